Background: an optimization exercise with open tools, aiming at small area and a short achievable clock period. Do not read the settings as production practice.
RTL that was checked went through simulation tests only; none was proved equivalent to the original.
Runs are listed by start time; runs that overlapped did not see each other's results, and the first one shown may already differ from the original design.
Some runs may be left out. An edit can pass the tests and still lose a function that they never use.
Only the layout flow was run in runs 4 to 7; the RTL was not checked for function there.
Power figures rest on the tool's default switching activity, not on a simulated workload.

--- flow/config.mk ---
export PLATFORM = sky130hd
export DESIGN_NAME = Calculator
export DESIGN_NICKNAME = Calculator
export VERILOG_FILES = /design/flow/design.v
export SDC_FILE = /design/flow/constraint.sdc
export NUM_CORES = 4
export LEC_CHECK = 0
export CAP_MARGIN = 20
export CORE_MARGIN = 2
export CORE_UTILIZATION = 40
export SLEW_MARGIN = 20
--- flow/constraint.sdc ---
create_clock -name core_clock -period 40.0 [get_ports {clk}]
set_input_delay 8.0000 -clock core_clock [delete_from_list [all_inputs] [get_ports {clk}]]
set_output_delay 8.0000 -clock core_clock [all_outputs]
set_load 0.01 [all_outputs]
--- flow/design.v ---
module Four_Bit_Adder #(parameter W = 4) (A, B, s0, s1, Result, sel, Reset);
    output [2*W:0]Result;
    input [W-1:0]A,B;
    input Reset, s0, s1;
    input [1:0]sel;
    reg [2*W-1:0]TResult;
    reg [2*W:0]Result;
    reg temp;
    always @(*)
        begin
            TResult = {2*W{1'b0}};
            temp = 1'b0;
            if(Reset)    
                begin
                    TResult = {2*W{1'b0}};
                    temp = 1'b0;
                end
            else
                begin
                    if(sel == 2'b0)  
                        begin   
                            if(s0 && ~s1)    
                                begin
                                    if(A>B)   
                                        begin
                                            TResult = B - A;   
                                            temp = 1'b1;
                                        end
                                    else if(A<B)  
                                        begin
                                            TResult = B - A;   
                                            temp = 1'b0;   
                                        end   
                                    else
                                        begin
                                            TResult = B-A;
                                            temp = 1'b0;
                                        end
                                end     
                            else if(~s0 && s1)  
                                begin
                                    if(A>B)   
                                        begin
                                            TResult = A - B;   
                                            temp = 1'b0;
                                        end
                                    else if(A<B)  
                                        begin
                                            TResult = A - B;   
                                            temp = 1'b1;
                                        end
                                    else
                                        begin
                                            TResult = A-B;
                                            temp = 1'b0;
                                        end
                                end    
                            else if(s0 && s1)    
                                begin
                                    TResult = (-A) + (-B);    
                                    temp = 1'b1;
                                end
                            else
                                begin
                                    TResult = A + B;
                                    temp = 1'b0;
                                end
                        end   
                    else   
                        begin
                            TResult = {2*W{1'b0}};
                            temp = 1'b0;
                        end
                end
            Result = {temp, TResult};
        end
endmodule
module Four_Bit_Multiplier #(parameter W = 4) (A, B, s0, s1, Result, sel, Reset);
    output [2*W:0]Result;
    input [W-1:0]A,B;
    input [1:0]sel;
    input s0, s1, Reset;
    reg temp;
    reg [2*W-1:0]TResult;
    reg [2*W:0]Result;
    always @(*)
        begin
            TResult = {2*W{1'b0}};
            temp = 1'b0;
            if(Reset)
                begin
                    TResult = {2*W{1'b0}};
                    temp = 1'b0;
                end
            else
                begin
                    if(sel == 2'b01)
                        begin
                            temp = s0^s1;
                            if(temp)
                                begin
                                    if(~s0 && s1)
                                        TResult = A*(-B);
                                    else if(s0 && ~s1)
                                        TResult = (-A)*B;
                                end
                            else
                                TResult = A*B;
                        end
                    else
                        begin
                            TResult = {2*W{1'b0}};
                            temp = 1'b0;
                        end
                end
            Result = {temp, TResult};
        end
endmodule
module Divider #(parameter W = 4) (A, B, Q, s0, s1, sel, reset);
    output [2*W:0]Q;
    input [W-1:0]A, B;
    input s0, s1, reset;
    input [1:0]sel;
    reg [2*W-1:0]Qr;
    reg [2*W:0]Q;
    always @(*)
        begin
            if(B == {W{1'b0}})
                Qr = {{W{1'b0}}, {W{1'b1}}};
            else
                Qr = A/B;
            if(reset)
                begin
                    Q = {(2*W+1){1'b0}};
                end
            else
                begin
                    if(sel == 2'b10)
                        begin
                            if((s0 && ~s1) || (~s0 && s1))
                                Q = ((~{1'b0, Qr})+1'b1);
                            else
                                Q = {1'b0, Qr};
                        end
                    else
                        begin
                            Q = {(2*W+1){1'b0}};
                        end
                end
        end
endmodule
module Conversion_B_G #(parameter W = 4) (Bin, Gout, sel, Reset);
    output [W-1:0]Gout;
    input [W-1:0]Bin;
    input [1:0]sel;
    input Reset;
    reg [W-1:0]Gout;
    always @(*)
        begin
            if(Reset)
                Gout = {W{1'b0}};
            else
                begin
                    if(sel == 2'b11)
                        Gout = Bin ^ (Bin >> 1);
                    else
                        Gout = {W{1'b0}};
                end
        end
endmodule
module Calculator #(parameter W = 8) (clk, Ain, Bin, s0, s1, ALUout, sel, Reset);
    input clk;
    input [W-1:0]Ain,Bin;
    input [1:0]sel;
    input s0, s1, Reset;
    output [2*W:0]ALUout;
    reg [2*W:0]ALUout;
    reg [2*W:0]ALUnext;
    wire [2*W:0]ASout, Mout, Dout;
    wire [W-1:0]Cout;
    Four_Bit_Adder #(.W(W)) mod1(.A(Ain), .B(Bin), .s0(s0), .s1(s1), .Result(ASout), .sel(sel), .Reset(Reset));
    Four_Bit_Multiplier #(.W(W)) mod2(.A(Ain), .B(Bin), .s0(s0), .s1(s1), .Result(Mout), .sel(sel), .Reset(Reset));
    Divider #(.W(W)) mod3(.A(Ain), .B(Bin), .Q(Dout), .s0(s0), .s1(s1), .sel(sel), .reset(Reset));
    Conversion_B_G #(.W(W)) mod4(.Bin(Ain), .Gout(Cout), .sel(sel), .Reset(Reset));
    always @(*)
        begin
            if(Reset)
                ALUnext = {(2*W+1){1'b0}};
            else
                begin
                    case(sel)
                        2'b00: ALUnext = ASout;
                        2'b01: ALUnext = Mout;
                        2'b10: ALUnext = Dout;
                        default: ALUnext = {{(W+1){1'b0}}, Cout};
                    endcase
                end
        end
    always @(posedge clk)
        ALUout <= ALUnext;
endmodule
--- flow/run.sh ---
#!/bin/bash
# synth_recipe.tcl (not shown) runs the flow's synth.tcl, then flattens the netlist and writes it again
# the make line also repeats each setting of config.mk as NAME=value (left out here)
make -C /OpenROAD-flow-scripts/flow DESIGN_CONFIG=/design/flow/config.mk WORK_HOME=/design/flow/orfs CLKGATE_MAP_FILE= SYNTH_SCRIPT=/design/flow/synth_recipe.tcl finish
==> metrics.yaml, run 1 <==
synth.ff_latch_count: 17
dieArea_um2: 43700
powerDensity_nw_per_um2: 68.96
cp_common_cell: "sky130_fd_sc_hd__o21a_1"
design_power_total_mw: 1.328
post-dp-hpwl_mm: 45.41
cts-root-to-sink-buffers: 2
chipHeight_um: 209.0
final_period_minus_worst_setup_slack_ns: 38.44
vias_per_cell: 5.788
global_route.overflow_total: 0
timing_worst_slew_pin_value_ns: 1.034
cts_root_buffer: "sky130_fd_sc_hd__clkbuf_16"
maxCapViolCount: 0
power.switching_fraction: 0.5468
synth-seq-area-share: 0.02024
syn2layout_area_growth_pct: 14.49
place_area_um2: 18440
route.detailed.drc: 0
totalWireLength_mm: 58.54
route.detailed.wl_per_inst_um: 20.29
grt_pass1_wl_mm: 91.22
grt_start_max_net_pins: 59
ant_nets: 0
ioPinCount: 39
cts_max_level: 1
async_flop_share: 0
numPortBuffers: 38
pre_cts_ws_ns: -1.229
cts.sinks: 17
design.final.nets: 2772
floorplan.rows: 75
clock.fmax_ghz: 0.02601
mapped_cell_area_um2: 16820
fin_area_um2: 19250
cts_hold_repair.buffers: 0
p_comb_frac: 0.966
cts_buffer_count: 3
regMostFlops: "ALUout"
cellInternalPower_uw: 601.7
first_pass_iters: 7
fin_hold_ws_ns: 8.613
postSynthAreaPerCell_um2: 7.518
cpMaxStageDelayCell: "sky130_fd_sc_hd__or4b_2"
floorplan.initialDensity: 0.4027
largest_reg_flops: 17
chipWidth_um: 209.0
hold_violations: 0
core_um2: 41760
layout_common_cells: "258 x sky130_fd_sc_hd__inv_1, 233 x sky130_fd_sc_hd__ha_1, 230 x sky130_fd_sc_hd__nand2_1"
grt_pass1_vias: 16840
worst_slew_margin_rel: 0.3098
setup_viol_count_final: 0
grt_antenna_before_repair: 1
antenna_cells_inserted: 0
timing_worst_setup_path_type: "in2reg"
layout.cells.most_common: "sky130_fd_sc_hd__inv_1"
timing.critical_path.fanout_max: 15
cts_tree: "built"
critPathArrivalTime_ns: 38.61
top_regs: "ALUout x17"
vias: 16700
sequentialPowerShare: 0.016
syn-instance-count: 2237
final_clock_period_utilization_by_the_worst_path: 0.9610
clk_transition_reported_paths_ns: 0.07
drt-initial-drc-count: 1128
globalplace.congestion: 0.9444
hold_path_class: "in2reg"
clock_power_share: 0.018
critPathLaunchType: "input pin"
synth_top_flop_cell: "sky130_fd_sc_hd__dfxtp_1"
count_of_flip_flops_with_a_built_in_enable_after_synthesis: 0
grt_usage: 0.2630
setup_ws_ns: 1.560
synth_cell_type_count: 102
cp_endpoint_kind: "flop"
worst_path_largest_cell_delay_ns: 0.64
vdd_drop_max_mv: 0.08689
p_leak_nw: 9.125
report.final.slew_viol_count: 0
timing.critical_path.required_ns: 40.17
post-route-util: 0.4611
power.switching_uw: 726.0
proportion_of_layout_cells_with_a_drive_suffix_above_1: 0.1219
outcome: "no timing/DRC/antenna violations"
synth.yosys.warnings: 5
synth_nets: 2661
==> routing by layer <==
layer,up-vias,track usage,part of all wire
met2,574,0.4598,0.47
met5,-,0,0
met4,0,0.1027,0.044
li1,7941,-,-
met1,8035,0.3360,0.43
met3,154,0.02209,0.056
==> final cells by class <==
cell class              count  area [um^2]
clock buffers               3        75.07
well taps                 539        674.4
fillers                  4183        22510
repair buffers            190         1545
clock inverters             1        7.507
multi-input cells        1866        15600
flip-flops and latches     17        340.3
inverters                 270         1013
==> kinds of logic (layout without fill, tap and decap cells) <==
| logic type | Yosys count | count (layout) | synth area share |
|---|---|---|---|
| xor gates and xnor gates | 141 | 141 | 0.07343 |
| buffers and inverters | 355 | 464 | 0.08035 |
| muxes | 35 | 35 | 0.02306 |
| AOI/OAI and AO/OA | 537 | 538 | 0.2151 |
| DFF | 17 | 17 | 0.02024 |
| and+or+nand+nor | 750 | 750 | 0.2173 |
| adders and majority gates | 402 | 402 | 0.3705 |
==> stage by stage <==
stage	instances	TNS (ns)
finish	2886	0
global route	2886	-0.2525
CTS	2851	0
detailed placement	2842	-11.36
global placement	2842	-1.977
floorplan	2237	0
==> timing repair <==
item / in CTS / in global routing
buffers inserted: 4 / 34
pin swaps: 5 / 36
endpoints found under the setup margin: 14 / 17
gates cloned: 1 / 1
resized for setup: 17 / 75
==> path summary, 6_finish.rpt <==
check	start	endpoint	depth (start not counted)
hold / removal	Reset	ALUout[16]$_SDFF_PP0_	2
setup / recovery	Ain[2]	ALUout[6]$_SDFF_PP0_	147
==> power groups by stage <==
stage / Sequential, mW / Clock, mW / Combinational, mW
after floorplan: 0.0226 / 0 / 0.907
after global placement: 0.0222 / 0 / 1.16
after CTS: 0.0218 / 0.0243 / 1.19
after global routing: 0.0220 / 0.0244 / 1.43
final: 0.0219 / 0.0239 / 1.28
after detailed placement: 0.0221 / 0 / 1.17
==> worst max-delay path, delay by kind of cell <==
| family | cells | cell delay [ns] |
|---|---|---|
| AND/OR/NAND/NOR | 46 | 7.96 |
| AO/OA/AOI/OAI | 67 | 13.01 |
| multiplexers | 7 | 2.55 |
| buffers and inverters | 10 | 1.82 |
| adder cells (fa/ha/maj) | 17 | 5.21 |
==> synthesized netlist by cell type, drive strengths merged (16+ instances only) <==
| cell type | instances | area, um^2 |
|---|---|---|
| a21oi | 167 | 835.8 |
| ha | 242 | 3028 |
| o21a | 48 | 360.4 |
| a221oi | 17 | 148.9 |
| o31ai | 21 | 162.6 |
| inv | 261 | 979.7 |
| a211oi | 28 | 227.7 |
| mux2i | 17 | 170.2 |
| nand2 | 236 | 895.9 |
| nor2b | 19 | 118.9 |
| o21ai | 76 | 387.9 |
| nand3 | 33 | 170.2 |
| clkbuf | 65 | 244.0 |
| and2 | 72 | 452.9 |
| mux2 | 17 | 195.2 |
| dfxtp | 17 | 340.3 |
| nor3 | 75 | 390.4 |
| a21o | 21 | 157.7 |
| o21bai | 47 | 352.8 |
| fa | 160 | 3203 |
| xnor2 | 106 | 928.4 |
| nor4 | 16 | 151.4 |
| nor2 | 200 | 758.2 |
| xor2 | 35 | 306.5 |
| buf | 20 | 93.84 |
==> run 2, diff against run 1 <==
==> flow/design.v (replaced) <==
module Calculator #(parameter W = 8) (clk, Ain, Bin, s0, s1, ALUout, sel, Reset);
    input clk;
    input [W-1:0] Ain, Bin;
    input [1:0] sel;
    input s0, s1, Reset;
    output [2*W:0] ALUout;
    reg [2*W:0] ALUout;
    wire [7:0] q;
    wire [0:0] t7 = Ain[7];
    wire [1:0] d7 = {1'b0, t7} - {1'b0, Bin[0:0]};
    assign q[7] = ~d7[1] & ~|Bin[7:1];
    wire [0:0] r7 = q[7] ? d7[0:0] : t7;
    wire [1:0] t6 = {r7, Ain[6]};
    wire [2:0] d6 = {1'b0, t6} - {1'b0, Bin[1:0]};
    assign q[6] = ~d6[2] & ~|Bin[7:2];
    wire [1:0] r6 = q[6] ? d6[1:0] : t6;
    wire [2:0] t5 = {r6, Ain[5]};
    wire [3:0] d5 = {1'b0, t5} - {1'b0, Bin[2:0]};
    assign q[5] = ~d5[3] & ~|Bin[7:3];
    wire [2:0] r5 = q[5] ? d5[2:0] : t5;
    wire [3:0] t4 = {r5, Ain[4]};
    wire [4:0] d4 = {1'b0, t4} - {1'b0, Bin[3:0]};
    assign q[4] = ~d4[4] & ~|Bin[7:4];
    wire [3:0] r4 = q[4] ? d4[3:0] : t4;
    wire [4:0] t3 = {r4, Ain[3]};
    wire [5:0] d3 = {1'b0, t3} - {1'b0, Bin[4:0]};
    assign q[3] = ~d3[5] & ~|Bin[7:5];
    wire [4:0] r3 = q[3] ? d3[4:0] : t3;
    wire [5:0] t2 = {r3, Ain[2]};
    wire [6:0] d2 = {1'b0, t2} - {1'b0, Bin[5:0]};
    assign q[2] = ~d2[6] & ~|Bin[7:6];
    wire [5:0] r2 = q[2] ? d2[5:0] : t2;
    wire [6:0] t1 = {r2, Ain[1]};
    wire [7:0] d1 = {1'b0, t1} - {1'b0, Bin[6:0]};
    assign q[1] = ~d1[7] & ~|Bin[7:7];
    wire [6:0] r1 = q[1] ? d1[6:0] : t1;
    wire [7:0] t0 = {r1, Ain[0]};
    wire [8:0] d0 = {1'b0, t0} - {1'b0, Bin[7:0]};
    assign q[0] = ~d0[8];
    wire m = s0 ^ s1;
    wire [9:0] avs = {2'b00, Ain} + ({2'b00, Bin} ^ {10{m}}) + {9'd0, m};
    wire [15:0] prod = Ain * Bin;
    reg [15:0] v;
    reg n;
    always @(*) begin
        case (sel)
            2'b00: begin v = {{6{avs[9]}}, avs}; n = s0; end
            2'b01: begin v = prod; n = m; end
            2'b10: begin v = {8'd0, q}; n = m; end
            default: begin v = {8'd0, Ain ^ (Ain >> 1)}; n = 1'b0; end
        endcase
    end
    wire [15:0] r = (v ^ {16{n}}) + {15'd0, n};
    reg f;
    always @(*) begin
        case (sel)
            2'b00: f = r[15] | (s0 & s1);
            2'b01: f = m;
            2'b10: f = r[15];
            default: f = 1'b0;
        endcase
    end
    always @(posedge clk)
        if (Reset) ALUout <= {(2*W+1){1'b0}};
        else ALUout <= {f, r};
endmodule
--- a/flow/config.mk
+++ b/flow/config.mk
@@ -5,6 +5,7 @@
 export SDC_FILE = /design/flow/constraint.sdc
 export NUM_CORES = 4
 export LEC_CHECK = 0
+export ABC_AREA = 1
 export CAP_MARGIN = 20
 export CORE_MARGIN = 2
 export CORE_UTILIZATION = 40
==> metrics.yaml, run 2 <==
outcome: "no timing/DRC/antenna violations"
worst_path_largest_cell_delay_ns: 0.76
cts_max_level: 1
count_of_flip_flops_with_a_built_in_enable_after_synthesis: 0
ant_nets: 0
mapped_cell_area_um2: 5967
cts-root-to-sink-buffers: 2
proportion_of_layout_cells_with_a_drive_suffix_above_1: 0.07104
final_cell_count_no_fill: 1113
power.switching_uw: 110.1
chipWidth_um: 126.1
ioPinCount: 39
critical_path_buf_inv_count: 6
vias: 5493
grt_pass1_wl_mm: 25.93
antenna_cells_inserted: 0
synth-compound-area-share: 0.1023
sequentialPowerShare: 0.099
vias_per_cell: 4.935
postCtsSetupBuffers: 0
cpMaxStageDelayCell: "sky130_fd_sc_hd__clkdlybuf4s50_1"
powerDensity_nw_per_um2: 31.64
cts_buffer_count: 3
cts_root_buffer: "sky130_fd_sc_hd__clkbuf_16"
route.detailed.wl_per_inst_um: 13.54
clock.fmax_ghz: 0.05230
placedCellCount: 1109
cts_hold_repair.buffers: 0
synth_simple_gate_area_share: 0.3252
synth_top_family_by_area: "adder cells"
chipHeight_um: 126.1
maxCapViolCount: 0
final_clock_period_utilization_by_the_worst_path: 0.4780
final_period_minus_worst_setup_slack_ns: 19.12
timing_worst_setup_path_type: "in2reg"
finalSetupTns_ns: 0
post-dp-hpwl_mm: 12.25
timing_worst_slew_pin_value_ns: 0.8038
report.final.slew_viol_count: 0
core_um2: 14530
synth.top_cells.by_count: "231 x sky130_fd_sc_hd__nand2_1, 169 x sky130_fd_sc_hd__inv_1, 93 x sky130_fd_sc_hd__ha_1, 63 x sky130_fd_sc_hd__nand3_1"
synth-xor-area-share: 0.03670
critPathArrivalTime_ns: 19.25
setup_viol_count_final: 0
synth.ff_latch_count: 17
synth.top_cells.by_area: "sky130_fd_sc_hd__ha_1 20%, sky130_fd_sc_hd__nand2_1 15%, sky130_fd_sc_hd__fa_1 14%"
design.final.nets: 1088
grt_start_max_net_pins: 20
floorplan.rows: 44
largest_reg_flops: 17
async_flop_share: 0
worst_slew_margin_rel: 0.4625
adder_cell_share_of_the_synthesized_area: 0.3393
timing.critical_path.max_delay_family: "simple AND/OR/NAND/NOR gates"
synth_top_cell_area_share: 0.1950
synthMuxAreaShare: 0.003355
drt-initial-drc-count: 268
layout.cells.most_common: "sky130_fd_sc_hd__nand2_1"
globalplace.congestion: 0.8837
critPathLaunchType: "input pin"
power.switching_fraction: 0.5320
multi_input_area_um2: 4815
postSynthAreaPerCell_um2: 6.564
clk_transition_reported_paths_ns: 0.05
clock_power_share: 0.096
totalWireLength_mm: 15.07
grt_usage: 0.1958
fill_cells: 1563
cellInternalPower_uw: 96.85
first_pass_iters: 5
post_cts_resized: 0
cp_common_cell: "sky130_fd_sc_hd__nand2_1"
grt_antenna_before_repair: 0
cp_endpoint_kind: "flop"
floorplan.initialDensity: 0.4106
regMostFlops: "ALUout"
layout_common_cells: "231 x sky130_fd_sc_hd__nand2_1, 169 x sky130_fd_sc_hd__inv_1, 93 x sky130_fd_sc_hd__ha_1"
sequential_cell_area_um2: 340.3
synth.yosys.warnings: 1
syn-instance-count: 909
global_route.overflow_total: 0
cts_tree: "built"
dieArea_um2: 15910
synth_cell_type_count: 41
hold_path_class: "in2reg"
p_leak_nw: 3.721
syn2layout_area_growth_pct: 9.625
synthMostInstantiatedCell: "sky130_fd_sc_hd__nand2_1"
synth-seq-area-share: 0.05704
cts.sinks: 17
vdd_drop_max_mv: 0.01544
rsz0062_at_grt: "no"
numPortBuffers: 38
top_regs: "ALUout x17"
timing.critical_path.required_ns: 40.13
grt_pass1_vias: 5510
most_area_hungry_cell_type_in_the_yosys_netlist: "sky130_fd_sc_hd__ha_1"
hold_violations: 0
p_comb_frac: 0.804
synth_top_flop_cell: "sky130_fd_sc_hd__dfxtp_1"
timing.critical_path.fanout_max: 12
route.detailed.drc: 0
synth_nets: 1067
[run 2: path summary, 6_finish.rpt]
kind / from / depth (start not counted) / to
setup / recovery: Bin[7] / 62 / ALUout[14]$_SDFF_PP0_
hold / removal: Reset / 2 / ALUout[3]$_SDFF_PP0_
[run 2: kinds of logic after synthesis]
logic type      after synthesis
simple gates                412
buf+inv                     203
fa+ha+maj                   136
compound gates              114
xor+xnor                     25
flops                        17
mux                           2
[run 2: through the flow]
| step | hold slack (ns) | total power, mW | utilization | instance area, um^2 | worst slack, ns |
|---|---|---|---|---|---|
| final | 8.368 | 0.2069 | 0.4501 | 6541 | 20.88 |
| after global routing | 8.424 | 0.2351 | 0.4501 | 6541 | 19.57 |
| after CTS | 8.377 | 0.2086 | 0.4501 | 6541 | 20.84 |
| after detailed placement | 8.631 | 0.1872 | 0.4446 | 6462 | 20.61 |
| after global placement | 8.629 | 0.1871 | 0.4446 | 6462 | 20.82 |
| after floorplan | 8.071 | 0.1483 | - | 5967 | 22.86 |
[run 2: layout make-up]
cell class,count,share of cell area
Clock buffer,4,0.01205
Inverter,177,0.1020
Multi-Input combinational cell,689,0.7360
Sequential cell,17,0.05203
Tap cell,184,0.03520
Timing Repair Buffer,42,0.06274
[run 2: power groups by stage]
stage          clock network (mW)  logic [mW]  registers, mW
3_5_place_dp                    0       0.166         0.0209
4_1_cts                    0.0202       0.168         0.0205
5_1_grt                    0.0215       0.193         0.0208
6_report                   0.0200       0.166         0.0205
3_3_place_gp                    0       0.166         0.0209
2_1_floorplan                   0       0.126         0.0225
[run 2: metal layers]
| metal | wire length (um) | GRT usage | vias up |
|---|---|---|---|
| li1 | - | - | 2881 |
| met1 | 7187 | 0.2608 | 2504 |
| met2 | 7377 | 0.3580 | 92 |
| met3 | 351 | 0.01147 | 16 |
| met4 | 154 | 0.02586 | 0 |
| met5 | 0 | 0 | - |
==> run 3, diff against run 2 <==
--- a/flow/config.mk
+++ b/flow/config.mk
@@ -8,5 +8,5 @@
 export ABC_AREA = 1
 export CAP_MARGIN = 20
 export CORE_MARGIN = 2
-export CORE_UTILIZATION = 40
+export CORE_UTILIZATION = 70
 export SLEW_MARGIN = 20
==> metrics.yaml, run 3 <==
critical_path_buf_inv_count: 6
synth_top_flop_cell: "sky130_fd_sc_hd__dfxtp_1"
syn-instance-count: 909
count_of_flip_flops_with_a_built_in_enable_after_synthesis: 0
route.detailed.drc: 0
grt_most_used_layer: "met2"
post-dp-hpwl_mm: 12.09
critPathArrivalTime_ns: 19.52
globalplace.congestion: 1.025
maxCapViolCount: 0
p_leak_nw: 3.693
timing_worst_slew_pin_value_ns: 0.7900
final_period_minus_worst_setup_slack_ns: 19.37
power.switching_fraction: 0.5521
synth.top_cells.by_area: "sky130_fd_sc_hd__ha_1 20%, sky130_fd_sc_hd__nand2_1 15%, sky130_fd_sc_hd__fa_1 14%"
grt_start_max_net_pins: 20
cts_tree: "built"
chipWidth_um: 96.33
power.switching_uw: 112.9
mapped_cell_area_um2: 5967
outcome: "no timing/DRC/antenna violations"
first_pass_iters: 5
timing.critical_path.max_delay_family: "adder cells"
timing.critical_path.fanout_max: 18
most_area_hungry_cell_type_in_the_yosys_netlist: "sky130_fd_sc_hd__ha_1"
design.final.nets: 1085
floorplan.rows: 33
worst_path_largest_cell_delay_ns: 0.84
synth-seq-area-share: 0.05704
synth.top_cells.by_count: "231 x sky130_fd_sc_hd__nand2_1, 169 x sky130_fd_sc_hd__inv_1, 93 x sky130_fd_sc_hd__ha_1, 63 x sky130_fd_sc_hd__nand3_1"
dieArea_um2: 9279
sequentialPowerShare: 0.100
global_route.overflow_total: 0
cts_hold_repair.buffers: 0
hold_crit_endpoint: "ALUout[15]$_SDFF_PP0_"
fin_hold_ws_ns: 8.381
ioPinCount: 39
fin_area_um2: 6387
groute.layer.met1.usage: 0.4259
async_flop_share: 0
numPortBuffers: 38
clock.fmax_ghz: 0.05163
timing.critical_path.required_ns: 40.15
synth_top_cell_area_share: 0.1950
postSynthAreaPerCell_um2: 6.564
hold_path_class: "in2reg"
powerDensity_nw_per_um2: 32.02
report.final.slew_viol_count: 0
grt_pass1_vias: 5693
cts_max_level: 1
cp_endpoint_kind: "flop"
synth_nets: 1067
cts_buffer_count: 3
largest_reg_flops: 17
clk_transition_reported_paths_ns: 0.07
global_routing_met3_resource_utilization: 0.01644
finalSetupTns_ns: 0
syn2layout_area_growth_pct: 7.046
layout_common_cells: "231 x sky130_fd_sc_hd__nand2_1, 169 x sky130_fd_sc_hd__inv_1, 93 x sky130_fd_sc_hd__ha_1"
worst_slew_margin_rel: 0.4717
post_cts_resized: 0
synth_cell_type_count: 41
route.detailed.wl_per_inst_um: 14.75
fill_cells: 648
regMostFlops: "ALUout"
place_area_um2: 6341
grt_usage: 0.3435
proportion_of_layout_cells_with_a_drive_suffix_above_1: 0.06911
timing_worst_setup_path_type: "in2reg"
core_um2: 8258
drt-initial-drc-count: 438
cts.sinks: 17
final_clock_period_utilization_by_the_worst_path: 0.4842
cts_root_buffer: "sky130_fd_sc_hd__clkbuf_8"
cts-root-to-sink-buffers: 2
totalWireLength_mm: 15.21
clock_power_share: 0.062
postCtsSetupBuffers: 0
chipHeight_um: 96.33
grt_pass1_wl_mm: 25.21
setup_viol_count_final: 0
vias: 5847
cellInternalPower_uw: 91.59
vdd_drop_max_mv: 0.02748
synthMostInstantiatedCell: "sky130_fd_sc_hd__nand2_1"
top_regs: "ALUout x17"
globalRouteMet2Util: 0.6267
setup_ws_ns: 20.63
p_comb_frac: 0.837
layout.cells.most_common: "sky130_fd_sc_hd__nand2_1"
pre_cts_ws_ns: 20.67
cp_common_cell: "sky130_fd_sc_hd__o21ai_0"
critPathLaunchType: "input pin"
hold_violations: 0
antenna_cells_inserted: 0
floorplan.initialDensity: 0.7226
rsz0062_at_grt: "no"
cpMaxStageDelayCell: "sky130_fd_sc_hd__clkdlybuf4s50_1"
synth.ff_latch_count: 17
hold_depth: 2
vias_per_cell: 5.671
ant_nets: 0
grt_antenna_before_repair: 0
worstHoldStart: "Reset"
synth.yosys.warnings: 1
-- run 3: per-layer routing --
layer / vias up / share of wire / wire length, um
met2: 223 / 0.47 / 7209
li1: 2880 / - / -
met1: 2697 / 0.42 / 6432
met3: 47 / 0.066 / 998
met4: 0 / 0.037 / 565
met5: - / 0 / 0
-- run 3: power by group through the flow --
stage	clock, mW	sequential [mW]	combinational, mW
3_3_place_gp	0	0.0208	0.163
2_1_floorplan	0	0.0225	0.126
6_report	0.0127	0.0205	0.171
5_1_grt	0.0135	0.0208	0.194
4_1_cts	0.0128	0.0205	0.169
3_5_place_dp	0	0.0209	0.168
-- run 3: worst max path at each step --
stage | start | endpoint | slack [ns] | cells past startpoint
detailed placement | Bin[0] | ALUout[14]$_SDFF_PP0_ | 20.67 | 60
global placement | Bin[0] | ALUout[14]$_SDFF_PP0_ | 21.34 | 60
CTS | Bin[0] | ALUout[14]$_SDFF_PP0_ | 20.92 | 60
global route | Bin[0] | ALUout[14]$_SDFF_PP0_ | 19.61 | 61
finish | Bin[0] | ALUout[14]$_SDFF_PP0_ | 20.63 | 60
floorplan | Ain[7] | ALUout[14]$_SDFF_PP0_ | 22.86 | 63
-- run 3: through the flow --
| step | utilization | instances | power (mW) |
|---|---|---|---|
| 6_report | 0.7735 | 1031 | 0.2045 |
| 5_1_grt | 0.7735 | 1031 | 0.2285 |
| 4_1_cts | 0.7735 | 1031 | 0.2026 |
| 3_5_place_dp | 0.7679 | 1027 | 0.1891 |
| 3_3_place_gp | 0.7679 | 1027 | 0.1834 |
| 2_1_floorplan | - | 909 | 0.1483 |
-- run 3: final cells by class --
| class | count | area (um^2) | share of cell area |
|---|---|---|---|
| clock buffers | 3 | 41.29 | 0.006464 |
| inverters | 177 | 666.9 | 0.1044 |
| multi-input cells | 689 | 4815 | 0.7538 |
| well taps | 105 | 131.4 | 0.02057 |
| clock inverters | 1 | 5.005 | 0.0007835 |
| flip-flops and latches | 17 | 340.3 | 0.05328 |
| repair buffers | 39 | 387.9 | 0.06072 |
-- run 3: cells by family (layout without fill, tap and decap cells) --
family / count (synthesis) / after routing / synth area share
compound gates: 114 / 114 / 0.1023
flops: 17 / 17 / 0.05704
xor+xnor: 25 / 25 / 0.03670
mux: 2 / 2 / 0.003355
fa+ha+maj: 136 / 136 / 0.3393
buf+inv: 203 / 220 / 0.1361
simple gates: 412 / 412 / 0.3252
==> run 4, diff against run 3 <==
==> flow/design.v (replaced) <==
module Calculator #(parameter W = 8) (clk, Ain, Bin, s0, s1, ALUout, sel, Reset);
    input clk;
    input [W-1:0] Ain, Bin;
    input [1:0] sel;
    input s0, s1, Reset;
    output [2*W:0] ALUout;
    reg [2*W:0] ALUout;
    wire [7:0] q;
    wire [8:0] b2 = {Bin, 1'b0};
    wire [9:0] b3 = {1'b0, b2} + {2'b00, Bin};
    wire [1:0] t6 = Ain[7:6];
    wire [2:0] d1_6 = {1'b0, t6[1:0]} - {1'b0, Bin[1:0]};
    wire c1_6 = ~d1_6[2] & ~|Bin[7:2];
    wire [2:0] d2_6 = {1'b0, t6[1:0]} - {1'b0, b2[1:0]};
    wire c2_6 = ~d2_6[2] & ~|b2[8:2];
    wire [2:0] d3_6 = {1'b0, t6[1:0]} - {1'b0, b3[1:0]};
    wire c3_6 = ~d3_6[2] & ~|b3[9:2];
    assign q[7] = c2_6;
    assign q[6] = c3_6 | (c1_6 & ~c2_6);
    wire [1:0] r6 = c3_6 ? d3_6[1:0] : c2_6 ? d2_6[1:0] : c1_6 ? d1_6[1:0] : t6[1:0];
    wire [3:0] t4 = {r6, Ain[5:4]};
    wire [4:0] d1_4 = {1'b0, t4[3:0]} - {1'b0, Bin[3:0]};
    wire c1_4 = ~d1_4[4] & ~|Bin[7:4];
    wire [4:0] d2_4 = {1'b0, t4[3:0]} - {1'b0, b2[3:0]};
    wire c2_4 = ~d2_4[4] & ~|b2[8:4];
    wire [4:0] d3_4 = {1'b0, t4[3:0]} - {1'b0, b3[3:0]};
    wire c3_4 = ~d3_4[4] & ~|b3[9:4];
    assign q[5] = c2_4;
    assign q[4] = c3_4 | (c1_4 & ~c2_4);
    wire [3:0] r4 = c3_4 ? d3_4[3:0] : c2_4 ? d2_4[3:0] : c1_4 ? d1_4[3:0] : t4[3:0];
    wire [5:0] t2 = {r4, Ain[3:2]};
    wire [6:0] d1_2 = {1'b0, t2[5:0]} - {1'b0, Bin[5:0]};
    wire c1_2 = ~d1_2[6] & ~|Bin[7:6];
    wire [6:0] d2_2 = {1'b0, t2[5:0]} - {1'b0, b2[5:0]};
    wire c2_2 = ~d2_2[6] & ~|b2[8:6];
    wire [6:0] d3_2 = {1'b0, t2[5:0]} - {1'b0, b3[5:0]};
    wire c3_2 = ~d3_2[6] & ~|b3[9:6];
    assign q[3] = c2_2;
    assign q[2] = c3_2 | (c1_2 & ~c2_2);
    wire [5:0] r2 = c3_2 ? d3_2[5:0] : c2_2 ? d2_2[5:0] : c1_2 ? d1_2[5:0] : t2[5:0];
    wire [7:0] t0 = {r2, Ain[1:0]};
    wire [8:0] d1_0 = {1'b0, t0[7:0]} - {1'b0, Bin[7:0]};
    wire c1_0 = ~d1_0[8];
    wire [8:0] d2_0 = {1'b0, t0[7:0]} - {1'b0, b2[7:0]};
    wire c2_0 = ~d2_0[8] & ~|b2[8:8];
    wire [8:0] d3_0 = {1'b0, t0[7:0]} - {1'b0, b3[7:0]};
    wire c3_0 = ~d3_0[8] & ~|b3[9:8];
    assign q[1] = c2_0;
    assign q[0] = c3_0 | (c1_0 & ~c2_0);
    wire m = s0 ^ s1;
    wire [9:0] avs = {2'b00, Ain} + ({2'b00, Bin} ^ {10{m}}) + {9'd0, m};
    wire [15:0] prod = Ain * Bin;
    reg [15:0] v;
    reg n;
    always @(*) begin
        case (sel)
            2'b00: begin v = {{6{avs[9]}}, avs}; n = s0; end
            2'b01: begin v = prod; n = m; end
            2'b10: begin v = {8'd0, q}; n = m; end
            default: begin v = {8'd0, Ain ^ (Ain >> 1)}; n = 1'b0; end
        endcase
    end
    wire [15:0] r = (v ^ {16{n}}) + {15'd0, n};
    reg f;
    always @(*) begin
        case (sel)
            2'b00: f = r[15] | (s0 & s1);
            2'b01: f = m;
            2'b10: f = r[15];
            default: f = 1'b0;
        endcase
    end
    always @(posedge clk)
        if (Reset) ALUout <= {(2*W+1){1'b0}};
        else ALUout <= {f, r};
endmodule
==> flow/flow/run.sh (new file) <==
#!/bin/bash
# Standard synthesis, then the combinational logic between the standard synthesis's
# registers is mapped again by ABC without the full/half-adder cells (the registers,
# their names and cell types are kept), then the standard layout from floorplan on.
set -euo pipefail
W=$(pwd)
R=$W/orfs/results/$FLOW_PLATFORM/Calculator/base
LIB=$FLOW_HOME/platforms/$FLOW_PLATFORM/lib/sky130_fd_sc_hd__tt_025C_1v80.lib

bash standard.sh synth > $W/log_synth_std.txt 2>&1
cp $R/1_2_yosys.v $W/std_synth.v

DU="-dont_use *clkbuf* -dont_use *probe* -dont_use *lpflow* -dont_use *dlygate* -dont_use *clkdly* -dont_use *buf_16* -dont_use *fa_* -dont_use *ha_*"
cat > $W/resynth.ys <<Y
read_liberty -ignore_miss_func $LIB
read_verilog $W/std_synth.v
hierarchy -top $FLOW_TOP
setattr -mod -set keep_hierarchy 1 sky130_fd_sc_hd__dfxtp_1
flatten
select $FLOW_TOP
opt -purge
abc -liberty $LIB $DU -script $W/flow/resynth.abc
opt_clean -purge
hilomap -singleton -hicell sky130_fd_sc_hd__conb_1 HI -locell sky130_fd_sc_hd__conb_1 LO
splitnets
opt_clean -purge
stat -liberty $LIB
write_verilog -noattr -selected $W/resynth.v
Y
yosys -s $W/resynth.ys > $W/log_resynth.txt 2>&1
cp $W/resynth.v $R/1_2_yosys.v
rm -f $R/1_synth.odb $R/1_synth.sdc
bash standard.sh synth > $W/log_synth_odb.txt 2>&1
bash standard.sh finish > $W/log_finish.txt 2>&1
==> flow/flow/resynth.abc (new file) <==
strash
dc2
dch -f
map -B 0.9
strash
dc2
dch -f
map -B 0.9
strash
dch -f
map -B 0.9
topo
stime -c
buffer -c
upsize -c
dnsize -c
==> flow/standard.sh (new file) <==
#!/bin/bash
# synth_recipe.tcl (not shown) runs the flow's synth.tcl, then flattens the netlist and writes it again
# the make line also repeats each setting of config.mk as NAME=value (left out here)
make -C /OpenROAD-flow-scripts/flow DESIGN_CONFIG=/design/flow/config.mk WORK_HOME=/design/flow/orfs CLKGATE_MAP_FILE= SYNTH_SCRIPT=/design/flow/synth_recipe.tcl "${@:-finish}"
--- a/flow/config.mk
+++ b/flow/config.mk
@@ -8,5 +8,5 @@
 export ABC_AREA = 1
 export CAP_MARGIN = 20
 export CORE_MARGIN = 2
-export CORE_UTILIZATION = 70
+export CORE_UTILIZATION = 40
 export SLEW_MARGIN = 20
removed: flow/run.sh
==> metrics.yaml, run 4 <==
outcome: "no timing/DRC/antenna violations"
vdd_drop_max_mv: 0.01049
report.final.slew_viol_count: 0
worst_path_largest_cell_delay_ns: 0.89
post-dp-hpwl_mm: 13.65
dieArea_um2: 14340
postSynthAreaPerCell_um2: 5.273
setup_viol_count_final: 0
sequentialPowerShare: 0.132
worst_slew_margin_rel: 0.2769
ioPinCount: 39
timing.critical_path.required_ns: 40.14
timing_worst_slew_pin_value_ns: 1.081
synth_nets: 1038
chipWidth_um: 119.7
globalplace.congestion: 0.9707
numPortBuffers: 38
core_um2: 13140
powerDensity_nw_per_um2: 25.57
regMostFlops: "ALUout"
cts.sinks: 17
cts-root-to-sink-buffers: 2
floorplan.rows: 42
cts_buffer_count: 3
cts_max_level: 1
design.final.nets: 1079
grt_pass1_wl_mm: 28.70
timing_worst_setup_path_type: "in2reg"
cts_root_buffer: "sky130_fd_sc_hd__clkbuf_16"
clock.fmax_ghz: 0.07097
critPathArrivalTime_ns: 14.23
power.switching_uw: 79.53
drt-initial-drc-count: 452
final_period_minus_worst_setup_slack_ns: 14.09
global_route.overflow_total: 0
pre_cts_ws_ns: 25.71
vias: 6335
hold_path_class: "in2reg"
route.detailed.wl_per_inst_um: 13.91
clock_power_share: 0.123
first_pass_iters: 5
totalWireLength_mm: 17.14
largest_reg_flops: 17
final_clock_period_utilization_by_the_worst_path: 0.3523
cp_endpoint_kind: "flop"
grt_start_max_net_pins: 21
floorplan.initialDensity: 0.4078
critPathLaunchType: "input pin"
power.switching_fraction: 0.5145
maxCapViolCount: 0
syn-instance-count: 1016
hold_violations: 0
route.detailed.drc: 0
post-route-util: 0.4601
mapped_cell_area_um2: 5358
rsz0062_at_grt: "no"
layout_common_cells: "335 x sky130_fd_sc_hd__nand2_1, 111 x sky130_fd_sc_hd__inv_1, 87 x sky130_fd_sc_hd__nor2_1"
proportion_of_layout_cells_with_a_drive_suffix_above_1: 0.1250
post_cts_resized: 0
antenna_cells_inserted: 0
grt_pass1_vias: 5813
synth.yosys.warnings: 1
clk_transition_reported_paths_ns: 0.05
fin_area_um2: 6045
grt_antenna_before_repair: 0
timing.critical_path.fanout_max: 20
setup_ws_ns: 25.91
layout.cells.most_common: "sky130_fd_sc_hd__nand2_1"
p_comb_frac: 0.745
top_regs: "ALUout x17"
chipHeight_um: 119.7
place_area_um2: 5964
cp_common_cell: "sky130_fd_sc_hd__nand2_1"
cpMaxStageDelayCell: "sky130_fd_sc_hd__clkdlybuf4s50_1"
vias_per_cell: 5.142
grt_usage: 0.2436
cts_hold_repair.buffers: 0
cellInternalPower_uw: 75.05
p_leak_nw: 3.177
postCtsSetupBuffers: 0
ant_nets: 0
syn2layout_area_growth_pct: 12.82
cts_tree: "built"
finalSetupTns_ns: 0
==> run 4: cell types whose count changed in the layout (fill, tap and decap cells not counted), moves of 8 or more <==
cell / delta
sky130_fd_sc_hd__nand2_1: +104
sky130_fd_sc_hd__ha_1: -93
sky130_fd_sc_hd__inv_1: -58
sky130_fd_sc_hd__nor2_1: +44
sky130_fd_sc_hd__fa_1: -43
sky130_fd_sc_hd__o21ai_0: +35
sky130_fd_sc_hd__xor2_1: +34
sky130_fd_sc_hd__inv_2: +20
sky130_fd_sc_hd__o22ai_1: +12
sky130_fd_sc_hd__or2_2: +12
sky130_fd_sc_hd__xnor2_1: +9
sky130_fd_sc_hd__nand3_2: +8
==> run 4: worst max-delay path: cells and delay by family <==
kind	cells	cell delay, ns
AOI/OAI and AO/OA	2	0.42
buffers and inverters	3	1.35
xor gates and xnor gates	1	0.26
and+or+nand+nor	44	4.19
==> run 4: worst paths after layout <==
kind | depth (start not counted) | end | from
min | 2 | ALUout[0]$_SDFF_PP0_ | Reset
max | 50 | ALUout[16]$_SDFF_PP0_ | Bin[1]
==> run 4: stage by stage <==
stage                     cells  power [mW]  hold WS [ns]
after floorplan            1016      0.1056         8.072
after global placement     1228      0.1349         8.612
after detailed placement   1228      0.1349         8.608
after CTS                  1232      0.1545         8.363
after global routing       1232      0.1724         8.379
final                      1232      0.1546         8.360
==> run 4: power by group through the flow <==
stage	combinational [mW]	clock [mW]	sequential [mW]
2_1_floorplan	0.0833	0	0.0223
3_5_place_dp	0.114	0	0.0207
4_1_cts	0.115	0.0194	0.0204
3_3_place_gp	0.114	0	0.0207
6_report	0.115	0.0191	0.0203
5_1_grt	0.132	0.0202	0.0205
==> run 4: cell type report <==
type,count,area [um^2]
inverters,143,548.0
clock buffers,3,75.07
well taps,176,220.2
multi-input cells,849,4438
clock inverters,1,5.005
fillers,1486,7093
flip-flops and latches,17,340.3
repair buffers,43,417.9
==> run 4: routing by layer <==
layer,GRT usage,vias to the layer above,part of all wire
met5,0,-,0
met4,0.08456,0,0.030
met2,0.4154,204,0.46
met1,0.3297,2745,0.46
met3,0.008080,31,0.056
li1,-,3355,-
==> run 5, diff against run 4 <==
--- a/flow/flow/run.sh
+++ b/flow/flow/run.sh
@@ -31,4 +31,4 @@
 cp $W/resynth.v $R/1_2_yosys.v
 rm -f $R/1_synth.odb $R/1_synth.sdc
 bash standard.sh synth > $W/log_synth_odb.txt 2>&1
-bash standard.sh finish > $W/log_finish.txt 2>&1
+bash standard.sh "BUFFER_PORTS_ARGS=-buffer_cell sky130_fd_sc_hd__buf_4" finish > $W/log_finish.txt 2>&1
==> metrics.yaml, run 5 <==
outcome: "no timing/DRC/antenna violations"
cts_root_buffer: "sky130_fd_sc_hd__clkbuf_16"
timing.critical_path.fanout_max: 20
worst_path_largest_cell_delay_ns: 0.34
chipWidth_um: 119.7
critical_path_buf_inv_count: 3
timing.critical_path.required_ns: 40.13
postCtsSetupBuffers: 0
syn2layout_area_growth_pct: 10.46
design_power_total_uw: 152.2
grt_start_max_net_pins: 21
fin_hold_ws_ns: 7.934
setup_viol_count_final: 0
cp_endpoint_kind: "flop"
power.switching_fraction: 0.5186
floorplan.initialDensity: 0.4078
timing_worst_slew_pin_value_ns: 0.9241
cp_common_cell: "sky130_fd_sc_hd__nand2_1"
final_period_minus_worst_setup_slack_ns: 13.20
antenna_cells_inserted: 0
postSynthAreaPerCell_um2: 5.273
cts_hold_repair.buffers: 0
numPortBuffers: 38
finalSetupTns_ns: 0
global_route.overflow_total: 0
post_cts_resized: 0
sequential_cell_area_um2: 340.3
largest_reg_flops: 17
syn-instance-count: 1016
top_regs: "ALUout x17"
maxCapViolCount: 0
totalWireLength_mm: 17.09
post-dp-hpwl_mm: 13.59
cpMaxStageDelayCell: "sky130_fd_sc_hd__inv_2"
proportion_of_layout_cells_with_a_drive_suffix_above_1: 0.1568
globalplace.congestion: 0.9373
dieArea_um2: 14340
p_leak_nw: 3.200
vias: 6332
vdd_drop_max_mv: 0.009815
regMostFlops: "ALUout"
design.final.nets: 1075
grt_antenna_before_repair: 0
final_clock_period_utilization_by_the_worst_path: 0.3299
critPathArrivalTime_ns: 13.33
timing.critical_path.max_delay_family: "simple AND/OR/NAND/NOR gates"
fill_cells: 1473
grt_usage: 0.2395
cts_tree: "built"
clock_power_share: 0.124
layout.cells.most_common: "sky130_fd_sc_hd__nand2_1"
report.final.slew_viol_count: 0
powerDensity_nw_per_um2: 25.72
first_pass_iters: 5
synth_nets: 1038
timing_worst_setup_path_type: "in2reg"
rsz0062_at_grt: "no"
grt_pass1_vias: 5813
mapped_cell_area_um2: 5358
cts_max_level: 1
grt_pass1_wl_mm: 28.22
hold_violations: 0
hold_path_class: "in2reg"
route.detailed.wl_per_inst_um: 13.92
layout_common_cells: "335 x sky130_fd_sc_hd__nand2_1, 111 x sky130_fd_sc_hd__inv_1, 87 x sky130_fd_sc_hd__nor2_1"
cts-root-to-sink-buffers: 2
p_comb_frac: 0.742
sequentialPowerShare: 0.134
ioPinCount: 39
route.detailed.drc: 0
core_um2: 13140
clk_transition_reported_paths_ns: 0.05
worst_slew_margin_rel: 0.3816
drt-initial-drc-count: 443
power.switching_uw: 78.92
cellInternalPower_uw: 73.27
cts_buffer_count: 3
critPathLaunchType: "input pin"
cts.sinks: 17
floorplan.rows: 42
vias_per_cell: 5.156
multi_input_area_um2: 4438
synth.yosys.warnings: 1
chipHeight_um: 119.7
ant_nets: 0
clock.fmax_ghz: 0.07578
## run 5: path summary, 6_finish.rpt
path / end / depth (start not counted) / start / slack [ns]
max: ALUout[16]$_SDFF_PP0_ / 49 / Bin[1] / 26.80
min: ALUout[0]$_SDFF_PP0_ / 2 / Reset / 7.93
## run 5: cell type report
cell class	instances	share of cell area
flip-flops and latches	17	0.05751
repair buffers	39	0.04947
well taps	176	0.03721
clock buffers	4	0.01332
multi-input cells	849	0.7499
inverters	143	0.09260
## run 5: metal layers
metal	wire, um	vias up	share of wire	GRT usage
li1	-	3347	-	-
met1	7759	2715	0.45	0.3129
met2	7740	222	0.45	0.4139
met3	903	48	0.053	0.009030
met4	688	0	0.040	0.09853
met5	0	-	0	0
## run 5: power groups by stage
stage	clock network [mW]	logic (mW)	registers, mW
6_report	0.0189	0.113	0.0204
3_5_place_dp	0	0.112	0.0207
4_1_cts	0.0193	0.113	0.0204
2_1_floorplan	0	0.0833	0.0223
3_3_place_gp	0	0.112	0.0207
5_1_grt	0.0200	0.128	0.0206
## run 5: per-stage QoR
stage          cells  cell area (um^2)  utilization  setup slack [ns]
5_1_grt         1228              5918       0.4505             26.15
4_1_cts         1228              5918       0.4505             26.88
2_1_floorplan   1016              5358            -             27.97
3_5_place_dp    1224              5839       0.4445             26.64
3_3_place_gp    1224              5839       0.4445             26.69
6_report        1228              5918       0.4505             26.80
==> run 6, diff against run 5 <==
--- a/flow/flow/run.sh
+++ b/flow/flow/run.sh
@@ -31,4 +31,4 @@
 cp $W/resynth.v $R/1_2_yosys.v
 rm -f $R/1_synth.odb $R/1_synth.sdc
 bash standard.sh synth > $W/log_synth_odb.txt 2>&1
-bash standard.sh "BUFFER_PORTS_ARGS=-buffer_cell sky130_fd_sc_hd__buf_4" finish > $W/log_finish.txt 2>&1
+bash standard.sh "BUFFER_PORTS_ARGS=-buffer_cell sky130_fd_sc_hd__buf_1" finish > $W/log_finish.txt 2>&1
==> metrics.yaml, run 6 <==
synth_nets: 1038
grt_antenna_before_repair: 0
sequential_cell_area_um2: 340.3
postSynthAreaPerCell_um2: 5.273
core_um2: 13140
timing.critical_path.fanout_max: 20
worst_slew_margin_rel: 0.3480
design_power_total_uw: 149.7
rsz0062_at_grt: "no"
pre_cts_ws_ns: 26.14
maxCapViolCount: 0
cp_endpoint_kind: "flop"
cts_max_level: 1
placedCellCount: 1235
p_comb_frac: 0.737
chipHeight_um: 119.7
antenna_cells_inserted: 0
drt-initial-drc-count: 448
largest_reg_flops: 17
final_clock_period_utilization_by_the_worst_path: 0.3427
met3WireLength_mm: 1.015
timing.critical_path.required_ns: 40.13
globalplace.congestion: 0.9676
top_regs: "ALUout x17"
outcome: "no timing/DRC/antenna violations"
critical_path_buf_inv_count: 3
cts_root_buffer: "sky130_fd_sc_hd__clkbuf_16"
cts_buffer_count: 3
route.detailed.wl_per_inst_um: 13.57
clock_power_share: 0.127
ioPinCount: 39
report.final.slew_viol_count: 0
met2RoutedLength_mm: 7.737
cts.sinks: 17
setup_viol_count_final: 0
worst_path_largest_cell_delay_ns: 0.56
postCtsSetupBuffers: 0
final_period_minus_worst_setup_slack_ns: 13.71
critPathArrivalTime_ns: 13.84
hold_violations: 0
final_cell_count_no_fill: 1239
ant_nets: 0
power.switching_fraction: 0.5265
highest_routed_metal_layer: "met4"
cp_common_cell: "sky130_fd_sc_hd__nand2_1"
fill_cells: 1525
cts_hold_repair.buffers: 0
timing_worst_slew_pin_value_ns: 0.9743
regMostFlops: "ALUout"
layout.cells.most_common: "sky130_fd_sc_hd__nand2_1"
chipWidth_um: 119.7
syn2layout_area_growth_pct: 9.341
cpMaxStageDelayCell: "sky130_fd_sc_hd__buf_1"
crit_cells: 50
grt_pass1_vias: 5641
vias: 6394
fin_hold_ws_ns: 7.993
vias_per_cell: 5.161
timing_worst_setup_path_type: "in2reg"
grt_pass1_wl_mm: 27.48
grt_start_max_net_pins: 21
post-route-util: 0.4459
design.final.nets: 1086
post_cts_resized: 0
power.switching_uw: 78.83
cts_tree: "built"
dieArea_um2: 14340
detail_route.wirelength.met1_mm: 7.428
global_route.overflow_total: 0
clk_transition_reported_paths_ns: 0.05
finalSetupTns_ns: 0
fin_area_um2: 5858
place_area_um2: 5779
route.detailed.drc: 0
mapped_cell_area_um2: 5358
cellInternalPower_uw: 70.89
sequentialPowerShare: 0.136
syn-instance-count: 1016
first_pass_iters: 7
layout_common_cells: "335 x sky130_fd_sc_hd__nand2_1, 111 x sky130_fd_sc_hd__inv_1, 87 x sky130_fd_sc_hd__nor2_1"
proportion_of_layout_cells_with_a_drive_suffix_above_1: 0.1298
critPathLaunchType: "input pin"
totalWireLength_mm: 16.82
hold_path_class: "in2reg"
cts-root-to-sink-buffers: 2
multi_input_area_um2: 4438
powerDensity_nw_per_um2: 25.56
post-dp-hpwl_mm: 13.45
p_leak_nw: 3.109
grt_usage: 0.2350
timing.critical_path.max_delay_family: "simple AND/OR/NAND/NOR gates"
floorplan.rows: 42
setup.worst_path.start: "Bin[1]"
floorplan.initialDensity: 0.4078
clock.fmax_ghz: 0.07295
synth.yosys.warnings: 1
setup_ws_ns: 26.29
timing.critical_path.to: "ALUout[16]$_SDFF_PP0_"
vdd_drop_max_mv: 0.01059
numPortBuffers: 38
-- run 6: worst min path at each step --
stage / depth (start not counted) / endpoint / from
floorplan: 1 / ALUout[0]$_SDFF_PP0_ / Reset
global placement: 2 / ALUout[0]$_SDFF_PP0_ / Reset
detailed placement: 2 / ALUout[0]$_SDFF_PP0_ / Reset
CTS: 2 / ALUout[0]$_SDFF_PP0_ / Reset
global route: 2 / ALUout[0]$_SDFF_PP0_ / Reset
finish: 2 / ALUout[0]$_SDFF_PP0_ / Reset
-- run 6: cell type report --
cell class                 count  area share
timing repair buffer          50     0.03973
clock buffer                   4     0.01346
inverter                     143     0.09355
multi-input combinational    849      0.7576
sequential                    17     0.05809
tap                          176     0.03759
-- run 6: power by group through the flow --
stage / combinational (mW) / clock (mW) / sequential (mW)
after CTS: 0.110 / 0.0192 / 0.0204
after global placement: 0.109 / 0 / 0.0207
after detailed placement: 0.110 / 0 / 0.0207
after global routing: 0.126 / 0.0198 / 0.0206
final: 0.110 / 0.0190 / 0.0203
after floorplan: 0.0833 / 0 / 0.0223
-- run 6: metal layers --
| metal | up-vias | global-route usage |
|---|---|---|
| li1 | 3364 | - |
| met1 | 2773 | 0.2974 |
| met2 | 213 | 0.4132 |
| met3 | 44 | 0.01521 |
| met4 | 0 | 0.09632 |
| met5 | - | 0 |
==> run 7, diff against run 6 <==
==> flow/design.v (replaced) <==
module Calculator #(parameter W = 8) (clk, Ain, Bin, s0, s1, ALUout, sel, Reset);
    input clk;
    input [W-1:0] Ain, Bin;
    input [1:0] sel;
    input s0, s1, Reset;
    output [2*W:0] ALUout;
    reg [2*W:0] ALUout;
    wire [7:0] q;
    wire [0:0] t7 = Ain[7];
    wire [1:0] d7 = {1'b0, t7} - {1'b0, Bin[0:0]};
    assign q[7] = ~d7[1] & ~|Bin[7:1];
    wire [0:0] r7 = q[7] ? d7[0:0] : t7;
    wire [1:0] t6 = {r7, Ain[6]};
    wire [2:0] d6 = {1'b0, t6} - {1'b0, Bin[1:0]};
    assign q[6] = ~d6[2] & ~|Bin[7:2];
    wire [1:0] r6 = q[6] ? d6[1:0] : t6;
    wire [2:0] t5 = {r6, Ain[5]};
    wire [3:0] d5 = {1'b0, t5} - {1'b0, Bin[2:0]};
    assign q[5] = ~d5[3] & ~|Bin[7:3];
    wire [2:0] r5 = q[5] ? d5[2:0] : t5;
    wire [3:0] t4 = {r5, Ain[4]};
    wire [4:0] d4 = {1'b0, t4} - {1'b0, Bin[3:0]};
    assign q[4] = ~d4[4] & ~|Bin[7:4];
    wire [3:0] r4 = q[4] ? d4[3:0] : t4;
    wire [4:0] t3 = {r4, Ain[3]};
    wire [5:0] d3 = {1'b0, t3} - {1'b0, Bin[4:0]};
    assign q[3] = ~d3[5] & ~|Bin[7:5];
    wire [4:0] r3 = q[3] ? d3[4:0] : t3;
    wire [5:0] t2 = {r3, Ain[2]};
    wire [6:0] d2 = {1'b0, t2} - {1'b0, Bin[5:0]};
    assign q[2] = ~d2[6] & ~|Bin[7:6];
    wire [5:0] r2 = q[2] ? d2[5:0] : t2;
    wire [6:0] t1 = {r2, Ain[1]};
    wire [7:0] d1 = {1'b0, t1} - {1'b0, Bin[6:0]};
    assign q[1] = ~d1[7] & ~|Bin[7:7];
    wire [6:0] r1 = q[1] ? d1[6:0] : t1;
    wire [7:0] t0 = {r1, Ain[0]};
    wire [8:0] d0 = {1'b0, t0} - {1'b0, Bin[7:0]};
    assign q[0] = ~d0[8];
    wire [15:0] prod = Ain * Bin;
    wire m = s0 ^ s1;
    wire [9:0] avs = {2'b00, Ain} + ({2'b00, Bin} ^ {10{m}}) + {9'd0, m};
    reg [15:0] v;
    reg n;
    always @(*) begin
        case (sel)
            2'b00: begin v = {{6{avs[9]}}, avs}; n = s0; end
            2'b01: begin v = prod; n = m; end
            2'b10: begin v = {8'd0, q}; n = m; end
            default: begin v = {8'd0, Ain ^ (Ain >> 1)}; n = 1'b0; end
        endcase
    end
    wire [15:0] r = (v ^ {16{n}}) + {15'd0, n};
    reg f;
    always @(*) begin
        case (sel)
            2'b00: f = r[15] | (s0 & s1);
            2'b01: f = m;
            2'b10: f = r[15];
            default: f = 1'b0;
        endcase
    end
    always @(posedge clk)
        if (Reset) ALUout <= {(2*W+1){1'b0}};
        else ALUout <= {f, r};
endmodule
--- a/flow/flow/run.sh
+++ b/flow/flow/run.sh
@@ -1,11 +1,15 @@
 #!/bin/bash
-# Standard synthesis, then the combinational logic between the standard synthesis's
-# registers is mapped again by ABC without the full/half-adder cells (the registers,
-# their names and cell types are kept), then the standard layout from floorplan on.
+# Layout flow: the standard synthesis (bash standard.sh synth), then the combinational
+# logic between its registers is mapped again by ABC (flow/resynth.abc) without the
+# full/half-adder cells; the registers, their names and cell types are kept. Then the
+# standard layout from floorplan on, with the port buffers made of buf_4 cells.
+# Each tool's output goes to a log_*.txt file in the work folder.
 set -euo pipefail
 W=$(pwd)
 R=$W/orfs/results/$FLOW_PLATFORM/Calculator/base
 LIB=$FLOW_HOME/platforms/$FLOW_PLATFORM/lib/sky130_fd_sc_hd__tt_025C_1v80.lib
+EXTRA=()
+[[ -f $W/flow/make_args ]] && mapfile -t EXTRA < $W/flow/make_args
 
 bash standard.sh synth > $W/log_synth_std.txt 2>&1
 cp $R/1_2_yosys.v $W/std_synth.v
@@ -31,4 +35,4 @@
 cp $W/resynth.v $R/1_2_yosys.v
 rm -f $R/1_synth.odb $R/1_synth.sdc
 bash standard.sh synth > $W/log_synth_odb.txt 2>&1
-bash standard.sh "BUFFER_PORTS_ARGS=-buffer_cell sky130_fd_sc_hd__buf_1" finish > $W/log_finish.txt 2>&1
+bash standard.sh "BUFFER_PORTS_ARGS=-buffer_cell sky130_fd_sc_hd__buf_4" "${EXTRA[@]}" finish > $W/log_finish.txt 2>&1
==> flow/flow/resynth.abc (replaced) <==
strash
&get -n
&deepsyn -T 60
&put
dch -f
map -B 0.9
topo
stime -c
buffer -c
upsize -c
dnsize -c
==> metrics.yaml, run 7 <==
globalplace.congestion: 0.9546
hold_depth: 2
top_regs: "ALUout x17"
numPortBuffers: 38
grt_pass1_vias: 4876
grt_pass1_wl_mm: 23.98
regMostFlops: "ALUout"
timing.critical_path.required_ns: 40.12
clock.fmax_ghz: 0.06934
first_pass_iters: 6
cpMaxStageDelayCell: "sky130_fd_sc_hd__inv_2"
antenna_cells_inserted: 0
postCtsSetupBuffers: 0
clock_power_share: 0.136
syn-instance-count: 837
proportion_of_layout_cells_with_a_drive_suffix_above_1: 0.1231
grt_start_max_net_pins: 26
hold_path_class: "in2reg"
chipWidth_um: 110.2
drt-initial-drc-count: 510
postSynthAreaPerCell_um2: 5.389
dieArea_um2: 12140
power.switching_fraction: 0.4977
cts.sinks: 17
layout.cells.most_common: "sky130_fd_sc_hd__nand2_1"
fill_cells: 1246
chipHeight_um: 110.2
synth.yosys.warnings: 1
vias_per_cell: 5.437
cellInternalPower_uw: 70.89
p_comb_frac: 0.717
mapped_cell_area_um2: 4511
worstHoldStart: "Reset"
totalWireLength_mm: 14.84
ant_nets: 0
setup_viol_count_final: 0
maxCapViolCount: 0
worst_path_largest_cell_delay_ns: 0.25
cts_max_level: 1
synth_nets: 859
cp_endpoint_kind: "flop"
clk_transition_reported_paths_ns: 0.05
global_route.overflow_total: 0
critPathArrivalTime_ns: 14.54
fin_hold_ws_ns: 7.950
cts-root-to-sink-buffers: 2
grt_usage: 0.2494
final_clock_period_utilization_by_the_worst_path: 0.3606
ioPinCount: 39
floorplan.initialDensity: 0.4125
core_um2: 10940
final_period_minus_worst_setup_slack_ns: 14.42
cts_hold_repair.buffers: 0
p_leak_nw: 2.625
grt_antenna_before_repair: 0
design.final.nets: 900
outcome: "no timing/DRC/antenna violations"
timing_worst_slew_pin_value_ns: 0.8101
powerDensity_nw_per_um2: 27.98
syn2layout_area_growth_pct: 11.84
timing_worst_setup_path_type: "in2reg"
cp_common_cell: "sky130_fd_sc_hd__nand2_1"
route.detailed.drc: 0
critPathLaunchType: "input pin"
finalSetupTns_ns: 0
cts_root_buffer: "sky130_fd_sc_hd__clkbuf_16"
hold_violations: 0
timing.critical_path.fanout_max: 15
post-dp-hpwl_mm: 11.58
floorplan.rows: 38
post_cts_resized: 0
power.switching_uw: 70.24
cts_tree: "built"
rsz0062_at_grt: "no"
sequentialPowerShare: 0.147
vias: 5529
hold_crit_endpoint: "ALUout[0]$_SDFF_PP0_"
largest_reg_flops: 17
worst_slew_margin_rel: 0.4542
route.detailed.wl_per_inst_um: 14.59
cts_buffer_count: 3
layout_common_cells: "276 x sky130_fd_sc_hd__nand2_1, 95 x sky130_fd_sc_hd__inv_1, 94 x sky130_fd_sc_hd__nand3_1"
report.final.slew_viol_count: 0
vdd_drop_max_mv: 0.02856
## run 7: worst max path at each step
stage                            end  slack, ns  cells past startpoint    from
2_1_floorplan  ALUout[14]$_SDFF_PP0_      26.63                     68  Bin[6]
3_3_place_gp   ALUout[14]$_SDFF_PP0_      25.42                     69  Bin[4]
3_5_place_dp   ALUout[13]$_SDFF_PP0_      25.38                     69  Bin[4]
4_1_cts        ALUout[13]$_SDFF_PP0_      25.62                     69  Bin[4]
5_1_grt        ALUout[13]$_SDFF_PP0_      24.71                     69  Bin[4]
6_report       ALUout[13]$_SDFF_PP0_      25.58                     69  Bin[4]
## run 7: per-stage QoR
step / instance area, um^2 / setup slack, ns / power, mW / utilization / cells
floorplan: 4511 / 26.63 / 0.09607 / - / 837
global placement: 4966 / 25.42 / 0.1212 / 0.4541 / 1013
detailed placement: 4966 / 25.38 / 0.1212 / 0.4541 / 1013
CTS: 5045 / 25.62 / 0.1408 / 0.4613 / 1017
global route: 5045 / 24.71 / 0.1570 / 0.4613 / 1017
finish: 5045 / 25.58 / 0.1411 / 0.4613 / 1017
## run 7: power by group through the flow
stage	Clock [mW]	Sequential, mW	Combinational, mW
after floorplan	0	0.0227	0.0733
after global placement	0	0.0210	0.100
after detailed placement	0	0.0211	0.100
after CTS	0.0197	0.0208	0.100
after global routing	0.0205	0.0212	0.115
final	0.0192	0.0207	0.101
## run 7: layout make-up
class / count / area (um^2) / area share
clock buffers: 4 / 78.83 / 0.01562
inverters: 110 / 417.9 / 0.08284
multi-input cells: 707 / 3740 / 0.7413
flip-flops and latches: 17 / 340.3 / 0.06746
well taps: 140 / 175.2 / 0.03472
repair buffers: 39 / 292.8 / 0.05804
## run 7: metal layers
| metal | up-vias | global-route usage | share of wire |
|---|---|---|---|
| li1 | 2894 | - | - |
| met3 | 30 | 0.01646 | 0.081 |
| met4 | 0 | 0.07232 | 0.021 |
| met2 | 216 | 0.4032 | 0.44 |
| met1 | 2389 | 0.3548 | 0.46 |
| met5 | - | 0 | 0 |
## run 7: critical path: cells and delay by family
family | cells | cell delay [ns]
AO/OA/AOI/OAI | 3 | 0.30
buffers and inverters | 4 | 0.64
AND/OR/NAND/NOR | 62 | 5.57
==> run 8, diff against run 7 <==
==> flow/design.v (replaced) <==
module Calculator #(parameter W = 8) (clk, Ain, Bin, s0, s1, ALUout, sel, Reset);
    input clk;
    input [W-1:0] Ain, Bin;
    input [1:0] sel;
    input s0, s1, Reset;
    output [2*W:0] ALUout;
    reg [2*W:0] ALUout;
    wire [7:0] q;
    wire [8:0] b2 = {Bin, 1'b0};
    wire [9:0] b3 = {1'b0, b2} + {2'b00, Bin};
    wire [1:0] t6 = Ain[7:6];
    wire [2:0] d1_6 = {1'b0, t6[1:0]} - {1'b0, Bin[1:0]};
    wire c1_6 = ~d1_6[2] & ~|Bin[7:2];
    wire [2:0] d2_6 = {1'b0, t6[1:0]} - {1'b0, b2[1:0]};
    wire c2_6 = ~d2_6[2] & ~|b2[8:2];
    wire [2:0] d3_6 = {1'b0, t6[1:0]} - {1'b0, b3[1:0]};
    wire c3_6 = ~d3_6[2] & ~|b3[9:2];
    assign q[7] = c2_6;
    assign q[6] = c3_6 | (c1_6 & ~c2_6);
    wire [1:0] r6 = c3_6 ? d3_6[1:0] : c2_6 ? d2_6[1:0] : c1_6 ? d1_6[1:0] : t6[1:0];
    wire [3:0] t4 = {r6, Ain[5:4]};
    wire [4:0] d1_4 = {1'b0, t4[3:0]} - {1'b0, Bin[3:0]};
    wire c1_4 = ~d1_4[4] & ~|Bin[7:4];
    wire [4:0] d2_4 = {1'b0, t4[3:0]} - {1'b0, b2[3:0]};
    wire c2_4 = ~d2_4[4] & ~|b2[8:4];
    wire [4:0] d3_4 = {1'b0, t4[3:0]} - {1'b0, b3[3:0]};
    wire c3_4 = ~d3_4[4] & ~|b3[9:4];
    assign q[5] = c2_4;
    assign q[4] = c3_4 | (c1_4 & ~c2_4);
    wire [3:0] r4 = c3_4 ? d3_4[3:0] : c2_4 ? d2_4[3:0] : c1_4 ? d1_4[3:0] : t4[3:0];
    wire [5:0] t2 = {r4, Ain[3:2]};
    wire [6:0] d1_2 = {1'b0, t2[5:0]} - {1'b0, Bin[5:0]};
    wire c1_2 = ~d1_2[6] & ~|Bin[7:6];
    wire [6:0] d2_2 = {1'b0, t2[5:0]} - {1'b0, b2[5:0]};
    wire c2_2 = ~d2_2[6] & ~|b2[8:6];
    wire [6:0] d3_2 = {1'b0, t2[5:0]} - {1'b0, b3[5:0]};
    wire c3_2 = ~d3_2[6] & ~|b3[9:6];
    assign q[3] = c2_2;
    assign q[2] = c3_2 | (c1_2 & ~c2_2);
    wire [5:0] r2 = c3_2 ? d3_2[5:0] : c2_2 ? d2_2[5:0] : c1_2 ? d1_2[5:0] : t2[5:0];
    wire [7:0] t0 = {r2, Ain[1:0]};
    wire [8:0] d1_0 = {1'b0, t0[7:0]} - {1'b0, Bin[7:0]};
    wire c1_0 = ~d1_0[8];
    wire [8:0] d2_0 = {1'b0, t0[7:0]} - {1'b0, b2[7:0]};
    wire c2_0 = ~d2_0[8] & ~|b2[8:8];
    wire [8:0] d3_0 = {1'b0, t0[7:0]} - {1'b0, b3[7:0]};
    wire c3_0 = ~d3_0[8] & ~|b3[9:8];
    assign q[1] = c2_0;
    assign q[0] = c3_0 | (c1_0 & ~c2_0);
    wire [15:0] prod = Ain * Bin;
    wire m = s0 ^ s1;
    wire [9:0] avs = {2'b00, Ain} + ({2'b00, Bin} ^ {10{m}}) + {9'd0, m};
    reg [15:0] v;
    reg n;
    always @(*) begin
        case (sel)
            2'b00: begin v = {{6{avs[9]}}, avs}; n = s0; end
            2'b01: begin v = prod; n = m; end
            2'b10: begin v = {8'd0, q}; n = m; end
            default: begin v = {8'd0, Ain ^ (Ain >> 1)}; n = 1'b0; end
        endcase
    end
    wire [15:0] r = (v ^ {16{n}}) + {15'd0, n};
    reg f;
    always @(*) begin
        case (sel)
            2'b00: f = r[15] | (s0 & s1);
            2'b01: f = m;
            2'b10: f = r[15];
            default: f = 1'b0;
        endcase
    end
    always @(posedge clk)
        if (Reset) ALUout <= {(2*W+1){1'b0}};
        else ALUout <= {f, r};
endmodule
==> metrics.yaml, run 8 <==
post-dp-hpwl_mm: 12.81
cts_tree: "built"
grt_antenna_before_repair: 0
rsz0062_at_grt: "no"
postSynthAreaPerCell_um2: 5.242
grt_pass1_wl_mm: 26.55
finalSetupTns_ns: 0
cts_root_buffer: "sky130_fd_sc_hd__clkbuf_16"
timing_worst_slew_pin_value_ns: 0.7193
postCtsSetupBuffers: 0
vdd_drop_max_mv: 0.01345
floorplan.rows: 40
clk_transition_reported_paths_ns: 0.05
fin_hold_ws_ns: 7.954
outcome: "no timing/DRC/antenna violations"
chipWidth_um: 113.6
worst_path_largest_cell_delay_ns: 0.31
final_clock_period_utilization_by_the_worst_path: 0.3189
setup_viol_count_final: 0
timing.critical_path.required_ns: 40.14
floorplan.initialDensity: 0.4053
cts_hold_repair.buffers: 0
hold_violations: 0
timing.critical_path.fanout_max: 18
synth.yosys.warnings: 1
critPathLaunchType: "input pin"
core_um2: 11860
largest_reg_flops: 17
regMostFlops: "ALUout"
worstHoldStart: "Reset"
layout_common_cells: "299 x sky130_fd_sc_hd__nand2_1, 112 x sky130_fd_sc_hd__nand3_1, 91 x sky130_fd_sc_hd__inv_1"
critPathArrivalTime_ns: 12.89
cts_max_level: 1
post-route-util: 0.4504
cp_endpoint_kind: "flop"
top_regs: "ALUout x17"
route.detailed.drc: 0
antenna_cells_inserted: 0
hold_path_class: "in2reg"
first_pass_iters: 6
global_route.overflow_total: 0
grt_usage: 0.2520
final_period_minus_worst_setup_slack_ns: 12.75
clock.fmax_ghz: 0.07840
cts-root-to-sink-buffers: 2
placedCellCount: 1099
layout.cells.most_common: "sky130_fd_sc_hd__nand2_1"
p_leak_nw: 2.836
worst_slew_margin_rel: 0.5154
grt_start_max_net_pins: 27
chipHeight_um: 113.6
route.detailed.wl_per_inst_um: 14.81
vias: 6043
cts.sinks: 17
setup.worst_path.start: "Bin[2]"
drt-initial-drc-count: 565
design_power_total_uw: 145.1
grt_pass1_vias: 5254
maxCapViolCount: 0
design.final.nets: 979
syn-instance-count: 917
cpMaxStageDelayCell: "sky130_fd_sc_hd__inv_2"
cp_common_cell: "sky130_fd_sc_hd__nand2_1"
dieArea_um2: 12910
timing_worst_setup_path_type: "in2reg"
numPortBuffers: 38
synth_nets: 939
mapped_cell_area_um2: 4807
powerDensity_nw_per_um2: 27.15
report.final.slew_viol_count: 0
post_cts_resized: 0
ant_nets: 0
cts_buffer_count: 3
proportion_of_layout_cells_with_a_drive_suffix_above_1: 0.1234
globalplace.congestion: 0.9571
syn2layout_area_growth_pct: 11.14
final_cell_count_no_fill: 1103
vias_per_cell: 5.479
ioPinCount: 39
totalWireLength_mm: 16.34
[run 8: changes by cell type in the layout (fill, tap and decap cells not counted), moves of 4 or more]
cell	change
sky130_fd_sc_hd__nor2_1	+27
sky130_fd_sc_hd__nand2_1	+23
sky130_fd_sc_hd__nand3_1	+18
sky130_fd_sc_hd__nand2_2	+9
sky130_fd_sc_hd__or2_2	-9
sky130_fd_sc_hd__inv_2	+7
sky130_fd_sc_hd__o21ai_0	+7
sky130_fd_sc_hd__nand3_2	-6
sky130_fd_sc_hd__a21oi_1	+5
sky130_fd_sc_hd__clkinv_1	-4
sky130_fd_sc_hd__inv_1	-4
sky130_fd_sc_hd__o21ai_2	+4
[run 8: worst max-delay path, delay by kind of cell]
family / cells / cell delay [ns]
and+or+nand+nor: 36 / 4.00
buffers and inverters: 3 / 0.57
AOI/OAI and AO/OA: 2 / 0.30
[run 8: path summary, 6_finish.rpt]
| path | slack, ns | to | depth (start not counted) |
|---|---|---|---|
| setup / recovery | 27.25 | ALUout[15]$_SDFF_PP0_ | 41 |
| hold / removal | 7.95 | ALUout[16]$_SDFF_PP0_ | 2 |
[run 8: cell type report]
type	instances	area (um^2)
clock buffer	4	78.83
fill	1339	6519
inverter	110	422.9
multi-input combinational	785	4016
sequential	17	340.3
tap	147	183.9
timing repair buffer	40	300.3
[run 8: routing by layer]
layer  vias up  global-route usage  wire (um)  part of all wire
met2       242              0.4068       7199              0.44
met1      2634              0.3630       7607              0.47
li1       3137                   -          -                 -
met3        30             0.01594       1180             0.072
met5         -                   0          0                 0
met4         0             0.07154        348             0.021
[run 8: report_power, final]
| part | leakage [nW] | internal (mW) | switching (mW) |
|---|---|---|---|
| sequential | 0.142 | 0.0198 | 0.000603 |
| clock | 0.0382 | 0.0135 | 0.00566 |
| combinational | 2.66 | 0.0374 | 0.0682 |
| total | 2.84 | 0.0706 | 0.0744 |
[run 8: through the flow]
stage | setup slack, ns | area [um^2]
6_report | 27.25 | 5343
5_1_grt | 26.61 | 5343
4_1_cts | 27.34 | 5343
3_5_place_dp | 27.10 | 5264
3_3_place_gp | 27.07 | 5264
2_1_floorplan | 28.29 | 4807
==> run 9, diff against run 8 <==
==> flow/flow/make_args (new file) <==
SETUP_SLACK_MARGIN=27
==> metrics.yaml, run 9 <==
timing.critical_path.fanout_max: 13
antenna_cells_inserted: 0
timing_worst_setup_path_type: "in2reg"
powerDensity_nw_per_um2: 26.84
route.detailed.drc: 0
vias_per_cell: 5.495
grt_pass1_vias: 5254
dieArea_um2: 12910
clock_power_share: 0.130
finalSetupTns_ns: 0
hold_path_class: "in2reg"
chipHeight_um: 113.6
vias: 6077
floorplan.initialDensity: 0.4053
rsz0062_at_grt: "no"
p_comb_frac: 0.731
cts_root_buffer: "sky130_fd_sc_hd__clkbuf_16"
p_leak_nw: 2.877
cts_max_level: 1
power.switching_uw: 75.47
cpMaxStageDelayCell: "sky130_fd_sc_hd__nor3_4"
cp_endpoint_kind: "flop"
layout_common_cells: "296 x sky130_fd_sc_hd__nand2_1, 110 x sky130_fd_sc_hd__nand3_1, 91 x sky130_fd_sc_hd__inv_1"
worst_path_largest_cell_delay_ns: 0.23
report.final.slew_viol_count: 0
critPathArrivalTime_ns: 12.58
synth.yosys.warnings: 1
ant_nets: 0
first_pass_iters: 5
core_um2: 11860
grt_antenna_before_repair: 0
ioPinCount: 39
drt-initial-drc-count: 576
hold_violations: 0
sequentialPowerShare: 0.139
final_period_minus_worst_setup_slack_ns: 12.45
syn-instance-count: 917
power.switching_fraction: 0.5125
regMostFlops: "ALUout"
synth_nets: 939
grt_pass1_wl_mm: 26.55
route.detailed.wl_per_inst_um: 14.78
fin_hold_ws_ns: 7.954
critPathLaunchType: "input pin"
fill_cells: 1333
floorplan.rows: 40
worst_slew_margin_rel: 0.4350
numPortBuffers: 38
globalplace.congestion: 0.9571
cts-root-to-sink-buffers: 2
postSynthAreaPerCell_um2: 5.242
totalWireLength_mm: 16.35
setup_ws_ns: 27.55
mapped_cell_area_um2: 4807
post-dp-hpwl_mm: 12.81
worstHoldStart: "Reset"
cp_common_cell: "sky130_fd_sc_hd__nand2_1"
syn2layout_area_growth_pct: 14.11
chipWidth_um: 113.6
cellInternalPower_uw: 71.78
design.final.nets: 982
global_route.overflow_total: 0
grt_start_max_net_pins: 27
timing.critical_path.required_ns: 40.14
top_regs: "ALUout x17"
final_clock_period_utilization_by_the_worst_path: 0.3112
setup.worst_path.start: "Bin[4]"
largest_reg_flops: 17
maxCapViolCount: 0
grt_usage: 0.2520
setup_viol_count_final: 0
cts.sinks: 17
outcome: "no timing/DRC/antenna violations"
proportion_of_layout_cells_with_a_drive_suffix_above_1: 0.1335
vdd_drop_max_mv: 0.01349
layout.cells.most_common: "sky130_fd_sc_hd__nand2_1"
hold_crit_endpoint: "ALUout[16]$_SDFF_PP0_"
clk_transition_reported_paths_ns: 0.05
cts_tree: "built"
clock.fmax_ghz: 0.08034
timing_worst_slew_pin_value_ns: 0.8386
cts_hold_repair.buffers: 0
cts_buffer_count: 3
hold_depth: 2
pre_cts_ws_ns: 27.10
[run 9: through the flow]
| step | total power, mW | util | instance area [um^2] | instances |
|---|---|---|---|---|
| 5_1_grt | 0.1617 | 0.4624 | 5485 | 1106 |
| 2_1_floorplan | 0.09742 | - | 4807 | 917 |
| 3_5_place_dp | 0.1245 | 0.4438 | 5264 | 1099 |
| 4_1_cts | 0.1441 | 0.4504 | 5343 | 1103 |
| 3_3_place_gp | 0.1239 | 0.4438 | 5264 | 1099 |
| 6_report | 0.1473 | 0.4624 | 5485 | 1106 |
[run 9: routing by layer]
layer | GRT usage | routed length [um] | vias up
met3 | 0.01594 | 1177 | 38
met5 | 0 | 0 | -
li1 | - | - | 3133
met1 | 0.3630 | 7552 | 2655
met2 | 0.4068 | 7133 | 251
met4 | 0.07154 | 484 | 0
[run 9: cell type report]
| cell class | instances | area, um^2 | share of cell area |
|---|---|---|---|
| clock buffers | 4 | 78.83 | 0.01437 |
| inverters | 110 | 430.4 | 0.07847 |
| multi-input cells | 785 | 4089 | 0.7454 |
| flip-flops and latches | 17 | 340.3 | 0.06204 |
| well taps | 147 | 183.9 | 0.03353 |
| repair buffers | 43 | 362.8 | 0.06615 |
[run 9: power by group through the flow]
stage,clock [mW],combinational (mW),sequential (mW)
2_1_floorplan,0,0.0751,0.0223
3_3_place_gp,0,0.103,0.0208
3_5_place_dp,0,0.104,0.0207
4_1_cts,0.0195,0.104,0.0204
5_1_grt,0.0201,0.121,0.0205
6_report,0.0192,0.108,0.0204
[run 9: timing repair]
item,in CTS,in global routing
gates resized for setup,0,27
setup endpoints to repair,0,8
setup buffers,0,3
[run 9: critical path: cells and delay by family]
family | cells | cell delay (ns)
AO/OA/AOI/OAI | 2 | 0.35
AND/OR/NAND/NOR | 36 | 3.88
buffers and inverters | 3 | 0.34
[run 9: how the worst max path moves through the flow]
stage	endpoint	slack [ns]	cells past startpoint
after global routing	ALUout[15]$_SDFF_PP0_	27.02	39
after floorplan	ALUout[15]$_SDFF_PP0_	28.29	38
after CTS	ALUout[15]$_SDFF_PP0_	27.34	39
after detailed placement	ALUout[15]$_SDFF_PP0_	27.10	39
final	ALUout[15]$_SDFF_PP0_	27.55	41
after global placement	ALUout[15]$_SDFF_PP0_	27.07	39
==> run 10, diff against run 9 <==
--- a/flow/design.v
+++ b/flow/design.v
@@ -50,27 +50,17 @@
     wire [15:0] prod = Ain * Bin;
     wire m = s0 ^ s1;
     wire [9:0] avs = {2'b00, Ain} + ({2'b00, Bin} ^ {10{m}}) + {9'd0, m};
-    reg [15:0] v;
-    reg n;
-    always @(*) begin
-        case (sel)
-            2'b00: begin v = {{6{avs[9]}}, avs}; n = s0; end
-            2'b01: begin v = prod; n = m; end
-            2'b10: begin v = {8'd0, q}; n = m; end
-            default: begin v = {8'd0, Ain ^ (Ain >> 1)}; n = 1'b0; end
-        endcase
-    end
+    wire e_add = ~Reset & (sel == 2'b00);
+    wire e_mul = ~Reset & (sel == 2'b01);
+    wire e_div = ~Reset & (sel == 2'b10);
+    wire e_gry = ~Reset & (sel == 2'b11);
+    wire [15:0] v = ({16{e_add}} & {{6{avs[9]}}, avs})
+                  | ({16{e_mul}} & prod)
+                  | ({16{e_div}} & {8'd0, q})
+                  | ({16{e_gry}} & {8'd0, Ain ^ (Ain >> 1)});
+    wire n = (e_add & s0) | ((e_mul | e_div) & m);
     wire [15:0] r = (v ^ {16{n}}) + {15'd0, n};
-    reg f;
-    always @(*) begin
-        case (sel)
-            2'b00: f = r[15] | (s0 & s1);
-            2'b01: f = m;
-            2'b10: f = r[15];
-            default: f = 1'b0;
-        endcase
-    end
+    wire f = ((e_add | e_div) & r[15]) | (e_add & s0 & s1) | (e_mul & m);
     always @(posedge clk)
-        if (Reset) ALUout <= {(2*W+1){1'b0}};
-        else ALUout <= {f, r};
+        ALUout <= {f, r};
 endmodule
==> flow/flow/resynth.abc (replaced) <==
strash
&get -n
&deepsyn -I 1 -J 50
&put
strash
dc2
dch -f
map -B 0.9
strash
dc2
dch -f
map -B 0.9
strash
dch -f
map -B 0.9
topo
stime -c
buffer -c
upsize -c
dnsize -c
--- a/flow/config.mk
+++ b/flow/config.mk
@@ -8,5 +8,5 @@
 export ABC_AREA = 1
 export CAP_MARGIN = 20
 export CORE_MARGIN = 2
-export CORE_UTILIZATION = 40
+export CORE_UTILIZATION = 65
 export SLEW_MARGIN = 20
removed: flow/flow/make_args
==> metrics.yaml, run 10 <==
outcome: "no timing/DRC/antenna violations"
grt_start_max_net_pins: 25
globalplace.congestion: 1.036
setup_viol_count_final: 0
timing_worst_setup_path_type: "in2reg"
fin_area_um2: 5119
postSynthAreaPerCell_um2: 5.212
post_cts_resized: 0
postCtsSetupBuffers: 0
final_clock_period_utilization_by_the_worst_path: 0.3156
chipWidth_um: 88.95
cts_max_level: 1
synth.yosys.warnings: 1
p_leak_nw: 2.725
grt_pass1_vias: 5796
maxCapViolCount: 0
floorplan.initialDensity: 0.6792
finalSetupTns_ns: 0
top_regs: "ALUout x17"
timing_worst_slew_pin_value_ns: 0.9712
vias_per_cell: 6.163
hold_violations: 0
fill_cells: 591
cts_root_buffer: "sky130_fd_sc_hd__clkbuf_8"
cp_endpoint_kind: "flop"
grt_antenna_before_repair: 0
final_cell_count_no_fill: 1033
vdd_drop_max_mv: 0.01469
setup_ws_ns: 27.38
vias: 6366
largest_reg_flops: 17
hold_path_class: "in2reg"
clk_transition_reported_paths_ns: 0.06
global_route.overflow_total: 0
final_period_minus_worst_setup_slack_ns: 12.62
pre_cts_ws_ns: 27.45
worst_path_largest_cell_delay_ns: 0.26
critPathLaunchType: "input pin"
grt_usage: 0.4137
syn2layout_area_growth_pct: 9.122
timing.critical_path.fanout_max: 16
ant_nets: 0
first_pass_iters: 8
cts_tree: "built"
regMostFlops: "ALUout"
numPortBuffers: 38
route.detailed.drc: 0
powerDensity_nw_per_um2: 30.40
critPathArrivalTime_ns: 12.77
ioPinCount: 39
drt-initial-drc-count: 796
design.final.nets: 960
cts.sinks: 17
timing.critical_path.required_ns: 40.15
floorplan.rows: 30
syn-instance-count: 900
place_area_um2: 5074
cts-root-to-sink-buffers: 2
cts_hold_repair.buffers: 0
rsz0062_at_grt: "no"
route.detailed.wl_per_inst_um: 15.77
grt_pass1_wl_mm: 26.13
layout.cells.most_common: "sky130_fd_sc_hd__nand2_1"
dieArea_um2: 7912
synth_nets: 922
core_um2: 6907
cpMaxStageDelayCell: "sky130_fd_sc_hd__a21oi_1"
placedCellCount: 1029
layout_common_cells: "327 x sky130_fd_sc_hd__nand2_1, 90 x sky130_fd_sc_hd__inv_1, 78 x sky130_fd_sc_hd__nor2_1"
mapped_cell_area_um2: 4691
post-dp-hpwl_mm: 12.60
worst_slew_margin_rel: 0.3525
fin_hold_ws_ns: 8.118
chipHeight_um: 88.95
report.final.slew_viol_count: 0
totalWireLength_mm: 16.29
clock.fmax_ghz: 0.07921
cts_buffer_count: 3
proportion_of_layout_cells_with_a_drive_suffix_above_1: 0.1302
antenna_cells_inserted: 0
==> run 10: routing by layer <==
layer | up-vias | GRT usage | routed length (um)
li1 | 2996 | - | -
met1 | 2771 | 0.4734 | 6014
met2 | 470 | 0.7144 | 7489
met3 | 129 | 0.09788 | 1803
met4 | 0 | 0.2171 | 984
met5 | - | 0 | 0
==> run 10: cell type report <==
type / count / area, um^2 / area share
clock buffers: 4 / 45.04 / 0.008800
inverters: 111 / 431.7 / 0.08433
multi-input cells: 766 / 3889 / 0.7597
flip-flops and latches: 17 / 340.3 / 0.06649
well taps: 96 / 120.1 / 0.02347
repair buffers: 39 / 292.8 / 0.05720
==> run 10: final timing paths <==
check  startpoint                  to  slack (ns)  cells past startpoint
max        Bin[1]  ALUout[16]$_DFF_P_       27.38                     37
min        sel[0]  ALUout[16]$_DFF_P_        8.12                      4
==> run 10: critical path: cells and delay by family <==
kind | cells | cell delay [ns]
and+or+nand+nor | 30 | 3.52
AOI/OAI and AO/OA | 5 | 0.90
buffers and inverters | 2 | 0.36
==> run 10: stage by stage <==
step           utilization  power (mW)
2_1_floorplan            -      0.1063
3_3_place_gp        0.7346      0.1339
3_5_place_dp        0.7346      0.1386
4_1_cts             0.7411      0.1523
5_1_grt             0.7411      0.1701
6_report            0.7411      0.1556
==> run 10: power by group <==
part	internal, mW	switching, mW
combinational	0.0419	0.0769
sequential	0.0223	0.00162
clock	0.00708	0.00576
==> run 11, diff against run 10 <==
==> flow/flow/run.sh (replaced) <==
#!/bin/bash
# Layout flow: the standard synthesis (bash standard.sh synth); then the combinational
# logic between its registers is mapped again by ABC without the full/half-adder cells,
# once per script flow/abc_*.abc (deepsyn with different seeds); the registers, their
# names and cell types are kept. The mapping with the smallest area x arrival time
# (OpenSTA on the netlist, no wires) is laid out by the standard flow from floorplan
# on, with the port buffers made of buf_4 cells. Each tool's output goes to a log_*
# file in the work folder.
set -euo pipefail
W=$(pwd)
R=$W/orfs/results/$FLOW_PLATFORM/Calculator/base
LIB=$FLOW_HOME/platforms/$FLOW_PLATFORM/lib/sky130_fd_sc_hd__tt_025C_1v80.lib

bash standard.sh synth > $W/log_synth_std.txt 2>&1
cp $R/1_2_yosys.v $W/std_synth.v
mkdir -p $W/resynth

DU="-dont_use *clkbuf* -dont_use *probe* -dont_use *lpflow* -dont_use *dlygate* -dont_use *clkdly* -dont_use *buf_16* -dont_use *fa_* -dont_use *ha_*"
for S in $W/flow/abc_*.abc; do
  T=$(basename $S .abc)
  cat > $W/resynth/$T.ys <<Y
read_liberty -ignore_miss_func $LIB
read_verilog $W/std_synth.v
hierarchy -top $FLOW_TOP
setattr -mod -set keep_hierarchy 1 sky130_fd_sc_hd__dfxtp_1
flatten
select $FLOW_TOP
opt -purge
abc -liberty $LIB $DU -script $S
opt_clean -purge
hilomap -singleton -hicell sky130_fd_sc_hd__conb_1 HI -locell sky130_fd_sc_hd__conb_1 LO
splitnets
opt_clean -purge
tee -o $W/resynth/$T.stat stat -liberty $LIB
write_verilog -noattr -selected $W/resynth/$T.v
Y
  cat > $W/resynth/$T.sta.tcl <<S
read_lef $FLOW_HOME/platforms/$FLOW_PLATFORM/lef/sky130_fd_sc_hd.tlef
read_lef $FLOW_HOME/platforms/$FLOW_PLATFORM/lef/sky130_fd_sc_hd_merged.lef
read_liberty $LIB
read_verilog $W/resynth/$T.v
link_design $FLOW_TOP
read_sdc $FLOW_SDC
puts "ARRIVAL [expr {$FLOW_PERIOD_NS - [sta::worst_slack_cmd max] * 1e9}]"
S
done
ls $W/resynth/*.ys | xargs -P ${NUM_CORES:-4} -I{} sh -c 'yosys -s {} > {}.log 2>&1'
best=""; bestv=""
for S in $W/flow/abc_*.abc; do
  T=$(basename $S .abc)
  [[ -f $W/resynth/$T.v ]] || continue
  openroad -no_init -exit $W/resynth/$T.sta.tcl > $W/resynth/$T.sta.log 2>&1 || continue
  A=$(awk '/Chip area/{print $NF}' $W/resynth/$T.stat)
  D=$(awk '/^ARRIVAL/{print $2}' $W/resynth/$T.sta.log)
  [[ -n "$A" && -n "$D" ]] || continue
  V=$(python3 -c "print($A * $D)")
  echo "$T area $A arrival $D product $V" >> $W/log_resynth_pick.txt
  if [[ -z "$bestv" ]] || python3 -c "import sys; sys.exit(0 if $V < $bestv else 1)"; then best=$T; bestv=$V; fi
done
echo "picked $best" >> $W/log_resynth_pick.txt
cp $W/resynth/$best.v $R/1_2_yosys.v
rm -f $R/1_synth.odb $R/1_synth.sdc
bash standard.sh synth > $W/log_synth_odb.txt 2>&1
bash standard.sh "BUFFER_PORTS_ARGS=-buffer_cell sky130_fd_sc_hd__buf_4" finish > $W/log_finish.txt 2>&1
==> flow/flow/abc_s0.abc (new file) <==
strash
&get -n
&deepsyn -I 1 -J 50 -S 0
&put
strash
dc2
dch -f
map -B 0.9
strash
dc2
dch -f
map -B 0.9
strash
dch -f
map -B 0.9
topo
stime -c
buffer -c
upsize -c
dnsize -c
==> flow/flow/abc_s1.abc (new file) <==
strash
&get -n
&deepsyn -I 1 -J 50 -S 1
&put
strash
dc2
dch -f
map -B 0.9
strash
dc2
dch -f
map -B 0.9
strash
dch -f
map -B 0.9
topo
stime -c
buffer -c
upsize -c
dnsize -c
==> flow/flow/abc_s2.abc (new file) <==
strash
&get -n
&deepsyn -I 1 -J 50 -S 2
&put
strash
dc2
dch -f
map -B 0.9
strash
dc2
dch -f
map -B 0.9
strash
dch -f
map -B 0.9
topo
stime -c
buffer -c
upsize -c
dnsize -c
==> flow/flow/abc_s3.abc (new file) <==
strash
&get -n
&deepsyn -I 1 -J 50 -S 3
&put
strash
dc2
dch -f
map -B 0.9
strash
dc2
dch -f
map -B 0.9
strash
dch -f
map -B 0.9
topo
stime -c
buffer -c
upsize -c
dnsize -c
==> flow/flow/abc_s4.abc (new file) <==
strash
&get -n
&deepsyn -I 1 -J 50 -S 4
&put
strash
dc2
dch -f
map -B 0.9
strash
dc2
dch -f
map -B 0.9
strash
dch -f
map -B 0.9
topo
stime -c
buffer -c
upsize -c
dnsize -c
==> flow/flow/abc_s5.abc (new file) <==
strash
&get -n
&deepsyn -I 1 -J 50 -S 5
&put
strash
dc2
dch -f
map -B 0.9
strash
dc2
dch -f
map -B 0.9
strash
dch -f
map -B 0.9
topo
stime -c
buffer -c
upsize -c
dnsize -c
==> flow/flow/abc_s6.abc (new file) <==
strash
&get -n
&deepsyn -I 1 -J 50 -S 6
&put
strash
dc2
dch -f
map -B 0.9
strash
dc2
dch -f
map -B 0.9
strash
dch -f
map -B 0.9
topo
stime -c
buffer -c
upsize -c
dnsize -c
==> flow/flow/abc_s7.abc (new file) <==
strash
&get -n
&deepsyn -I 1 -J 50 -S 7
&put
strash
dc2
dch -f
map -B 0.9
strash
dc2
dch -f
map -B 0.9
strash
dch -f
map -B 0.9
topo
stime -c
buffer -c
upsize -c
dnsize -c
--- a/flow/config.mk
+++ b/flow/config.mk
@@ -8,5 +8,5 @@
 export ABC_AREA = 1
 export CAP_MARGIN = 20
 export CORE_MARGIN = 2
-export CORE_UTILIZATION = 65
+export CORE_UTILIZATION = 40
 export SLEW_MARGIN = 20
removed: flow/flow/resynth.abc
==> metrics.yaml, run 11 <==
numPortBuffers: 38
synth_nets: 922
postSynthAreaPerCell_um2: 5.212
report.final.slew_viol_count: 0
hold_depth: 4
chipHeight_um: 112.3
antenna_cells_inserted: 0
globalplace.congestion: 1.011
cts_hold_repair.buffers: 0
ioPinCount: 39
route.detailed.wl_per_inst_um: 14.49
sequentialPowerShare: 0.151
syn-instance-count: 900
grt_antenna_before_repair: 0
timing_worst_slew_pin_value_ns: 0.7980
cts_max_level: 1
hold_violations: 0
largest_reg_flops: 17
pre_cts_ws_ns: 27.44
layout.cells.most_common: "sky130_fd_sc_hd__nand2_1"
power.switching_uw: 78.88
grt_start_max_net_pins: 25
critPathLaunchType: "input pin"
setup_viol_count_final: 0
first_pass_iters: 5
ant_nets: 0
setup_ws_ns: 27.62
totalWireLength_mm: 15.67
design_power_total_uw: 156.5
powerDensity_nw_per_um2: 29.98
grt_pass1_vias: 5293
p_comb_frac: 0.724
grt_usage: 0.2488
cts_buffer_count: 3
cp_endpoint_kind: "flop"
fin_area_um2: 5220
clk_transition_reported_paths_ns: 0.05
grt_pass1_wl_mm: 26.23
synth.yosys.warnings: 1
route.detailed.drc: 0
global_route.overflow_total: 0
clock.fmax_ghz: 0.08078
floorplan.initialDensity: 0.4108
outcome: "no timing/DRC/antenna violations"
cellInternalPower_uw: 77.64
cts_tree: "built"
proportion_of_layout_cells_with_a_drive_suffix_above_1: 0.1322
cts-root-to-sink-buffers: 2
power.switching_fraction: 0.5040
final_period_minus_worst_setup_slack_ns: 12.38
place_area_um2: 5140
core_um2: 11420
final_clock_period_utilization_by_the_worst_path: 0.3095
cp_common_cell: "sky130_fd_sc_hd__nand2_1"
drt-initial-drc-count: 449
hold_path_class: "in2reg"
vias_per_cell: 5.404
timing.critical_path.required_ns: 40.14
p_leak_nw: 2.749
finalSetupTns_ns: 0
clock_power_share: 0.125
cts.sinks: 17
design.final.nets: 961
timing.critical_path.fanout_max: 24
timing_worst_setup_path_type: "in2reg"
regMostFlops: "ALUout"
dieArea_um2: 12610
maxCapViolCount: 0
cpMaxStageDelayCell: "sky130_fd_sc_hd__buf_4"
vdd_drop_max_mv: 0.03049
worst_slew_margin_rel: 0.4639
floorplan.rows: 39
syn2layout_area_growth_pct: 11.28
vias: 5842
post_cts_resized: 0
cts_root_buffer: "sky130_fd_sc_hd__clkbuf_16"
top_regs: "ALUout x17"
post-dp-hpwl_mm: 12.46
chipWidth_um: 112.3
rsz0062_at_grt: "no"
postCtsSetupBuffers: 0
layout_common_cells: "327 x sky130_fd_sc_hd__nand2_1, 90 x sky130_fd_sc_hd__inv_1, 78 x sky130_fd_sc_hd__nor2_1"
critPathArrivalTime_ns: 12.52
mapped_cell_area_um2: 4691
worst_path_largest_cell_delay_ns: 0.29
run 11: changes by cell type in the layout (fill, tap and decap cells not counted):
cell	delta
sky130_fd_sc_hd__clkbuf_8	-3
sky130_fd_sc_hd__clkbuf_1	-1
sky130_fd_sc_hd__clkbuf_16	+3
sky130_fd_sc_hd__clkinv_2	+1
sky130_fd_sc_hd__buf_4	+1
run 11: power by group through the flow:
| stage | sequential (mW) | clock [mW] | combinational [mW] |
|---|---|---|---|
| final | 0.0236 | 0.0196 | 0.113 |
| after global routing | 0.0241 | 0.0213 | 0.128 |
| after detailed placement | 0.0241 | 0 | 0.113 |
| after global placement | 0.0240 | 0 | 0.112 |
| after CTS | 0.0237 | 0.0200 | 0.113 |
| after floorplan | 0.0268 | 0 | 0.0794 |
run 11: path summary, 6_finish.rpt:
| path | start | to | slack (ns) |
|---|---|---|---|
| max | Bin[2] | ALUout[16]$_DFF_P_ | 27.62 |
| min | sel[0] | ALUout[16]$_DFF_P_ | 8.07 |
run 11: metrics by stage:
stage          std cells  hold slack (ns)    util
2_1_floorplan        900            8.196       -
3_3_place_gp        1077            8.328  0.4501
3_5_place_dp        1077            8.329  0.4501
4_1_cts             1081            8.071  0.4572
5_1_grt             1081            8.125  0.4572
6_report            1081            8.068  0.4572
run 11: layout make-up:
class | count | area [um^2]
fill | 1315 | 6198
multi-input combinational | 766 | 3889
inverter | 111 | 431.7
sequential | 17 | 340.3
timing repair buffer | 40 | 300.3
tap | 143 | 178.9
clock buffer | 3 | 75.07
clock inverter | 1 | 5.005
run 11: metal layers:
layer | vias to the layer above | GRT usage | part of all wire
met5 | - | 0 | 0
met4 | 0 | 0.06748 | 0.027
met3 | 40 | 0.02430 | 0.065
met2 | 220 | 0.4064 | 0.45
met1 | 2586 | 0.3506 | 0.45
li1 | 2996 | - | -
run 11: worst max-delay path, delay by kind of cell:
family	cells	cell delay, ns
AND/OR/NAND/NOR	38	3.72
buffers and inverters	2	0.46
AO/OA/AOI/OAI	2	0.33
==> run 12, diff against run 11 <==
==> flow/flow/run.sh (replaced) <==
#!/bin/bash
# Layout flow: the standard synthesis (bash standard.sh synth), then the combinational
# logic between its registers is mapped again by ABC (flow/resynth.abc) without the
# full/half-adder cells; the registers, their names and cell types are kept. Then the
# standard layout from floorplan on, with the port buffers made of buf_4 cells.
# Each tool's output goes to a log_*.txt file in the work folder.
set -euo pipefail
W=$(pwd)
R=$W/orfs/results/$FLOW_PLATFORM/Calculator/base
LIB=$FLOW_HOME/platforms/$FLOW_PLATFORM/lib/sky130_fd_sc_hd__tt_025C_1v80.lib
EXTRA=()
[[ -f $W/flow/make_args ]] && mapfile -t EXTRA < $W/flow/make_args

bash standard.sh synth > $W/log_synth_std.txt 2>&1
cp $R/1_2_yosys.v $W/std_synth.v

DU="-dont_use *clkbuf* -dont_use *probe* -dont_use *lpflow* -dont_use *dlygate* -dont_use *clkdly* -dont_use *buf_16* -dont_use *fa_* -dont_use *ha_*"
cat > $W/resynth.ys <<Y
read_liberty -ignore_miss_func $LIB
read_verilog $W/std_synth.v
hierarchy -top $FLOW_TOP
setattr -mod -set keep_hierarchy 1 sky130_fd_sc_hd__dfxtp_1
flatten
select $FLOW_TOP
opt -purge
abc -liberty $LIB $DU -script $W/flow/resynth.abc
opt_clean -purge
hilomap -singleton -hicell sky130_fd_sc_hd__conb_1 HI -locell sky130_fd_sc_hd__conb_1 LO
splitnets
opt_clean -purge
stat -liberty $LIB
write_verilog -noattr -selected $W/resynth.v
Y
yosys -s $W/resynth.ys > $W/log_resynth.txt 2>&1
cp $W/resynth.v $R/1_2_yosys.v
rm -f $R/1_synth.odb $R/1_synth.sdc
bash standard.sh synth > $W/log_synth_odb.txt 2>&1
bash standard.sh "BUFFER_PORTS_ARGS=-buffer_cell sky130_fd_sc_hd__buf_4" "${EXTRA[@]}" finish > $W/log_finish.txt 2>&1
==> flow/flow/resynth.abc (new file) <==
strash
&get -n
&deepsyn -I 1 -J 50
&put
strash
dc2
dch -f
map -B 0.9
strash
dc2
dch -f
map -B 0.9
strash
dch -f
map -B 0.9
topo
stime -c
buffer -c
upsize -c
dnsize -c
removed: flow/flow/abc_s0.abc
removed: flow/flow/abc_s1.abc
removed: flow/flow/abc_s2.abc
removed: flow/flow/abc_s3.abc
removed: flow/flow/abc_s4.abc
removed: flow/flow/abc_s5.abc
removed: flow/flow/abc_s6.abc
removed: flow/flow/abc_s7.abc
==> metrics.yaml, run 12 <==
numPortBuffers: 38
global_route.overflow_total: 0
grt_pass1_wl_mm: 26.23
mapped_cell_area_um2: 4691
grt_antenna_before_repair: 0
final_period_minus_worst_setup_slack_ns: 12.38
layout.cells.most_common: "sky130_fd_sc_hd__nand2_1"
cts_tree: "built"
grt_pass1_vias: 5293
vias_per_cell: 5.404
chipHeight_um: 112.3
cts.sinks: 17
first_pass_iters: 5
power.switching_fraction: 0.5040
critPathLaunchType: "input pin"
synth.yosys.warnings: 1
cts-root-to-sink-buffers: 2
dieArea_um2: 12610
route.detailed.drc: 0
cts_root_buffer: "sky130_fd_sc_hd__clkbuf_16"
route.detailed.wl_per_inst_um: 14.49
regMostFlops: "ALUout"
ant_nets: 0
powerDensity_nw_per_um2: 29.98
cellInternalPower_uw: 77.64
largest_reg_flops: 17
cts_hold_repair.buffers: 0
core_um2: 11420
chipWidth_um: 112.3
cp_endpoint_kind: "flop"
timing_worst_slew_pin_value_ns: 0.7980
placedCellCount: 1077
cpMaxStageDelayCell: "sky130_fd_sc_hd__buf_4"
final_cell_count_no_fill: 1081
floorplan.initialDensity: 0.4108
layout_common_cells: "327 x sky130_fd_sc_hd__nand2_1, 90 x sky130_fd_sc_hd__inv_1, 78 x sky130_fd_sc_hd__nor2_1"
proportion_of_layout_cells_with_a_drive_suffix_above_1: 0.1322
postCtsSetupBuffers: 0
synth_nets: 922
antenna_cells_inserted: 0
place_area_um2: 5140
timing.critical_path.fanout_max: 24
post-dp-hpwl_mm: 12.46
setup_viol_count_final: 0
clock.fmax_ghz: 0.08078
outcome: "no timing/DRC/antenna violations"
met3WireLength_mm: 1.014
syn2layout_area_growth_pct: 11.28
clock_power_share: 0.125
sequentialPowerShare: 0.151
final_clock_period_utilization_by_the_worst_path: 0.3095
hold_violations: 0
floorplan.rows: 39
detail_route.wirelength.met1_mm: 7.121
grt_start_max_net_pins: 25
design.final.nets: 961
globalplace.congestion: 1.011
cp_common_cell: "sky130_fd_sc_hd__nand2_1"
top_regs: "ALUout x17"
power.switching_uw: 78.88
rsz0062_at_grt: "no"
syn-instance-count: 900
hold_path_class: "in2reg"
p_comb_frac: 0.724
cts_max_level: 1
met2RoutedLength_mm: 7.107
grt_usage: 0.2488
worst_path_largest_cell_delay_ns: 0.29
critPathArrivalTime_ns: 12.52
highest_routed_metal_layer: "met4"
vdd_drop_max_mv: 0.03049
clk_transition_reported_paths_ns: 0.05
timing.critical_path.required_ns: 40.14
p_leak_nw: 2.749
postSynthAreaPerCell_um2: 5.212
totalWireLength_mm: 15.67
finalSetupTns_ns: 0
cts_buffer_count: 3
post_cts_resized: 0
worst_slew_margin_rel: 0.4639
post-route-util: 0.4572
ioPinCount: 39
report.final.slew_viol_count: 0
vias: 5842
fin_area_um2: 5220
drt-initial-drc-count: 449
timing_worst_setup_path_type: "in2reg"
maxCapViolCount: 0
run 12: cell counts in the layout (fill, tap and decap cells not counted):
No cell type changed its count.
run 12: per-stage QoR:
stage          worst slack (ns)  hold WS (ns)  total power [mW]
6_report                  27.62         8.068            0.1565
5_1_grt                   27.10         8.125            0.1738
4_1_cts                   27.69         8.071            0.1570
3_5_place_dp              27.44         8.329            0.1368
3_3_place_gp              27.47         8.328            0.1365
2_1_floorplan             28.51         8.196            0.1063
run 12: worst paths after layout:
kind | from | endpoint | cells past startpoint
hold / removal | sel[0] | ALUout[16]$_DFF_P_ | 4
setup / recovery | Bin[2] | ALUout[16]$_DFF_P_ | 42
run 12: critical path, delay by kind of cell:
family                 cells  cell delay, ns
buffers and inverters      2            0.46
and+or+nand+nor           38            3.72
AOI/OAI and AO/OA          2            0.33
run 12: cell type report:
| class | count | area [um^2] |
|---|---|---|
| clock buffer | 3 | 75.07 |
| clock inverter | 1 | 5.005 |
| fill | 1315 | 6198 |
| inverter | 111 | 431.7 |
| multi-input combinational | 766 | 3889 |
| sequential | 17 | 340.3 |
| tap | 143 | 178.9 |
| timing repair buffer | 40 | 300.3 |
run 12: power groups by stage:
| stage | clock [mW] | combinational (mW) | sequential, mW |
|---|---|---|---|
| final | 0.0196 | 0.113 | 0.0236 |
| after global routing | 0.0213 | 0.128 | 0.0241 |
| after CTS | 0.0200 | 0.113 | 0.0237 |
| after detailed placement | 0 | 0.113 | 0.0241 |
| after global placement | 0 | 0.112 | 0.0240 |
| after floorplan | 0 | 0.0794 | 0.0268 |
run 12: metal layers:
metal | GRT usage | vias to the layer above
met4 | 0.06748 | 0
met2 | 0.4064 | 220
met3 | 0.02430 | 40
met5 | 0 | -
met1 | 0.3506 | 2586
li1 | - | 2996
==> run 13, diff against run 12 <==
==> flow/flow/run.sh (replaced) <==
#!/bin/bash
# Layout flow: the standard synthesis (bash standard.sh synth); then the combinational
# logic between its registers is mapped again by ABC without the full/half-adder cells,
# once per script flow/abc_*.abc (deepsyn with different seeds); the registers, their
# names and cell types are kept. The mapping with the smallest area x arrival time
# (OpenSTA on the netlist, no wires) is laid out by the standard flow from floorplan
# on, with buf_4 port buffers on the inputs and buf_1 on the outputs (flow/buffer_ports.tcl). Each tool's output goes to a log_*
# file in the work folder.
set -euo pipefail
W=$(pwd)
R=$W/orfs/results/$FLOW_PLATFORM/Calculator/base
LIB=$FLOW_HOME/platforms/$FLOW_PLATFORM/lib/sky130_fd_sc_hd__tt_025C_1v80.lib

bash standard.sh synth > $W/log_synth_std.txt 2>&1
cp $R/1_2_yosys.v $W/std_synth.v
mkdir -p $W/resynth

DU="-dont_use *clkbuf* -dont_use *probe* -dont_use *lpflow* -dont_use *dlygate* -dont_use *clkdly* -dont_use *buf_16* -dont_use *fa_* -dont_use *ha_*"
for S in $W/flow/abc_*.abc; do
  T=$(basename $S .abc)
  cat > $W/resynth/$T.ys <<Y
read_liberty -ignore_miss_func $LIB
read_verilog $W/std_synth.v
hierarchy -top $FLOW_TOP
setattr -mod -set keep_hierarchy 1 sky130_fd_sc_hd__dfxtp_1
flatten
select $FLOW_TOP
opt -purge
abc -liberty $LIB $DU -script $S
opt_clean -purge
hilomap -singleton -hicell sky130_fd_sc_hd__conb_1 HI -locell sky130_fd_sc_hd__conb_1 LO
splitnets
opt_clean -purge
tee -o $W/resynth/$T.stat stat -liberty $LIB
write_verilog -noattr -selected $W/resynth/$T.v
Y
  cat > $W/resynth/$T.sta.tcl <<S
read_lef $FLOW_HOME/platforms/$FLOW_PLATFORM/lef/sky130_fd_sc_hd.tlef
read_lef $FLOW_HOME/platforms/$FLOW_PLATFORM/lef/sky130_fd_sc_hd_merged.lef
read_liberty $LIB
read_verilog $W/resynth/$T.v
link_design $FLOW_TOP
read_sdc $FLOW_SDC
puts "ARRIVAL [expr {$FLOW_PERIOD_NS - [sta::worst_slack_cmd max] * 1e9}]"
S
done
ls $W/resynth/*.ys | xargs -P ${NUM_CORES:-4} -I{} sh -c 'yosys -s {} > {}.log 2>&1'
best=""; bestv=""
for S in $W/flow/abc_*.abc; do
  T=$(basename $S .abc)
  [[ -f $W/resynth/$T.v ]] || continue
  openroad -no_init -exit $W/resynth/$T.sta.tcl > $W/resynth/$T.sta.log 2>&1 || continue
  A=$(awk '/Chip area/{print $NF}' $W/resynth/$T.stat)
  D=$(awk '/^ARRIVAL/{print $2}' $W/resynth/$T.sta.log)
  [[ -n "$A" && -n "$D" ]] || continue
  V=$(python3 -c "print($A * $D)")
  echo "$T area $A arrival $D product $V" >> $W/log_resynth_pick.txt
  if [[ -z "$bestv" ]] || python3 -c "import sys; sys.exit(0 if $V < $bestv else 1)"; then best=$T; bestv=$V; fi
done
echo "picked $best" >> $W/log_resynth_pick.txt
cp $W/resynth/$best.v $R/1_2_yosys.v
rm -f $R/1_synth.odb $R/1_synth.sdc
bash standard.sh synth > $W/log_synth_odb.txt 2>&1
bash standard.sh DONT_BUFFER_PORTS=1 PRE_GLOBAL_PLACE_TCL=$W/flow/buffer_ports.tcl finish > $W/log_finish.txt 2>&1
==> flow/flow/abc_s0.abc (new file) <==
strash
&get -n
&deepsyn -I 1 -J 50 -S 0
&put
strash
dc2
dch -f
map -B 0.9
strash
dc2
dch -f
map -B 0.9
strash
dch -f
map -B 0.9
topo
stime -c
buffer -c
upsize -c
dnsize -c
==> flow/flow/buffer_ports.tcl (new file) <==
# Port buffers: buf_4 on the inputs (they fan out widely), buf_1 on the outputs
# (each drives one output pin from a register). Every port still gets its buffer.
buffer_ports -inputs -buffer_cell sky130_fd_sc_hd__buf_4
buffer_ports -outputs -buffer_cell sky130_fd_sc_hd__buf_1
--- a/flow/config.mk
+++ b/flow/config.mk
@@ -9,4 +9,5 @@
 export CAP_MARGIN = 20
 export CORE_MARGIN = 2
 export CORE_UTILIZATION = 40
+export CTS_BUF_LIST = sky130_fd_sc_hd__clkbuf_4
 export SLEW_MARGIN = 20
removed: flow/flow/resynth.abc
==> metrics.yaml, run 13 <==
dieArea_um2: 12610
pre_cts_ws_ns: 27.79
maxCapViolCount: 0
hold_path_class: "in2reg"
outcome: "no timing/DRC/antenna violations"
powerDensity_nw_per_um2: 27.25
clock.fmax_ghz: 0.08347
timing_worst_slew_pin_value_ns: 1.050
critPathLaunchType: "input pin"
report.final.slew_viol_count: 0
worst_slew_margin_rel: 0.2949
globalplace.congestion: 0.9539
grt_antenna_before_repair: 0
cts_root_buffer: "sky130_fd_sc_hd__clkbuf_4"
rsz0062_at_grt: "no"
cpMaxStageDelayCell: "sky130_fd_sc_hd__nor2_4"
cp_endpoint_kind: "flop"
cts_buffer_count: 3
setup_ws_ns: 28.02
final_clock_period_utilization_by_the_worst_path: 0.2995
timing.critical_path.required_ns: 40.19
vias: 5770
top_regs: "ALUout x17"
cp_common_cell: "sky130_fd_sc_hd__nand2_1"
first_pass_iters: 7
design.final.nets: 922
totalWireLength_mm: 15.68
numPortBuffers: 38
ioPinCount: 39
route.detailed.wl_per_inst_um: 15.05
finalSetupTns_ns: 0
route.detailed.drc: 0
syn-instance-count: 900
grt_usage: 0.2403
grt_pass1_vias: 5140
worst_path_largest_cell_delay_ns: 0.18
chipHeight_um: 112.3
postSynthAreaPerCell_um2: 5.212
floorplan.initialDensity: 0.4108
chipWidth_um: 112.3
fin_hold_ws_ns: 7.917
cts_tree: "built"
post_cts_resized: 0
grt_pass1_wl_mm: 25.23
postCtsSetupBuffers: 0
syn2layout_area_growth_pct: 3.974
mapped_cell_area_um2: 4691
multi_input_area_um2: 3889
ant_nets: 0
fill_cells: 1313
place_area_um2: 4847
proportion_of_layout_cells_with_a_drive_suffix_above_1: 0.09455
timing.critical_path.fanout_max: 16
core_um2: 11420
regMostFlops: "ALUout"
synth_nets: 922
antenna_cells_inserted: 0
synth.yosys.warnings: 1
drt-initial-drc-count: 533
layout.cells.most_common: "sky130_fd_sc_hd__nand2_1"
global_route.overflow_total: 0
p_leak_nw: 2.535
clk_transition_reported_paths_ns: 0.09
setup_viol_count_final: 0
largest_reg_flops: 17
post-dp-hpwl_mm: 12.37
layout_common_cells: "327 x sky130_fd_sc_hd__nand2_1, 90 x sky130_fd_sc_hd__inv_1, 78 x sky130_fd_sc_hd__nor2_1"
final_period_minus_worst_setup_slack_ns: 11.98
cts.sinks: 17
cts-root-to-sink-buffers: 2
vias_per_cell: 5.537
floorplan.rows: 39
critPathArrivalTime_ns: 12.17
fin_area_um2: 4877
post-route-util: 0.4271
timing_worst_setup_path_type: "in2reg"
cts_hold_repair.buffers: 0
cts_max_level: 1
vdd_drop_max_mv: 0.02481
hold_violations: 0
grt_start_max_net_pins: 25
sequential_cell_area_um2: 340.3
[run 13: path summary, 6_finish.rpt]
path / start / to / slack [ns] / depth (start not counted)
setup / recovery: Bin[4] / ALUout[16]$_DFF_P_ / 28.02 / 42
hold / removal: sel[0] / ALUout[16]$_DFF_P_ / 7.92 / 3
[run 13: layer usage]
layer / share of wire / global-route usage / wire (um)
met2: 0.47 / 0.4209 / 7378
met4: 0.021 / 0.04390 / 327
met5: 0 / 0 / 0
met3: 0.071 / 0.02484 / 1115
met1: 0.44 / 0.3232 / 6861
[run 13: layout make-up]
class / count / share of cell area
inverters: 111 / 0.08851
well taps: 143 / 0.03669
multi-input cells: 766 / 0.7973
flip-flops and latches: 17 / 0.06978
clock buffers: 4 / 0.006157
repair buffers: 1 / 0.001539
[run 13: report_power, final]
| group | internal, mW | leakage, nW | switching, mW | total (mW) |
|---|---|---|---|---|
| sequential | 0.0224 | 0.143 | 0.00441 | 0.0268 |
| clock | 0.00455 | 0.0184 | 0.00509 | 0.00964 |
| combinational | 0.0346 | 2.37 | 0.0619 | 0.0965 |
| total | 0.0615 | 2.54 | 0.0714 | 0.133 |
[run 13: worst max-delay path, delay by kind of cell]
kind	cells	cell delay [ns]
buf+inv	1	0.16
simple gates	40	3.87
compound gates	1	0.13
[run 13: metrics by stage]
stage               cells  power (mW)
finish               1042      0.1329
floorplan             900      0.1063
global placement     1038      0.1225
global route         1042      0.1477
detailed placement   1038      0.1230
CTS                  1042      0.1329
==> run 14, diff against run 13 <==
--- a/flow/flow/run.sh
+++ b/flow/flow/run.sh
@@ -4,7 +4,7 @@
 # once per script flow/abc_*.abc (deepsyn with different seeds); the registers, their
 # names and cell types are kept. The mapping with the smallest area x arrival time
 # (OpenSTA on the netlist, no wires) is laid out by the standard flow from floorplan
-# on, with buf_4 port buffers on the inputs and buf_1 on the outputs (flow/buffer_ports.tcl). Each tool's output goes to a log_*
+# on, with the port buffers made of buf_4 cells. Each tool's output goes to a log_*
 # file in the work folder.
 set -euo pipefail
 W=$(pwd)
@@ -61,4 +61,4 @@
 cp $W/resynth/$best.v $R/1_2_yosys.v
 rm -f $R/1_synth.odb $R/1_synth.sdc
 bash standard.sh synth > $W/log_synth_odb.txt 2>&1
-bash standard.sh DONT_BUFFER_PORTS=1 PRE_GLOBAL_PLACE_TCL=$W/flow/buffer_ports.tcl finish > $W/log_finish.txt 2>&1
+bash standard.sh "BUFFER_PORTS_ARGS=-buffer_cell sky130_fd_sc_hd__buf_4" finish > $W/log_finish.txt 2>&1
removed: flow/flow/buffer_ports.tcl
==> metrics.yaml, run 14 <==
outcome: "no timing/DRC/antenna violations"
timing.critical_path.required_ns: 40.19
drt-initial-drc-count: 475
timing_worst_setup_path_type: "in2reg"
top_regs: "ALUout x17"
regMostFlops: "ALUout"
layout.cells.most_common: "sky130_fd_sc_hd__nand2_1"
grt_usage: 0.2479
layout_common_cells: "327 x sky130_fd_sc_hd__nand2_1, 90 x sky130_fd_sc_hd__inv_1, 78 x sky130_fd_sc_hd__nor2_1"
critPathLaunchType: "input pin"
ant_nets: 0
grt_antenna_before_repair: 0
clk_transition_reported_paths_ns: 0.10
hold_depth: 4
design.final.nets: 961
postCtsSetupBuffers: 0
global_route.overflow_total: 0
cts.sinks: 17
floorplan.rows: 39
dieArea_um2: 12610
report.final.slew_viol_count: 0
postSynthAreaPerCell_um2: 5.212
hold_path_class: "in2reg"
grt_pass1_vias: 5279
critical_path_buf_inv_count: 2
clock.fmax_ghz: 0.08122
route.detailed.drc: 0
cp_endpoint_kind: "flop"
maxCapViolCount: 0
synth.yosys.warnings: 1
globalplace.congestion: 1.011
worst_path_largest_cell_delay_ns: 0.29
worstHoldStart: "sel[0]"
proportion_of_layout_cells_with_a_drive_suffix_above_1: 0.1322
critPathArrivalTime_ns: 12.50
rsz0062_at_grt: "no"
p_leak_nw: 2.725
final_clock_period_utilization_by_the_worst_path: 0.3078
antenna_cells_inserted: 0
cp_common_cell: "sky130_fd_sc_hd__nand2_1"
vdd_drop_max_mv: 0.02817
grt_start_max_net_pins: 25
post_cts_resized: 0
hold_violations: 0
totalWireLength_mm: 15.65
largest_reg_flops: 17
cts_root_buffer: "sky130_fd_sc_hd__clkbuf_4"
hold_crit_endpoint: "ALUout[16]$_DFF_P_"
worst_slew_margin_rel: 0.4240
cts_buffer_count: 3
post-dp-hpwl_mm: 12.46
vias: 5831
route.detailed.wl_per_inst_um: 14.47
grt_pass1_wl_mm: 26.17
fin_hold_ws_ns: 8.026
mapped_cell_area_um2: 4691
syn2layout_area_growth_pct: 10.16
syn-instance-count: 900
cts-root-to-sink-buffers: 2
timing.critical_path.max_delay_family: "simple AND/OR/NAND/NOR gates"
floorplan.initialDensity: 0.4108
chipHeight_um: 112.3
numPortBuffers: 38
vias_per_cell: 5.394
ioPinCount: 39
core_um2: 11420
first_pass_iters: 5
fill_cells: 1316
cpMaxStageDelayCell: "sky130_fd_sc_hd__buf_4"
cts_max_level: 1
synth_nets: 922
final_period_minus_worst_setup_slack_ns: 12.31
cts_hold_repair.buffers: 0
timing.critical_path.fanout_max: 24
chipWidth_um: 112.3
powerDensity_nw_per_um2: 28.17
timing_worst_slew_pin_value_ns: 0.8640
finalSetupTns_ns: 0
cts_tree: "built"
setup_viol_count_final: 0
## run 14: cell count changes in the layout (fill, tap and decap cells not counted)
cell                       delta
sky130_fd_sc_hd__buf_4       +39
sky130_fd_sc_hd__clkbuf_4     -1
sky130_fd_sc_hd__clkinv_2     +1
## run 14: area by class of cell
type                            count  area (um^2)  area share
Clock buffer                        3        22.52    0.004358
Sequential cell                    17        340.3     0.06586
Multi-Input combinational cell    766         3889      0.7525
Tap cell                          143        178.9     0.03462
Inverter                          111        431.7     0.08354
Timing Repair Buffer               40        300.3     0.05811
Clock inverter                      1        5.005   0.0009685
## run 14: worst max-delay path by stage
stage | endpoint | start | cells after the start
5_1_grt | ALUout[16]$_DFF_P_ | Bin[0] | 46
4_1_cts | ALUout[16]$_DFF_P_ | Bin[2] | 42
6_report | ALUout[16]$_DFF_P_ | Bin[2] | 42
2_1_floorplan | ALUout[16]$_DFF_P_ | Bin[5] | 35
3_5_place_dp | ALUout[16]$_DFF_P_ | Bin[0] | 46
3_3_place_gp | ALUout[16]$_DFF_P_ | Bin[2] | 42
## run 14: metrics by stage
| step | util | power, mW | setup WS [ns] | std cells | area (um^2) |
|---|---|---|---|---|---|
| after CTS | 0.4526 | 0.1461 | 27.75 | 1081 | 5167 |
| after detailed placement | 0.4501 | 0.1368 | 27.44 | 1077 | 5140 |
| final | 0.4526 | 0.1456 | 27.69 | 1081 | 5167 |
| after global placement | 0.4501 | 0.1365 | 27.47 | 1077 | 5140 |
| after floorplan | - | 0.1063 | 28.51 | 900 | 4691 |
| after global routing | 0.4526 | 0.1629 | 27.18 | 1081 | 5167 |
## run 14: report_power, final
part	total, mW	leakage (nW)	internal (mW)	switching, mW
Sequential	0.0236	0.143	0.0223	0.00130
Combinational	0.113	2.56	0.0420	0.0713
Clock	0.00874	0.0177	0.00371	0.00503
Total	0.146	2.73	0.0679	0.0777
## run 14: per-layer routing
layer | up-vias | track usage | share of wire
li1 | 3001 | - | -
met1 | 2596 | 0.3510 | 0.46
met2 | 203 | 0.4052 | 0.45
met3 | 31 | 0.02268 | 0.061
met4 | 0 | 0.06504 | 0.025
met5 | - | 0 | 0
==> run 15, diff against run 14 <==
--- a/flow/flow/run.sh
+++ b/flow/flow/run.sh
@@ -4,7 +4,7 @@
 # once per script flow/abc_*.abc (deepsyn with different seeds); the registers, their
 # names and cell types are kept. The mapping with the smallest area x arrival time
 # (OpenSTA on the netlist, no wires) is laid out by the standard flow from floorplan
-# on, with the port buffers made of buf_4 cells. Each tool's output goes to a log_*
+# on, with buf_4 port buffers on the inputs and buf_1 on the outputs (flow/buffer_ports.tcl). Each tool's output goes to a log_*
 # file in the work folder.
 set -euo pipefail
 W=$(pwd)
@@ -61,4 +61,4 @@
 cp $W/resynth/$best.v $R/1_2_yosys.v
 rm -f $R/1_synth.odb $R/1_synth.sdc
 bash standard.sh synth > $W/log_synth_odb.txt 2>&1
-bash standard.sh "BUFFER_PORTS_ARGS=-buffer_cell sky130_fd_sc_hd__buf_4" finish > $W/log_finish.txt 2>&1
+bash standard.sh DONT_BUFFER_PORTS=1 PRE_GLOBAL_PLACE_TCL=$W/flow/buffer_ports.tcl finish > $W/log_finish.txt 2>&1
==> flow/flow/buffer_ports.tcl (new file) <==
# Port buffers, in place of the standard flow's single buffer_ports call (run with
# DONT_BUFFER_PORTS=1 and GPL_TIMING_DRIVEN=0, so this hook does the buffer removal
# that timing-driven placement would do first): buf_4 on the inputs (they fan out
# widely), buf_1 on the outputs (each drives one output pin from a register).
# Every port still gets its buffer.
remove_buffers
buffer_ports -inputs -buffer_cell sky130_fd_sc_hd__buf_4
buffer_ports -outputs -buffer_cell sky130_fd_sc_hd__buf_1
--- a/flow/config.mk
+++ b/flow/config.mk
@@ -10,4 +10,5 @@
 export CORE_MARGIN = 2
 export CORE_UTILIZATION = 40
 export CTS_BUF_LIST = sky130_fd_sc_hd__clkbuf_4
+export GPL_TIMING_DRIVEN = 0
 export SLEW_MARGIN = 20
==> metrics.yaml, run 15 <==
route.detailed.drc: 0
cp_endpoint_kind: "flop"
cts_hold_repair.buffers: 0
route.detailed.wl_per_inst_um: 13.87
post_cts_resized: 0
hold_depth: 4
hold_path_class: "in2reg"
critPathLaunchType: "input pin"
cts.sinks: 17
cp_common_cell: "sky130_fd_sc_hd__nand2_1"
layout.cells.most_common: "sky130_fd_sc_hd__nand2_1"
first_pass_iters: 6
setup_ws_ns: 27.66
hold_crit_endpoint: "ALUout[16]$_DFF_P_"
dieArea_um2: 12610
largest_reg_flops: 17
grt_pass1_vias: 5116
drt-initial-drc-count: 430
p_leak_nw: 2.657
rsz0062_at_grt: "no"
numPortBuffers: 38
timing.critical_path.fanout_max: 24
grt_usage: 0.2354
powerDensity_nw_per_um2: 27.47
outcome: "no timing/DRC/antenna violations"
vias: 5691
chipWidth_um: 112.3
synth_nets: 922
final_clock_period_utilization_by_the_worst_path: 0.3085
design.final.nets: 960
worst_slew_margin_rel: 0.5292
cpMaxStageDelayCell: "sky130_fd_sc_hd__buf_4"
critPathArrivalTime_ns: 12.53
timing.critical_path.required_ns: 40.19
regMostFlops: "ALUout"
fin_hold_ws_ns: 8.034
clk_transition_reported_paths_ns: 0.09
worst_path_largest_cell_delay_ns: 0.28
synth.yosys.warnings: 1
chipHeight_um: 112.3
layout_common_cells: "327 x sky130_fd_sc_hd__nand2_1, 90 x sky130_fd_sc_hd__inv_1, 78 x sky130_fd_sc_hd__nor2_1"
final_period_minus_worst_setup_slack_ns: 12.34
ant_nets: 0
fill_cells: 1358
cts_buffer_count: 3
grt_pass1_wl_mm: 24.63
floorplan.rows: 39
globalRouteMet2Util: 0.4064
critical_path_buf_inv_count: 3
timing.critical_path.max_delay_family: "simple AND/OR/NAND/NOR gates"
vdd_drop_max_mv: 0.02356
mapped_cell_area_um2: 4691
vias_per_cell: 5.269
report.final.slew_viol_count: 0
maxCapViolCount: 0
postCtsSetupBuffers: 0
setup_viol_count_final: 0
pre_cts_ws_ns: 27.41
antenna_cells_inserted: 0
post-dp-hpwl_mm: 11.87
core_um2: 11420
totalWireLength_mm: 14.98
grt_start_max_net_pins: 25
floorplan.initialDensity: 0.4108
syn-instance-count: 900
proportion_of_layout_cells_with_a_drive_suffix_above_1: 0.1142
timing_worst_setup_path_type: "in2reg"
ioPinCount: 39
postSynthAreaPerCell_um2: 5.212
cts-root-to-sink-buffers: 2
finalSetupTns_ns: 0
global_route.overflow_total: 0
timing_worst_slew_pin_value_ns: 0.7036
cts_tree: "built"
cts_root_buffer: "sky130_fd_sc_hd__clkbuf_4"
groute.layer.met1.usage: 0.3222
top_regs: "ALUout x17"
worstHoldStart: "sel[0]"
globalplace.congestion: 0.8706
grt_antenna_before_repair: 0
cts_max_level: 1
clock.fmax_ghz: 0.08103
grt_most_used_layer: "met2"
global_routing_met3_resource_utilization: 0.01998
crit_cells: 41
hold_violations: 0
syn2layout_area_growth_pct: 8.749
==> run 15: worst max-delay path by stage <==
stage                 from                  to
floorplan           Bin[5]  ALUout[16]$_DFF_P_
CTS                 Bin[0]  ALUout[16]$_DFF_P_
global route        Bin[2]  ALUout[16]$_DFF_P_
detailed placement  Bin[0]  ALUout[16]$_DFF_P_
global placement    Bin[2]  ALUout[16]$_DFF_P_
finish              Bin[2]  ALUout[16]$_DFF_P_
==> run 15: per-stage QoR <==
| step | std cells | utilization | area, um^2 | total power, mW |
|---|---|---|---|---|
| after floorplan | 900 | - | 4691 | 0.1063 |
| after global placement | 1075 | 0.4432 | 5061 | 0.1303 |
| after detailed placement | 1076 | 0.4443 | 5074 | 0.1314 |
| after CTS | 1080 | 0.4467 | 5101 | 0.1407 |
| after global routing | 1080 | 0.4467 | 5101 | 0.1568 |
| final | 1080 | 0.4467 | 5101 | 0.1401 |
==> run 15: power by group <==
part / leakage, nW / internal (mW) / switching [mW]
clock: 0.0177 / 0.00372 / 0.00518
sequential: 0.143 / 0.0222 / 0.00112
combinational: 2.50 / 0.0378 / 0.0701
==> run 15: cell type report <==
type                            instances  area (um^2)  share of cell area
Clock buffer                            3        22.52            0.004415
Clock inverter                          1        5.005           0.0009811
Inverter                              111        431.7             0.08462
Multi-Input combinational cell        766         3894              0.7633
Sequential cell                        17        340.3             0.06672
Tap cell                              143        178.9             0.03507
Timing Repair Buffer                   39        229.0             0.04489
==> run 15: per-layer routing <==
layer,share of wire,up-vias
met5,0,-
met4,0.021,0
met3,0.064,27
met1,0.46,2467
met2,0.46,197
li1,-,3000
==> run 16, diff against run 15 <==
--- a/flow/design.v
+++ b/flow/design.v
@@ -47,19 +47,20 @@
     wire c3_0 = ~d3_0[8] & ~|b3[9:8];
     assign q[1] = c2_0;
     assign q[0] = c3_0 | (c1_0 & ~c2_0);
-    wire [15:0] prod = Ain * Bin;
     wire m = s0 ^ s1;
-    wire [9:0] avs = {2'b00, Ain} + ({2'b00, Bin} ^ {10{m}}) + {9'd0, m};
     wire e_add = ~Reset & (sel == 2'b00);
     wire e_mul = ~Reset & (sel == 2'b01);
     wire e_div = ~Reset & (sel == 2'b10);
     wire e_gry = ~Reset & (sel == 2'b11);
+    wire [15:0] prod = Ain * Bin;
+    wire [9:0] avs = {2'b00, Ain} + ({2'b00, Bin} ^ {10{m}}) + {9'd0, m};
     wire [15:0] v = ({16{e_add}} & {{6{avs[9]}}, avs})
                   | ({16{e_mul}} & prod)
                   | ({16{e_div}} & {8'd0, q})
                   | ({16{e_gry}} & {8'd0, Ain ^ (Ain >> 1)});
     wire n = (e_add & s0) | ((e_mul | e_div) & m);
-    wire [15:0] r = (v ^ {16{n}}) + {15'd0, n};
+    wire [15:0] r0 = (v ^ {16{n}}) + {15'd0, n};
+    wire [15:0] r = r0;
     wire f = ((e_add | e_div) & r[15]) | (e_add & s0 & s1) | (e_mul & m);
     always @(posedge clk)
         ALUout <= {f, r};
--- a/flow/flow/run.sh
+++ b/flow/flow/run.sh
@@ -4,8 +4,8 @@
 # once per script flow/abc_*.abc (deepsyn with different seeds); the registers, their
 # names and cell types are kept. The mapping with the smallest area x arrival time
 # (OpenSTA on the netlist, no wires) is laid out by the standard flow from floorplan
-# on, with buf_4 port buffers on the inputs and buf_1 on the outputs (flow/buffer_ports.tcl). Each tool's output goes to a log_*
-# file in the work folder.
+# on, with buf_4 port buffers on the inputs and buf_1 on the outputs
+# (flow/buffer_ports.tcl). Each tool's output goes to a log_* file in the work folder.
 set -euo pipefail
 W=$(pwd)
 R=$W/orfs/results/$FLOW_PLATFORM/Calculator/base
==> flow/flow/abc_s1.abc (new file) <==
strash
&get -n
&deepsyn -I 1 -J 50 -S 1
&put
strash
dc2
dch -f
map -B 0.9
strash
dc2
dch -f
map -B 0.9
strash
dch -f
map -B 0.9
topo
stime -c
buffer -c
upsize -c
dnsize -c
==> flow/flow/abc_s2.abc (new file) <==
strash
&get -n
&deepsyn -I 1 -J 50 -S 2
&put
strash
dc2
dch -f
map -B 0.9
strash
dc2
dch -f
map -B 0.9
strash
dch -f
map -B 0.9
topo
stime -c
buffer -c
upsize -c
dnsize -c
==> flow/flow/abc_s3.abc (new file) <==
strash
&get -n
&deepsyn -I 1 -J 50 -S 3
&put
strash
dc2
dch -f
map -B 0.9
strash
dc2
dch -f
map -B 0.9
strash
dch -f
map -B 0.9
topo
stime -c
buffer -c
upsize -c
dnsize -c
==> flow/flow/abc_s4.abc (new file) <==
strash
&get -n
&deepsyn -I 1 -J 50 -S 4
&put
strash
dc2
dch -f
map -B 0.9
strash
dc2
dch -f
map -B 0.9
strash
dch -f
map -B 0.9
topo
stime -c
buffer -c
upsize -c
dnsize -c
==> flow/flow/abc_s5.abc (new file) <==
strash
&get -n
&deepsyn -I 1 -J 50 -S 5
&put
strash
dc2
dch -f
map -B 0.9
strash
dc2
dch -f
map -B 0.9
strash
dch -f
map -B 0.9
topo
stime -c
buffer -c
upsize -c
dnsize -c
==> flow/flow/abc_s6.abc (new file) <==
strash
&get -n
&deepsyn -I 1 -J 50 -S 6
&put
strash
dc2
dch -f
map -B 0.9
strash
dc2
dch -f
map -B 0.9
strash
dch -f
map -B 0.9
topo
stime -c
buffer -c
upsize -c
dnsize -c
==> flow/flow/abc_s7.abc (new file) <==
strash
&get -n
&deepsyn -I 1 -J 50 -S 7
&put
strash
dc2
dch -f
map -B 0.9
strash
dc2
dch -f
map -B 0.9
strash
dch -f
map -B 0.9
topo
stime -c
buffer -c
upsize -c
dnsize -c
==> metrics.yaml, run 16 <==
grt_pass1_wl_mm: 24.12
grt_usage: 0.2322
setup.worst_path.start: "Bin[0]"
placedCellCount: 1055
synth.yosys.warnings: 1
sequential_cell_area_um2: 340.3
cpMaxStageDelayCell: "sky130_fd_sc_hd__inv_1"
grt_antenna_before_repair: 0
timing_worst_setup_path_type: "in2reg"
grt_pass1_vias: 4880
floorplan.rows: 39
cts_root_buffer: "sky130_fd_sc_hd__clkbuf_4"
route.detailed.drc: 0
design_power_total_uw: 133.5
synth_nets: 902
antenna_cells_inserted: 0
grt_start_max_net_pins: 26
floorplan.initialDensity: 0.4084
dieArea_um2: 12540
totalWireLength_mm: 14.81
top_regs: "ALUout x17"
syn2layout_area_growth_pct: 8.801
global_route.overflow_total: 0
cts-root-to-sink-buffers: 2
timing_worst_slew_pin_value_ns: 1.029
hold_depth: 3
regMostFlops: "ALUout"
post-dp-hpwl_mm: 11.65
cp_common_cell: "sky130_fd_sc_hd__nand2_1"
ioPinCount: 39
postSynthAreaPerCell_um2: 5.299
post-route-util: 0.4443
syn-instance-count: 880
fin_hold_ws_ns: 8.104
worst_slew_margin_rel: 0.3078
mapped_cell_area_um2: 4663
p_leak_nw: 2.651
finalSetupTns_ns: 0
cts_buffer_count: 3
clk_transition_reported_paths_ns: 0.09
outcome: "no timing/DRC/antenna violations"
critPathLaunchType: "input pin"
fill_cells: 1315
postCtsSetupBuffers: 0
final_period_minus_worst_setup_slack_ns: 12.14
post_cts_resized: 0
final_clock_period_utilization_by_the_worst_path: 0.3036
vias_per_cell: 5.356
cts_hold_repair.buffers: 0
powerDensity_nw_per_um2: 26.32
timing.critical_path.required_ns: 40.18
critPathArrivalTime_ns: 12.33
hold_violations: 0
proportion_of_layout_cells_with_a_drive_suffix_above_1: 0.1037
design.final.nets: 939
cp_endpoint_kind: "flop"
multi_input_area_um2: 3860
ant_nets: 0
layout.cells.most_common: "sky130_fd_sc_hd__nand2_1"
first_pass_iters: 5
vdd_drop_max_mv: 0.02551
timing.critical_path.fanout_max: 23
vias: 5672
setup_viol_count_final: 0
cts_max_level: 1
largest_reg_flops: 17
chipWidth_um: 112.0
numPortBuffers: 38
clock.fmax_ghz: 0.08235
hold_path_class: "in2reg"
chipHeight_um: 112.0
worstHoldStart: "sel[0]"
cts.sinks: 17
worst_path_largest_cell_delay_ns: 0.36
rsz0062_at_grt: "no"
maxCapViolCount: 0
cts_tree: "built"
report.final.slew_viol_count: 0
drt-initial-drc-count: 463
layout_common_cells: "303 x sky130_fd_sc_hd__nand2_1, 93 x sky130_fd_sc_hd__inv_1, 81 x sky130_fd_sc_hd__nand3_1"
core_um2: 11420
route.detailed.wl_per_inst_um: 13.98
globalplace.congestion: 0.9338
final_cell_count_no_fill: 1059
run 16: layout make-up:
type	instances	share of cell area
Timing Repair Buffer	39	0.04587
Clock buffer	3	0.004439
Inverter	111	0.08557
Tap cell	143	0.03527
Sequential cell	17	0.06708
Clock inverter	1	0.0009864
Multi-Input combinational cell	745	0.7608
run 16: path summary, 6_finish.rpt:
check	to	slack, ns
min	ALUout[16]$_DFF_P_	8.10
max	ALUout[13]$_DFF_P_	27.86
run 16: worst max-delay path: cells and delay by family:
| kind | cells | cell delay [ns] |
|---|---|---|
| buffers and inverters | 3 | 0.69 |
| AND/OR/NAND/NOR | 32 | 3.20 |
| AO/OA/AOI/OAI | 3 | 0.42 |
run 16: layer usage:
metal  global-route usage  vias to the layer above  wire length (um)
met2               0.3883                      189              6613
met1               0.3353                     2490              7024
met5                    0                        -                 0
li1                     -                     2977                 -
met3             0.007077                       16               958
met4              0.04878                        0               214
run 16: where the power goes:
| part | internal (mW) | total [mW] | switching [mW] | leakage [nW] |
|---|---|---|---|---|
| registers | 0.0213 | 0.0222 | 0.000843 | 0.142 |
| clock network | 0.00371 | 0.00862 | 0.00491 | 0.0177 |
| logic | 0.0361 | 0.103 | 0.0667 | 2.49 |
run 16: metrics by stage:
stage | worst slack, ns | area (um^2)
6_report | 27.86 | 5074
5_1_grt | 27.33 | 5074
4_1_cts | 27.91 | 5074
3_5_place_dp | 27.58 | 5046
3_3_place_gp | 27.58 | 5030
2_1_floorplan | 28.71 | 4663
==> run 17, diff against run 16 <==
--- a/flow/design.v
+++ b/flow/design.v
@@ -52,10 +52,161 @@
     wire e_mul = ~Reset & (sel == 2'b01);
     wire e_div = ~Reset & (sel == 2'b10);
     wire e_gry = ~Reset & (sel == 2'b11);
-    wire [15:0] prod = Ain * Bin;
-    wire [9:0] avs = {2'b00, Ain} + ({2'b00, Bin} ^ {10{m}}) + {9'd0, m};
-    wire [15:0] v = ({16{e_add}} & {{6{avs[9]}}, avs})
-                  | ({16{e_mul}} & prod)
+    wire [15:0] prod;
+    wire pp0_0 = Ain[0] & Bin[0];
+    wire pp1_0 = Ain[0] & Bin[1];
+    wire pp1_1 = Ain[1] & Bin[0];
+    wire pp2_0 = Ain[0] & Bin[2];
+    wire pp2_1 = Ain[1] & Bin[1];
+    wire pp2_2 = Ain[2] & Bin[0];
+    wire pp3_0 = Ain[0] & Bin[3];
+    wire pp3_1 = Ain[1] & Bin[2];
+    wire pp3_2 = Ain[2] & Bin[1];
+    wire pp3_3 = Ain[3] & Bin[0];
+    wire pp4_0 = Ain[0] & Bin[4];
+    wire pp4_1 = Ain[1] & Bin[3];
+    wire pp4_2 = Ain[2] & Bin[2];
+    wire pp4_3 = Ain[3] & Bin[1];
+    wire pp4_4 = Ain[4] & Bin[0];
+    wire pp5_0 = Ain[0] & Bin[5];
+    wire pp5_1 = Ain[1] & Bin[4];
+    wire pp5_2 = Ain[2] & Bin[3];
+    wire pp5_3 = Ain[3] & Bin[2];
+    wire pp5_4 = Ain[4] & Bin[1];
+    wire pp5_5 = Ain[5] & Bin[0];
+    wire pp6_0 = Ain[0] & Bin[6];
+    wire pp6_1 = Ain[1] & Bin[5];
+    wire pp6_2 = Ain[2] & Bin[4];
+    wire pp6_3 = Ain[3] & Bin[3];
+    wire pp6_4 = Ain[4] & Bin[2];
+    wire pp6_5 = Ain[5] & Bin[1];
+    wire pp6_6 = Ain[6] & Bin[0];
+    wire pp7_0 = Ain[0] & Bin[7];
+    wire pp7_1 = Ain[1] & Bin[6];
+    wire pp7_2 = Ain[2] & Bin[5];
+    wire pp7_3 = Ain[3] & Bin[4];
+    wire pp7_4 = Ain[4] & Bin[3];
+    wire pp7_5 = Ain[5] & Bin[2];
+    wire pp7_6 = Ain[6] & Bin[1];
+    wire pp7_7 = Ain[7] & Bin[0];
+    wire pp8_0 = Ain[1] & Bin[7];
+    wire pp8_1 = Ain[2] & Bin[6];
+    wire pp8_2 = Ain[3] & Bin[5];
+    wire pp8_3 = Ain[4] & Bin[4];
+    wire pp8_4 = Ain[5] & Bin[3];
+    wire pp8_5 = Ain[6] & Bin[2];
+    wire pp8_6 = Ain[7] & Bin[1];
+    wire pp9_0 = Ain[2] & Bin[7];
+    wire pp9_1 = Ain[3] & Bin[6];
+    wire pp9_2 = Ain[4] & Bin[5];
+    wire pp9_3 = Ain[5] & Bin[4];
+    wire pp9_4 = Ain[6] & Bin[3];
+    wire pp9_5 = Ain[7] & Bin[2];
+    wire pp10_0 = Ain[3] & Bin[7];
+    wire pp10_1 = Ain[4] & Bin[6];
+    wire pp10_2 = Ain[5] & Bin[5];
+    wire pp10_3 = Ain[6] & Bin[4];
+    wire pp10_4 = Ain[7] & Bin[3];
+    wire pp11_0 = Ain[4] & Bin[7];
+    wire pp11_1 = Ain[5] & Bin[6];
+    wire pp11_2 = Ain[6] & Bin[5];
+    wire pp11_3 = Ain[7] & Bin[4];
+    wire pp12_0 = Ain[5] & Bin[7];
+    wire pp12_1 = Ain[6] & Bin[6];
+    wire pp12_2 = Ain[7] & Bin[5];
+    wire pp13_0 = Ain[6] & Bin[7];
+    wire pp13_1 = Ain[7] & Bin[6];
+    wire pp14_0 = Ain[7] & Bin[7];
+    wire m1 = pp6_0 ^ pp6_1;
+    wire m2 = pp6_0 & pp6_1;
+    wire m3 = pp7_0 ^ pp7_1 ^ pp7_2;
+    wire m4 = (pp7_0 & pp7_1) | (pp7_0 & pp7_2) | (pp7_1 & pp7_2);
+    wire m5 = pp7_3 ^ pp7_4;
+    wire m6 = pp7_3 & pp7_4;
+    wire m7 = pp8_0 ^ pp8_1 ^ pp8_2;
+    wire m8 = (pp8_0 & pp8_1) | (pp8_0 & pp8_2) | (pp8_1 & pp8_2);
+    wire m9 = pp8_3 ^ pp8_4;
+    wire m10 = pp8_3 & pp8_4;
+    wire m11 = pp9_0 ^ pp9_1 ^ pp9_2;
+    wire m12 = (pp9_0 & pp9_1) | (pp9_0 & pp9_2) | (pp9_1 & pp9_2);
+    wire m13 = pp4_0 ^ pp4_1;
+    wire m14 = pp4_0 & pp4_1;
+    wire m15 = pp5_0 ^ pp5_1 ^ pp5_2;
+    wire m16 = (pp5_0 & pp5_1) | (pp5_0 & pp5_2) | (pp5_1 & pp5_2);
+    wire m17 = pp5_3 ^ pp5_4;
+    wire m18 = pp5_3 & pp5_4;
+    wire m19 = m1 ^ pp6_2 ^ pp6_3;
+    wire m20 = (m1 & pp6_2) | (m1 & pp6_3) | (pp6_2 & pp6_3);
+    wire m21 = pp6_4 ^ pp6_5 ^ pp6_6;
+    wire m22 = (pp6_4 & pp6_5) | (pp6_4 & pp6_6) | (pp6_5 & pp6_6);
+    wire m23 = m2 ^ m3 ^ m5;
+    wire m24 = (m2 & m3) | (m2 & m5) | (m3 & m5);
+    wire m25 = pp7_5 ^ pp7_6 ^ pp7_7;
+    wire m26 = (pp7_5 & pp7_6) | (pp7_5 & pp7_7) | (pp7_6 & pp7_7);
+    wire m27 = m4 ^ m6 ^ m7;
+    wire m28 = (m4 & m6) | (m4 & m7) | (m6 & m7);
+    wire m29 = m9 ^ pp8_5 ^ pp8_6;
+    wire m30 = (m9 & pp8_5) | (m9 & pp8_6) | (pp8_5 & pp8_6);
+    wire m31 = m8 ^ m10 ^ m11;
+    wire m32 = (m8 & m10) | (m8 & m11) | (m10 & m11);
+    wire m33 = pp9_3 ^ pp9_4 ^ pp9_5;
+    wire m34 = (pp9_3 & pp9_4) | (pp9_3 & pp9_5) | (pp9_4 & pp9_5);
+    wire m35 = m12 ^ pp10_0 ^ pp10_1;
+    wire m36 = (m12 & pp10_0) | (m12 & pp10_1) | (pp10_0 & pp10_1);
+    wire m37 = pp10_2 ^ pp10_3 ^ pp10_4;
+    wire m38 = (pp10_2 & pp10_3) | (pp10_2 & pp10_4) | (pp10_3 & pp10_4);
+    wire m39 = pp11_0 ^ pp11_1 ^ pp11_2;
+    wire m40 = (pp11_0 & pp11_1) | (pp11_0 & pp11_2) | (pp11_1 & pp11_2);
+    wire m41 = pp3_0 ^ pp3_1;
+    wire m42 = pp3_0 & pp3_1;
+    wire m43 = m13 ^ pp4_2 ^ pp4_3;
+    wire m44 = (m13 & pp4_2) | (m13 & pp4_3) | (pp4_2 & pp4_3);
+    wire m45 = m14 ^ m15 ^ m17;
+    wire m46 = (m14 & m15) | (m14 & m17) | (m15 & m17);
+    wire m47 = m16 ^ m18 ^ m19;
+    wire m48 = (m16 & m18) | (m16 & m19) | (m18 & m19);
+    wire m49 = m20 ^ m22 ^ m23;
+    wire m50 = (m20 & m22) | (m20 & m23) | (m22 & m23);
+    wire m51 = m24 ^ m26 ^ m27;
+    wire m52 = (m24 & m26) | (m24 & m27) | (m26 & m27);
+    wire m53 = m28 ^ m30 ^ m31;
+    wire m54 = (m28 & m30) | (m28 & m31) | (m30 & m31);
+    wire m55 = m32 ^ m34 ^ m35;
+    wire m56 = (m32 & m34) | (m32 & m35) | (m34 & m35);
+    wire m57 = m36 ^ m38 ^ m39;
+    wire m58 = (m36 & m38) | (m36 & m39) | (m38 & m39);
+    wire m59 = m40 ^ pp12_0 ^ pp12_1;
+    wire m60 = (m40 & pp12_0) | (m40 & pp12_1) | (pp12_0 & pp12_1);
+    wire m61 = pp2_0 ^ pp2_1;
+    wire m62 = pp2_0 & pp2_1;
+    wire m63 = m41 ^ pp3_2 ^ pp3_3;
+    wire m64 = (m41 & pp3_2) | (m41 & pp3_3) | (pp3_2 & pp3_3);
+    wire m65 = m42 ^ m43 ^ pp4_4;
+    wire m66 = (m42 & m43) | (m42 & pp4_4) | (m43 & pp4_4);
+    wire m67 = m44 ^ m45 ^ pp5_5;
+    wire m68 = (m44 & m45) | (m44 & pp5_5) | (m45 & pp5_5);
+    wire m69 = m46 ^ m47 ^ m21;
+    wire m70 = (m46 & m47) | (m46 & m21) | (m47 & m21);
+    wire m71 = m48 ^ m49 ^ m25;
+    wire m72 = (m48 & m49) | (m48 & m25) | (m49 & m25);
+    wire m73 = m50 ^ m51 ^ m29;
+    wire m74 = (m50 & m51) | (m50 & m29) | (m51 & m29);
+    wire m75 = m52 ^ m53 ^ m33;
+    wire m76 = (m52 & m53) | (m52 & m33) | (m53 & m33);
+    wire m77 = m54 ^ m55 ^ m37;
+    wire m78 = (m54 & m55) | (m54 & m37) | (m55 & m37);
+    wire m79 = m56 ^ m57 ^ pp11_3;
+    wire m80 = (m56 & m57) | (m56 & pp11_3) | (m57 & pp11_3);
+    wire m81 = m58 ^ m59 ^ pp12_2;
+    wire m82 = (m58 & m59) | (m58 & pp12_2) | (m59 & pp12_2);
+    wire m83 = m60 ^ pp13_0 ^ pp13_1;
+    wire m84 = (m60 & pp13_0) | (m60 & pp13_1) | (pp13_0 & pp13_1);
+    wire [15:0] fr0 = {1'b0, m84, m82, m80, m78, m76, m74, m72, m70, m68, m66, m64, m62, m61, pp1_0, pp0_0};
+    wire [15:0] fr1 = {1'b0, pp14_0, m83, m81, m79, m77, m75, m73, m71, m69, m67, m65, m63, pp2_2, pp1_1, 1'b0};
+    wire [15:0] fa0 = e_add ? {8'd0, Ain} : fr0;
+    wire [15:0] fa1 = e_add ? {{8{m}}, Bin ^ {8{m}}} : fr1;
+    assign prod = fa0 + fa1 + {15'd0, e_add & m};
+    wire [15:0] v = ({16{e_add | e_mul}} & prod)
                   | ({16{e_div}} & {8'd0, q})
                   | ({16{e_gry}} & {8'd0, Ain ^ (Ain >> 1)});
     wire n = (e_add & s0) | ((e_mul | e_div) & m);
==> metrics.yaml, run 17 <==
cellInternalPower_uw: 56.65
final_clock_period_utilization_by_the_worst_path: 0.3188
timing.critical_path.fanout_max: 14
first_pass_iters: 5
floorplan.initialDensity: 0.4066
cts_max_level: 1
cts-root-to-sink-buffers: 2
grt_pass1_wl_mm: 24.14
vias: 5458
clock_power_share: 0.076
regMostFlops: "ALUout"
design.final.nets: 931
final_period_minus_worst_setup_slack_ns: 12.75
power.switching_fraction: 0.5297
maxCapViolCount: 0
grt_antenna_before_repair: 0
route.detailed.drc: 0
vias_per_cell: 5.193
postSynthAreaPerCell_um2: 5.279
global_route.overflow_total: 0
design_power_total_uw: 120.5
multi_input_area_um2: 3786
syn-instance-count: 872
dieArea_um2: 12380
cts.sinks: 17
layout_common_cells: "302 x sky130_fd_sc_hd__nand2_1, 94 x sky130_fd_sc_hd__inv_1, 72 x sky130_fd_sc_hd__nand3_1"
cp_common_cell: "sky130_fd_sc_hd__nand2_1"
p_comb_frac: 0.742
timing.critical_path.required_ns: 40.23
largest_reg_flops: 17
cts_hold_repair.buffers: 0
synth_nets: 894
synth.yosys.warnings: 1
ant_nets: 0
numPortBuffers: 38
hold_depth: 3
chipHeight_um: 111.3
route.detailed.wl_per_inst_um: 13.84
p_leak_nw: 2.717
report.final.slew_viol_count: 0
critPathLaunchType: "input pin"
setup.worst_path.start: "Bin[4]"
ioPinCount: 39
powerDensity_nw_per_um2: 24.06
core_um2: 11320
finalSetupTns_ns: 0
pre_cts_ws_ns: 27.01
clk_transition_reported_paths_ns: 0.09
post-dp-hpwl_mm: 11.63
setup_ws_ns: 27.25
power.switching_uw: 63.82
antenna_cells_inserted: 0
timing.critical_path.to: "ALUout[16]$_DFF_P_"
hold_violations: 0
cp_endpoint_kind: "flop"
setup_viol_count_final: 0
cts_buffer_count: 3
rsz0062_at_grt: "no"
worst_slew_margin_rel: 0.3366
grt_start_max_net_pins: 24
worst_path_largest_cell_delay_ns: 0.31
globalplace.congestion: 0.9242
cpMaxStageDelayCell: "sky130_fd_sc_hd__inv_2"
mapped_cell_area_um2: 4603
top_regs: "ALUout x17"
proportion_of_layout_cells_with_a_drive_suffix_above_1: 0.1211
fill_cells: 1312
chipWidth_um: 111.3
layout.cells.most_common: "sky130_fd_sc_hd__nand2_1"
cts_tree: "built"
sequentialPowerShare: 0.182
clock.fmax_ghz: 0.07842
outcome: "no timing/DRC/antenna violations"
sequential_cell_area_um2: 340.3
hold_path_class: "in2reg"
drt-initial-drc-count: 503
vdd_drop_max_mv: 0.02084
postCtsSetupBuffers: 0
syn2layout_area_growth_pct: 8.752
post_cts_resized: 0
grt_usage: 0.2336
totalWireLength_mm: 14.55
grt_pass1_vias: 4909
floorplan.rows: 39
timing_worst_setup_path_type: "in2reg"
critPathArrivalTime_ns: 12.98
timing_worst_slew_pin_value_ns: 0.9875
cts_root_buffer: "sky130_fd_sc_hd__clkbuf_4"
[run 17: worst max-delay path, delay by kind of cell]
family                 cells  cell delay [ns]
AO/OA/AOI/OAI              1             0.29
buffers and inverters      3             0.54
AND/OR/NAND/NOR           42             4.15
[run 17: routing by layer]
metal | routed length [um] | part of all wire | GRT usage | vias to the layer above
met1 | 6827 | 0.47 | 0.3295 | 2360
met4 | 276 | 0.019 | 0.06420 | 0
met5 | 0 | 0 | 0 | -
met2 | 6475 | 0.45 | 0.3850 | 175
met3 | 969 | 0.067 | 0.01531 | 25
li1 | - | - | - | 2898
[run 17: how the worst min path moves through the flow]
stage	from	to
floorplan	sel[0]	ALUout[16]$_DFF_P_
global placement	sel[0]	ALUout[16]$_DFF_P_
detailed placement	sel[0]	ALUout[16]$_DFF_P_
CTS	sel[0]	ALUout[16]$_DFF_P_
global route	sel[0]	ALUout[16]$_DFF_P_
finish	sel[0]	ALUout[16]$_DFF_P_
[run 17: stage by stage]
| stage | hold slack [ns] | cells | util | cell area [um^2] |
|---|---|---|---|---|
| finish | 8.043 | 1051 | 0.4422 | 5006 |
| global placement | 8.338 | 1047 | 0.4395 | 4976 |
| CTS | 8.030 | 1051 | 0.4422 | 5006 |
| detailed placement | 8.333 | 1047 | 0.4395 | 4976 |
| global route | 8.052 | 1051 | 0.4422 | 5006 |
| floorplan | 8.145 | 872 | - | 4603 |
[run 17: final cells by class]
| cell class | count | area share |
|---|---|---|
| inverter | 117 | 0.08973 |
| sequential | 17 | 0.06798 |
| tap | 143 | 0.03574 |
| multi-input combinational | 732 | 0.7563 |
| timing repair buffer | 38 | 0.04424 |
| clock buffer | 4 | 0.005999 |
[run 17: power groups by stage]
stage	sequential [mW]	clock [mW]	combinational [mW]
after CTS	0.0220	0.00971	0.0895
after floorplan	0.0249	0	0.0652
final	0.0220	0.00916	0.0894
after detailed placement	0.0224	0	0.0892
after global placement	0.0224	0	0.0885
after global routing	0.0223	0.0100	0.102
==> run 18, diff against run 17 <==
==> flow/design.v: back to that of run 16 <==
==> flow/flow/abc_s00.abc (new file) <==
strash
&get -n
&deepsyn -I 1 -J 50 -S 0
&put
strash
dc2
dch -f
map -B 0.9
strash
dc2
dch -f
map -B 0.9
strash
dch -f
map -B 0.9
topo
stime -c
buffer -c
upsize -c
dnsize -c
==> flow/flow/abc_s01.abc (new file) <==
strash
&get -n
&deepsyn -I 1 -J 50 -S 1
&put
strash
dc2
dch -f
map -B 0.9
strash
dc2
dch -f
map -B 0.9
strash
dch -f
map -B 0.9
topo
stime -c
buffer -c
upsize -c
dnsize -c
==> flow/flow/abc_s02.abc (new file) <==
strash
&get -n
&deepsyn -I 1 -J 50 -S 2
&put
strash
dc2
dch -f
map -B 0.9
strash
dc2
dch -f
map -B 0.9
strash
dch -f
map -B 0.9
topo
stime -c
buffer -c
upsize -c
dnsize -c
==> flow/flow/abc_s03.abc (new file) <==
strash
&get -n
&deepsyn -I 1 -J 50 -S 3
&put
strash
dc2
dch -f
map -B 0.9
strash
dc2
dch -f
map -B 0.9
strash
dch -f
map -B 0.9
topo
stime -c
buffer -c
upsize -c
dnsize -c
==> flow/flow/abc_s04.abc (new file) <==
strash
&get -n
&deepsyn -I 1 -J 50 -S 4
&put
strash
dc2
dch -f
map -B 0.9
strash
dc2
dch -f
map -B 0.9
strash
dch -f
map -B 0.9
topo
stime -c
buffer -c
upsize -c
dnsize -c
==> flow/flow/abc_s05.abc (new file) <==
strash
&get -n
&deepsyn -I 1 -J 50 -S 5
&put
strash
dc2
dch -f
map -B 0.9
strash
dc2
dch -f
map -B 0.9
strash
dch -f
map -B 0.9
topo
stime -c
buffer -c
upsize -c
dnsize -c
==> flow/flow/abc_s06.abc (new file) <==
strash
&get -n
&deepsyn -I 1 -J 50 -S 6
&put
strash
dc2
dch -f
map -B 0.9
strash
dc2
dch -f
map -B 0.9
strash
dch -f
map -B 0.9
topo
stime -c
buffer -c
upsize -c
dnsize -c
==> flow/flow/abc_s07.abc (new file) <==
strash
&get -n
&deepsyn -I 1 -J 50 -S 7
&put
strash
dc2
dch -f
map -B 0.9
strash
dc2
dch -f
map -B 0.9
strash
dch -f
map -B 0.9
topo
stime -c
buffer -c
upsize -c
dnsize -c
==> flow/flow/abc_s08.abc (new file) <==
strash
&get -n
&deepsyn -I 1 -J 50 -S 8
&put
strash
dc2
dch -f
map -B 0.9
strash
dc2
dch -f
map -B 0.9
strash
dch -f
map -B 0.9
topo
stime -c
buffer -c
upsize -c
dnsize -c
==> flow/flow/abc_s09.abc (new file) <==
strash
&get -n
&deepsyn -I 1 -J 50 -S 9
&put
strash
dc2
dch -f
map -B 0.9
strash
dc2
dch -f
map -B 0.9
strash
dch -f
map -B 0.9
topo
stime -c
buffer -c
upsize -c
dnsize -c
==> flow/flow/abc_s10.abc (new file) <==
strash
&get -n
&deepsyn -I 1 -J 50 -S 10
&put
strash
dc2
dch -f
map -B 0.9
strash
dc2
dch -f
map -B 0.9
strash
dch -f
map -B 0.9
topo
stime -c
buffer -c
upsize -c
dnsize -c
==> flow/flow/abc_s11.abc (new file) <==
strash
&get -n
&deepsyn -I 1 -J 50 -S 11
&put
strash
dc2
dch -f
map -B 0.9
strash
dc2
dch -f
map -B 0.9
strash
dch -f
map -B 0.9
topo
stime -c
buffer -c
upsize -c
dnsize -c
==> flow/flow/abc_s12.abc (new file) <==
strash
&get -n
&deepsyn -I 1 -J 50 -S 12
&put
strash
dc2
dch -f
map -B 0.9
strash
dc2
dch -f
map -B 0.9
strash
dch -f
map -B 0.9
topo
stime -c
buffer -c
upsize -c
dnsize -c
==> flow/flow/abc_s13.abc (new file) <==
strash
&get -n
&deepsyn -I 1 -J 50 -S 13
&put
strash
dc2
dch -f
map -B 0.9
strash
dc2
dch -f
map -B 0.9
strash
dch -f
map -B 0.9
topo
stime -c
buffer -c
upsize -c
dnsize -c
==> flow/flow/abc_s14.abc (new file) <==
strash
&get -n
&deepsyn -I 1 -J 50 -S 14
&put
strash
dc2
dch -f
map -B 0.9
strash
dc2
dch -f
map -B 0.9
strash
dch -f
map -B 0.9
topo
stime -c
buffer -c
upsize -c
dnsize -c
==> flow/flow/abc_s15.abc (new file) <==
strash
&get -n
&deepsyn -I 1 -J 50 -S 15
&put
strash
dc2
dch -f
map -B 0.9
strash
dc2
dch -f
map -B 0.9
strash
dch -f
map -B 0.9
topo
stime -c
buffer -c
upsize -c
dnsize -c
removed: flow/flow/abc_s0.abc
removed: flow/flow/abc_s1.abc
removed: flow/flow/abc_s2.abc
removed: flow/flow/abc_s3.abc
removed: flow/flow/abc_s4.abc
removed: flow/flow/abc_s5.abc
removed: flow/flow/abc_s6.abc
removed: flow/flow/abc_s7.abc
==> metrics.yaml, run 18 <==
outcome: "no timing/DRC/antenna violations"
final_period_minus_worst_setup_slack_ns: 12.45
timing_worst_setup_path_type: "in2reg"
cts.sinks: 17
postCtsSetupBuffers: 0
post-route-util: 0.4429
floorplan.initialDensity: 0.4056
rsz0062_at_grt: "no"
route.detailed.drc: 0
proportion_of_layout_cells_with_a_drive_suffix_above_1: 0.1208
worst_slew_margin_rel: 0.3200
post_cts_resized: 0
multi_input_area_um2: 3799
post-dp-hpwl_mm: 11.66
regMostFlops: "ALUout"
vias_per_cell: 5.372
grt_antenna_before_repair: 0
fill_cells: 1297
mapped_cell_area_um2: 4592
cts_max_level: 1
dieArea_um2: 12350
fin_hold_ws_ns: 8.049
hold_violations: 0
postSynthAreaPerCell_um2: 5.371
cts-root-to-sink-buffers: 2
powerDensity_nw_per_um2: 27.04
ant_nets: 0
first_pass_iters: 5
cts_root_buffer: "sky130_fd_sc_hd__clkbuf_4"
largest_reg_flops: 17
numPortBuffers: 38
hold_path_class: "in2reg"
layout_common_cells: "279 x sky130_fd_sc_hd__nand2_1, 88 x sky130_fd_sc_hd__inv_1, 71 x sky130_fd_sc_hd__nor2_1"
setup_viol_count_final: 0
p_leak_nw: 2.635
totalWireLength_mm: 14.71
drt-initial-drc-count: 453
worst_path_largest_cell_delay_ns: 0.30
grt_pass1_vias: 5092
report.final.slew_viol_count: 0
critPathLaunchType: "input pin"
timing.critical_path.required_ns: 40.20
maxCapViolCount: 0
cpMaxStageDelayCell: "sky130_fd_sc_hd__inv_2"
chipHeight_um: 111.1
cts_tree: "built"
grt_usage: 0.2407
chipWidth_um: 111.1
vias: 5571
syn2layout_area_growth_pct: 9.183
synth.yosys.warnings: 1
final_clock_period_utilization_by_the_worst_path: 0.3112
syn-instance-count: 855
design.final.nets: 917
floorplan.rows: 39
antenna_cells_inserted: 0
synth_nets: 877
clk_transition_reported_paths_ns: 0.11
finalSetupTns_ns: 0
timing_worst_slew_pin_value_ns: 1.012
timing.critical_path.fanout_max: 19
route.detailed.wl_per_inst_um: 14.18
top_regs: "ALUout x17"
ioPinCount: 39
vdd_drop_max_mv: 0.02466
grt_pass1_wl_mm: 24.90
pre_cts_ws_ns: 27.32
cp_endpoint_kind: "flop"
cts_hold_repair.buffers: 0
design_power_total_uw: 135.5
critPathArrivalTime_ns: 12.65
cp_common_cell: "sky130_fd_sc_hd__nand2_1"
clock.fmax_ghz: 0.08033
sequential_cell_area_um2: 340.3
global_route.overflow_total: 0
core_um2: 11320
cts_buffer_count: 3
globalplace.congestion: 0.8936
layout.cells.most_common: "sky130_fd_sc_hd__nand2_1"
setup_ws_ns: 27.55
grt_start_max_net_pins: 23
-- run 18: stage by stage --
| step | instance area [um^2] | cells |
|---|---|---|
| 4_1_cts | 5014 | 1037 |
| 2_1_floorplan | 4592 | 855 |
| 3_3_place_gp | 4974 | 1032 |
| 6_report | 5014 | 1037 |
| 5_1_grt | 5014 | 1037 |
| 3_5_place_dp | 4986 | 1033 |
-- run 18: final cells by class --
class                           instances  share of cell area
Sequential cell                        17             0.06788
Timing Repair Buffer                   39             0.04567
Tap cell                              143             0.03569
Clock buffer                            3            0.004492
Clock inverter                          1           0.0009983
Inverter                              111             0.08760
Multi-Input combinational cell        723              0.7577
-- run 18: worst max-delay path: cells and delay by family --
| family | cells | cell delay, ns |
|---|---|---|
| buffers and inverters | 4 | 0.60 |
| xor gates and xnor gates | 1 | 0.16 |
| and+or+nand+nor | 26 | 2.69 |
| AOI/OAI and AO/OA | 8 | 1.19 |
-- run 18: report_power, final --
part	leakage, nW	switching [mW]	internal [mW]	total (mW)
sequential	0.141	0.000811	0.0208	0.0216
clock	0.0177	0.00580	0.00372	0.00953
combinational	2.48	0.0676	0.0369	0.104
total	2.63	0.0742	0.0614	0.136
-- run 18: worst paths after layout --
path	from	slack, ns	end	cells after the start
max	Bin[2]	27.55	ALUout[6]$_DFF_P_	39
min	s0	8.05	ALUout[16]$_DFF_P_	4
-- run 18: metal layers --
| layer | track usage | wire length [um] | vias up |
|---|---|---|---|
| li1 | - | - | 2904 |
| met1 | 0.3271 | 6608 | 2440 |
| met2 | 0.4102 | 6893 | 198 |
| met3 | 0.02460 | 897 | 29 |
| met4 | 0.05844 | 310 | 0 |
| met5 | 0 | 0 | - |
==> run 19, diff against run 18 <==
==> flow/flow/abc_t0.abc (new file) <==
strash
&get -n
&deepsyn -I 1 -J 50 -S 0
&put
strash
dc2
dch -f
map -B 0.9
strash
dc2
dch -f
map -B 0.9
strash
dch -f
map -B 0.9
topo
stime -c
==> flow/flow/abc_t1.abc (new file) <==
strash
&get -n
&deepsyn -I 1 -J 50 -S 1
&put
strash
dc2
dch -f
map -B 0.9
strash
dc2
dch -f
map -B 0.9
strash
dch -f
map -B 0.9
topo
stime -c
==> flow/flow/abc_t2.abc (new file) <==
strash
&get -n
&deepsyn -I 1 -J 50 -S 2
&put
strash
dc2
dch -f
map -B 0.9
strash
dc2
dch -f
map -B 0.9
strash
dch -f
map -B 0.9
topo
stime -c
==> flow/flow/abc_t3.abc (new file) <==
strash
&get -n
&deepsyn -I 1 -J 50 -S 3
&put
strash
dc2
dch -f
map -B 0.9
strash
dc2
dch -f
map -B 0.9
strash
dch -f
map -B 0.9
topo
stime -c
==> flow/flow/abc_t4.abc (new file) <==
strash
&get -n
&deepsyn -I 1 -J 50 -S 4
&put
strash
dc2
dch -f
map -B 0.9
strash
dc2
dch -f
map -B 0.9
strash
dch -f
map -B 0.9
topo
stime -c
==> flow/flow/abc_t5.abc (new file) <==
strash
&get -n
&deepsyn -I 1 -J 50 -S 5
&put
strash
dc2
dch -f
map -B 0.9
strash
dc2
dch -f
map -B 0.9
strash
dch -f
map -B 0.9
topo
stime -c
==> flow/flow/abc_t6.abc (new file) <==
strash
&get -n
&deepsyn -I 1 -J 50 -S 6
&put
strash
dc2
dch -f
map -B 0.9
strash
dc2
dch -f
map -B 0.9
strash
dch -f
map -B 0.9
topo
stime -c
==> flow/flow/abc_t7.abc (new file) <==
strash
&get -n
&deepsyn -I 1 -J 50 -S 7
&put
strash
dc2
dch -f
map -B 0.9
strash
dc2
dch -f
map -B 0.9
strash
dch -f
map -B 0.9
topo
stime -c
removed: flow/flow/abc_s00.abc
removed: flow/flow/abc_s01.abc
removed: flow/flow/abc_s02.abc
removed: flow/flow/abc_s03.abc
removed: flow/flow/abc_s04.abc
removed: flow/flow/abc_s05.abc
removed: flow/flow/abc_s06.abc
removed: flow/flow/abc_s07.abc
removed: flow/flow/abc_s08.abc
removed: flow/flow/abc_s09.abc
removed: flow/flow/abc_s10.abc
removed: flow/flow/abc_s11.abc
removed: flow/flow/abc_s12.abc
removed: flow/flow/abc_s13.abc
removed: flow/flow/abc_s14.abc
removed: flow/flow/abc_s15.abc
==> metrics.yaml, run 19 <==
cts_hold_repair.buffers: 0
hold_path_class: "in2reg"
cts_root_buffer: "sky130_fd_sc_hd__clkbuf_4"
floorplan.rows: 38
maxCapViolCount: 0
sequential_cell_area_um2: 340.3
core_um2: 10750
layout.cells.most_common: "sky130_fd_sc_hd__nand2_1"
critPathLaunchType: "input pin"
ant_nets: 0
route.detailed.wl_per_inst_um: 14.21
proportion_of_layout_cells_with_a_drive_suffix_above_1: 0.06044
syn2layout_area_growth_pct: 10.14
post_cts_resized: 0
layout_common_cells: "328 x sky130_fd_sc_hd__nand2_1, 108 x sky130_fd_sc_hd__clkinv_1, 80 x sky130_fd_sc_hd__nand3_1"
synth.yosys.warnings: 1
grt_antenna_before_repair: 0
finalSetupTns_ns: 0
groute.layer.met1.usage: 0.3615
grt_pass1_wl_mm: 24.01
fill_cells: 1260
rsz0062_at_grt: "no"
drt-initial-drc-count: 518
top_regs: "ALUout x17"
vias_per_cell: 5.399
postCtsSetupBuffers: 0
critical_path_buf_inv_count: 4
cpMaxStageDelayCell: "sky130_fd_sc_hd__o21ai_0"
grt_usage: 0.2558
design_power_total_uw: 125.4
cts.sinks: 17
setup_viol_count_final: 0
hold_violations: 0
vias: 5669
timing.critical_path.max_delay_family: "simple AND/OR/NAND/NOR gates"
powerDensity_nw_per_um2: 26.07
globalRouteMet2Util: 0.4223
timing.critical_path.fanout_max: 16
outcome: "no timing/DRC/antenna violations"
antenna_cells_inserted: 0
worst_slew_margin_rel: 0.4613
totalWireLength_mm: 14.92
floorplan.initialDensity: 0.4064
cts_max_level: 1
cts_buffer_count: 3
report.final.slew_viol_count: 0
timing_worst_slew_pin_value_ns: 0.8037
largest_reg_flops: 17
mapped_cell_area_um2: 4367
timing_worst_setup_path_type: "in2reg"
cts-root-to-sink-buffers: 2
vdd_drop_max_mv: 0.01804
cts_tree: "built"
fin_hold_ws_ns: 8.035
globalplace.congestion: 0.9338
numPortBuffers: 38
timing.critical_path.required_ns: 40.18
final_clock_period_utilization_by_the_worst_path: 0.3410
post-dp-hpwl_mm: 11.62
chipWidth_um: 108.5
grt_pass1_vias: 4870
multi_input_area_um2: 3632
cp_endpoint_kind: "flop"
p_leak_nw: 2.245
first_pass_iters: 5
ioPinCount: 39
design.final.nets: 933
postSynthAreaPerCell_um2: 5.037
final_period_minus_worst_setup_slack_ns: 13.64
route.detailed.drc: 0
synth_nets: 889
global_route.overflow_total: 0
grt_start_max_net_pins: 26
global_routing_met3_resource_utilization: 0.02230
grt_most_used_layer: "met2"
syn-instance-count: 867
regMostFlops: "ALUout"
cp_common_cell: "sky130_fd_sc_hd__nand2_1"
clock.fmax_ghz: 0.07331
worst_path_largest_cell_delay_ns: 0.54
critPathArrivalTime_ns: 13.82
clk_transition_reported_paths_ns: 0.08
chipHeight_um: 108.5
dieArea_um2: 11770
[run 19: cell type report]
| class | instances | area share |
|---|---|---|
| inverter | 108 | 0.08429 |
| sequential | 17 | 0.07076 |
| multi-input combinational | 742 | 0.7552 |
| tap | 140 | 0.03642 |
| timing repair buffer | 39 | 0.04709 |
| clock buffer | 4 | 0.006243 |
[run 19: power breakdown]
part / total [mW] / leakage, nW / switching [mW] / internal (mW)
Sequential: 0.0216 / 0.141 / 0.000835 / 0.0208
Clock: 0.00918 / 0.0184 / 0.00464 / 0.00455
Combinational: 0.0946 / 2.09 / 0.0615 / 0.0331
[run 19: path summary, 6_finish.rpt]
path / startpoint / to / cells past startpoint
max: Bin[4] / ALUout[16]$_DFF_P_ / 42
min: Reset / ALUout[16]$_DFF_P_ / 4
[run 19: routing by layer]
layer | part of all wire | up-vias | wire length (um)
li1 | - | 2963 | -
met1 | 0.47 | 2498 | 7051
met2 | 0.44 | 188 | 6624
met3 | 0.070 | 20 | 1043
met4 | 0.013 | 0 | 199
met5 | 0 | - | 0
[run 19: through the flow]
stage / cell area [um^2] / std cells / setup slack [ns] / util
floorplan: 4367 / 867 / 28.05 / -
global placement: 4763 / 1045 / 26.22 / 0.4433
detailed placement: 4780 / 1046 / 26.23 / 0.4448
CTS: 4810 / 1050 / 26.54 / 0.4476
global route: 4810 / 1050 / 25.73 / 0.4476
finish: 4810 / 1050 / 26.36 / 0.4476
==> run 20, diff against run 19 <==
==> flow/flow/abc_s5.abc (new file) <==
strash
&get -n
&deepsyn -I 1 -J 50 -S 5
&put
strash
dc2
dch -f
map -B 0.9
strash
dc2
dch -f
map -B 0.9
strash
dch -f
map -B 0.9
topo
stime -c
buffer -c
upsize -c
dnsize -c
--- a/flow/config.mk
+++ b/flow/config.mk
@@ -11,4 +11,5 @@
 export CORE_UTILIZATION = 40
 export CTS_BUF_LIST = sky130_fd_sc_hd__clkbuf_4
 export GPL_TIMING_DRIVEN = 0
+export PLACE_DENSITY = 0.8
 export SLEW_MARGIN = 20
removed: flow/flow/abc_t0.abc
removed: flow/flow/abc_t1.abc
removed: flow/flow/abc_t2.abc
removed: flow/flow/abc_t3.abc
removed: flow/flow/abc_t4.abc
removed: flow/flow/abc_t5.abc
removed: flow/flow/abc_t6.abc
removed: flow/flow/abc_t7.abc
==> metrics.yaml, run 20 <==
post_cts_resized: 0
clk_transition_reported_paths_ns: 0.08
cts_buffer_count: 3
cp_endpoint_kind: "flop"
clock_power_share: 0.066
route.detailed.wl_per_inst_um: 13.41
timing_worst_setup_path_type: "in2reg"
route.detailed.drc: 0
maxCapViolCount: 0
layout.cells.most_common: "sky130_fd_sc_hd__nand2_1"
timing.critical_path.required_ns: 40.22
ioPinCount: 39
power.switching_fraction: 0.5353
hold_depth: 3
layout_common_cells: "303 x sky130_fd_sc_hd__nand2_1, 93 x sky130_fd_sc_hd__inv_1, 81 x sky130_fd_sc_hd__nand3_1"
report.final.slew_viol_count: 0
hold_violations: 0
numPortBuffers: 38
synth.yosys.warnings: 1
grt_antenna_before_repair: 0
design_power_total_uw: 133.2
worst_path_largest_cell_delay_ns: 0.34
grt_pass1_vias: 5098
antenna_cells_inserted: 0
top_regs: "ALUout x17"
globalplace.congestion: 1.011
drt-initial-drc-count: 495
sequential_cell_area_um2: 340.3
design.final.nets: 939
clock.fmax_ghz: 0.08217
regMostFlops: "ALUout"
post-dp-hpwl_mm: 11.06
postCtsSetupBuffers: 0
outcome: "no timing/DRC/antenna violations"
worst_slew_margin_rel: 0.3818
cts_max_level: 1
postSynthAreaPerCell_um2: 5.299
cts_hold_repair.buffers: 0
critPathArrivalTime_ns: 12.39
cts-root-to-sink-buffers: 2
fill_cells: 1255
ant_nets: 0
hold_crit_endpoint: "ALUout[16]$_DFF_P_"
synth_nets: 902
global_route.overflow_total: 0
totalWireLength_mm: 14.20
grt_usage: 0.2226
vias: 5782
syn-instance-count: 880
cellInternalPower_uw: 61.90
cts_root_buffer: "sky130_fd_sc_hd__clkbuf_4"
rsz0062_at_grt: "no"
setup_viol_count_final: 0
floorplan.rows: 39
chipHeight_um: 112.0
critPathLaunchType: "input pin"
multi_input_area_um2: 3860
chipWidth_um: 112.0
first_pass_iters: 5
vias_per_cell: 5.460
hold_path_class: "in2reg"
cts.sinks: 17
largest_reg_flops: 17
placedCellCount: 1055
dieArea_um2: 12540
cts_tree: "built"
floorplan.initialDensity: 0.4084
proportion_of_layout_cells_with_a_drive_suffix_above_1: 0.1037
mapped_cell_area_um2: 4663
finalSetupTns_ns: 0
p_leak_nw: 2.651
power.switching_uw: 71.32
grt_start_max_net_pins: 26
p_comb_frac: 0.767
final_period_minus_worst_setup_slack_ns: 12.17
grt_pass1_wl_mm: 23.49
powerDensity_nw_per_um2: 26.26
timing_worst_slew_pin_value_ns: 0.9188
cp_common_cell: "sky130_fd_sc_hd__nand2_1"
core_um2: 11420
cpMaxStageDelayCell: "sky130_fd_sc_hd__nand2_1"
syn2layout_area_growth_pct: 8.774
final_clock_period_utilization_by_the_worst_path: 0.3042
timing.critical_path.fanout_max: 23
final_cell_count_no_fill: 1059
worstHoldStart: "sel[0]"
sequentialPowerShare: 0.167
vdd_drop_max_mv: 0.02537
-- run 20: layout make-up --
type | count | share of cell area
inverter | 111 | 0.08559
multi-input combinational | 745 | 0.7610
timing repair buffer | 39 | 0.04514
sequential | 17 | 0.06709
clock buffer | 4 | 0.005920
tap | 143 | 0.03527
-- run 20: power by group through the flow --
stage          sequential [mW]  combinational (mW)  clock (mW)
3_3_place_gp            0.0226              0.0987           0
3_5_place_dp            0.0227               0.101           0
2_1_floorplan           0.0252              0.0748           0
4_1_cts                 0.0223               0.101     0.00919
6_report                0.0222               0.102     0.00879
5_1_grt                 0.0225               0.116     0.00966
-- run 20: per-layer routing --
metal | track usage | wire length (um) | up-vias
li1 | - | - | 2983
met1 | 0.2996 | 6316 | 2492
met2 | 0.3685 | 6157 | 265
met3 | 0.02341 | 1215 | 42
met4 | 0.08293 | 509 | 0
met5 | 0 | 0 | -
-- run 20: worst max-delay path: cells and delay by family --
family | cells | cell delay, ns
buffers and inverters | 4 | 0.71
AOI/OAI and AO/OA | 2 | 0.28
and+or+nand+nor | 33 | 3.38
-- run 20: worst max path at each step --
stage / from / slack (ns) / cells after the start / endpoint
after floorplan: Bin[6] / 28.71 / 28 / ALUout[13]$_DFF_P_
after global placement: Bin[0] / 27.72 / 38 / ALUout[13]$_DFF_P_
after detailed placement: Bin[0] / 27.67 / 39 / ALUout[15]$_DFF_P_
after CTS: Bin[0] / 27.95 / 39 / ALUout[15]$_DFF_P_
after global routing: Bin[0] / 27.31 / 42 / ALUout[15]$_DFF_P_
final: Bin[0] / 27.83 / 39 / ALUout[15]$_DFF_P_
-- run 20: metrics by stage --
stage	cell area, um^2	hold slack (ns)	util	setup slack [ns]
after CTS	5072	8.094	0.4442	27.95
after floorplan	4663	8.162	-	28.71
after global placement	5030	8.378	0.4405	27.72
after detailed placement	5042	8.381	0.4416	27.67
final	5072	8.097	0.4442	27.83
after global routing	5072	8.121	0.4442	27.31
==> run 21, diff against run 20 <==
--- a/flow/flow/abc_s5.abc
+++ b/flow/flow/abc_s5.abc
@@ -18,3 +18,5 @@
 buffer -c
 upsize -c
 dnsize -c
+upsize -c
+dnsize -c
--- a/flow/config.mk
+++ b/flow/config.mk
@@ -11,5 +11,4 @@
 export CORE_UTILIZATION = 40
 export CTS_BUF_LIST = sky130_fd_sc_hd__clkbuf_4
 export GPL_TIMING_DRIVEN = 0
-export PLACE_DENSITY = 0.8
 export SLEW_MARGIN = 20
==> metrics.yaml, run 21 <==
hold_violations: 0
synth.yosys.warnings: 1
rsz0062_at_grt: "no"
synth_nets: 902
drt-initial-drc-count: 463
vdd_drop_max_mv: 0.02551
global_route.overflow_total: 0
chipWidth_um: 112.0
cts_root_buffer: "sky130_fd_sc_hd__clkbuf_4"
mapped_cell_area_um2: 4663
worst_slew_margin_rel: 0.3078
final_cell_count_no_fill: 1059
vias_per_cell: 5.356
ant_nets: 0
cts_hold_repair.buffers: 0
cpMaxStageDelayCell: "sky130_fd_sc_hd__inv_1"
regMostFlops: "ALUout"
design.final.nets: 939
floorplan.initialDensity: 0.4084
post_cts_resized: 0
pre_cts_ws_ns: 27.58
critPathArrivalTime_ns: 12.33
globalplace.congestion: 0.9338
report.final.slew_viol_count: 0
hold_path_class: "in2reg"
maxCapViolCount: 0
layout.cells.most_common: "sky130_fd_sc_hd__nand2_1"
grt_pass1_wl_mm: 24.12
antenna_cells_inserted: 0
finalSetupTns_ns: 0
postSynthAreaPerCell_um2: 5.299
layout_common_cells: "303 x sky130_fd_sc_hd__nand2_1, 93 x sky130_fd_sc_hd__inv_1, 81 x sky130_fd_sc_hd__nand3_1"
cts_tree: "built"
dieArea_um2: 12540
ioPinCount: 39
grt_start_max_net_pins: 26
timing.critical_path.required_ns: 40.18
clk_transition_reported_paths_ns: 0.09
outcome: "no timing/DRC/antenna violations"
chipHeight_um: 112.0
floorplan.rows: 39
syn-instance-count: 880
worst_path_largest_cell_delay_ns: 0.36
totalWireLength_mm: 14.81
vias: 5672
proportion_of_layout_cells_with_a_drive_suffix_above_1: 0.1037
cts_buffer_count: 3
route.detailed.drc: 0
first_pass_iters: 5
placedCellCount: 1055
setup_ws_ns: 27.86
clock.fmax_ghz: 0.08235
grt_usage: 0.2322
cts_max_level: 1
final_clock_period_utilization_by_the_worst_path: 0.3036
final_period_minus_worst_setup_slack_ns: 12.14
syn2layout_area_growth_pct: 8.801
postCtsSetupBuffers: 0
largest_reg_flops: 17
route.detailed.wl_per_inst_um: 13.98
setup_viol_count_final: 0
grt_pass1_vias: 4880
core_um2: 11420
grt_antenna_before_repair: 0
numPortBuffers: 38
timing.critical_path.fanout_max: 23
design_power_total_uw: 133.5
critPathLaunchType: "input pin"
p_leak_nw: 2.651
cts-root-to-sink-buffers: 2
post-dp-hpwl_mm: 11.65
timing_worst_slew_pin_value_ns: 1.029
top_regs: "ALUout x17"
powerDensity_nw_per_um2: 26.32
cp_endpoint_kind: "flop"
cp_common_cell: "sky130_fd_sc_hd__nand2_1"
cts.sinks: 17
timing_worst_setup_path_type: "in2reg"
fin_hold_ws_ns: 8.104
## run 21: worst max-delay path: cells and delay by family
kind / cells / cell delay, ns
simple gates: 32 / 3.20
compound gates: 3 / 0.42
buf+inv: 3 / 0.69
## run 21: worst paths after layout
check / start / end / slack, ns / cells past startpoint
max: Bin[0] / ALUout[13]$_DFF_P_ / 27.86 / 38
min: sel[0] / ALUout[16]$_DFF_P_ / 8.10 / 3
## run 21: cell type report
type / count / area, um^2
repair buffers: 39 / 232.7
clock buffers: 3 / 22.52
fillers: 1315 / 6345
multi-input cells: 745 / 3860
clock inverters: 1 / 5.005
inverters: 111 / 434.2
flip-flops and latches: 17 / 340.3
well taps: 143 / 178.9
## run 21: report_power, final
part / internal (mW) / total (mW) / switching [mW]
Sequential: 0.0213 / 0.0222 / 0.000843
Combinational: 0.0361 / 0.103 / 0.0667
Clock: 0.00371 / 0.00862 / 0.00491
## run 21: through the flow
| stage | instance area (um^2) | utilization |
|---|---|---|
| 2_1_floorplan | 4663 | - |
| 3_3_place_gp | 5030 | 0.4405 |
| 3_5_place_dp | 5046 | 0.4419 |
| 4_1_cts | 5074 | 0.4443 |
| 5_1_grt | 5074 | 0.4443 |
| 6_report | 5074 | 0.4443 |
## run 21: per-layer routing
layer  GRT usage  share of wire  routed length, um
met3    0.007077          0.065                958
met2      0.3883           0.45               6613
met4     0.04878          0.014                214
met1      0.3353           0.47               7024
met5           0              0                  0
==> run 22, diff against run 21 <==
--- a/flow/flow/run.sh
+++ b/flow/flow/run.sh
@@ -14,6 +14,7 @@
 bash standard.sh synth > $W/log_synth_std.txt 2>&1
 cp $R/1_2_yosys.v $W/std_synth.v
 mkdir -p $W/resynth
+printf "set_driving_cell sky130_fd_sc_hd__buf_4\nset_load 10\n" > $W/resynth/abc.constr
 
 DU="-dont_use *clkbuf* -dont_use *probe* -dont_use *lpflow* -dont_use *dlygate* -dont_use *clkdly* -dont_use *buf_16* -dont_use *fa_* -dont_use *ha_*"
 for S in $W/flow/abc_*.abc; do
@@ -26,7 +27,7 @@
 flatten
 select $FLOW_TOP
 opt -purge
-abc -liberty $LIB $DU -script $S
+abc -liberty $LIB $DU -constr $W/resynth/abc.constr -script $S
 opt_clean -purge
 hilomap -singleton -hicell sky130_fd_sc_hd__conb_1 HI -locell sky130_fd_sc_hd__conb_1 LO
 splitnets
--- a/flow/flow/abc_s5.abc
+++ b/flow/flow/abc_s5.abc
@@ -18,5 +18,3 @@
 buffer -c
 upsize -c
 dnsize -c
-upsize -c
-dnsize -c
==> metrics.yaml, run 22 <==
cts_root_buffer: "sky130_fd_sc_hd__clkbuf_4"
vias: 5731
chipWidth_um: 113.2
maxCapViolCount: 0
grt_pass1_vias: 5295
finalSetupTns_ns: 0
cts_hold_repair.buffers: 0
syn-instance-count: 899
critPathArrivalTime_ns: 12.56
route.detailed.drc: 0
worst_slew_margin_rel: 0.3053
numPortBuffers: 38
p_comb_frac: 0.771
outcome: "no timing/DRC/antenna violations"
power.switching_uw: 73.01
postSynthAreaPerCell_um2: 5.305
hold_path_class: "in2reg"
cp_endpoint_kind: "flop"
post_cts_resized: 0
dieArea_um2: 12810
layout_common_cells: "304 x sky130_fd_sc_hd__nand2_1, 94 x sky130_fd_sc_hd__inv_1, 78 x sky130_fd_sc_hd__nand3_1"
worst_path_largest_cell_delay_ns: 0.42
vdd_drop_max_mv: 0.01041
floorplan.rows: 39
first_pass_iters: 16
critPathLaunchType: "input pin"
grt_pass1_wl_mm: 25.38
clk_transition_reported_paths_ns: 0.09
syn2layout_area_growth_pct: 6.165
regMostFlops: "ALUout"
floorplan.initialDensity: 0.4142
setup_viol_count_final: 0
final_clock_period_utilization_by_the_worst_path: 0.3081
hold_violations: 0
post-dp-hpwl_mm: 11.84
grt_start_max_net_pins: 26
vias_per_cell: 5.412
rsz0062_at_grt: "no"
cellInternalPower_uw: 61.16
chipHeight_um: 113.2
largest_reg_flops: 17
proportion_of_layout_cells_with_a_drive_suffix_above_1: 0.1037
design.final.nets: 939
totalWireLength_mm: 15.20
synth.yosys.warnings: 1
core_um2: 11520
ioPinCount: 39
hold_depth: 3
global_route.overflow_total: 0
timing.critical_path.fanout_max: 13
postCtsSetupBuffers: 0
worstHoldStart: "sel[0]"
final_period_minus_worst_setup_slack_ns: 12.32
route.detailed.wl_per_inst_um: 14.35
cts_max_level: 1
cts_tree: "built"
clock.fmax_ghz: 0.08115
synth_nets: 921
globalplace.congestion: 0.9185
cts_buffer_count: 3
ant_nets: 0
grt_usage: 0.2404
cts.sinks: 17
antenna_cells_inserted: 0
timing.critical_path.required_ns: 40.23
timing_worst_slew_pin_value_ns: 1.033
powerDensity_nw_per_um2: 26.50
timing_worst_setup_path_type: "in2reg"
report.final.slew_viol_count: 0
layout.cells.most_common: "sky130_fd_sc_hd__nand2_1"
design_power_total_uw: 134.2
clock_power_share: 0.064
grt_antenna_before_repair: 0
sequentialPowerShare: 0.165
cpMaxStageDelayCell: "sky130_fd_sc_hd__inv_1"
mapped_cell_area_um2: 4770
cts-root-to-sink-buffers: 2
power.switching_fraction: 0.5442
hold_crit_endpoint: "ALUout[16]$_DFF_P_"
p_leak_nw: 2.658
cp_common_cell: "sky130_fd_sc_hd__nand2_1"
drt-initial-drc-count: 433
top_regs: "ALUout x17"
[run 22: critical path, delay by kind of cell]
family | cells | cell delay [ns]
AO/OA/AOI/OAI | 2 | 0.28
AND/OR/NAND/NOR | 38 | 3.64
buffers and inverters | 2 | 0.60
[run 22: area by class of cell]
cell class,instances,area (um^2)
Multi-Input combinational cell,745,3864
Fill cell,1318,6452
Inverter,111,424.2
Clock inverter,1,5.005
Timing Repair Buffer,39,229.0
Sequential cell,17,340.3
Tap cell,143,178.9
Clock buffer,3,22.52
[run 22: routing by layer]
layer | vias up | wire, um | track usage
met5 | - | 0 | 0
met4 | 0 | 160 | 0.06667
met3 | 18 | 1234 | 0.02625
met2 | 239 | 6684 | 0.3932
met1 | 2494 | 7116 | 0.3348
li1 | 2980 | - | -
[run 22: how the worst max path moves through the flow]
stage / from / endpoint / slack [ns] / cells past startpoint
global placement: Bin[0] / ALUout[13]$_DFF_P_ / 27.48 / 38
CTS: Ain[7] / ALUout[14]$_DFF_P_ / 27.75 / 40
finish: Ain[7] / ALUout[14]$_DFF_P_ / 27.68 / 42
floorplan: Bin[4] / ALUout[13]$_DFF_P_ / 28.63 / 39
global route: Bin[0] / ALUout[15]$_DFF_P_ / 27.20 / 40
detailed placement: Ain[7] / ALUout[14]$_DFF_P_ / 27.46 / 40
[run 22: per-stage QoR]
stage / hold WS [ns] / utilization / area, um^2 / worst slack [ns] / std cells
final: 8.086 / 0.4397 / 5064 / 27.68 / 1059
after global routing: 8.100 / 0.4397 / 5064 / 27.20 / 1059
after CTS: 8.089 / 0.4397 / 5064 / 27.75 / 1059
after detailed placement: 8.384 / 0.4373 / 5036 / 27.46 / 1055
after global placement: 8.385 / 0.4362 / 5024 / 27.48 / 1054
after floorplan: 8.162 / - / 4770 / 28.63 / 899
[run 22: power by group through the flow]
stage | Combinational (mW) | Clock [mW] | Sequential (mW)
after floorplan | 0.0780 | 0 | 0.0252
after global placement | 0.102 | 0 | 0.0226
after detailed placement | 0.103 | 0 | 0.0226
after CTS | 0.103 | 0.00902 | 0.0222
after global routing | 0.117 | 0.00924 | 0.0226
final | 0.103 | 0.00863 | 0.0222
==> run 23, diff against run 22 <==
--- a/flow/flow/run.sh
+++ b/flow/flow/run.sh
@@ -8,13 +8,14 @@
 # (flow/buffer_ports.tcl). Each tool's output goes to a log_* file in the work folder.
 set -euo pipefail
 W=$(pwd)
+EXTRA=()
+[[ -f $W/flow/make_args ]] && mapfile -t EXTRA < $W/flow/make_args
 R=$W/orfs/results/$FLOW_PLATFORM/Calculator/base
 LIB=$FLOW_HOME/platforms/$FLOW_PLATFORM/lib/sky130_fd_sc_hd__tt_025C_1v80.lib
 
 bash standard.sh synth > $W/log_synth_std.txt 2>&1
 cp $R/1_2_yosys.v $W/std_synth.v
 mkdir -p $W/resynth
-printf "set_driving_cell sky130_fd_sc_hd__buf_4\nset_load 10\n" > $W/resynth/abc.constr
 
 DU="-dont_use *clkbuf* -dont_use *probe* -dont_use *lpflow* -dont_use *dlygate* -dont_use *clkdly* -dont_use *buf_16* -dont_use *fa_* -dont_use *ha_*"
 for S in $W/flow/abc_*.abc; do
@@ -27,7 +28,7 @@
 flatten
 select $FLOW_TOP
 opt -purge
-abc -liberty $LIB $DU -constr $W/resynth/abc.constr -script $S
+abc -liberty $LIB $DU -script $S
 opt_clean -purge
 hilomap -singleton -hicell sky130_fd_sc_hd__conb_1 HI -locell sky130_fd_sc_hd__conb_1 LO
 splitnets
@@ -62,4 +63,4 @@
 cp $W/resynth/$best.v $R/1_2_yosys.v
 rm -f $R/1_synth.odb $R/1_synth.sdc
 bash standard.sh synth > $W/log_synth_odb.txt 2>&1
-bash standard.sh DONT_BUFFER_PORTS=1 PRE_GLOBAL_PLACE_TCL=$W/flow/buffer_ports.tcl finish > $W/log_finish.txt 2>&1
+bash standard.sh DONT_BUFFER_PORTS=1 PRE_GLOBAL_PLACE_TCL=$W/flow/buffer_ports.tcl "${EXTRA[@]}" finish > $W/log_finish.txt 2>&1
==> flow/flow/make_args (new file) <==
SETUP_SLACK_MARGIN=28
SETUP_MOVE_SEQUENCE=sizeup,swap
==> metrics.yaml, run 23 <==
grt_pass1_vias: 4881
route.detailed.wl_per_inst_um: 14.12
critPathLaunchType: "input pin"
grt_pass1_wl_mm: 24.12
timing_worst_setup_path_type: "in2reg"
post-route-util: 0.4740
chipWidth_um: 112.0
core_um2: 11420
vias: 5709
report.final.slew_viol_count: 0
proportion_of_layout_cells_with_a_drive_suffix_above_1: 0.1441
final_cell_count_no_fill: 1059
globalplace.congestion: 0.9338
timing.critical_path.fanout_max: 8
setup_viol_count_final: 0
cts_max_level: 1
timing.critical_path.required_ns: 40.24
postSynthAreaPerCell_um2: 5.299
dieArea_um2: 12540
p_leak_nw: 2.737
top_regs: "ALUout x17"
met3WireLength_mm: 1.118
timing.critical_path.max_delay_family: "simple AND/OR/NAND/NOR gates"
rsz0062_at_grt: "yes"
final_period_minus_worst_setup_slack_ns: 11.93
cts_tree: "built"
timing_worst_slew_pin_value_ns: 1.030
clock.fmax_ghz: 0.08380
worst_slew_margin_rel: 0.3072
setup_ws_ns: 28.07
place_area_um2: 5046
met2RoutedLength_mm: 6.626
grt_start_max_net_pins: 26
antenna_cells_inserted: 0
vdd_drop_max_mv: 0.02576
cts-root-to-sink-buffers: 2
chipHeight_um: 112.0
crit_cells: 40
cts_hold_repair.buffers: 0
synth_nets: 902
finalSetupTns_ns: 0
design_power_total_uw: 138.3
hold_path_class: "in2reg"
syn2layout_area_growth_pct: 16.07
highest_routed_metal_layer: "met4"
regMostFlops: "ALUout"
route.detailed.drc: 0
worst_path_largest_cell_delay_ns: 0.20
ant_nets: 0
grt_antenna_before_repair: 0
outcome: "no timing/DRC/antenna violations"
layout_common_cells: "283 x sky130_fd_sc_hd__nand2_1, 90 x sky130_fd_sc_hd__inv_1, 73 x sky130_fd_sc_hd__nor2_1"
cpMaxStageDelayCell: "sky130_fd_sc_hd__o21bai_4"
syn-instance-count: 880
cts_root_buffer: "sky130_fd_sc_hd__clkbuf_4"
powerDensity_nw_per_um2: 25.55
mapped_cell_area_um2: 4663
maxCapViolCount: 0
cts_buffer_count: 3
final_clock_period_utilization_by_the_worst_path: 0.2983
critPathArrivalTime_ns: 12.17
global_route.overflow_total: 0
first_pass_iters: 5
fin_hold_ws_ns: 8.105
cts.sinks: 17
hold_violations: 0
synth.yosys.warnings: 1
design.final.nets: 939
clk_transition_reported_paths_ns: 0.09
numPortBuffers: 38
post-dp-hpwl_mm: 11.65
floorplan.rows: 39
pre_cts_ws_ns: 27.58
fin_area_um2: 5413
cp_endpoint_kind: "flop"
totalWireLength_mm: 14.96
vias_per_cell: 5.391
placedCellCount: 1055
fill_cells: 1277
hold_depth: 3
drt-initial-drc-count: 408
largest_reg_flops: 17
ioPinCount: 39
cp_common_cell: "sky130_fd_sc_hd__nand2_2"
critical_path_buf_inv_count: 1
grt_usage: 0.2322
layout.cells.most_common: "sky130_fd_sc_hd__nand2_1"
detail_route.wirelength.met1_mm: 6.957
floorplan.initialDensity: 0.4084
[run 23: timing repair]
action / 4_1_cts / 5_1_grt
buffers inserted: 0 / 0
endpoints found under the hold margin: 0 / 0
endpoints found under the setup margin: 5 / 11
cloned: 0 / 0
pin swaps: 0 / 28
resized for setup: 2 / 94
[run 23: path summary, 6_finish.rpt]
| check | slack (ns) | from | end |
|---|---|---|---|
| worst min-delay path | 8.11 | sel[0] | ALUout[16]$_DFF_P_ |
| worst max-delay path | 28.07 | Bin[7] | ALUout[15]$_DFF_P_ |
[run 23: cell type report]
type,instances,area [um^2],share of cell area
Multi-Input combinational cell,745,4039,0.7462
Tap cell,143,178.9,0.03306
Timing Repair Buffer,39,327.8,0.06056
Clock buffer,3,22.52,0.004161
Clock inverter,1,5.005,0.0009246
Inverter,111,499.2,0.09223
Sequential cell,17,340.3,0.06288
[run 23: power breakdown]
part           internal [mW]  total, mW  switching (mW)
logic                 0.0386      0.107          0.0689
registers             0.0213     0.0222        0.000852
clock network        0.00371    0.00864         0.00493
total                 0.0636      0.138          0.0746
[run 23: routing by layer]
layer,vias to the layer above,track usage
met4,0,0.04878
li1,2976,-
met5,-,0
met3,19,0.007077
met2,220,0.3883
met1,2494,0.3353

==> re-timing with driven ports <==
In the flow no input, the clock included, has a driving cell. The finished layouts below were timed again as built, in two steps.
Step 1 sets driving cells, clkbuf_16 on the clock port and buf_2 on the other inputs (assumed; they add their load-dependent delay and slew).
Step 2, shift: input delay + t, output delay - t, t = (earliest + latest rising clock arrival at the registers) / 2. This alone moves slack from input paths to output paths.
Three values: no drivers, after step 1, after step 2; two values: the first two.
| run | shift t [ns] | slack for setup (ns) | cell pins on the clock port's net |
|---|---|---|---|
| run 1 | 0.300 | 1.560 / 1.563 / 1.262 | 1 |
| run 2 | 0.274 | 20.879 / 20.887 / 20.613 | 1 |
| run 3 | 0.271 | 20.630 / 20.629 / 20.358 | 1 |
| run 4 | 0.268 | 25.910 / 25.914 / 25.647 | 1 |
| run 5 | 0.268 | 26.805 / 26.811 / 26.544 | 1 |
| run 6 | 0.269 | 26.292 / 26.297 / 26.028 | 1 |
| run 7 | 0.268 | 25.578 / 25.579 / 25.311 | 1 |
| run 8 | 0.272 | 27.245 / 27.256 / 26.984 | 1 |
| run 9 | 0.272 | 27.553 / 27.540 / 27.269 | 1 |
| run 10 | 0.277 | 27.376 / 27.375 / 27.098 | 1 |
| run 11 | 0.275 | 27.621 / 27.627 / 27.352 | 1 |
| run 12 | 0.275 | 27.621 / 27.627 / 27.352 | 1 |
| run 13 | 0.306 | 28.019 / 27.598 / 27.292 | 1 |
| run 14 | 0.305 | 27.687 / 27.687 / 27.382 | 1 |
| run 15 | 0.309 | 27.659 / 27.655 / 27.345 | 1 |
| run 16 | 0.303 | 27.857 / 27.853 / 27.549 | 1 |
| run 17 | 0.300 | 27.248 / 27.249 / 26.948 | 1 |
| run 18 | 0.318 | 27.551 / 27.555 / 27.237 | 1 |
| run 19 | 0.297 | 26.359 / 26.356 / 26.058 | 1 |
| run 20 | 0.287 | 27.830 / 27.822 / 27.535 | 1 |
| run 21 | 0.303 | 27.857 / 27.853 / 27.549 | 1 |
| run 22 | 0.303 | 27.677 / 27.676 / 27.372 | 1 |
| run 23 | 0.303 | 28.067 / 28.015 / 27.712 | 1 |
After both steps setup and hold are still met in every run listed. The setup slack of run 13, which loses most, moves by -0.421 ns with the drivers and by -0.727 ns with both steps.
